Source: an optimization exercise on an open RTL-to-GDS flow (aim: small area and a short achievable clock period). Production flows keep margins and buffers that such runs may drop. At most, simulation tests tie the RTL to the original design; equivalence was not proved. Order is by start time. A run may have started before the one above it ended, and the first run may already hold edits. Some runs may be left out. An edit can pass the tests and still lose a function that they never use. The RTL of run 2 was laid out without a check of its function. Power is estimated from default activity; no workload was simulated.

## flow/config.mk

```make
export PLATFORM = sky130hd
export DESIGN_NAME = CPU
export DESIGN_NICKNAME = CPU
export VERILOG_FILES = /design/flow/design.v
export SDC_FILE = /design/flow/constraint.sdc
export NUM_CORES = 4
export LEC_CHECK = 0
export CAP_MARGIN = 20
export CORE_MARGIN = 2
export CORE_UTILIZATION = 30
export GPL_ROUTABILITY_DRIVEN = 1
export PLACE_DENSITY = 0.42
export SLEW_MARGIN = 20
```

## flow/constraint.sdc

```tcl
create_clock -name core_clock -period 12.0 [get_ports {clk}]
set_input_delay 2.4000 -clock core_clock [delete_from_list [all_inputs] [get_ports {clk}]]
set_output_delay 2.4000 -clock core_clock [all_outputs]
set_load 0.01 [all_outputs]
```

## flow/design.v

```verilog
`timescale 1ns / 1ps
module ALU(
    input [31:0] A,
    input [31:0] B,
    input [3:0] Op,
    output [31:0] C
    );
	wire [4:0] shamt;
	wire [31:0] ShiftTemp;
	assign shamt=A[4:0];
	assign ShiftTemp=$signed(B)>>>shamt;
	assign C=(Op==4'b0000)?(A+B):
				  (Op==4'b0001)?(A-B):
				  (Op==4'b0010)?(A&B):
				  (Op==4'b0011)?(A|B):
				  (Op==4'b0100)?(A^B):
				  (Op==4'b0101)?(~(A|B)):
				  (Op==4'b1000)?(B<<shamt):
				  (Op==4'b1001)?(B>>shamt):
				  (Op==4'b1010)?(ShiftTemp):
				  (Op==4'b1100)?($signed(A)<$signed(B)):
				  (Op==4'b1101)?(A<B):
				  32'hffff_ffff;
endmodule
`timescale 1ns / 1ps
module BJPC(
    input [31:0] PCin,
    output [31:0] PCout,
	 output [31:0] PCplus8,
    input Branch,
    input jump,
    input [31:0] BOffset,
    input [31:0] JAddr
    );
	assign PCplus8=PCin+8;
	assign PCout=(jump)?JAddr:
					 (Branch)?(PCin+4+(BOffset<<2)):
					 (PCin+4);
endmodule
`timescale 1ns / 1ps
module CMP( 
			Br,
			A,
			B,
			Op);
	input [31:0] A;
	input [31:0] B;
	input [2:0] Op;
	output Br;
	assign Br = (Op==3'b000)?(A[31]):
					(Op==3'b001)?(A[31]|(A==32'b0)):
					(Op==3'b010)?(~A[31]&(A!=32'b0)):
					(Op==3'b011)?(~A[31]):
					(Op==3'b100)?(A==B):
					(Op==3'b101)?(A!=B):1'b0;
endmodule
`timescale 1ns / 1ps
module CP0( 
			IntReq,
			Dout,
			EPC,
			clk,
			rst,
			Addr,
			We,
			Din,
			PC,
			HWInt,
			EXLClr);
	input clk;
	input rst;
	input [4:0] Addr;
	input We;
	input [31:0] Din;
	input [31:0] PC;
	input [15:10] HWInt;
	input EXLClr;
	output IntReq;
	output [31:0] Dout;
	output reg [31:0] EPC;
	reg [15:10] IP;
	reg [15:10] IM;
	reg EXL,IE;
	wire [31:0] SR,Cause,PRId;
	assign IntReq=(|(HWInt&IM))&~EXL&IE;
	always @(posedge clk) begin
		if (rst) begin
			IM<=6'b111111;
			EXL<=1'b0;
			IE<=1'b1;	
		end
		else if (IntReq) begin
			EXL<=1'b1;
		end
		else if (EXLClr) begin
			EXL<=1'b0;
		end
		else if(We&&(Addr==5'd12)) begin
			IM<=Din[15:10];
			EXL<=Din[1];
			IE<=Din[0];
		end 
	end
	assign SR={16'b0,IM,8'b0,EXL,IE};
	always @(posedge clk) begin
		if (rst) begin
			IP<=6'b0;			
		end
		else if (IntReq) begin
			IP<=HWInt;
		end		
	end
	assign Cause={16'b0,IP,10'b0};
	always @(posedge clk) begin
		if (rst) begin
			EPC<=32'b0;			
		end
		else if (IntReq) begin
			EPC<=PC;
		end
		else if(We&&(Addr==5'd14)) begin
			EPC<=Din;
		end
	end
	assign PRId = 32'h14061139;
	assign Dout = (Addr==5'd12)?SR:
				  (Addr==5'd13)?Cause:
				  (Addr==5'd14)?EPC:
				  (Addr==5'd15)?PRId:
				  32'b0;
endmodule
`timescale 1ns / 1ps
module DMIN( 
			WDOut,
			DMWe,
			BE,
			WDIn,
			Addr,
			MemWrite);
	input [31:0] WDIn;
	input [1:0] Addr;
	input [1:0] MemWrite;
	output [31:0] WDOut;
	output DMWe;
	output [3:0] BE;
	wire sw,sh,sb;
	assign sw=(MemWrite==2'b11);
	assign sh=(MemWrite==2'b01);
	assign sb=(MemWrite==2'b10);
	assign BE[3]=sw|(sh&Addr[1])|(sb&Addr[1]&Addr[0]);
	assign BE[2]=sw|(sh&Addr[1])|(sb&Addr[1]&~Addr[0]);
	assign BE[1]=sw|(sh&~Addr[1])|(sb&~Addr[1]&Addr[0]);
	assign BE[0]=sw|(sh&~Addr[1])|(sb&~Addr[1]&~Addr[0]);
	assign DMWe=sw|sh|sb;
	assign WDOut=(sw)?WDIn:
				 (sh)?(Addr[1]?{WDIn[15:0],16'b0}:{16'b0,WDIn[15:0]}):
				 (sb)?((Addr==2'b00)?{24'b0,WDIn[7:0]}:
				 	   (Addr==2'b01)?{16'b0,WDIn[7:0],8'b0}:
				 	   (Addr==2'b10)?{8'b0,WDIn[7:0],16'b0}:
				 	   {Addr==2'b11}?{WDIn[7:0],24'b0}:
				 	   32'b0):
				 32'b0;
endmodule
`timescale 1ns / 1ps
module EXT(
    input [15:0] imm16,
    input [1:0] EXTOp,
    output [31:0] imm32
    );
	assign imm32=(EXTOp==2'b00)?{16'b0,imm16}:
					 (EXTOp==2'b01)?{{16{imm16[15]}},imm16}:
					 ((EXTOp==2'b10)||(EXTOp==2'b11))?{imm16,16'b0}:
					 32'hffff_ffff;
endmodule
`timescale 1ns / 1ps
module HazardUnit( 
			Forward_rs_D,
			Forward_rs_E,
			Forward_rt_D,
			Forward_rt_E,
			Forward_rt_M,
			stall_D,
			stall_E,
			RegWrite_E,
			RegWrite_M,
			RegWrite_W,
			RegWriteSrcE_E,
			RegWriteSrcM_E,
			RegWriteSrcM_M,
			RFA3_E,
			RFA3_M,
			RFA3_W,
			rs_D,
			rs_E,
			rt_D,
			rt_E,
			rt_M,
			rsUseInID_D,
			rsUseInEXE_D,
			rsUseInEXE_E,
			rtUseInID_D,
			rtUseInEXE_D,
			rtUseInEXE_E,
			MnDStart_E,
			MnDBusy_E,
			MnDWe_D,
			MnDMove_D,
			MnDStart_D);
	input RegWrite_E,RegWrite_M,RegWrite_W;
	input [1:0] RegWriteSrcE_E,RegWriteSrcM_M,RegWriteSrcM_E;
	input [4:0] RFA3_E,RFA3_M,RFA3_W;
	input [4:0] rs_D,rs_E;
	input [4:0] rt_D,rt_E,rt_M;
	input rsUseInID_D,rsUseInEXE_D,rsUseInEXE_E;
	input rtUseInID_D,rtUseInEXE_D,rtUseInEXE_E;
	input MnDStart_E,MnDBusy_E;
	input MnDWe_D,MnDMove_D,MnDStart_D;
	output reg [1:0] Forward_rs_D,Forward_rs_E;
	output reg [1:0] Forward_rt_D,Forward_rt_E;
	output reg Forward_rt_M;
	output reg stall_D,stall_E;
	always@(*)
		begin
			if(RegWrite_E&&rs_D==RFA3_E&&RFA3_E!=5'b0&&RegWriteSrcE_E==2'b11)			 
				Forward_rs_D=2'b01;										
			else if(RegWrite_M&&rs_D==RFA3_M&&RFA3_M!=5'b0&&RegWriteSrcM_M==2'b11) 		 
				Forward_rs_D=2'b10;										
			else
				Forward_rs_D=2'b00; 							 
			if(RegWrite_E&&rt_D==RFA3_E&&RFA3_E!=5'b0&&RegWriteSrcE_E==2'b11)
				Forward_rt_D=2'b01;
			else if(RegWrite_M&&rt_D==RFA3_M&&RFA3_M!=5'b0&&RegWriteSrcM_M==2'b11)
				Forward_rt_D=2'b10;
			else
				Forward_rt_D=2'b00;
			if(RegWrite_M&&rs_E==RFA3_M&&RFA3_M!=5'b0&&RegWriteSrcM_M==2'b11) 			 
				Forward_rs_E=2'b01; 											 
			else if(RegWrite_W&&rs_E==RFA3_W&&RFA3_W!=5'b0)										 
				Forward_rs_E=2'b10;											 
			else
				Forward_rs_E=2'b00; 							 
			if(RegWrite_M&&rt_E==RFA3_M&&RFA3_M!=5'b0)
				Forward_rt_E=2'b01;
			else if(RegWrite_W&&rt_E==RFA3_W&&RFA3_W!=5'b0)
				Forward_rt_E=2'b10;
			else
				Forward_rt_E=2'b00;
			if(RegWrite_W&&rt_M==RFA3_W&&RFA3_W!=5'b0) 			 
				Forward_rt_M=1; 								 
			else
				Forward_rt_M=0;
			if(RegWrite_E&&rs_D==RFA3_E&&RFA3_E!=5'b0&&RegWriteSrcE_E!=2'b11&&rsUseInID_D)
				stall_D=1;
			else if(RegWrite_M&&rs_D==RFA3_M&&RFA3_M!=5'b0&&RegWriteSrcM_M!=2'b11&&rsUseInID_D)
				stall_D=1;
			else if(RegWrite_E&&rt_D==RFA3_E&&RFA3_E!=5'b0&&RegWriteSrcE_E!=2'b11&&rtUseInID_D)
				stall_D=1;
			else if(RegWrite_M&&rt_D==RFA3_M&&RFA3_M!=5'b0&&RegWriteSrcM_M!=2'b11&&rtUseInID_D)
				stall_D=1;
			else if((MnDStart_E||MnDBusy_E)&&(MnDWe_D||MnDMove_D||MnDStart_D))		 
				stall_D=1;
			else if(RegWrite_E && RegWriteSrcM_E!=2'b11 &&
			   ((rsUseInEXE_D && RFA3_E==rs_D && rs_D!=5'b0)||
			   	(rtUseInEXE_D && RFA3_E==rt_D && rt_D!=5'b0)))
				stall_D=1;
			else
				stall_D=0;
			if(RegWrite_M&&rs_E==RFA3_M&&RFA3_M!=5'b0&&RegWriteSrcM_M!=2'b11&&rsUseInEXE_E)
				stall_E=1;
			else if(RegWrite_M&&rt_E==RFA3_M&&RFA3_M!=5'b0&&RegWriteSrcM_M!=2'b11&&rtUseInEXE_E)
				stall_E=1;
			else
				stall_E=0;
		end
endmodule
`timescale 1ns / 1ps
module LOADOUT( 
			Dout,
			A,
			Din,
			Op);
	input [1:0] A;
	input [31:0] Din;
	input [2:0] Op;
	output [31:0] Dout;
	wire lh,lb,lhu,lbu;
	wire [7:0] Byte;
	wire [15:0] Half;
	assign Byte=(A==2'b00)?Din[7:0]:
				(A==2'b01)?Din[15:8]:
				(A==2'b10)?Din[23:16]:
				(A==2'b11)?Din[31:24]:
				8'b0;
	assign Half=(A[1])?Din[31:16]:Din[15:0];
	assign lb=(Op==3'b010);
	assign lh=(Op==3'b100);
	assign lbu=(Op==3'b001);
	assign lhu=(Op==3'b011);
	assign Dout = (lbu)?{24'b0,Byte}:
				  (lhu)?{16'b0,Half}:
				  (lb)?{{24{Byte[7]}},Byte}:
				  (lh)?{{16{Half[15]}},Half}:
				  Din;
endmodule
`timescale 1ns / 1ps
module MULandDIV( 
			Busy,
			HI,
			LO,
			clk,
			rst,
			D1,
			D2,
			HiLo,
			Op,
			Start,
			We);
	input clk,rst;
	input [31:0] D1,D2;
	input HiLo;
	input [1:0] Op;
	input Start;
	input We;
	output reg Busy;
	output reg [31:0] HI,LO;
	reg [31:0] SrcA,SrcB;
	reg [5:0] count;
	reg [1:0] OpReg;
	wire [63:0] SignedMulTemp,UnsignedMulTemp;
	wire [31:0] SignedDivTempQ,SignedDivTempR;
	wire [31:0] UnsignedDivTempQ,UnsignedDivTempR;
	reg [31:0] DivR,DivQ;
	wire DivSigned = OpReg[0];
	wire [31:0] DivBMag = (DivSigned&SrcB[31])?(-SrcB):SrcB;
	wire [32:0] DivRShift = {DivR,DivQ[31]};
	wire [32:0] DivDiff = DivRShift-{1'b0,DivBMag};
	wire DivNegQ = DivSigned&(SrcA[31]^SrcB[31]);
	wire DivNegR = DivSigned&SrcA[31];
	assign UnsignedMulTemp = SrcA*SrcB;
	assign SignedMulTemp = $signed(SrcA)*$signed(SrcB);
	assign UnsignedDivTempQ = DivQ;
	assign UnsignedDivTempR = DivR;
	assign SignedDivTempQ = DivNegQ?(-DivQ):DivQ;
	assign SignedDivTempR = DivNegR?(-DivR):DivR;
	always@(posedge clk)
		begin
			if(rst)
				begin 
					HI<=32'b0;
					LO<=32'b0;
					Busy<=1'b0;
					count<=4'b0;
					SrcA<=0;
					SrcB<=0;
				end
			else if(We)
				begin
					if(HiLo)
						HI<=D1;
					else
						LO<=D1;
				end
			else if(Start==1'b1 && Busy==1'b0)
				begin
					SrcA<=D1;
					SrcB<=D2;				
					Busy<=1'b1;
					OpReg<=Op;
					DivR<=32'b0;
					DivQ<=(Op[0]&D1[31])?(-D1):D1;
				end
			else if(Busy==1'b1)
				begin
					if(OpReg[1]&&count<6'd32)
						begin
							if(!DivDiff[32])
								begin
									DivR<=DivDiff[31:0];
									DivQ<={DivQ[30:0],1'b1};
								end
							else
								begin
									DivR<=DivRShift[31:0];
									DivQ<={DivQ[30:0],1'b0};
								end
						end
					if(OpReg==2'b00)
						begin
							if(count==6'd10)
								begin
									{HI,LO}<=UnsignedMulTemp;						
									count<=4'b0;
									Busy<=1'b0;
								end
							else 
								count<=count+1;
						end
					else if(OpReg==2'b01)
						begin
							if(count==6'd10)
								begin
									{HI,LO}<=SignedMulTemp;						
									count<=4'b0;
									Busy<=1'b0;
								end
							else 
								count<=count+1;
						end						
					else if(OpReg==2'b10)
						begin
							if(count==6'd40)
								begin
									if(SrcB!=32'b0)
										begin
											HI<=UnsignedDivTempR;
											LO<=UnsignedDivTempQ;
										end									
									count<=4'b0;
									Busy<=1'b0;
								end
							else 
								count<=count+1;
						end
					else if(OpReg==2'b11)
						begin
							if(count==6'd40)
								begin
									if(SrcB!=32'b0)
										begin
											HI<=SignedDivTempR;
											LO<=SignedDivTempQ;
										end								
									count<=4'b0;
									Busy<=1'b0;
								end
							else 
								count<=count+1;
						end	
				end
		end
endmodule
`timescale 1ns / 1ps
module PC(
    input clk,
    input rst,
    input en,
    input [31:0] nextPC,
    output reg [31:0] currentPC
    );
	always@(posedge clk)
		begin
			if(rst)
				currentPC<=32'h0000_3000;
			else if(en)
				currentPC<=nextPC;
		end
endmodule
`timescale 1ns / 1ps
module PR_EXE_MEM( 
			ALUResult_M,
			RD2_M,
			RFA3_M,
			rt_M,
			RFWDE_M,
			MemWrite_M,
			LoadOp_M,
			RegWrite_M,
			RegWriteSrcE_M,
			RegWriteSrcM_M,
			HI_M,
			LO_M,
			currentPC_M,
			rd_M,
			EXLClr_M,
			CP0_We_M,
			BorJ_M,
			clk,
			PR_EXE_MEM_Clr,
			ALUResult_E,
			RD2_Forward_E,
			RFA3_E,
			rt_E,
			RFWD_E,
			MemWrite_E,
			LoadOp_E,
			RegWrite_E,
			RegWriteSrcE_E,
			RegWriteSrcM_E,
			HI_E,
			LO_E,
			currentPC_E,
			rd_E,
			EXLClr_E,
			CP0_We_E,
			BorJ_E);
	input clk;
	input PR_EXE_MEM_Clr;
	input [31:0]ALUResult_E;
	input [31:0]RD2_Forward_E;
	input [4:0]RFA3_E;
	input [4:0]rt_E;
	input [31:0]RFWD_E;
	input [1:0] MemWrite_E;
	input [2:0] LoadOp_E;
	input RegWrite_E;
	input [1:0] RegWriteSrcE_E;
	input [1:0] RegWriteSrcM_E;
	input [31:0] HI_E;
	input [31:0] LO_E;
	input [31:0] currentPC_E;
	input [4:0] rd_E;
	input EXLClr_E;
	input CP0_We_E;
	input BorJ_E;
	output reg [31:0]ALUResult_M;
	output reg [31:0]RD2_M;
	output reg [4:0]RFA3_M;
	output reg [4:0]rt_M;
	output reg [31:0]RFWDE_M;
	output reg [1:0] MemWrite_M;
	output reg [2:0] LoadOp_M;
	output reg RegWrite_M;
	output reg [1:0] RegWriteSrcE_M;
	output reg [1:0] RegWriteSrcM_M;
	output reg [31:0] HI_M;
	output reg [31:0] LO_M;
	output reg [31:0] currentPC_M;
	output reg [4:0] rd_M;
	output reg EXLClr_M;
	output reg CP0_We_M;
	output reg BorJ_M;
	always@(posedge clk)
		begin
			if(PR_EXE_MEM_Clr)
				begin
					RegWrite_M<=1'b0;
					MemWrite_M<=2'b0;
					currentPC_M<=currentPC_E;
				end
			else
				begin
					ALUResult_M<=ALUResult_E;
					RD2_M<=RD2_Forward_E;
					RFA3_M<=RFA3_E;
					rt_M<=rt_E;
					RFWDE_M<=RFWD_E;
					MemWrite_M<=MemWrite_E;
					LoadOp_M<=LoadOp_E;
					RegWrite_M<=RegWrite_E;
					RegWriteSrcE_M<=RegWriteSrcE_E;
					RegWriteSrcM_M<=RegWriteSrcM_E;
					HI_M<=HI_E;
					LO_M<=LO_E;
					currentPC_M<=currentPC_E;
					EXLClr_M<=EXLClr_E;
					CP0_We_M<=CP0_We_E;
					rd_M<=rd_E;	
					BorJ_M<=BorJ_E;				
				end
		end
endmodule
`timescale 1ns / 1ps
module PR_ID_EXE( 
			ALUSrcA_E,
			ALUSrcB_E,
			shamt_E,
			ALUOp_E,
			MemWrite_E,
			LoadOp_E,
			RegWrite_E,
			RegWriteSrcD_E,
			RegWriteSrcE_E,
			RegWriteSrcM_E,
			RD1_E,
			RD2_E,
			imm32_E,
			rs_E,
			rt_E,
			RFA3_E,
			PCplus8_E,
			rsUseInEXE_E,
			rtUseInEXE_E,
			MnDOp_E,
			MnDWe_E,
			MnDStart_E,
			MnDHiLo_E,
			currentPC_E,
			EXLClr_E,
			CP0_We_E,
			rd_E,
			BorJ_E,
			clk,
			PR_ID_EXE_En,
			PR_ID_EXE_Clr,
			RD1_Forward_D,
			RD2_Forward_D,
			imm32_D,
			rs_D,
			rt_D,
			RFA3_D,
			PCplus8_D,
			ALUSrcA_D,
			ALUSrcB_D,
			shamt_D,
			ALUOp_D,
			MemWrite_D,
			LoadOp_D,
			RegWrite_D,
			RegWriteSrcD_D,
			RegWriteSrcE_D,
			RegWriteSrcM_D,
			rsUseInEXE_D,
			rtUseInEXE_D,
			MnDOp_D,
			MnDWe_D,
			MnDStart_D,
			MnDHiLo_D,
			currentPC_D,
			rd_D,
			EXLClr_D,
			CP0_We_D,
			BorJ_D);
	input clk;
	input PR_ID_EXE_En;
	input PR_ID_EXE_Clr;
	input [31:0] RD1_Forward_D,RD2_Forward_D,imm32_D;
	input [4:0] rs_D,rt_D,RFA3_D;
	input [31:0] PCplus8_D;
	input ALUSrcA_D;
	input ALUSrcB_D;
	input [4:0] shamt_D;
	input [3:0] ALUOp_D;
	input [1:0] MemWrite_D;
	input [2:0] LoadOp_D;
	input RegWrite_D;
	input RegWriteSrcD_D;
	input [1:0] RegWriteSrcE_D;
	input [1:0] RegWriteSrcM_D;
	input rsUseInEXE_D,rtUseInEXE_D;
	input [1:0] MnDOp_D;
	input MnDWe_D;
	input MnDStart_D;
	input MnDHiLo_D;
	input [31:0] currentPC_D;
	input [4:0] rd_D;
	input EXLClr_D;
	input CP0_We_D;
	input BorJ_D;
	output reg ALUSrcA_E;
	output reg ALUSrcB_E;
	output reg [4:0] shamt_E;
	output reg [3:0] ALUOp_E;
	output reg [1:0] MemWrite_E;
	output reg [2:0] LoadOp_E;
	output reg RegWrite_E;
	output reg RegWriteSrcD_E;
	output reg [1:0] RegWriteSrcE_E;
	output reg [1:0] RegWriteSrcM_E;
	output reg [31:0] RD1_E,RD2_E,imm32_E;
	output reg [4:0] rs_E,rt_E,RFA3_E;
	output reg [31:0] PCplus8_E;
	output reg rsUseInEXE_E,rtUseInEXE_E;
	output reg [1:0] MnDOp_E;
	output reg MnDWe_E;
	output reg MnDStart_E;
	output reg MnDHiLo_E;
	output reg [31:0] currentPC_E;
	output reg EXLClr_E;
	output reg CP0_We_E;
	output reg [4:0] rd_E;
	output reg BorJ_E;
	always@(posedge clk)
		begin
			if (PR_ID_EXE_Clr)
				begin
					RegWrite_E<=1'b0;
					MemWrite_E<=2'b0;
					MnDStart_E<=1'b0;
					MnDWe_E<=1'b0;
					rs_E<=5'b0;
					rt_E<=5'b0;
					RFA3_E<=5'b0;
					currentPC_E<=currentPC_D;
				end
			else if(PR_ID_EXE_En)
				begin
					RD1_E<=RD1_Forward_D;
					RD2_E<=RD2_Forward_D;
					imm32_E<=imm32_D;
					rs_E<=rs_D;
					rt_E<=rt_D;
					RFA3_E<=RFA3_D;
					PCplus8_E<=PCplus8_D;
					ALUSrcA_E<=ALUSrcA_D;
					ALUSrcB_E<=ALUSrcB_D;
					shamt_E<=shamt_D;
					ALUOp_E<=ALUOp_D;
					MemWrite_E<=MemWrite_D;
					LoadOp_E<=LoadOp_D;
					RegWrite_E<=RegWrite_D;
					RegWriteSrcD_E<=RegWriteSrcD_D;
					RegWriteSrcE_E<=RegWriteSrcE_D;
					RegWriteSrcM_E<=RegWriteSrcM_D;
					rsUseInEXE_E<=rsUseInEXE_D;
					rtUseInEXE_E<=rtUseInEXE_D;
					MnDOp_E<=MnDOp_D;
					MnDWe_E<=MnDWe_D;
					MnDStart_E<=MnDStart_D;
					MnDHiLo_E<=MnDHiLo_D;
					currentPC_E<=currentPC_D;
					EXLClr_E<=EXLClr_D;
					CP0_We_E<=CP0_We_D;
					rd_E<=rd_D;
					BorJ_E<=BorJ_D;
				end
		end
endmodule
`timescale 1ns / 1ps
module PR_IF_ID( 
			Instr_D,
			currentPC_D,
			clk,
			rst,
			PR_IF_ID_Clr,
			PR_IF_ID_En,
			Instr_F,
			currentPC_F);
	input clk,rst;
	input PR_IF_ID_Clr;
	input PR_IF_ID_En;
	input [31:0]Instr_F;
	input [31:0]currentPC_F;
	output reg [31:0]Instr_D;
	output reg [31:0]currentPC_D;
	always@(posedge clk)
		begin
			if(PR_IF_ID_Clr||rst)
				begin
					Instr_D<=32'h0000_0000;
					currentPC_D<=32'h0000_3000;
				end
			else if(PR_IF_ID_En)
				begin
					Instr_D<=Instr_F;
					currentPC_D<=currentPC_F;
				end
		end
endmodule
`timescale 1ns / 1ps
module PR_MEM_WB( 
			LoadOut_W,
			ByteAddr_W,
			RFA3_W,
			RFWDM_W,
			RegWrite_W,
			RegWriteSrcM_W,
			LoadOp_W,
			CP0_Out_W,
			currentPC_W,
			BorJ_W,
			EXLClr_W,
			clk,
			PR_MEM_WB_Clr,
			LoadOut_M,
			ByteAddr_M,
			RFA3_M,
			RFWD_M,
			RegWrite_M,
			RegWriteSrcM_M,
			LoadOp_M,
			CP0_Out_M,
			currentPC_M,
			BorJ_M,
			EXLClr_M);
	input clk;
	input PR_MEM_WB_Clr;
	input [31:0] LoadOut_M;
	input [1:0] ByteAddr_M;
	input [4:0] RFA3_M;
	input [31:0] RFWD_M;
	input RegWrite_M;
	input [1:0] RegWriteSrcM_M;
	input [2:0] LoadOp_M;
	input [31:0] CP0_Out_M;
	input [31:0] currentPC_M;
	input BorJ_M;
	input EXLClr_M;
	output reg [31:0] LoadOut_W;
	output reg [1:0] ByteAddr_W;
	output reg [4:0] RFA3_W;
	output reg [31:0] RFWDM_W;
	output reg RegWrite_W;
	output reg [1:0] RegWriteSrcM_W;
	output reg [2:0] LoadOp_W;
	output reg [31:0] CP0_Out_W;
	output reg [31:0] currentPC_W;
	output reg BorJ_W;
	output reg EXLClr_W;
	always@(posedge clk)
		begin
			if(PR_MEM_WB_Clr)
				begin
					RegWrite_W<=0;
				end
			else
				begin
					LoadOut_W<=LoadOut_M;
					ByteAddr_W<=ByteAddr_M;
					RFA3_W<=RFA3_M;
					RFWDM_W<=RFWD_M;
					RegWrite_W<=RegWrite_M;
					RegWriteSrcM_W<=RegWriteSrcM_M;
					LoadOp_W<=LoadOp_M;
					CP0_Out_W<=CP0_Out_M;	
					currentPC_W<=currentPC_M;
					BorJ_W<=BorJ_M;
					EXLClr_W<=EXLClr_M;
				end
		end
endmodule
`timescale 1ns / 1ps
module RegFile(
    input Clk,
    input Rst,
    input [4:0] A1,
    input [4:0] A2,
    input [4:0] A3,
    input [31:0] WD,
    input We,
    output [31:0] RD1,
    output [31:0] RD2
    );
	reg [31:0] GPR[1:31];
	integer i;
	always@(posedge Clk)
		begin
			if(Rst)
				for(i=1;i<32;i=i+1)
					GPR[i]<=32'b0;
			else if(We&&A3!=5'b0)
				begin
					GPR[A3]<=WD;
				end
		end
	assign RD1=(A1==5'b0)?32'b0:
			   (We==1&&A1==A3)?WD:GPR[A1];
	assign RD2=(A2==5'b0)?32'b0:
			   (We==1&&A2==A3)?WD:GPR[A2];
endmodule
`timescale 1ns / 1ps
module Controller( 
			RegWrite,
			jump,
			JumpSrc,
			RegWriteSrcD,
			RegWriteSrcE,
			RegWriteSrcM,
			Branch,
			CMPOp,
			MemWrite,
			LoadOp,
			ALUOp,
			ALUSrcB,
			ALUSrcA,
			RegDst,
			EXTOp,
			rsUseInID,
			rsUseInEXE,
			rtUseInID,
			rtUseInEXE,
			MnDOp,
			MnDWe,
			MnDStart,
			MnDHiLo,
			MnDMove,
			EXLClr,
			CP0_We,
			op,
			funct,
			rs,
			rt);
	input [5:0] op,funct;
	input [4:0] rs,rt;
	output RegWrite,jump,JumpSrc;
	output RegWriteSrcD;
	output [1:0] RegWriteSrcE;
	output [1:0] RegWriteSrcM;
	output Branch;
	output [2:0] CMPOp;
	output [1:0] MemWrite;
	output [2:0] LoadOp;
	output [3:0] ALUOp;
	output ALUSrcB,ALUSrcA;
	output [1:0] RegDst,EXTOp;
	output rsUseInID,rsUseInEXE;
	output rtUseInID,rtUseInEXE;
	output [1:0] MnDOp;
	output MnDWe,MnDStart,MnDHiLo,MnDMove;
	output EXLClr,CP0_We;
	wire R,add,addu,sub,subu,And,Or,Xor,Nor,sll,srl,sra,sllv,srlv,srav,slt,sltu,jr,jalr;
	wire R_Shift,R_Arithmetic;
	wire addi,addiu,andi,ori,xori,lui,slti,sltiu,I_Arithmetic;
	wire lw,lh,lb,lhu,lbu,Load;
	wire sw,sh,sb,Store;
	wire beq,bne,bltz,blez,bgtz,bgez,branch,REGIMM;
	wire j,jal;
	wire mult,multu,div,divu,mfhi,mflo,mthi,mtlo;
	wire COP0,eret,mfc0,mtc0;
	assign R    =(op==6'b000000);
	assign add  =R&(funct==6'b100000);
	assign addu =R&(funct==6'b100001);
	assign sub  =R&(funct==6'b100010);
	assign subu =R&(funct==6'b100011); 
	assign And  =R&(funct==6'b100100);
	assign Or   =R&(funct==6'b100101);
	assign Xor  =R&(funct==6'b100110);
	assign Nor  =R&(funct==6'b100111);
	assign sll  =R&(funct==6'b000000);
	assign srl  =R&(funct==6'b000010);
	assign sra  =R&(funct==6'b000011);
	assign sllv =R&(funct==6'b000100);
	assign srlv =R&(funct==6'b000110);
	assign srav =R&(funct==6'b000111);
	assign slt  =R&(funct==6'b101010);	
	assign sltu =R&(funct==6'b101011);
	assign mult =R&(funct==6'b011000);
	assign multu=R&(funct==6'b011001);
	assign div  =R&(funct==6'b011010);
	assign divu =R&(funct==6'b011011);
	assign mfhi =R&(funct==6'b010000);
	assign mflo =R&(funct==6'b010010);
	assign mthi =R&(funct==6'b010001);
	assign mtlo =R&(funct==6'b010011);
	assign R_Shift=sll|srl|sra|sllv|srlv|srav;
	assign R_Arithmetic=add|addu|sub|subu|And|Or|Xor|Nor|sllv|srlv|srav|slt|sltu;
	assign jr   =R&(funct==6'b001000);
	assign jalr =R&(funct==6'b001001);
	assign addi =(op==6'b001000);
	assign addiu=(op==6'b001001);
	assign andi =(op==6'b001100);
	assign ori  =(op==6'b001101);
	assign xori =(op==6'b001110);
	assign lui  =(op==6'b001111);
	assign slti =(op==6'b001010);
	assign sltiu=(op==6'b001011);
	assign I_Arithmetic=addi|addiu|andi|ori|xori|lui|slti|sltiu;
	assign lw   =(op==6'b100011);
	assign lh   =(op==6'b100001);
	assign lb   =(op==6'b100000);
	assign lhu  =(op==6'b100101);
	assign lbu  =(op==6'b100100);
	assign sw   =(op==6'b101011);
	assign sh   =(op==6'b101001);
	assign sb   =(op==6'b101000);
	assign Load=lw|lh|lb|lhu|lbu;
	assign Store=sw|sh|sb;
	assign REGIMM=(op==6'b000001);
	assign beq  =(op==6'b000100);
	assign bne  =(op==6'b000101);
	assign bltz =REGIMM&(rt==5'b00000);
	assign blez =(op==6'b000110);
	assign bgtz =(op==6'b000111);
	assign bgez =REGIMM&(rt==5'b00001);
	assign branch=beq|bne|bltz|blez|bgtz|bgez;
	assign j    =(op==6'b000010);
	assign jal  =(op==6'b000011);
	assign COP0 =(op==6'b010000);
	assign eret =COP0&(funct==6'b011000);
	assign mfc0 =COP0&(rs==5'b00000);
	assign mtc0 =COP0&(rs==5'b00100);
	assign RegDst[1]=jal;
	assign RegDst[0]=I_Arithmetic|Load|mfc0;
	assign RegWrite=R_Arithmetic|R_Shift|I_Arithmetic|Load|jal|jalr|mfhi|mflo|mfc0;
	assign ALUSrcB=I_Arithmetic|Load|Store;
	assign ALUSrcA=sll|srl|sra;
	assign ALUOp[3]=R_Shift|slt|sltu|slti|sltiu;
	assign ALUOp[2]=Xor|Nor|xori|slt|sltu|slti|sltiu;
	assign ALUOp[1]=And|andi|Or|ori|sra|srav;
	assign ALUOp[0]=sub|subu|Or|ori|Nor|beq|srl|srlv|sltu|sltiu;
	assign EXTOp[1]=lui;
	assign EXTOp[0]=addi|addiu|slti|sltiu|Load|Store|branch;
	assign CMPOp[2]=beq|bne;
	assign CMPOp[1]=bgtz|bgez;
	assign CMPOp[0]=bne|blez|bgez;
	assign RegWriteSrcD=jal|jalr;
	assign RegWriteSrcE[1]=jal|jalr|lui|mfhi;
	assign RegWriteSrcE[0]=jal|jalr|lui|mflo;
	assign RegWriteSrcM[1]=~Load;
	assign RegWriteSrcM[0]=~Load&~mfc0;
	assign MemWrite[1]=sw|sb;
	assign MemWrite[0]=sw|sh;
	assign LoadOp[2]=lh;
	assign LoadOp[1]=lb|lhu;
	assign LoadOp[0]=lhu|lbu;
	assign Branch=branch;
	assign jump=j|jr|jal|jalr;
	assign JumpSrc=jr|jalr;
	assign rsUseInID=branch|jr|jalr;
	assign rtUseInID=beq|bne;
	assign rsUseInEXE=R_Arithmetic|I_Arithmetic|Load|Store|mult|multu|div|divu|mthi|mtlo;
	assign rtUseInEXE=R_Arithmetic|sll|srl|sra|mult|multu|div|divu|mtc0;
	assign MnDOp[1] = div|divu;
	assign MnDOp[0] = mult|div;
	assign MnDWe = mthi|mtlo;
	assign MnDStart = mult|multu|div|divu;
	assign MnDHiLo = mthi;
	assign MnDMove = mfhi|mflo;
	assign EXLClr = eret;
	assign CP0_We = mtc0;
endmodule
`timescale 1ns / 1ps
module CPU(
    input clk,
    input rst,
    input [31:0] PrRD,
    input [15:10] HWInt,
    output [31:0] PrAddr,
    output [31:0] PrWD,
    output PrWe,
    output [12:2] IAddr,
    input [31:0] IRD,
    output [11:2] DAddr,
    output [3:0] DBE,
    output [31:0] DWD,
    output DWe,
    input [31:0] DRD
    );
	wire [31:0]currentPC_F,nextPC_F,NormalnextPC_F,eretPC_F;
	wire [31:0]Instr_F;
	wire NormalPCSrc_F;
	wire [1:0] PCSrc_F;
	wire [31:0]IMaddr_F;
	wire [31:0]Instr_D;
	wire [5:0] op_D,funct_D;
	wire [4:0] rs_D,rt_D,rd_D;
	wire [4:0] shamt_D;
	wire [15:0]imm16_D;
	wire [25:0]imm26_D;
	wire [31:0]currentPC_D,PCplus8_D;
	wire [31:0]JAddr_D,JImm_D;
	wire [31:0]BorJPC_D;
	wire BorJ_D;
	wire CMPResult_D;
	wire [31:0] RD1_D,RD2_D;
	wire [4:0] RFA3_D;
	wire [31:0] RD1_Forward_D,RD2_Forward_D;
	wire [31:0]imm32_D;
	wire [31:0]currentPC_E;
	wire [31:0] RD1_E,RD2_E,imm32_E;
	wire [31:0] RD1_Forward_E,RD2_Forward_E;
	wire [4:0] rs_E,rt_E,rd_E,RFA3_E;
	wire [31:0] ALUinA_E,ALUinB_E;
	wire [4:0] shamt_E;
	wire [31:0] ALUResult_E;
	wire [31:0] PCplus8_E;
	wire [31:0] RFWD_E;
	wire MnDBusy_E;
	wire [31:0] HI_E,LO_E;
	wire BorJ_E;
	wire [31:0]currentPC_M;
	wire [31:0]ALUResult_M;
	wire [31:0]RD2_M,RD2_Forward_M;
	wire [4:0]RFA3_M;
	wire [4:0]rt_M,rd_M;
	wire [31:0] DMRD_M;
	wire [31:0] RFWD_M,RFWDE_M;
	wire DMWe_M;
	wire [31:0] DMWD_M;
	wire [3:0] BE_M;
	wire [31:0] DMlowAddr_M;
	wire [31:0] HI_M,LO_M;
	wire [31:0] LoadOut_M;
	wire [1:0] ByteAddr_M;
	wire BorJ_M;
	wire [31:0]LoadOut_W;
	wire [31:0]LoadResult_W;
	wire [31:0]DMRD_W;
	wire [1:0] ByteAddr_W;
	wire [4:0]RFA3_W;
	wire [31:0]RFWD_W,RFWDM_W;
	wire [31:0] currentPC_W;
	wire BorJ_W;
	wire [1:0]EXTOp_D;
	wire Branch_D; 
	wire jump_D;
	wire JumpSrc_D;
	wire [1:0]RegDst_D;
	wire ALUSrcA_D;
	wire ALUSrcB_D;
	wire [3:0]ALUOp_D;
	wire [1:0]MemWrite_D;
	wire [2:0]LoadOp_D;
	wire RegWrite_D;
	wire RegWriteSrcD_D;
	wire [1:0]RegWriteSrcE_D;
	wire [1:0]RegWriteSrcM_D;
	wire rsUseInID_D,rsUseInEXE_D;
	wire rtUseInID_D,rtUseInEXE_D;
	wire [2:0] CMPOp_D;
	wire [1:0] MnDOp_D;
	wire MnDWe_D,MnDStart_D,MnDHiLo_D,MnDMove_D;
	wire EXLClr_D;
	wire CP0_We_D;
	wire ALUSrcA_E;
	wire ALUSrcB_E;
	wire [3:0]ALUOp_E;
	wire [1:0]MemWrite_E;
	wire [2:0]LoadOp_E;
	wire RegWrite_E;
	wire RegWriteSrcD_E;
	wire [1:0]RegWriteSrcE_E;
	wire [1:0]RegWriteSrcM_E;
	wire rsUseInEXE_E;
	wire rtUseInEXE_E;
	wire [1:0] MnDOp_E;
	wire MnDWe_E,MnDStart_E,MnDHiLo_E;
	wire EXLClr_E;
	wire CP0_We_E;
	wire [1:0]MemWrite_M;
	wire [2:0]LoadOp_M;
	wire RegWrite_M;
	wire [1:0]RegWriteSrcE_M;
	wire [1:0]RegWriteSrcM_M;
	wire EXLClr_M;
	wire CP0_We_M;
	wire RegWrite_W;
	wire [1:0]RegWriteSrcM_W;
	wire [2:0]LoadOp_W;
	wire EXLClr_W;
	wire [1:0] Forward_rs_D,Forward_rs_E;
	wire [1:0] Forward_rt_D,Forward_rt_E;
	wire Forward_rt_M;
	wire stall_D,stall_E;
	wire PC_En;
	wire PR_IF_ID_En,PR_ID_EXE_En;
	wire PR_IF_ID_Clr,PR_ID_EXE_Clr,PR_EXE_MEM_Clr,PR_MEM_WB_Clr;
	wire IntReq;
	wire [31:0] CP0_Out_M,CP0_Out_W; 
	wire [31:0] CP0_PCin;
	wire [31:0] EPC;
	assign NormalPCSrc_F=(Branch_D&CMPResult_D)|jump_D;
	assign NormalnextPC_F=(NormalPCSrc_F)?BorJPC_D:(currentPC_F+4);
	assign eretPC_F=(CP0_We_E&&(rd_E==5'd14))?RD2_Forward_E:
					(CP0_We_M&&(rd_M==5'd14))?RD2_Forward_M:
					EPC;
	assign PCSrc_F[1]=IntReq|EXLClr_D;
	assign PCSrc_F[0]=EXLClr_D;	
	assign nextPC_F=(PCSrc_F[1]==1'b1)?
						((PCSrc_F[0]==1'b1)?eretPC_F:32'h0000_4180):
						NormalnextPC_F;
	assign IMaddr_F=currentPC_F-32'h0000_3000;
	PC PC(.clk(clk),.rst(rst),.en(PC_En),.nextPC(nextPC_F),.currentPC(currentPC_F));
	assign IAddr=IMaddr_F[12:2];
	assign Instr_F=IRD;
PR_IF_ID IF_ID( 
			.Instr_D(Instr_D[31:0]),
			.currentPC_D(currentPC_D[31:0]),
			.clk(clk),
			.rst(rst),
			.PR_IF_ID_Clr(PR_IF_ID_Clr),
			.PR_IF_ID_En(PR_IF_ID_En),
			.Instr_F(Instr_F[31:0]),
			.currentPC_F(currentPC_F[31:0]));
	assign op_D=Instr_D[31:26];
	assign funct_D=Instr_D[5:0];
	assign rs_D=Instr_D[25:21];
	assign rt_D=Instr_D[20:16];
	assign rd_D=Instr_D[15:11];
	assign shamt_D=Instr_D[10:6];
	assign imm16_D=Instr_D[15:0];
	assign imm26_D=Instr_D[25:0];
	RegFile RF(.Clk(clk),.Rst(rst),.A1(rs_D),.A2(rt_D),.A3(RFA3_W),
				  .WD(RFWD_W),.We(RegWrite_W),.RD1(RD1_D),.RD2(RD2_D));
	assign RD1_Forward_D=(Forward_rs_D==2'b01)?RFWD_E:
						 (Forward_rs_D==2'b10)?RFWD_M:
						 RD1_D;
	assign RD2_Forward_D=(Forward_rt_D==2'b01)?RFWD_E:
						 (Forward_rt_D==2'b10)?RFWD_M:
						 RD2_D;
	EXT EXT(.imm16(imm16_D),.EXTOp(EXTOp_D),.imm32(imm32_D));
	assign JImm_D={currentPC_D[31:28],imm26_D,2'b00};
	assign JAddr_D=(JumpSrc_D)?RD1_Forward_D:JImm_D;
	CMP CMP(.A(RD1_Forward_D),.B(RD2_Forward_D),.Op(CMPOp_D),.Br(CMPResult_D));
	BJPC BJPC(.PCin(currentPC_D),.PCout(BorJPC_D),.PCplus8(PCplus8_D),
				 .Branch(Branch_D),.jump(jump_D),.BOffset(imm32_D),.JAddr(JAddr_D));
	assign BorJ_D = Branch_D|jump_D;
	assign RFA3_D=(RegDst_D[1])?5'b11111:
				  (RegDst_D[0])?rt_D:rd_D;
PR_ID_EXE ID_EXE( 
			.ALUSrcA_E(ALUSrcA_E),
			.ALUSrcB_E(ALUSrcB_E),
			.shamt_E(shamt_E[4:0]),
			.ALUOp_E(ALUOp_E[3:0]),
			.MemWrite_E(MemWrite_E[1:0]),
			.LoadOp_E(LoadOp_E[2:0]),
			.RegWrite_E(RegWrite_E),
			.RegWriteSrcD_E(RegWriteSrcD_E),
			.RegWriteSrcE_E(RegWriteSrcE_E[1:0]),
			.RegWriteSrcM_E(RegWriteSrcM_E[1:0]),
			.RD1_E(RD1_E[31:0]),
			.RD2_E(RD2_E[31:0]),
			.imm32_E(imm32_E[31:0]),
			.rs_E(rs_E[4:0]),
			.rt_E(rt_E[4:0]),
			.RFA3_E(RFA3_E[4:0]),
			.PCplus8_E(PCplus8_E[31:0]),
			.rsUseInEXE_E(rsUseInEXE_E),
			.rtUseInEXE_E(rtUseInEXE_E),
			.MnDOp_E(MnDOp_E[1:0]),
			.MnDWe_E(MnDWe_E),
			.MnDStart_E(MnDStart_E),
			.MnDHiLo_E(MnDHiLo_E),
			.currentPC_E(currentPC_E[31:0]),
			.EXLClr_E(EXLClr_E),
			.CP0_We_E(CP0_We_E),
			.rd_E(rd_E[4:0]),
			.BorJ_E(BorJ_E),
			.clk(clk),
			.PR_ID_EXE_En(PR_ID_EXE_En),
			.PR_ID_EXE_Clr(PR_ID_EXE_Clr),
			.RD1_Forward_D(RD1_Forward_D[31:0]),
			.RD2_Forward_D(RD2_Forward_D[31:0]),
			.imm32_D(imm32_D[31:0]),
			.rs_D(rs_D[4:0]),
			.rt_D(rt_D[4:0]),
			.RFA3_D(RFA3_D[4:0]),
			.PCplus8_D(PCplus8_D[31:0]),
			.ALUSrcA_D(ALUSrcA_D),
			.ALUSrcB_D(ALUSrcB_D),
			.shamt_D(shamt_D[4:0]),
			.ALUOp_D(ALUOp_D[3:0]),
			.MemWrite_D(MemWrite_D[1:0]),
			.LoadOp_D(LoadOp_D[2:0]),
			.RegWrite_D(RegWrite_D),
			.RegWriteSrcD_D(RegWriteSrcD_D),
			.RegWriteSrcE_D(RegWriteSrcE_D[1:0]),
			.RegWriteSrcM_D(RegWriteSrcM_D[1:0]),
			.rsUseInEXE_D(rsUseInEXE_D),
			.rtUseInEXE_D(rtUseInEXE_D),
			.MnDOp_D(MnDOp_D[1:0]),
			.MnDWe_D(MnDWe_D),
			.MnDStart_D(MnDStart_D),
			.MnDHiLo_D(MnDHiLo_D),
			.currentPC_D(currentPC_D[31:0]),
			.rd_D(rd_D[4:0]),
			.EXLClr_D(EXLClr_D),
			.CP0_We_D(CP0_We_D),
			.BorJ_D(BorJ_D));
	assign RD1_Forward_E=(Forward_rs_E==2'b01)?RFWD_M:
						 (Forward_rs_E==2'b10)?RFWD_W:
						 RD1_E;
	assign RD2_Forward_E=(Forward_rt_E==2'b01)?RFWD_M:
						 (Forward_rt_E==2'b10)?RFWD_W:
						 RD2_E;
	assign ALUinA_E=(ALUSrcA_E)?({26'b0,shamt_E}):RD1_Forward_E;
	assign ALUinB_E=(ALUSrcB_E)?imm32_E:RD2_Forward_E;
	assign RFWD_E=(RegWriteSrcD_E)?PCplus8_E:imm32_E;
	ALU ALU(.A(ALUinA_E),.B(ALUinB_E),.Op(ALUOp_E),.C(ALUResult_E));
	MULandDIV MULandDIV( 
			.Busy(MnDBusy_E),
			.HI(HI_E),
			.LO(LO_E),
			.clk(clk),
			.rst(rst),
			.D1(RD1_Forward_E),
			.D2(RD2_Forward_E),
			.HiLo(MnDHiLo_E),
			.Op(MnDOp_E),
			.Start(MnDStart_E&(~IntReq)),
			.We(MnDWe_E&(~IntReq)));
PR_EXE_MEM EXE_MEM( 
			.ALUResult_M(ALUResult_M[31:0]),
			.RD2_M(RD2_M[31:0]),
			.RFA3_M(RFA3_M[4:0]),
			.rt_M(rt_M[4:0]),
			.RFWDE_M(RFWDE_M[31:0]),
			.MemWrite_M(MemWrite_M[1:0]),
			.LoadOp_M(LoadOp_M[2:0]),
			.RegWrite_M(RegWrite_M),
			.RegWriteSrcE_M(RegWriteSrcE_M[1:0]),
			.RegWriteSrcM_M(RegWriteSrcM_M[1:0]),
			.HI_M(HI_M[31:0]),
			.LO_M(LO_M[31:0]),
			.currentPC_M(currentPC_M[31:0]),
			.rd_M(rd_M[4:0]),
			.EXLClr_M(EXLClr_M),
			.CP0_We_M(CP0_We_M),
			.BorJ_M(BorJ_M),
			.clk(clk),
			.PR_EXE_MEM_Clr(PR_EXE_MEM_Clr),
			.ALUResult_E(ALUResult_E[31:0]),
			.RD2_Forward_E(RD2_Forward_E[31:0]),
			.RFA3_E(RFA3_E[4:0]),
			.rt_E(rt_E[4:0]),
			.RFWD_E(RFWD_E[31:0]),
			.MemWrite_E(MemWrite_E[1:0]),
			.LoadOp_E(LoadOp_E[2:0]),
			.RegWrite_E(RegWrite_E),
			.RegWriteSrcE_E(RegWriteSrcE_E[1:0]),
			.RegWriteSrcM_E(RegWriteSrcM_E[1:0]),
			.HI_E(HI_E[31:0]),
			.LO_E(LO_E[31:0]),
			.currentPC_E(currentPC_E[31:0]),
			.rd_E(rd_E[4:0]),
			.EXLClr_E(EXLClr_E),
			.CP0_We_E(CP0_We_E),
			.BorJ_E(BorJ_E));
	assign RD2_Forward_M=(Forward_rt_M)?RFWD_W:RD2_M;
	assign RFWD_M=(RegWriteSrcE_M==2'b00)?ALUResult_M:
				  (RegWriteSrcE_M==2'b01)?LO_M:
				  (RegWriteSrcE_M==2'b10)?HI_M:
				  RFWDE_M;
	assign DMlowAddr_M=ALUResult_M;
	assign ByteAddr_M=DMlowAddr_M[1:0];
	assign PrWD = RD2_Forward_M;
	assign PrAddr = DMlowAddr_M;
	assign PrWe = (MemWrite_M[1]&MemWrite_M[0])&(~IntReq);
	DMIN DMIN(.WDOut(DMWD_M),
			  .DMWe(DMWe_M),
			  .BE(BE_M),
			  .WDIn(RD2_Forward_M),
			  .Addr(DMlowAddr_M[1:0]),
			  .MemWrite(MemWrite_M));
	assign DAddr=DMlowAddr_M[11:2];
	assign DBE=BE_M;
	assign DWD=DMWD_M;
	assign DWe=DMWe_M&(~IntReq)&(DMlowAddr_M[31:8]!=24'h0000_7f);
	assign DMRD_M=DRD;
	assign LoadOut_M = (DMlowAddr_M[31:8]==24'h0000_7f)?PrRD:DMRD_M;
PR_MEM_WB MEM_WB( 
			.LoadOut_W(LoadOut_W[31:0]),
			.ByteAddr_W(ByteAddr_W[1:0]),
			.RFA3_W(RFA3_W[4:0]),
			.RFWDM_W(RFWDM_W[31:0]),
			.RegWrite_W(RegWrite_W),
			.RegWriteSrcM_W(RegWriteSrcM_W[1:0]),
			.LoadOp_W(LoadOp_W[2:0]),
			.CP0_Out_W(CP0_Out_W[31:0]),
			.currentPC_W(currentPC_W[31:0]),
			.BorJ_W(BorJ_W),
			.EXLClr_W(EXLClr_W),
			.clk(clk),
			.PR_MEM_WB_Clr(PR_MEM_WB_Clr),
			.LoadOut_M(LoadOut_M[31:0]),
			.ByteAddr_M(ByteAddr_M[1:0]),
			.RFA3_M(RFA3_M[4:0]),
			.RFWD_M(RFWD_M[31:0]),
			.RegWrite_M(RegWrite_M),
			.RegWriteSrcM_M(RegWriteSrcM_M[1:0]),
			.LoadOp_M(LoadOp_M[2:0]),
			.CP0_Out_M(CP0_Out_M[31:0]),
			.currentPC_M(currentPC_M[31:0]),
			.BorJ_M(BorJ_M),
			.EXLClr_M(EXLClr_M));
	LOADOUT LOADOUT( 
			.Dout(LoadResult_W),
			.A(ByteAddr_W),
			.Din(LoadOut_W),
			.Op(LoadOp_W));
	assign RFWD_W=(RegWriteSrcM_W[1])?
					((RegWriteSrcM_W[0])?RFWDM_W:CP0_Out_W):
					LoadResult_W;
Controller Controller( 
			.RegWrite(RegWrite_D),
			.jump(jump_D),
			.JumpSrc(JumpSrc_D),
			.RegWriteSrcD(RegWriteSrcD_D),
			.RegWriteSrcE(RegWriteSrcE_D),
			.RegWriteSrcM(RegWriteSrcM_D),
			.Branch(Branch_D),
			.CMPOp(CMPOp_D),
			.MemWrite(MemWrite_D),
			.LoadOp(LoadOp_D),
			.ALUOp(ALUOp_D),
			.ALUSrcB(ALUSrcB_D),
			.ALUSrcA(ALUSrcA_D),
			.RegDst(RegDst_D),
			.EXTOp(EXTOp_D),
			.rsUseInID(rsUseInID_D),
			.rsUseInEXE(rsUseInEXE_D),
			.rtUseInID(rtUseInID_D),
			.rtUseInEXE(rtUseInEXE_D),
			.MnDOp(MnDOp_D),
			.MnDWe(MnDWe_D),
			.MnDStart(MnDStart_D),
			.MnDHiLo(MnDHiLo_D),
			.MnDMove(MnDMove_D),
			.EXLClr(EXLClr_D),
			.CP0_We(CP0_We_D),
			.op(op_D),
			.funct(funct_D),
			.rs(rs_D),
			.rt(rt_D));
HazardUnit HazardUnit( 
			.Forward_rs_D(Forward_rs_D[1:0]),
			.Forward_rs_E(Forward_rs_E[1:0]),
			.Forward_rt_D(Forward_rt_D[1:0]),
			.Forward_rt_E(Forward_rt_E[1:0]),
			.Forward_rt_M(Forward_rt_M),
			.stall_D(stall_D),
			.stall_E(stall_E),
			.RegWrite_E(RegWrite_E),
			.RegWrite_M(RegWrite_M),
			.RegWrite_W(RegWrite_W),
			.RegWriteSrcE_E(RegWriteSrcE_E[1:0]),
			.RegWriteSrcM_M(RegWriteSrcM_M[1:0]),
			.RegWriteSrcM_E(RegWriteSrcM_E[1:0]),
			.RFA3_E(RFA3_E[4:0]),
			.RFA3_M(RFA3_M[4:0]),
			.RFA3_W(RFA3_W[4:0]),
			.rs_D(rs_D[4:0]),
			.rs_E(rs_E[4:0]),
			.rt_D(rt_D[4:0]),
			.rt_E(rt_E[4:0]),
			.rt_M(rt_M[4:0]),
			.rsUseInID_D(rsUseInID_D),
			.rsUseInEXE_D(rsUseInEXE_D),
			.rsUseInEXE_E(rsUseInEXE_E),
			.rtUseInID_D(rtUseInID_D),
			.rtUseInEXE_D(rtUseInEXE_D),
			.rtUseInEXE_E(rtUseInEXE_E),
			.MnDStart_E(MnDStart_E),
			.MnDBusy_E(MnDBusy_E),
			.MnDWe_D(MnDWe_D),
			.MnDMove_D(MnDMove_D),
			.MnDStart_D(MnDStart_D));
	assign PC_En=(~(stall_D|stall_E))|IntReq;
	assign PR_IF_ID_En=~(stall_D|stall_E);
	assign PR_ID_EXE_En=~stall_E;
	assign PR_IF_ID_Clr=rst|IntReq|EXLClr_D;
	assign PR_ID_EXE_Clr=stall_D&~stall_E|IntReq;
	assign PR_EXE_MEM_Clr=stall_E|IntReq;
	assign PR_MEM_WB_Clr=(IntReq&~EXLClr_E);
	assign CP0_PCin = (BorJ_W)?currentPC_W:
					  (EXLClr_E)?currentPC_F:
					  (EXLClr_M)?currentPC_D:
					  (EXLClr_W)?currentPC_E:
					  currentPC_M;
	CP0 CP0( 
			.IntReq(IntReq),
			.Dout(CP0_Out_M),
			.EPC(EPC[31:0]),
			.clk(clk),
			.rst(rst),
			.Addr(rd_M),
			.We(CP0_We_M&(~IntReq)),
			.Din(RD2_Forward_M),
			.PC(CP0_PCin),
			.HWInt(HWInt),
			.EXLClr(EXLClr_D));
endmodule
```

## flow/run.sh

```bash
#!/bin/bash
# synth_recipe.tcl (not shown) runs the flow's synth.tcl, then flattens the netlist and writes it again
# the make line also repeats each setting of config.mk as NAME=value (left out here)
make -C /OpenROAD-flow-scripts/flow DESIGN_CONFIG=/design/flow/config.mk WORK_HOME=/design/flow/orfs CLKGATE_MAP_FILE= SYNTH_SCRIPT=/design/flow/synth_recipe.tcl finish
```

==> results.py, run 1 <==
metrics = {
    "setup_path": {
        "timing.critical_path.fanout_max": 16,
        "worst_path_most_repeated_cell": "sky130_fd_sc_hd__fa_1",
        "reg2regPathDepth": 29,
        "critPathSlowestCell": "sky130_fd_sc_hd__a2111oi_1",
        "critPathMaxStageDelay_ns": 0.96,
        "path_buf_inv": 5,
        "timing.critical_path.from": "MULandDIV.SrcA[7]",
        "critPathCaptureType": "flip-flop",
        "timing.setup.critical_path_class": "reg2reg",
        "arrival_ns": 11.04,
        "cp_top_family": "compound AO/OA/AOI/OAI gates",
        "critical_path.reg2reg.endpoint": "MULandDIV.HI[30]",
        "r2r_start": "MULandDIV.SrcA[7]",
        "timing.critical_path.required_ns": 12.78,
        "rrSetupSlack_ns": 1.74,
        "startpoint_class_of_the_critical_path": "flip-flop",
    },
    "cts": {
        "cts_htree_levels": 4,
        "tritoncts": "done",
        "worst_skew_late_latency_ns": 1.03,
        "post-cts-setup-buffers": 0,
        "cts.hold.buffers_added": 0,
        "clock_sinks": 1952,
        "tritoncts.num_buffers": 240,
        "post_cts_resized": 0,
        "cts_max_path_buffers": 4,
        "cts-root-buf": "sky130_fd_sc_hd__clkbuf_16",
        "cts.reportedPaths.clkPinSlew_ns": 0.06,
    },
    "timing": {
        "final_hold_viol_count": 0,
        "fin_worst_skew_ns": 0.133,
        "fin_setup_tns_ns": 0,
        "finalCritPeriodShare_pct": 85.5,
        "final_period_minus_worst_setup_slack_ns": 10.26,
        "transition_time_at_the_pin_with_the_least_slew_margin_ns": 1.39,
        "finalSetupViolCount": 0,
        "max-slew-margin-rel_pct": 7.04,
        "grt_setup_unrepaired": "no",
        "max_clock_freq_mhz": 97.4,
        "report.final.slew_viol_count": 0,
    },
    "min_path": {
        "worstHoldStart": "ID_EXE.currentPC_E[28]",
        "holdPathStages": 0,
        "min_to": "EXE_MEM.currentPC_M[28]",
        "hp-class": "reg2reg",
    },
    "yosys": {
        "synth_cells": 16163,
        "ys_dominant_reg_cell": "sky130_fd_sc_hd__edfxtp_1",
        "synth-seq-area-share_pct": 33.5,
        "yosysUniqueCellTypes": 117,
        "synth_largest_type_area_fraction_pct": 29.3,
        "yosysWarningCount": 9,
        "syn_area_cell_um2": 10.2,
        "yosysTopAreaCell": "sky130_fd_sc_hd__edfxtp_1",
        "ys_async_sr_fraction_pct": 0,
        "ys_top_cells_by_area": "sky130_fd_sc_hd__edfxtp_1, sky130_fd_sc_hd__fa_1, sky130_fd_sc_hd__mux4_2, sky130_fd_sc_hd__nor2_1, sky130_fd_sc_hd__ha_1",
        "cell_area_synth_um2": 165000,
        "synth_enable_flop_cells": 1609,
        "ys_seq_elements": 1952,
    },
    "finish": {
        "drive_gt1_share_pct": 11.6,
        "syn2layout_area_growth_pct": 11.9,
        "register_containing_the_most_flip_flops_in_the_final_layout": "RF.GPR",
        "layout_commonest_cell": "sky130_fd_sc_hd__nor2_1",
        "fin_area_um2": 184000,
        "num-nets-final": 18185,
        "fin_cells": 23583,
        "most-common-layout-cells": "sky130_fd_sc_hd__nor2_1, sky130_fd_sc_hd__inv_1, sky130_fd_sc_hd__edfxtp_1",
        "max_reg_flops": 1024,
    },
    "power_and_ir_drop": {
        "intPower_mw": 13.2,
        "pwr-share-comb_pct": 23.6,
        "power.share.sequential_pct": 39.8,
        "power.ir.vdd_worst_mv": 0.144,
        "power_density_nw_per_um2": 111,
        "power.static_leakage_nw": 74.9,
        "net-switching-power_mw": 7.20,
        "power.share.clock_pct": 36.5,
        "switching_share_pct": 35.2,
    },
    "floorplanning": {
        "starting_density_of_the_core_pct": 30.1,
        "core_area_um2": 548000,
        "ioPinCount": 227,
        "placement_rows": 272,
        "die_x_um": 745,
        "floorplan.die.height_um": 745,
        "die-area_um2": 555000,
    },
    "placement": {
        "numPortBuffers": 226,
        "dp_cells": 23066,
        "finalWeightedCongestion": 1.00,
        "placed_area_um2": 177000,
        "post_dp_hpwl_um": 608000,
    },
    "routing": {
        "wire_length_per_cell_um": 34.3,
        "drcViolationCount": 0,
        "routed-via-count": 133096,
        "drtAntennaViolNets": 0,
        "post_drt_via_cell_ratio": 5.64,
        "totalWireLength_um": 808000,
        "dr.first_iter.drc_count": 17738,
        "dr.pass1.iters": 7,
    },
    "global_route": {
        "antenna_violations_before_repair": 132,
        "grt_pass1_wl_um": 1110000,
        "number_of_global_route_vias_before_repair": 129804,
        "track_usage_pct": 28.4,
        "pin_count_of_the_biggest_net_entering_global_routing": 140,
        "grt_overflow": 0,
    },
    "run_status": {
        "status": "timing/DRC/antenna clean",
    },
    "job": {
        "cap_violations": 0,
    },
}
-- cell type report --
| type | instances | area [um2] |
|---|---|---|
| multi-input combinational | 11204 | 98600 |
| clock buffer | 310 | 6520 |
| sequential | 1952 | 55300 |
| fill | 56181 | 363000 |
| clock inverter | 135 | 1170 |
| antenna | 70 | 175 |
| timing repair buffer | 782 | 6610 |
| inverter | 1869 | 7020 |
| tap | 7261 | 9080 |
-- worst reg2reg max path: cells and delay by family, from the launching register on --
kind | cells | cell delay (ns)
buf+inv | 5 | 0.57
compound gates | 13 | 4.26
fa+ha+maj | 9 | 3.90
simple gates | 2 | 0.46
flops | 1 | 0.86
-- per-layer routing --
layer | vias up | track usage (%) | part of all wire [%]
met1 | 69500 | 39.9 | 43
met4 | 48 | 11.9 | 4.9
met3 | 1201 | 7.07 | 10
li1 | 55378 | - | -
met5 | - | 0 | 0.046
met2 | 6969 | 41.4 | 42
-- how the worst max path moves through the flow --
stage                         to  slack, ns  cells past startpoint
6_report        MULandDIV.HI[30]       1.74                     29
4_1_cts         MULandDIV.HI[30]       1.82                     27
5_1_grt         MULandDIV.HI[30]       1.30                     28
3_3_place_gp    MULandDIV.HI[26]       2.03                     27
2_1_floorplan  ID_EXE.ALUOp_E[0]       1.65                      7
3_5_place_dp    MULandDIV.HI[30]       1.96                     27
-- synth_stat cells, drive strengths merged (191+ instances only) --
cell type / count
o21ai: 473
ha: 556
mux4: 467
dfxtp: 343
mux2i: 478
buf: 320
nor2: 1894
nand2: 1371
a21oi: 736
fa: 1476
edfxtp: 1609
inv: 1859
xor2: 191
clkbuf: 849
and2: 589
nor3: 206
a211oi: 233
xnor2: 270
-- cell families (layout without fill, tap and decap cells) --
family	count (synthesis)	in the layout	synth area share, %
and+or+nand+nor	4899	4899	13.5
buffers and inverters	3038	3096	7.26
AOI/OAI and AO/OA	2696	2696	10.9
adders and majority gates	2032	2032	22.1
DFF	1952	1952	33.5
muxes	1084	1084	10.2
xor gates and xnor gates	461	461	2.45
other	1	102	0.00227
-- through the flow --
stage          setup WS (ns)  util [%]  power, mW  hold WS (ns)
6_report                1.74      33.7       20.4         0.355
5_1_grt                 1.30      33.6       20.8         0.373
4_1_cts                 1.82      33.6       20.2         0.355
3_5_place_dp            1.96      32.2       12.9         0.354
3_3_place_gp            2.03      32.2       12.9         0.351
2_1_floorplan           1.65         -       10.4         0.348
-- power by group through the flow --
stage	clock, mW	combinational (mW)	sequential [mW]
finish	7.46	4.83	8.13
global placement	0	4.63	8.25
CTS	7.50	4.63	8.11
detailed placement	0	4.62	8.25
floorplan	0	2.38	8.00
global route	7.73	4.88	8.14
==> inputs of run 2 (changes only) <==
--- a/flow/design.v
+++ b/flow/design.v
@@ -6,20 +6,34 @@
     output [31:0] C
     );
-	wire [4:0] shamt;
-	wire [31:0] ShiftTemp;
-	assign shamt=A[4:0];
-	assign ShiftTemp=$signed(B)>>>shamt;
-	assign C=(Op==4'b0000)?(A+B):
-				  (Op==4'b0001)?(A-B):
-				  (Op==4'b0010)?(A&B):
-				  (Op==4'b0011)?(A|B):
-				  (Op==4'b0100)?(A^B):
-				  (Op==4'b0101)?(~(A|B)):
-				  (Op==4'b1000)?(B<<shamt):
-				  (Op==4'b1001)?(B>>shamt):
-				  (Op==4'b1010)?(ShiftTemp):
-				  (Op==4'b1100)?($signed(A)<$signed(B)):
-				  (Op==4'b1101)?(A<B):
-				  32'hffff_ffff;
+	wire sub = Op[0] | Op[2];
+	wire [31:0] Bx = B ^ {32{sub}};
+	wire [32:0] sum = {1'b0,A} + {1'b0,Bx} + {32'b0,sub};
+	wire ltu = ~sum[32];
+	wire lts = (A[31]^B[31]) ? A[31] : sum[31];
+	wire lt = Op[0] ? ltu : lts;
+	wire left = ~Op[1] & ~Op[0];
+	wire [4:0] shamt = A[4:0];
+	reg [31:0] Brev, Rrev;
+	integer i;
+	always @(*)
+		for (i=0;i<32;i=i+1)
+			Brev[i] = B[31-i];
+	wire [31:0] Sin = left ? Brev : B;
+	wire [31:0] Sr = $signed({Op[1]&B[31],Sin}) >>> shamt;
+	always @(*)
+		for (i=0;i<32;i=i+1)
+			Rrev[i] = Sr[31-i];
+	wire [31:0] Sh = left ? Rrev : Sr;
+	reg [31:0] Lg;
+	always @(*)
+		case (Op[1:0])
+			2'b00: Lg = A^B;
+			2'b01: Lg = ~(A|B);
+			2'b10: Lg = A&B;
+			default: Lg = A|B;
+		endcase
+	assign C = Op[3] ? (Op[2] ? {31'b0,lt} : Sh) :
+			   (Op[2] | Op[1]) ? Lg :
+			   sum[31:0];
 endmodule
 `timescale 1ns / 1ps
@@ -27,5 +41,4 @@
     input [31:0] PCin,
     output [31:0] PCout,
-	 output [31:0] PCplus8,
     input Branch,
     input jump,
@@ -33,8 +46,6 @@
     input [31:0] JAddr
     );
-	assign PCplus8=PCin+8;
-	assign PCout=(jump)?JAddr:
-					 (Branch)?(PCin+4+(BOffset<<2)):
-					 (PCin+4);
+	wire [29:0] BTarget = PCin[31:2] + BOffset[29:0] + 30'd1;
+	assign PCout=(jump)?JAddr:{BTarget,PCin[1:0]};
 endmodule
 `timescale 1ns / 1ps
@@ -324,33 +335,39 @@
 	output reg Busy;
 	output reg [31:0] HI,LO;
-	reg [31:0] SrcA,SrcB;
+	reg [31:0] M;
 	reg [5:0] count;
 	reg [1:0] OpReg;
-	wire [63:0] SignedMulTemp,UnsignedMulTemp;
-	wire [31:0] SignedDivTempQ,SignedDivTempR;
-	wire [31:0] UnsignedDivTempQ,UnsignedDivTempR;
-	reg [31:0] DivR,DivQ;
-	wire DivSigned = OpReg[0];
-	wire [31:0] DivBMag = (DivSigned&SrcB[31])?(-SrcB):SrcB;
-	wire [32:0] DivRShift = {DivR,DivQ[31]};
-	wire [32:0] DivDiff = DivRShift-{1'b0,DivBMag};
-	wire DivNegQ = DivSigned&(SrcA[31]^SrcB[31]);
-	wire DivNegR = DivSigned&SrcA[31];
-	assign UnsignedMulTemp = SrcA*SrcB;
-	assign SignedMulTemp = $signed(SrcA)*$signed(SrcB);
-	assign UnsignedDivTempQ = DivQ;
-	assign UnsignedDivTempR = DivR;
-	assign SignedDivTempQ = DivNegQ?(-DivQ):DivQ;
-	assign SignedDivTempR = DivNegR?(-DivR):DivR;
+	reg DivZ,NegQ,NegR;
+	wire sgn = OpReg[0];
+	wire isdiv = OpReg[1];
+	wire c0 = (count==6'd0);
+	wire dstep = ~c0 & ~count[5] | (count==6'd32);	 
+	wire fixR = (count==6'd33);
+	wire fixQ = (count==6'd34);
+	wire mlast = (count==6'd10);
+	wire [35:0] Aext = {{4{sgn&M[31]}},M};
+	wire [35:0] Hext = {{4{sgn&HI[31]}},HI};
+	wire mneg = mlast&sgn&LO[1];
+	wire [35:0] pp0 = LO[0] ? Aext : 36'b0;
+	wire [35:0] pp1 = LO[1] ? {Aext[34:0],1'b0} : 36'b0;
+	wire [35:0] pp2 = (LO[2]&~mlast) ? {Aext[33:0],2'b0} : 36'b0;
+	wire madd = sgn&M[31];			 
+	wire [31:0] NegSrc = fixR ? HI : LO;
+	wire [35:0] X = ~isdiv ? Hext : dstep ? {3'b0,HI,LO[31]} : 36'b0;
+	wire [35:0] Y = ~isdiv ? pp0 :
+					dstep ? (madd ? Aext : ~{4'b0,M}) :
+					{4'hf,~NegSrc};
+	wire [35:0] Z = ~isdiv ? (mneg ? ~pp1 : pp1) : 36'b0;
+	wire [35:0] W = ~isdiv ? pp2 : 36'b0;
+	wire cin = ~isdiv ? mneg : ~(dstep & madd);
+	wire [35:0] sum = X + Y + Z + W + {35'b0,cin};
 	always@(posedge clk)
 		begin
 			if(rst)
-				begin 
+				begin
 					HI<=32'b0;
 					LO<=32'b0;
 					Busy<=1'b0;
-					count<=4'b0;
-					SrcA<=0;
-					SrcB<=0;
+					count<=6'b0;
 				end
 			else if(We)
@@ -363,78 +380,85 @@
 			else if(Start==1'b1 && Busy==1'b0)
 				begin
-					SrcA<=D1;
-					SrcB<=D2;				
 					Busy<=1'b1;
 					OpReg<=Op;
-					DivR<=32'b0;
-					DivQ<=(Op[0]&D1[31])?(-D1):D1;
+					DivZ<=(D2==32'b0);
+					if(Op[1])
+						begin
+							M<=D2;
+							if(D2!=32'b0)
+								LO<=D1;
+						end
+					else
+						begin
+							M<=D1;
+							LO<=D2;
+							HI<=32'b0;
+						end
 				end
 			else if(Busy==1'b1)
 				begin
-					if(OpReg[1]&&count<6'd32)
+					if(!isdiv)
 						begin
-							if(!DivDiff[32])
+							if(mlast)
 								begin
-									DivR<=DivDiff[31:0];
-									DivQ<={DivQ[30:0],1'b1};
+									HI<=sum[33:2];
+									LO<={sum[1:0],LO[31:2]};
+									count<=6'b0;
+									Busy<=1'b0;
 								end
 							else
 								begin
-									DivR<=DivRShift[31:0];
-									DivQ<={DivQ[30:0],1'b0};
+									HI<=sum[34:3];
+									LO<={sum[2:0],LO[31:3]};
+									count<=count+1;
 								end
 						end
-					if(OpReg==2'b00)
+					else
 						begin
-							if(count==6'd10)
+							if(count==6'd40)
 								begin
-									{HI,LO}<=UnsignedMulTemp;						
-									count<=4'b0;
+									count<=6'b0;
 									Busy<=1'b0;
 								end
-							else 
+							else
 								count<=count+1;
-						end
-					else if(OpReg==2'b01)
-						begin
-							if(count==6'd10)
+							if(c0)
 								begin
-									{HI,LO}<=SignedMulTemp;						
-									count<=4'b0;
-									Busy<=1'b0;
+									NegQ<=sgn&(LO[31]^M[31]);
+									NegR<=sgn&LO[31];
 								end
-							else 
-								count<=count+1;
-						end						
-					else if(OpReg==2'b10)
-						begin
-							if(count==6'd40)
+							if(!DivZ)
 								begin
-									if(SrcB!=32'b0)
+									if(c0)
 										begin
-											HI<=UnsignedDivTempR;
-											LO<=UnsignedDivTempQ;
-										end									
-									count<=4'b0;
-									Busy<=1'b0;
-								end
-							else 
-								count<=count+1;
-						end
-					else if(OpReg==2'b11)
-						begin
-							if(count==6'd40)
-								begin
-									if(SrcB!=32'b0)
+											HI<=32'b0;
+											if(sgn&LO[31])
+												LO<=sum[31:0];
+										end
+									else if(dstep)
 										begin
-											HI<=SignedDivTempR;
-											LO<=SignedDivTempQ;
-										end								
-									count<=4'b0;
-									Busy<=1'b0;
+											if(!sum[35])
+												begin
+													HI<=sum[31:0];
+													LO<={LO[30:0],1'b1};
+												end
+											else
+												begin
+													HI<={HI[30:0],LO[31]};
+													LO<={LO[30:0],1'b0};
+												end
+										end
+									else if(fixR)
+										begin
+											if(NegR)
+												HI<=sum[31:0];
+										end
+									else if(fixQ)
+										begin
+											if(NegQ)
+												LO<=sum[31:0];
+										end
 								end
-							else 
-								count<=count+1;
-						end	
+						end
 				end
 		end
@@ -457,104 +481,55 @@
 endmodule
 `timescale 1ns / 1ps
-module PR_EXE_MEM( 
-			ALUResult_M,
-			RD2_M,
-			RFA3_M,
-			rt_M,
-			RFWDE_M,
-			MemWrite_M,
-			LoadOp_M,
-			RegWrite_M,
-			RegWriteSrcE_M,
-			RegWriteSrcM_M,
-			HI_M,
-			LO_M,
-			currentPC_M,
-			rd_M,
-			EXLClr_M,
-			CP0_We_M,
-			BorJ_M,
-			clk,
-			PR_EXE_MEM_Clr,
-			ALUResult_E,
-			RD2_Forward_E,
-			RFA3_E,
-			rt_E,
-			RFWD_E,
-			MemWrite_E,
-			LoadOp_E,
-			RegWrite_E,
-			RegWriteSrcE_E,
-			RegWriteSrcM_E,
-			HI_E,
-			LO_E,
-			currentPC_E,
-			rd_E,
-			EXLClr_E,
-			CP0_We_E,
-			BorJ_E);
-	input clk;
-	input PR_EXE_MEM_Clr;
-	input [31:0]ALUResult_E;
-	input [31:0]RD2_Forward_E;
-	input [4:0]RFA3_E;
-	input [4:0]rt_E;
-	input [31:0]RFWD_E;
-	input [1:0] MemWrite_E;
-	input [2:0] LoadOp_E;
-	input RegWrite_E;
-	input [1:0] RegWriteSrcE_E;
-	input [1:0] RegWriteSrcM_E;
-	input [31:0] HI_E;
-	input [31:0] LO_E;
-	input [31:0] currentPC_E;
-	input [4:0] rd_E;
-	input EXLClr_E;
-	input CP0_We_E;
-	input BorJ_E;
-	output reg [31:0]ALUResult_M;
-	output reg [31:0]RD2_M;
-	output reg [4:0]RFA3_M;
-	output reg [4:0]rt_M;
-	output reg [31:0]RFWDE_M;
-	output reg [1:0] MemWrite_M;
-	output reg [2:0] LoadOp_M;
-	output reg RegWrite_M;
-	output reg [1:0] RegWriteSrcE_M;
-	output reg [1:0] RegWriteSrcM_M;
-	output reg [31:0] HI_M;
-	output reg [31:0] LO_M;
-	output reg [31:0] currentPC_M;
-	output reg [4:0] rd_M;
-	output reg EXLClr_M;
-	output reg CP0_We_M;
-	output reg BorJ_M;
+module PR_EXE_MEM(
+	input clk,
+	input PR_EXE_MEM_Clr,
+	input [31:0] ALUResult_E,
+	input [31:0] RD2_Forward_E,
+	input [4:0] RFA3_E,
+	input [4:0] rt_E,
+	input [1:0] MemWrite_E,
+	input [2:0] LoadOp_E,
+	input RegWrite_E,
+	input [1:0] RegWriteSrcM_E,
+	input [31:0] currentPC_E,
+	input [4:0] rd_E,
+	input EXLClr_E,
+	input CP0_We_E,
+	input BorJ_E,
+	output reg [31:0] ALUResult_M,
+	output reg [31:0] RD2_M,
+	output reg [4:0] RFA3_M,
+	output reg [4:0] rt_M,
+	output reg [1:0] MemWrite_M,
+	output reg [2:0] LoadOp_M,
+	output reg RegWrite_M,
+	output reg [1:0] RegWriteSrcM_M,
+	output reg [31:0] currentPC_M,
+	output reg [4:0] rd_M,
+	output reg EXLClr_M,
+	output reg CP0_We_M,
+	output reg BorJ_M);
 	always@(posedge clk)
 		begin
+			ALUResult_M<=ALUResult_E;
+			currentPC_M<=currentPC_E;
 			if(PR_EXE_MEM_Clr)
 				begin
 					RegWrite_M<=1'b0;
 					MemWrite_M<=2'b0;
-					currentPC_M<=currentPC_E;
 				end
 			else
 				begin
-					ALUResult_M<=ALUResult_E;
 					RD2_M<=RD2_Forward_E;
 					RFA3_M<=RFA3_E;
 					rt_M<=rt_E;
-					RFWDE_M<=RFWD_E;
 					MemWrite_M<=MemWrite_E;
 					LoadOp_M<=LoadOp_E;
 					RegWrite_M<=RegWrite_E;
-					RegWriteSrcE_M<=RegWriteSrcE_E;
 					RegWriteSrcM_M<=RegWriteSrcM_E;
-					HI_M<=HI_E;
-					LO_M<=LO_E;
-					currentPC_M<=currentPC_E;
 					EXLClr_M<=EXLClr_E;
 					CP0_We_M<=CP0_We_E;
-					rd_M<=rd_E;	
-					BorJ_M<=BorJ_E;				
+					rd_M<=rd_E;
+					BorJ_M<=BorJ_E;
 				end
 		end
@@ -564,5 +539,4 @@
 			ALUSrcA_E,
 			ALUSrcB_E,
-			shamt_E,
 			ALUOp_E,
 			MemWrite_E,
@@ -574,9 +548,9 @@
 			RD1_E,
 			RD2_E,
-			imm32_E,
+			imm16_E,
+			EXTOp_E,
 			rs_E,
 			rt_E,
 			RFA3_E,
-			PCplus8_E,
 			rsUseInEXE_E,
 			rtUseInEXE_E,
@@ -588,5 +562,4 @@
 			EXLClr_E,
 			CP0_We_E,
-			rd_E,
 			BorJ_E,
 			clk,
@@ -595,12 +568,11 @@
 			RD1_Forward_D,
 			RD2_Forward_D,
-			imm32_D,
+			imm16_D,
+			EXTOp_D,
 			rs_D,
 			rt_D,
 			RFA3_D,
-			PCplus8_D,
 			ALUSrcA_D,
 			ALUSrcB_D,
-			shamt_D,
 			ALUOp_D,
 			MemWrite_D,
@@ -617,5 +589,4 @@
 			MnDHiLo_D,
 			currentPC_D,
-			rd_D,
 			EXLClr_D,
 			CP0_We_D,
@@ -624,10 +595,10 @@
 	input PR_ID_EXE_En;
 	input PR_ID_EXE_Clr;
-	input [31:0] RD1_Forward_D,RD2_Forward_D,imm32_D;
+	input [31:0] RD1_Forward_D,RD2_Forward_D;
+	input [15:0] imm16_D;
+	input [1:0] EXTOp_D;
 	input [4:0] rs_D,rt_D,RFA3_D;
-	input [31:0] PCplus8_D;
 	input ALUSrcA_D;
 	input ALUSrcB_D;
-	input [4:0] shamt_D;
 	input [3:0] ALUOp_D;
 	input [1:0] MemWrite_D;
@@ -643,5 +614,4 @@
 	input MnDHiLo_D;
 	input [31:0] currentPC_D;
-	input [4:0] rd_D;
 	input EXLClr_D;
 	input CP0_We_D;
@@ -649,5 +619,4 @@
 	output reg ALUSrcA_E;
 	output reg ALUSrcB_E;
-	output reg [4:0] shamt_E;
 	output reg [3:0] ALUOp_E;
 	output reg [1:0] MemWrite_E;
@@ -657,7 +626,8 @@
 	output reg [1:0] RegWriteSrcE_E;
 	output reg [1:0] RegWriteSrcM_E;
-	output reg [31:0] RD1_E,RD2_E,imm32_E;
+	output reg [31:0] RD1_E,RD2_E;
+	output reg [15:0] imm16_E;
+	output reg [1:0] EXTOp_E;
 	output reg [4:0] rs_E,rt_E,RFA3_E;
-	output reg [31:0] PCplus8_E;
 	output reg rsUseInEXE_E,rtUseInEXE_E;
 	output reg [1:0] MnDOp_E;
@@ -668,5 +638,4 @@
 	output reg EXLClr_E;
 	output reg CP0_We_E;
-	output reg [4:0] rd_E;
 	output reg BorJ_E;
 	always@(posedge clk)
@@ -687,12 +656,11 @@
 					RD1_E<=RD1_Forward_D;
 					RD2_E<=RD2_Forward_D;
-					imm32_E<=imm32_D;
+					imm16_E<=imm16_D;
+					EXTOp_E<=EXTOp_D;
 					rs_E<=rs_D;
 					rt_E<=rt_D;
 					RFA3_E<=RFA3_D;
-					PCplus8_E<=PCplus8_D;
 					ALUSrcA_E<=ALUSrcA_D;
 					ALUSrcB_E<=ALUSrcB_D;
-					shamt_E<=shamt_D;
 					ALUOp_E<=ALUOp_D;
 					MemWrite_E<=MemWrite_D;
@@ -711,5 +679,4 @@
 					EXLClr_E<=EXLClr_D;
 					CP0_We_E<=CP0_We_D;
-					rd_E<=rd_D;
 					BorJ_E<=BorJ_D;
 				end
@@ -748,55 +715,23 @@
 endmodule
 `timescale 1ns / 1ps
-module PR_MEM_WB( 
-			LoadOut_W,
-			ByteAddr_W,
-			RFA3_W,
-			RFWDM_W,
-			RegWrite_W,
-			RegWriteSrcM_W,
-			LoadOp_W,
-			CP0_Out_W,
-			currentPC_W,
-			BorJ_W,
-			EXLClr_W,
-			clk,
-			PR_MEM_WB_Clr,
-			LoadOut_M,
-			ByteAddr_M,
-			RFA3_M,
-			RFWD_M,
-			RegWrite_M,
-			RegWriteSrcM_M,
-			LoadOp_M,
-			CP0_Out_M,
-			currentPC_M,
-			BorJ_M,
-			EXLClr_M);
-	input clk;
-	input PR_MEM_WB_Clr;
-	input [31:0] LoadOut_M;
-	input [1:0] ByteAddr_M;
-	input [4:0] RFA3_M;
-	input [31:0] RFWD_M;
-	input RegWrite_M;
-	input [1:0] RegWriteSrcM_M;
-	input [2:0] LoadOp_M;
-	input [31:0] CP0_Out_M;
-	input [31:0] currentPC_M;
-	input BorJ_M;
-	input EXLClr_M;
-	output reg [31:0] LoadOut_W;
-	output reg [1:0] ByteAddr_W;
-	output reg [4:0] RFA3_W;
-	output reg [31:0] RFWDM_W;
-	output reg RegWrite_W;
-	output reg [1:0] RegWriteSrcM_W;
-	output reg [2:0] LoadOp_W;
-	output reg [31:0] CP0_Out_W;
-	output reg [31:0] currentPC_W;
-	output reg BorJ_W;
-	output reg EXLClr_W;
+module PR_MEM_WB(
+	input clk,
+	input PR_MEM_WB_Clr,
+	input [4:0] RFA3_M,
+	input [31:0] RFWD_M,
+	input RegWrite_M,
+	input [31:0] currentPC_M,
+	input BorJ_M,
+	input EXLClr_M,
+	output reg [4:0] RFA3_W,
+	output reg [31:0] RFWDM_W,
+	output reg RegWrite_W,
+	output reg [31:0] currentPC_W,
+	output reg BorJ_W,
+	output reg EXLClr_W);
 	always@(posedge clk)
 		begin
+			RFA3_W<=RFA3_M;
+			RFWDM_W<=RFWD_M;
 			if(PR_MEM_WB_Clr)
 				begin
@@ -805,12 +740,5 @@
 			else
 				begin
-					LoadOut_W<=LoadOut_M;
-					ByteAddr_W<=ByteAddr_M;
-					RFA3_W<=RFA3_M;
-					RFWDM_W<=RFWD_M;
 					RegWrite_W<=RegWrite_M;
-					RegWriteSrcM_W<=RegWriteSrcM_M;
-					LoadOp_W<=LoadOp_M;
-					CP0_Out_W<=CP0_Out_M;	
 					currentPC_W<=currentPC_M;
 					BorJ_W<=BorJ_M;
@@ -819,5 +747,4 @@
 		end
 endmodule
-`timescale 1ns / 1ps
 module RegFile(
     input Clk,
@@ -831,20 +758,19 @@
     output [31:0] RD2
     );
-	reg [31:0] GPR[1:31];
-	integer i;
-	always@(posedge Clk)
-		begin
-			if(Rst)
-				for(i=1;i<32;i=i+1)
-					GPR[i]<=32'b0;
-			else if(We&&A3!=5'b0)
-				begin
-					GPR[A3]<=WD;
-				end
-		end
-	assign RD1=(A1==5'b0)?32'b0:
-			   (We==1&&A1==A3)?WD:GPR[A1];
-	assign RD2=(A2==5'b0)?32'b0:
-			   (We==1&&A2==A3)?WD:GPR[A2];
+	wire [31:0] wd = WD & {32{~Rst}};
+	wire [32*32-1:0] flat;
+	assign flat[31:0] = 32'b0;
+	genvar i;
+	generate for (i=1;i<32;i=i+1) begin : g
+		reg [31:0] r;
+		always @(posedge Clk)
+			if (Rst | (We && A3==i))
+				r <= wd;
+		assign flat[i*32+31:i*32] = r;
+	end endgenerate
+	wire [31:0] g1 = flat[A1*32 +: 32];
+	wire [31:0] g2 = flat[A2*32 +: 32];
+	assign RD1=(A1==5'b0)?32'b0:(We==1&&A1==A3)?WD:g1;
+	assign RD2=(A2==5'b0)?32'b0:(We==1&&A2==A3)?WD:g2;
 endmodule
 `timescale 1ns / 1ps
@@ -1182,5 +1108,5 @@
 	assign JAddr_D=(JumpSrc_D)?RD1_Forward_D:JImm_D;
 	CMP CMP(.A(RD1_Forward_D),.B(RD2_Forward_D),.Op(CMPOp_D),.Br(CMPResult_D));
-	BJPC BJPC(.PCin(currentPC_D),.PCout(BorJPC_D),.PCplus8(PCplus8_D),
+	BJPC BJPC(.PCin(currentPC_D),.PCout(BorJPC_D),
 				 .Branch(Branch_D),.jump(jump_D),.BOffset(imm32_D),.JAddr(JAddr_D));
 	assign BorJ_D = Branch_D|jump_D;
@@ -1190,19 +1116,18 @@
 			.ALUSrcA_E(ALUSrcA_E),
 			.ALUSrcB_E(ALUSrcB_E),
-			.shamt_E(shamt_E[4:0]),
 			.ALUOp_E(ALUOp_E[3:0]),
 			.MemWrite_E(MemWrite_E[1:0]),
 			.LoadOp_E(LoadOp_E[2:0]),
 			.RegWrite_E(RegWrite_E),
-			.RegWriteSrcD_E(RegWriteSrcD_E),
 			.RegWriteSrcE_E(RegWriteSrcE_E[1:0]),
+			.RegWriteSrcD_E(RegWriteSrcD_E),
 			.RegWriteSrcM_E(RegWriteSrcM_E[1:0]),
 			.RD1_E(RD1_E[31:0]),
 			.RD2_E(RD2_E[31:0]),
-			.imm32_E(imm32_E[31:0]),
+			.imm16_E(imm16_E),
+			.EXTOp_E(EXTOp_E),
 			.rs_E(rs_E[4:0]),
 			.rt_E(rt_E[4:0]),
 			.RFA3_E(RFA3_E[4:0]),
-			.PCplus8_E(PCplus8_E[31:0]),
 			.rsUseInEXE_E(rsUseInEXE_E),
 			.rtUseInEXE_E(rtUseInEXE_E),
@@ -1214,5 +1139,4 @@
 			.EXLClr_E(EXLClr_E),
 			.CP0_We_E(CP0_We_E),
-			.rd_E(rd_E[4:0]),
 			.BorJ_E(BorJ_E),
 			.clk(clk),
@@ -1221,12 +1145,11 @@
 			.RD1_Forward_D(RD1_Forward_D[31:0]),
 			.RD2_Forward_D(RD2_Forward_D[31:0]),
-			.imm32_D(imm32_D[31:0]),
+			.imm16_D(imm16_D),
+			.EXTOp_D(EXTOp_D),
 			.rs_D(rs_D[4:0]),
 			.rt_D(rt_D[4:0]),
 			.RFA3_D(RFA3_D[4:0]),
-			.PCplus8_D(PCplus8_D[31:0]),
 			.ALUSrcA_D(ALUSrcA_D),
 			.ALUSrcB_D(ALUSrcB_D),
-			.shamt_D(shamt_D[4:0]),
 			.ALUOp_D(ALUOp_D[3:0]),
 			.MemWrite_D(MemWrite_D[1:0]),
@@ -1243,5 +1166,4 @@
 			.MnDHiLo_D(MnDHiLo_D),
 			.currentPC_D(currentPC_D[31:0]),
-			.rd_D(rd_D[4:0]),
 			.EXLClr_D(EXLClr_D),
 			.CP0_We_D(CP0_We_D),
@@ -1253,7 +1175,17 @@
 						 (Forward_rt_E==2'b10)?RFWD_W:
 						 RD2_E;
+	wire [15:0] imm16_E;
+	wire [1:0] EXTOp_E;
+	assign shamt_E=imm16_E[10:6];
+	assign rd_E=imm16_E[15:11];
+	EXT EXT_E(.imm16(imm16_E),.EXTOp(EXTOp_E),.imm32(imm32_E));
 	assign ALUinA_E=(ALUSrcA_E)?({26'b0,shamt_E}):RD1_Forward_E;
 	assign ALUinB_E=(ALUSrcB_E)?imm32_E:RD2_Forward_E;
+	assign PCplus8_E=currentPC_E+32'd8;
 	assign RFWD_E=(RegWriteSrcD_E)?PCplus8_E:imm32_E;
+	wire [31:0] Res_E=(RegWriteSrcE_E==2'b00)?ALUResult_E:
+				  (RegWriteSrcE_E==2'b01)?LO_E:
+				  (RegWriteSrcE_E==2'b10)?HI_E:
+				  RFWD_E;
 	ALU ALU(.A(ALUinA_E),.B(ALUinB_E),.Op(ALUOp_E),.C(ALUResult_E));
 	MULandDIV MULandDIV( 
@@ -1274,12 +1206,8 @@
 			.RFA3_M(RFA3_M[4:0]),
 			.rt_M(rt_M[4:0]),
-			.RFWDE_M(RFWDE_M[31:0]),
 			.MemWrite_M(MemWrite_M[1:0]),
 			.LoadOp_M(LoadOp_M[2:0]),
 			.RegWrite_M(RegWrite_M),
-			.RegWriteSrcE_M(RegWriteSrcE_M[1:0]),
 			.RegWriteSrcM_M(RegWriteSrcM_M[1:0]),
-			.HI_M(HI_M[31:0]),
-			.LO_M(LO_M[31:0]),
 			.currentPC_M(currentPC_M[31:0]),
 			.rd_M(rd_M[4:0]),
@@ -1289,16 +1217,12 @@
 			.clk(clk),
 			.PR_EXE_MEM_Clr(PR_EXE_MEM_Clr),
-			.ALUResult_E(ALUResult_E[31:0]),
+			.ALUResult_E(Res_E),
 			.RD2_Forward_E(RD2_Forward_E[31:0]),
 			.RFA3_E(RFA3_E[4:0]),
 			.rt_E(rt_E[4:0]),
-			.RFWD_E(RFWD_E[31:0]),
 			.MemWrite_E(MemWrite_E[1:0]),
 			.LoadOp_E(LoadOp_E[2:0]),
 			.RegWrite_E(RegWrite_E),
-			.RegWriteSrcE_E(RegWriteSrcE_E[1:0]),
 			.RegWriteSrcM_E(RegWriteSrcM_E[1:0]),
-			.HI_E(HI_E[31:0]),
-			.LO_E(LO_E[31:0]),
 			.currentPC_E(currentPC_E[31:0]),
 			.rd_E(rd_E[4:0]),
@@ -1307,8 +1231,8 @@
 			.BorJ_E(BorJ_E));
 	assign RD2_Forward_M=(Forward_rt_M)?RFWD_W:RD2_M;
-	assign RFWD_M=(RegWriteSrcE_M==2'b00)?ALUResult_M:
-				  (RegWriteSrcE_M==2'b01)?LO_M:
-				  (RegWriteSrcE_M==2'b10)?HI_M:
-				  RFWDE_M;
+	assign RFWD_M=ALUResult_M;
+	wire [31:0] Res_M=(RegWriteSrcM_M[1])?
+					((RegWriteSrcM_M[0])?RFWD_M:CP0_Out_M):
+					LoadResult_M;
 	assign DMlowAddr_M=ALUResult_M;
 	assign ByteAddr_M=DMlowAddr_M[1:0];
@@ -1328,13 +1252,14 @@
 	assign DMRD_M=DRD;
 	assign LoadOut_M = (DMlowAddr_M[31:8]==24'h0000_7f)?PrRD:DMRD_M;
+	wire [31:0] LoadResult_M;
+	LOADOUT LOADOUT( 
+			.Dout(LoadResult_M),
+			.A(ByteAddr_M),
+			.Din(LoadOut_M),
+			.Op(LoadOp_M));
 PR_MEM_WB MEM_WB( 
-			.LoadOut_W(LoadOut_W[31:0]),
-			.ByteAddr_W(ByteAddr_W[1:0]),
 			.RFA3_W(RFA3_W[4:0]),
 			.RFWDM_W(RFWDM_W[31:0]),
 			.RegWrite_W(RegWrite_W),
-			.RegWriteSrcM_W(RegWriteSrcM_W[1:0]),
-			.LoadOp_W(LoadOp_W[2:0]),
-			.CP0_Out_W(CP0_Out_W[31:0]),
 			.currentPC_W(currentPC_W[31:0]),
 			.BorJ_W(BorJ_W),
@@ -1342,23 +1267,11 @@
 			.clk(clk),
 			.PR_MEM_WB_Clr(PR_MEM_WB_Clr),
-			.LoadOut_M(LoadOut_M[31:0]),
-			.ByteAddr_M(ByteAddr_M[1:0]),
 			.RFA3_M(RFA3_M[4:0]),
-			.RFWD_M(RFWD_M[31:0]),
+			.RFWD_M(Res_M),
 			.RegWrite_M(RegWrite_M),
-			.RegWriteSrcM_M(RegWriteSrcM_M[1:0]),
-			.LoadOp_M(LoadOp_M[2:0]),
-			.CP0_Out_M(CP0_Out_M[31:0]),
 			.currentPC_M(currentPC_M[31:0]),
 			.BorJ_M(BorJ_M),
 			.EXLClr_M(EXLClr_M));
-	LOADOUT LOADOUT( 
-			.Dout(LoadResult_W),
-			.A(ByteAddr_W),
-			.Din(LoadOut_W),
-			.Op(LoadOp_W));
-	assign RFWD_W=(RegWriteSrcM_W[1])?
-					((RegWriteSrcM_W[0])?RFWDM_W:CP0_Out_W):
-					LoadResult_W;
+	assign RFWD_W=RFWDM_W;
 Controller Controller( 
 			.RegWrite(RegWrite_D),
==> results.py, run 2 <==
metrics = {
    "run_status": {
        "status": "timing/DRC/antenna clean",
    },
    "power_and_ir_drop": {
        "power.ir.vdd_worst_mv": 0.114,
        "power_density_nw_per_um2": 151,
        "power.static_leakage_nw": 39.0,
    },
    "timing": {
        "grt_setup_unrepaired": "no",
        "max_clock_freq_mhz": 120,
        "transition_time_at_the_pin_with_the_least_slew_margin_ns": 1.32,
        "fin_worst_skew_ns": 0.0688,
        "finalCritPeriodShare_pct": 69.4,
        "finalSetupViolCount": 0,
        "fin_setup_tns_ns": 0,
        "report.final.slew_viol_count": 0,
        "final_period_minus_worst_setup_slack_ns": 8.33,
        "max-slew-margin-rel_pct": 11.2,
        "final_hold_viol_count": 0,
    },
    "cts": {
        "tritoncts.num_buffers": 193,
        "cts_max_path_buffers": 4,
        "tritoncts": "done",
        "post-cts-setup-buffers": 0,
        "worst_skew_late_latency_ns": 0.92,
        "cts_htree_levels": 4,
        "cts.hold.buffers_added": 0,
        "post_cts_resized": 0,
        "cts-root-buf": "sky130_fd_sc_hd__clkbuf_16",
        "clock_sinks": 1592,
        "cts.reportedPaths.clkPinSlew_ns": 0.06,
    },
    "setup_path": {
        "rrSetupSlack_ns": 3.67,
        "cp_top_family": "simple AND/OR/NAND/NOR gates",
        "critPathMaxStageDelay_ns": 0.63,
        "timing.critical_path.required_ns": 12.78,
        "critPathCaptureType": "flip-flop",
        "critPathSlowestCell": "sky130_fd_sc_hd__or4b_2",
        "startpoint_class_of_the_critical_path": "flip-flop",
        "worst_path_most_repeated_cell": "sky130_fd_sc_hd__buf_4",
        "timing.setup.critical_path_class": "reg2reg",
        "reg2regPathDepth": 27,
        "timing.critical_path.fanout_max": 52,
        "path_buf_inv": 5,
        "r2r_start": "MULandDIV.count[0]",
        "arrival_ns": 9.11,
        "critical_path.reg2reg.endpoint": "MULandDIV.HI[13]",
    },
    "min_path": {
        "min_to": "MEM_WB.BorJ_W",
        "holdPathStages": 0,
        "hp-class": "reg2reg",
        "worstHoldStart": "EXE_MEM.BorJ_M",
    },
    "placement": {
        "post_dp_hpwl_um": 348000,
        "numPortBuffers": 226,
        "finalWeightedCongestion": 0.976,
        "dp_cells": 12886,
    },
    "floorplanning": {
        "ioPinCount": 227,
        "die-area_um2": 328000,
        "core_area_um2": 321000,
        "floorplan.die.height_um": 572,
        "starting_density_of_the_core_pct": 30.2,
        "placement_rows": 208,
        "die_x_um": 572,
    },
    "yosys": {
        "cell_area_synth_um2": 96900,
        "yosysUniqueCellTypes": 113,
        "synth_enable_flop_cells": 1254,
        "yosysTopAreaCell": "sky130_fd_sc_hd__edfxtp_1",
        "synth_cells": 8695,
        "syn_area_cell_um2": 11.1,
        "synth-seq-area-share_pct": 45.8,
        "synth_largest_type_area_fraction_pct": 38.8,
        "most_common_cell_in_the_netlist": "sky130_fd_sc_hd__edfxtp_1",
        "ys_async_sr_fraction_pct": 0,
        "synth.top_cells.by_count": "sky130_fd_sc_hd__edfxtp_1, sky130_fd_sc_hd__nand2_1, sky130_fd_sc_hd__nor2_1",
        "ys_seq_elements": 1592,
        "yosysWarningCount": 10,
        "ys_dominant_reg_cell": "sky130_fd_sc_hd__edfxtp_1",
        "ys_top_cells_by_area": "sky130_fd_sc_hd__edfxtp_1, sky130_fd_sc_hd__mux4_2, sky130_fd_sc_hd__dfxtp_1, sky130_fd_sc_hd__mux2i_1, sky130_fd_sc_hd__nand2_1",
    },
    "global_route": {
        "antenna_violations_before_repair": 53,
        "grt_overflow": 0,
        "grt_pass1_wl_um": 675000,
        "pin_count_of_the_biggest_net_entering_global_routing": 137,
        "track_usage_pct": 29.7,
        "number_of_global_route_vias_before_repair": 77789,
    },
    "finish": {
        "layout_commonest_cell": "sky130_fd_sc_hd__edfxtp_1",
        "drive_gt1_share_pct": 17.1,
        "fin_cells": 13255,
        "syn2layout_area_growth_pct": 15.0,
        "most-common-layout-cells": "sky130_fd_sc_hd__edfxtp_1, sky130_fd_sc_hd__nand2_1, sky130_fd_sc_hd__nor2_1",
        "num-nets-final": 9119,
        "register_containing_the_most_flip_flops_in_the_final_layout": "RF.g.r",
        "max_reg_flops": 992,
    },
    "routing": {
        "drtAntennaViolNets": 0,
        "drcViolationCount": 0,
        "dr.pass1.iters": 8,
        "totalWireLength_um": 499000,
        "routed-via-count": 81021,
        "post_drt_via_cell_ratio": 6.11,
        "wire_length_per_cell_um": 37.7,
        "dr.first_iter.drc_count": 10903,
    },
    "job": {
        "cap_violations": 0,
    },
}
==> run 2: changes by cell type in the layout (fill, tap and decap cells not counted), moves of 76 or more <==
cell	change
sky130_fd_sc_hd__inv_1	-1637
sky130_fd_sc_hd__fa_1	-1405
sky130_fd_sc_hd__nor2_1	-1268
sky130_fd_sc_hd__and2_1	-511
sky130_fd_sc_hd__nand2_1	-473
sky130_fd_sc_hd__ha_1	-389
sky130_fd_sc_hd__edfxtp_1	-355
sky130_fd_sc_hd__buf_4	-171
sky130_fd_sc_hd__a21oi_1	-143
sky130_fd_sc_hd__xnor2_1	-134
sky130_fd_sc_hd__a211oi_1	-110
sky130_fd_sc_hd__nor3_1	-84
sky130_fd_sc_hd__mux2i_1	-76
==> run 2: per-stage QoR <==
step | setup WS, ns | power, mW | cell area (um2) | hold slack (ns) | util [%]
global route | 3.17 | 17.3 | 111000 | 0.432 | 34.7
detailed placement | 3.77 | 10.7 | 105000 | 0.406 | 32.6
CTS | 3.74 | 16.8 | 111000 | 0.419 | 34.6
floorplan | 0.789 | 8.81 | 96900 | 0.343 | -
finish | 3.67 | 16.9 | 111000 | 0.418 | 34.7
global placement | 3.73 | 10.7 | 105000 | 0.404 | 32.6
==> run 2: cell families (layout without fill, tap and decap cells) <==
| logic type | count (synthesis) | after routing | share of synthesized area (%) |
|---|---|---|---|
| AOI/OAI and AO/OA | 2195 | 2195 | 15.0 |
| xor gates and xnor gates | 268 | 268 | 2.42 |
| adders and majority gates | 238 | 238 | 3.61 |
| buffers and inverters | 945 | 1181 | 4.35 |
| DFF | 1592 | 1592 | 45.8 |
| muxes | 1046 | 1046 | 17.2 |
| other | 0 | 19 | 0 |
| and+or+nand+nor | 2411 | 2411 | 11.6 |
==> run 2: worst max-delay path by stage <==
stage                             end               start  cells past startpoint
floorplan           ID_EXE.ALUOp_E[0]           HWInt[12]                      7
global placement     MULandDIV.HI[13]  MULandDIV.count[2]                     26
detailed placement   MULandDIV.HI[13]  MULandDIV.count[0]                     27
CTS                  MULandDIV.HI[13]  MULandDIV.count[2]                     26
global route         MULandDIV.HI[13]  MULandDIV.count[0]                     27
finish               MULandDIV.HI[13]  MULandDIV.count[0]                     27
==> run 2: final cells by class <==
cell class	instances	area [um2]
Fill cell	31790	210000
Antenna cell	19	47.5
Timing Repair Buffer	609	5260
Inverter	224	842
Sequential cell	1592	44500
Clock inverter	99	1140
Clock buffer	249	5300
Multi-Input combinational cell	6158	49000
Tap cell	4305	5390
==> run 2: power by group <==
group	total (mW)	switching, mW	internal, mW
Sequential	6.88	0.396	6.49
Combinational	3.82	2.57	1.26
Clock	6.16	2.57	3.59
==> run 2: metal layers <==
layer  track usage, %  wire length [um]  part of all wire, %  up-vias
li1                 -                 -                    -    33684
met5                0               328                0.066        -
met2             46.4            225000                   45     4391
met1             38.5            200000                   40    41866
met4             15.9             30800                  6.2       38
met3             6.16             43800                  8.8     1042
==> inputs of run 3 (changes only) <==
--- a/flow/design.v
+++ b/flow/design.v
@@ -164,12 +164,8 @@
 	assign BE[0]=sw|(sh&~Addr[1])|(sb&~Addr[1]&~Addr[0]);
 	assign DMWe=sw|sh|sb;
-	assign WDOut=(sw)?WDIn:
-				 (sh)?(Addr[1]?{WDIn[15:0],16'b0}:{16'b0,WDIn[15:0]}):
-				 (sb)?((Addr==2'b00)?{24'b0,WDIn[7:0]}:
-				 	   (Addr==2'b01)?{16'b0,WDIn[7:0],8'b0}:
-				 	   (Addr==2'b10)?{8'b0,WDIn[7:0],16'b0}:
-				 	   {Addr==2'b11}?{WDIn[7:0],24'b0}:
-				 	   32'b0):
-				 32'b0;
+	assign WDOut[7:0]=WDIn[7:0];
+	assign WDOut[15:8]=MemWrite[0]?WDIn[15:8]:WDIn[7:0];
+	assign WDOut[23:16]=sw?WDIn[23:16]:WDIn[7:0];
+	assign WDOut[31:24]=sw?WDIn[31:24]:MemWrite[0]?WDIn[15:8]:WDIn[7:0];
 endmodule
 `timescale 1ns / 1ps
@@ -338,12 +334,23 @@
 	reg [5:0] count;
 	reg [1:0] OpReg;
-	reg DivZ,NegQ,NegR;
+	reg DivZ,NegQ,NegR,Rs;
+	reg c0,mlast,dstep,fixC,fixR,fixQ,cend;
 	wire sgn = OpReg[0];
 	wire isdiv = OpReg[1];
-	wire c0 = (count==6'd0);
-	wire dstep = ~c0 & ~count[5] | (count==6'd32);	 
-	wire fixR = (count==6'd33);
-	wire fixQ = (count==6'd34);
-	wire mlast = (count==6'd10);
+	wire start = Start & ~Busy;
+	wire done = Busy & (isdiv ? cend : mlast);
+	wire [5:0] count_n = (rst | done) ? 6'd0 :
+						 (~We & ~start & Busy) ? count+6'd1 : count;
+	always@(posedge clk)
+		begin
+			count<=count_n;
+			c0<=(count_n==6'd0);
+			mlast<=(count_n==6'd10);
+			dstep<=(count_n>=6'd1)&&(count_n<=6'd32);
+			fixC<=(count_n==6'd33);
+			fixR<=(count_n==6'd34);
+			fixQ<=(count_n==6'd35);
+			cend<=(count_n==6'd40);
+		end
 	wire [35:0] Aext = {{4{sgn&M[31]}},M};
 	wire [35:0] Hext = {{4{sgn&HI[31]}},HI};
@@ -352,13 +359,16 @@
 	wire [35:0] pp1 = LO[1] ? {Aext[34:0],1'b0} : 36'b0;
 	wire [35:0] pp2 = (LO[2]&~mlast) ? {Aext[33:0],2'b0} : 36'b0;
-	wire madd = sgn&M[31];			 
+	wire addM = Rs ^ (sgn&M[31]);		 
+	wire divadd = dstep | fixC;
 	wire [31:0] NegSrc = fixR ? HI : LO;
-	wire [35:0] X = ~isdiv ? Hext : dstep ? {3'b0,HI,LO[31]} : 36'b0;
+	wire [35:0] X = ~isdiv ? Hext :
+					dstep ? {{3{Rs}},HI,LO[31]} :
+					fixC ? {{4{Rs}},HI} : 36'b0;
 	wire [35:0] Y = ~isdiv ? pp0 :
-					dstep ? (madd ? Aext : ~{4'b0,M}) :
+					divadd ? (addM ? Aext : ~Aext) :
 					{4'hf,~NegSrc};
 	wire [35:0] Z = ~isdiv ? (mneg ? ~pp1 : pp1) : 36'b0;
 	wire [35:0] W = ~isdiv ? pp2 : 36'b0;
-	wire cin = ~isdiv ? mneg : ~(dstep & madd);
+	wire cin = ~isdiv ? mneg : ~(divadd & addM);
 	wire [35:0] sum = X + Y + Z + W + {35'b0,cin};
 	always@(posedge clk)
@@ -369,5 +379,4 @@
 					LO<=32'b0;
 					Busy<=1'b0;
-					count<=6'b0;
 				end
 			else if(We)
@@ -378,5 +387,5 @@
 						LO<=D1;
 				end
-			else if(Start==1'b1 && Busy==1'b0)
+			else if(start)
 				begin
 					Busy<=1'b1;
@@ -398,4 +407,6 @@
 			else if(Busy==1'b1)
 				begin
+					if(done)
+						Busy<=1'b0;
 					if(!isdiv)
 						begin
@@ -404,6 +415,4 @@
 									HI<=sum[33:2];
 									LO<={sum[1:0],LO[31:2]};
-									count<=6'b0;
-									Busy<=1'b0;
 								end
 							else
@@ -411,20 +420,13 @@
 									HI<=sum[34:3];
 									LO<={sum[2:0],LO[31:3]};
-									count<=count+1;
 								end
 						end
 					else
 						begin
-							if(count==6'd40)
-								begin
-									count<=6'b0;
-									Busy<=1'b0;
-								end
-							else
-								count<=count+1;
 							if(c0)
 								begin
 									NegQ<=sgn&(LO[31]^M[31]);
 									NegR<=sgn&LO[31];
+									Rs<=1'b0;
 								end
 							if(!DivZ)
@@ -438,14 +440,12 @@
 									else if(dstep)
 										begin
-											if(!sum[35])
-												begin
-													HI<=sum[31:0];
-													LO<={LO[30:0],1'b1};
-												end
-											else
-												begin
-													HI<={HI[30:0],LO[31]};
-													LO<={LO[30:0],1'b0};
-												end
+											HI<=sum[31:0];
+											Rs<=sum[35];
+											LO<={LO[30:0],~sum[35]};
+										end
+									else if(fixC)
+										begin
+											if(Rs)
+												HI<=sum[31:0];
 										end
 									else if(fixR)
@@ -687,4 +687,6 @@
 			Instr_D,
 			currentPC_D,
+			S1_D,
+			S2_D,
 			clk,
 			rst,
@@ -700,4 +702,7 @@
 	output reg [31:0]Instr_D;
 	output reg [31:0]currentPC_D;
+	output reg [31:0]S1_D,S2_D;
+	wire [31:0] S1_F = 32'b1 << Instr_F[25:21];
+	wire [31:0] S2_F = 32'b1 << Instr_F[20:16];
 	always@(posedge clk)
 		begin
@@ -706,4 +711,6 @@
 					Instr_D<=32'h0000_0000;
 					currentPC_D<=32'h0000_3000;
+					S1_D<=32'b1;
+					S2_D<=32'b1;
 				end
 			else if(PR_IF_ID_En)
@@ -711,4 +718,6 @@
 					Instr_D<=Instr_F;
 					currentPC_D<=currentPC_F;
+					S1_D<=S1_F;
+					S2_D<=S2_F;
 				end
 		end
@@ -747,9 +756,12 @@
 		end
 endmodule
+`timescale 1ns / 1ps
 module RegFile(
     input Clk,
     input Rst,
-    input [4:0] A1,
-    input [4:0] A2,
+    input B1,
+    input B2,
+    input [31:0] S1,
+    input [31:0] S2,
     input [4:0] A3,
     input [31:0] WD,
@@ -758,19 +770,25 @@
     output [31:0] RD2
     );
-	wire [31:0] wd = WD & {32{~Rst}};
-	wire [32*32-1:0] flat;
-	assign flat[31:0] = 32'b0;
+	wire [31:0] wdata = WD & {32{~Rst}};
+	reg [31:0] o1, o2;
+	wire [31:0] r [1:31];
 	genvar i;
 	generate for (i=1;i<32;i=i+1) begin : g
-		reg [31:0] r;
+		reg [31:0] q;
 		always @(posedge Clk)
 			if (Rst | (We && A3==i))
-				r <= wd;
-		assign flat[i*32+31:i*32] = r;
+				q <= wdata;
+		assign r[i] = q;
 	end endgenerate
-	wire [31:0] g1 = flat[A1*32 +: 32];
-	wire [31:0] g2 = flat[A2*32 +: 32];
-	assign RD1=(A1==5'b0)?32'b0:(We==1&&A1==A3)?WD:g1;
-	assign RD2=(A2==5'b0)?32'b0:(We==1&&A2==A3)?WD:g2;
+	integer k;
+	always @(*) begin
+		o1 = 32'b0; o2 = 32'b0;
+		for (k=1;k<32;k=k+1) begin
+			o1 = o1 | (r[k] & {32{S1[k]}});
+			o2 = o2 | (r[k] & {32{S2[k]}});
+		end
+	end
+	assign RD1 = B1 ? WD : o1;
+	assign RD2 = B2 ? WD : o2;
 endmodule
 `timescale 1ns / 1ps
@@ -958,4 +976,5 @@
 	wire [31:0]IMaddr_F;
 	wire [31:0]Instr_D;
+	wire [31:0]S1_D,S2_D;
 	wire [5:0] op_D,funct_D;
 	wire [4:0] rs_D,rt_D,rd_D;
@@ -1082,4 +1101,6 @@
 			.Instr_D(Instr_D[31:0]),
 			.currentPC_D(currentPC_D[31:0]),
+			.S1_D(S1_D),
+			.S2_D(S2_D),
 			.clk(clk),
 			.rst(rst),
@@ -1096,11 +1117,11 @@
 	assign imm16_D=Instr_D[15:0];
 	assign imm26_D=Instr_D[25:0];
-	RegFile RF(.Clk(clk),.Rst(rst),.A1(rs_D),.A2(rt_D),.A3(RFA3_W),
+	RegFile RF(.Clk(clk),.Rst(rst),.B1(Byp_rs_D),.B2(Byp_rt_D),.S1(S1_D),.S2(S2_D),.A3(RFA3_W),
 				  .WD(RFWD_W),.We(RegWrite_W),.RD1(RD1_D),.RD2(RD2_D));
-	assign RD1_Forward_D=(Forward_rs_D==2'b01)?RFWD_E:
-						 (Forward_rs_D==2'b10)?RFWD_M:
+	assign RD1_Forward_D=(Fwd_rs_D==2'b01)?RFWD_E:
+						 (Fwd_rs_D==2'b10)?RFWD_M:
 						 RD1_D;
-	assign RD2_Forward_D=(Forward_rt_D==2'b01)?RFWD_E:
-						 (Forward_rt_D==2'b10)?RFWD_M:
+	assign RD2_Forward_D=(Fwd_rt_D==2'b01)?RFWD_E:
+						 (Fwd_rt_D==2'b10)?RFWD_M:
 						 RD2_D;
 	EXT EXT(.imm16(imm16_D),.EXTOp(EXTOp_D),.imm32(imm32_D));
@@ -1169,9 +1190,9 @@
 			.CP0_We_D(CP0_We_D),
 			.BorJ_D(BorJ_D));
-	assign RD1_Forward_E=(Forward_rs_E==2'b01)?RFWD_M:
-						 (Forward_rs_E==2'b10)?RFWD_W:
+	assign RD1_Forward_E=(Fwd_rs_E==2'b01)?RFWD_M:
+						 (Fwd_rs_E==2'b10)?RFWD_W:
 						 RD1_E;
-	assign RD2_Forward_E=(Forward_rt_E==2'b01)?RFWD_M:
-						 (Forward_rt_E==2'b10)?RFWD_W:
+	assign RD2_Forward_E=(Fwd_rt_E==2'b01)?RFWD_M:
+						 (Fwd_rt_E==2'b10)?RFWD_W:
 						 RD2_E;
 	wire [15:0] imm16_E;
@@ -1230,5 +1251,9 @@
 			.CP0_We_E(CP0_We_E),
 			.BorJ_E(BorJ_E));
-	assign RD2_Forward_M=(Forward_rt_M)?RFWD_W:RD2_M;
+	reg Forward_rt_M_r;
+	always@(posedge clk)
+		Forward_rt_M_r<=~PR_MEM_WB_Clr&RegWrite_M&(RFA3_M!=5'b0)&
+						((PR_EXE_MEM_Clr?rt_M:rt_E)==RFA3_M);
+	assign RD2_Forward_M=(Forward_rt_M_r)?RFWD_W:RD2_M;
 	assign RFWD_M=ALUResult_M;
 	wire [31:0] Res_M=(RegWriteSrcM_M[1])?
@@ -1340,4 +1365,34 @@
 	assign PC_En=(~(stall_D|stall_E))|IntReq;
 	assign PR_IF_ID_En=~(stall_D|stall_E);
+	wire [4:0] rs_D_n=PR_IF_ID_Clr?5'b0:PR_IF_ID_En?Instr_F[25:21]:rs_D;
+	wire [4:0] rt_D_n=PR_IF_ID_Clr?5'b0:PR_IF_ID_En?Instr_F[20:16]:rt_D;
+	wire RegWrite_E_n=PR_ID_EXE_Clr?1'b0:PR_ID_EXE_En?RegWrite_D:RegWrite_E;
+	wire [4:0] RFA3_E_n=PR_ID_EXE_Clr?5'b0:PR_ID_EXE_En?RFA3_D:RFA3_E;
+	wire [1:0] RWSE_E_n=(~PR_ID_EXE_Clr&PR_ID_EXE_En)?RegWriteSrcE_D:RegWriteSrcE_E;
+	wire [4:0] rs_E_n=PR_ID_EXE_Clr?5'b0:PR_ID_EXE_En?rs_D:rs_E;
+	wire [4:0] rt_E_n=PR_ID_EXE_Clr?5'b0:PR_ID_EXE_En?rt_D:rt_E;
+	wire RegWrite_M_n=PR_EXE_MEM_Clr?1'b0:RegWrite_E;
+	wire [4:0] RFA3_M_n=PR_EXE_MEM_Clr?RFA3_M:RFA3_E;
+	wire [1:0] RWSM_M_n=PR_EXE_MEM_Clr?RegWriteSrcM_M:RegWriteSrcM_E;
+	wire RegWrite_W_n=PR_MEM_WB_Clr?1'b0:RegWrite_M;
+	wire [4:0] RFA3_W_n=RFA3_M;
+	wire E_ok_n=RegWrite_E_n&&RFA3_E_n!=5'b0&&RWSE_E_n==2'b11;
+	wire M_ok_n=RegWrite_M_n&&RFA3_M_n!=5'b0;
+	wire W_ok_n=RegWrite_W_n&&RFA3_W_n!=5'b0;
+	reg [1:0] Fwd_rs_D,Fwd_rt_D,Fwd_rs_E,Fwd_rt_E;
+	reg Byp_rs_D,Byp_rt_D;
+	always@(posedge clk)
+		begin
+			Fwd_rs_D<=(E_ok_n&&rs_D_n==RFA3_E_n)?2'b01:
+					  (M_ok_n&&RWSM_M_n==2'b11&&rs_D_n==RFA3_M_n)?2'b10:2'b00;
+			Fwd_rt_D<=(E_ok_n&&rt_D_n==RFA3_E_n)?2'b01:
+					  (M_ok_n&&RWSM_M_n==2'b11&&rt_D_n==RFA3_M_n)?2'b10:2'b00;
+			Fwd_rs_E<=(M_ok_n&&RWSM_M_n==2'b11&&rs_E_n==RFA3_M_n)?2'b01:
+					  (W_ok_n&&rs_E_n==RFA3_W_n)?2'b10:2'b00;
+			Fwd_rt_E<=(M_ok_n&&rt_E_n==RFA3_M_n)?2'b01:
+					  (W_ok_n&&rt_E_n==RFA3_W_n)?2'b10:2'b00;
+			Byp_rs_D<=W_ok_n&&rs_D_n==RFA3_W_n;
+			Byp_rt_D<=W_ok_n&&rt_D_n==RFA3_W_n;
+		end
 	assign PR_ID_EXE_En=~stall_E;
 	assign PR_IF_ID_Clr=rst|IntReq|EXLClr_D;
--- a/flow/config.mk
+++ b/flow/config.mk
@@ -11,3 +11,4 @@
 export GPL_ROUTABILITY_DRIVEN = 1
 export PLACE_DENSITY = 0.42
+export SETUP_SLACK_MARGIN = 5
 export SLEW_MARGIN = 20
==> results.py, run 3 <==
metrics = {
    "yosys": {
        "synth.top_cells.by_count": "sky130_fd_sc_hd__edfxtp_1, sky130_fd_sc_hd__nor2_1, sky130_fd_sc_hd__a21oi_1",
        "ys_seq_elements": 1673,
        "syn_area_cell_um2": 10.3,
        "cell_area_synth_um2": 94200,
        "synth_largest_type_area_fraction_pct": 39.6,
        "yosysWarningCount": 11,
        "synth_cells": 9157,
        "yosysUniqueCellTypes": 91,
        "ys_async_sr_fraction_pct": 0,
        "synth_enable_flop_cells": 1243,
        "most_common_cell_in_the_netlist": "sky130_fd_sc_hd__edfxtp_1",
        "synth-seq-area-share_pct": 48.7,
        "ys_dominant_reg_cell": "sky130_fd_sc_hd__edfxtp_1",
        "ys_top_cells_by_area": "sky130_fd_sc_hd__edfxtp_1, sky130_fd_sc_hd__dfxtp_1, sky130_fd_sc_hd__mux2i_1, sky130_fd_sc_hd__a22oi_1, sky130_fd_sc_hd__a21oi_1",
        "yosysTopAreaCell": "sky130_fd_sc_hd__edfxtp_1",
    },
    "finish": {
        "max_reg_flops": 992,
        "fin_area_um2": 110000,
        "register_containing_the_most_flip_flops_in_the_final_layout": "RF.g.q",
        "num-nets-final": 9618,
        "most-common-layout-cells": "sky130_fd_sc_hd__edfxtp_1, sky130_fd_sc_hd__nor2_1, sky130_fd_sc_hd__a21oi_1",
        "layout_commonest_cell": "sky130_fd_sc_hd__edfxtp_1",
        "fin_cells": 13622,
        "drive_gt1_share_pct": 12.8,
        "syn2layout_area_growth_pct": 16.8,
    },
    "routing": {
        "dr.first_iter.drc_count": 15035,
        "drtAntennaViolNets": 0,
        "wire_length_per_cell_um": 42.3,
        "post_drt_via_cell_ratio": 6.54,
        "dr.pass1.iters": 10,
        "routed-via-count": 89061,
        "drcViolationCount": 0,
        "totalWireLength_um": 576000,
    },
    "setup_path": {
        "r2r_start": "IF_ID.S1_D[31]",
        "path_buf_inv": 2,
        "critPathSlowestCell": "sky130_fd_sc_hd__nor4_1",
        "timing.setup.critical_path_class": "reg2reg",
        "timing.critical_path.required_ns": 12.79,
        "critPathMaxStageDelay_ns": 0.87,
        "critical_path.cell_chain": "buf_4 > a22oi_1 > nand2_1 > nor4_1 > a211oi_1 > o22ai_1 > nor2_1 > or3_1 > or4_1 > or4_1 > o2111ai_1 > and3b_1 > o21ai_2 > nor2_4 > buf_4 > mux2_2 > a211oi_1",
        "timing.critical_path.fanout_max": 22,
        "rrSetupSlack_ns": 5.04,
        "arrival_ns": 7.75,
        "cp_top_family": "simple AND/OR/NAND/NOR gates",
        "critPathCaptureType": "flip-flop",
        "critical_path.reg2reg.endpoint": "PC.currentPC[12]",
        "startpoint_class_of_the_critical_path": "flip-flop",
        "reg2regPathDepth": 17,
    },
    "floorplanning": {
        "core_area_um2": 312000,
        "starting_density_of_the_core_pct": 30.2,
        "die_x_um": 564,
        "die-area_um2": 319000,
        "placement_rows": 205,
        "floorplan.die.height_um": 564,
        "ioPinCount": 227,
    },
    "power_and_ir_drop": {
        "power.ir.vdd_worst_mv": 0.103,
        "power.static_leakage_nw": 39.6,
        "power_density_nw_per_um2": 163,
    },
    "timing": {
        "fin_worst_skew_ns": 0.0978,
        "finalSetupViolCount": 0,
        "max_clock_freq_mhz": 144,
        "final_hold_viol_count": 0,
        "grt_setup_unrepaired": "yes",
        "max-slew-margin-rel_pct": 17.1,
        "final_period_minus_worst_setup_slack_ns": 6.96,
        "report.final.slew_viol_count": 0,
        "finalCritPeriodShare_pct": 58.0,
        "transition_time_at_the_pin_with_the_least_slew_margin_ns": 1.24,
        "fin_setup_tns_ns": 0,
    },
    "global_route": {
        "pin_count_of_the_biggest_net_entering_global_routing": 173,
        "grt_use_met2_pct": 52.7,
        "globalRouteMet1Util_pct": 43.8,
        "grt_overflow": 0,
        "track_usage_pct": 34.8,
        "number_of_global_route_vias_before_repair": 83040,
        "globalRoute.busiestLayer": "met2",
        "antenna_violations_before_repair": 54,
        "grt_use_met3_pct": 8.58,
        "grt_pass1_wl_um": 759000,
    },
    "cts": {
        "cts_max_path_buffers": 4,
        "worst_skew_late_latency_ns": 0.94,
        "cts-root-buf": "sky130_fd_sc_hd__clkbuf_16",
        "tritoncts.num_buffers": 200,
        "cts_htree_levels": 4,
        "tritoncts": "done",
        "cts.reportedPaths.clkPinSlew_ns": 0.06,
        "clock_sinks": 1673,
    },
    "min_path": {
        "worstHoldStart": "ID_EXE.currentPC_E[1]",
        "min_to": "EXE_MEM.currentPC_M[1]",
        "hp-class": "reg2reg",
        "holdPathStages": 0,
    },
    "placement": {
        "post_dp_hpwl_um": 385000,
        "numPortBuffers": 226,
        "placed_area_um2": 103000,
        "dp_cells": 13201,
        "finalWeightedCongestion": 0.981,
    },
    "job": {
        "cap_violations": 0,
    },
    "run_status": {
        "status": "timing/DRC/antenna clean",
    },
}
## run 3: changes by cell type after synthesis, sizes merged, moves of 99 or more
cell    before  now
nor2       630  750
a21oi      583  682
nand2      845  658
buf        294  194
clkbuf     427  556
a22oi      101  488
a22o        48  327
mux4       478   12
a221oi     133  326
## run 3: cell families after synthesis
kind of cell / after synthesis / share of synthesized area [%]
AOI/OAI and AO/OA: 2965 / 21.8
and+or+nand+nor: 2399 / 11.9
DFF: 1673 / 48.7
buffers and inverters: 946 / 3.90
muxes: 628 / 7.04
xor gates and xnor gates: 312 / 2.90
adders and majority gates: 234 / 3.66
## run 3: report_power, final
part / switching, mW / total (mW) / internal (mW)
logic: 2.62 / 3.71 / 1.08
registers: 0.571 / 7.49 / 6.92
clock network: 2.75 / 6.69 / 3.95
## run 3: per-layer routing
metal	routed length (um)	vias to the layer above
li1	-	35582
met1	218000	44501
met2	248000	6989
met3	62300	1973
met4	48400	16
met5	101	-
## run 3: final cells by class
| type | instances | area [um2] |
|---|---|---|
| repair inverters | 1 | 5.00 |
| clock buffers | 247 | 5360 |
| repair buffers | 670 | 5680 |
| multi-input cells | 6538 | 45400 |
| well taps | 4140 | 5180 |
| fillers | 31038 | 202000 |
| diodes | 34 | 85.1 |
| clock inverters | 123 | 1600 |
| flip-flops and latches | 1673 | 46000 |
| inverters | 196 | 743 |
## run 3: timing repair
action,in CTS,in global routing
buffers inserted,0,10
setup endpoints to repair,25,35
resized for setup,9,33
pin swaps,0,4
hold buffers,0,0
cloned,0,3
## run 3: stage by stage
| stage | utilization [%] | setup WS [ns] | hold WS, ns | total power, mW |
|---|---|---|---|---|
| 4_1_cts | 35.1 | 4.79 | 0.421 | 17.7 |
| 3_5_place_dp | 32.9 | 4.33 | 0.408 | 11.1 |
| 3_3_place_gp | 32.9 | 3.88 | 0.393 | 11.1 |
| 2_1_floorplan | - | 5.38 | 0.346 | 9.08 |
| 6_report | 35.3 | 5.04 | 0.416 | 17.9 |
| 5_1_grt | 35.2 | 4.91 | 0.433 | 18.2 |
## run 3: worst register-to-register path, cell delays in order (launching register included)
cell                        delay [ns]
sky130_fd_sc_hd__dfxtp_2          0.58
sky130_fd_sc_hd__buf_4            0.55
sky130_fd_sc_hd__a22oi_1          0.30
sky130_fd_sc_hd__nand2_1          0.10
sky130_fd_sc_hd__nor4_1           0.87
sky130_fd_sc_hd__a211oi_1         0.18
sky130_fd_sc_hd__o22ai_1          0.71
sky130_fd_sc_hd__nor2_1           0.10
sky130_fd_sc_hd__or3_1            0.33
sky130_fd_sc_hd__or4_1            0.40
sky130_fd_sc_hd__or4_1            0.63
sky130_fd_sc_hd__o2111ai_1        0.16
sky130_fd_sc_hd__and3b_1          0.60
sky130_fd_sc_hd__o21ai_2          0.20
sky130_fd_sc_hd__nor2_4           0.31
sky130_fd_sc_hd__buf_4            0.27
sky130_fd_sc_hd__mux2_2           0.35
sky130_fd_sc_hd__a211oi_1         0.21
## run 3: worst max-delay path by stage
stage                       start               end  slack [ns]  cells after the start
3_5_place_dp      MULandDIV.dstep  MULandDIV.HI[30]        4.33                     28
5_1_grt        MULandDIV.OpReg[1]  MULandDIV.HI[30]        4.91                     24
3_3_place_gp      MULandDIV.dstep  MULandDIV.HI[30]        3.88                     27
4_1_cts           MULandDIV.M[31]  MULandDIV.HI[30]        4.79                     28
6_report           IF_ID.S1_D[31]  PC.currentPC[12]        5.04                     17
2_1_floorplan           HWInt[12]       Fwd_rt_D[1]        5.38                      9
==> inputs of run 4 (changes only) <==
--- a/flow/design.v
+++ b/flow/design.v
@@ -8,5 +8,6 @@
 	wire sub = Op[0] | Op[2];
 	wire [31:0] Bx = B ^ {32{sub}};
-	wire [32:0] sum = {1'b0,A} + {1'b0,Bx} + {32'b0,sub};
+	wire [33:0] sumc = {1'b0,A,1'b1} + {1'b0,Bx,sub};
+	wire [32:0] sum = sumc[33:1];
 	wire ltu = ~sum[32];
 	wire lts = (A[31]^B[31]) ? A[31] : sum[31];
@@ -46,5 +47,6 @@
     input [31:0] JAddr
     );
-	wire [29:0] BTarget = PCin[31:2] + BOffset[29:0] + 30'd1;
+	wire [30:0] BTargetC = {PCin[31:2],1'b1} + {BOffset[29:0],1'b1};
+	wire [29:0] BTarget = BTargetC[30:1];
 	assign PCout=(jump)?JAddr:{BTarget,PCin[1:0]};
 endmodule
@@ -334,91 +336,77 @@
 	reg [5:0] count;
 	reg [1:0] OpReg;
-	reg DivZ,NegQ,NegR,Rs;
+	reg DivZ,NegQ,NegR,Rs,L0;
 	reg c0,mlast,dstep,fixC,fixR,fixQ,cend;
+	reg sXm,sXd,sXc,sY0,sYp,sYn,sYneg,sNegHI,sZ,sWp,sWn;
 	wire sgn = OpReg[0];
 	wire isdiv = OpReg[1];
+	wire [35:0] Aext = {{4{sgn&M[31]}},M};
+	wire [35:0] A8 = {Aext[32:0],3'b0};
+	wire [35:0] Hext = {{4{sgn&HI[31]}},HI};
+	wire [31:0] NegSrc = sNegHI ? HI : LO;
+	wire [35:0] X = ({36{sXm}} & Hext) |
+					({36{sXd}} & {HI,LO[31],3'b0}) |
+					({36{sXc}} & {Rs,HI,3'b0});
+	wire [35:0] Y = ({36{sY0}} & Aext) |
+					({36{sYp}} & A8) |
+					({36{sYn}} & ~A8) |
+					({36{sYneg}} & {1'b1,~NegSrc,3'b111});
+	wire [35:0] Z = {36{sZ}} & {Aext[34:0],1'b0};
+	wire [35:0] W = ({36{sWp}} & {Aext[33:0],2'b0}) |
+					({36{sWn}} & ~{Aext[33:0],2'b0});
+	wire cin = sWn | sYn | sYneg;
+	wire [35:0] sum = X + Y + Z + W + {35'b0,cin};
 	wire start = Start & ~Busy;
 	wire done = Busy & (isdiv ? cend : mlast);
 	wire [5:0] count_n = (rst | done) ? 6'd0 :
 						 (~We & ~start & Busy) ? count+6'd1 : count;
-	always@(posedge clk)
-		begin
-			count<=count_n;
-			c0<=(count_n==6'd0);
-			mlast<=(count_n==6'd10);
-			dstep<=(count_n>=6'd1)&&(count_n<=6'd32);
-			fixC<=(count_n==6'd33);
-			fixR<=(count_n==6'd34);
-			fixQ<=(count_n==6'd35);
-			cend<=(count_n==6'd40);
-		end
-	wire [35:0] Aext = {{4{sgn&M[31]}},M};
-	wire [35:0] Hext = {{4{sgn&HI[31]}},HI};
-	wire mneg = mlast&sgn&LO[1];
-	wire [35:0] pp0 = LO[0] ? Aext : 36'b0;
-	wire [35:0] pp1 = LO[1] ? {Aext[34:0],1'b0} : 36'b0;
-	wire [35:0] pp2 = (LO[2]&~mlast) ? {Aext[33:0],2'b0} : 36'b0;
-	wire addM = Rs ^ (sgn&M[31]);		 
-	wire divadd = dstep | fixC;
-	wire [31:0] NegSrc = fixR ? HI : LO;
-	wire [35:0] X = ~isdiv ? Hext :
-					dstep ? {{3{Rs}},HI,LO[31]} :
-					fixC ? {{4{Rs}},HI} : 36'b0;
-	wire [35:0] Y = ~isdiv ? pp0 :
-					divadd ? (addM ? Aext : ~Aext) :
-					{4'hf,~NegSrc};
-	wire [35:0] Z = ~isdiv ? (mneg ? ~pp1 : pp1) : 36'b0;
-	wire [35:0] W = ~isdiv ? pp2 : 36'b0;
-	wire cin = ~isdiv ? mneg : ~(divadd & addM);
-	wire [35:0] sum = X + Y + Z + W + {35'b0,cin};
-	always@(posedge clk)
+	reg [31:0] HI_n,LO_n,M_n;
+	reg [1:0] OpReg_n;
+	reg Busy_n,DivZ_n,NegQ_n,NegR_n,Rs_n,L0_n;
+	always@(*)
 		begin
+			HI_n=HI; LO_n=LO; M_n=M; OpReg_n=OpReg; Busy_n=Busy;
+			DivZ_n=DivZ; NegQ_n=NegQ; NegR_n=NegR; Rs_n=Rs; L0_n=L0;
 			if(rst)
 				begin
-					HI<=32'b0;
-					LO<=32'b0;
-					Busy<=1'b0;
+					HI_n=32'b0;
+					LO_n=32'b0;
+					Busy_n=1'b0;
 				end
 			else if(We)
 				begin
 					if(HiLo)
-						HI<=D1;
+						HI_n=D1;
 					else
-						LO<=D1;
+						LO_n=D1;
 				end
 			else if(start)
 				begin
-					Busy<=1'b1;
-					OpReg<=Op;
-					DivZ<=(D2==32'b0);
+					Busy_n=1'b1;
+					OpReg_n=Op;
+					DivZ_n=(D2==32'b0);
+					L0_n=1'b0;
 					if(Op[1])
 						begin
-							M<=D2;
+							M_n=D2;
 							if(D2!=32'b0)
-								LO<=D1;
+								LO_n=D1;
 						end
 					else
 						begin
-							M<=D1;
-							LO<=D2;
-							HI<=32'b0;
+							M_n=D1;
+							LO_n=D2;
+							HI_n=32'b0;
 						end
 				end
-			else if(Busy==1'b1)
+			else if(Busy)
 				begin
 					if(done)
-						Busy<=1'b0;
+						Busy_n=1'b0;
 					if(!isdiv)
 						begin
-							if(mlast)
-								begin
-									HI<=sum[33:2];
-									LO<={sum[1:0],LO[31:2]};
-								end
-							else
-								begin
-									HI<=sum[34:3];
-									LO<={sum[2:0],LO[31:3]};
-								end
+							HI_n=sum[34:3];
+							LO_n={sum[2:0],LO[31:3]};
+							L0_n=LO[2];
 						end
 					else
@@ -426,7 +414,7 @@
 							if(c0)
 								begin
-									NegQ<=sgn&(LO[31]^M[31]);
-									NegR<=sgn&LO[31];
-									Rs<=1'b0;
+									NegQ_n=sgn&(LO[31]^M[31]);
+									NegR_n=sgn&LO[31];
+									Rs_n=1'b0;
 								end
 							if(!DivZ)
@@ -434,28 +422,28 @@
 									if(c0)
 										begin
-											HI<=32'b0;
+											HI_n=32'b0;
 											if(sgn&LO[31])
-												LO<=sum[31:0];
+												LO_n=sum[34:3];
 										end
 									else if(dstep)
 										begin
-											HI<=sum[31:0];
-											Rs<=sum[35];
-											LO<={LO[30:0],~sum[35]};
+											HI_n=sum[34:3];
+											Rs_n=sum[35];
+											LO_n={LO[30:0],~sum[35]};
 										end
 									else if(fixC)
 										begin
 											if(Rs)
-												HI<=sum[31:0];
+												HI_n=sum[34:3];
 										end
 									else if(fixR)
 										begin
 											if(NegR)
-												HI<=sum[31:0];
+												HI_n=sum[34:3];
 										end
 									else if(fixQ)
 										begin
 											if(NegQ)
-												LO<=sum[31:0];
+												LO_n=sum[34:3];
 										end
 								end
@@ -463,4 +451,32 @@
 				end
 		end
+	wire isdiv_n = OpReg_n[1];
+	wire dstep_n = (count_n>=6'd1)&&(count_n<=6'd32);
+	wire fixC_n = (count_n==6'd33);
+	wire addM_n = Rs_n^(OpReg_n[0]&M_n[31]);
+	always@(posedge clk)
+		begin
+			HI<=HI_n; LO<=LO_n; M<=M_n; OpReg<=OpReg_n; Busy<=Busy_n;
+			DivZ<=DivZ_n; NegQ<=NegQ_n; NegR<=NegR_n; Rs<=Rs_n; L0<=L0_n;
+			count<=count_n;
+			c0<=(count_n==6'd0);
+			mlast<=(count_n==6'd10);
+			dstep<=dstep_n;
+			fixC<=fixC_n;
+			fixR<=(count_n==6'd34);
+			fixQ<=(count_n==6'd35);
+			cend<=(count_n==6'd40);
+			sXm<=~isdiv_n;
+			sXd<=isdiv_n&dstep_n;
+			sXc<=isdiv_n&fixC_n;
+			sY0<=~isdiv_n&L0_n;
+			sYp<=isdiv_n&(dstep_n|fixC_n)&addM_n;
+			sYn<=isdiv_n&(dstep_n|fixC_n)&~addM_n;
+			sYneg<=isdiv_n&((count_n==6'd0)|(count_n==6'd34)|(count_n==6'd35));
+			sNegHI<=(count_n==6'd34);
+			sZ<=~isdiv_n&LO_n[0];
+			sWp<=~isdiv_n&LO_n[1]&~((count_n==6'd10)&OpReg_n[0]);
+			sWn<=~isdiv_n&LO_n[1]&(count_n==6'd10)&OpReg_n[0];
+		end
 endmodule
 `timescale 1ns / 1ps
@@ -1201,5 +1217,5 @@
 	assign rd_E=imm16_E[15:11];
 	EXT EXT_E(.imm16(imm16_E),.EXTOp(EXTOp_E),.imm32(imm32_E));
-	assign ALUinA_E=(ALUSrcA_E)?({26'b0,shamt_E}):RD1_Forward_E;
+	assign ALUinA_E={RD1_Forward_E[31:5],(ALUSrcA_E)?shamt_E:RD1_Forward_E[4:0]};
 	assign ALUinB_E=(ALUSrcB_E)?imm32_E:RD2_Forward_E;
 	assign PCplus8_E=currentPC_E+32'd8;
==> flow/flow/run.sh (new file) <==
#!/bin/bash
# Own flow: the standard layout (standard.sh, standard synthesis
# unchanged) with two changes to how the layout is made:
#  - the port buffers that placement inserts are buf_2 cells (ORFS's
#    default choice here is a delay cell, clkdlybuf4s50_1);
#  - timing repair aims for a setup slack margin of 5.8 ns.
# The SDC, clock period, IO delays and loads are the standard flow's, unchanged.
set -euo pipefail
export BUFFER_PORTS_ARGS="-buffer_cell sky130_fd_sc_hd__buf_2"
bash standard.sh SETUP_SLACK_MARGIN=5.8 finish > standard_flow.log 2>&1
==> flow/standard.sh (new file) <==
#!/bin/bash
# synth_recipe.tcl (not shown) runs the flow's synth.tcl, then flattens the netlist and writes it again
# the make line also repeats each setting of config.mk as NAME=value (left out here)
make -C /OpenROAD-flow-scripts/flow DESIGN_CONFIG=/design/flow/config.mk WORK_HOME=/design/flow/orfs CLKGATE_MAP_FILE= SYNTH_SCRIPT=/design/flow/synth_recipe.tcl "${@:-finish}"
--- a/flow/config.mk
+++ b/flow/config.mk
@@ -8,7 +8,6 @@
 export CAP_MARGIN = 20
 export CORE_MARGIN = 2
-export CORE_UTILIZATION = 30
+export CORE_UTILIZATION = 50
 export GPL_ROUTABILITY_DRIVEN = 1
-export PLACE_DENSITY = 0.42
-export SETUP_SLACK_MARGIN = 5
+export PLACE_DENSITY = 0.6
 export SLEW_MARGIN = 20
removed: flow/run.sh
==> results.py, run 4 <==
metrics = {
    "timing": {
        "final_hold_viol_count": 0,
        "layout_setup_ws_ns": 5.56,
        "fin_setup_tns_ns": 0,
        "grt_setup_unrepaired": "yes",
        "report.final.slew_viol_count": 0,
        "finalCritPeriodShare_pct": 53.7,
        "finalSetupViolCount": 0,
        "transition_time_at_the_pin_with_the_least_slew_margin_ns": 1.35,
        "final_period_minus_worst_setup_slack_ns": 6.44,
        "max_clock_freq_mhz": 155,
        "fin_worst_skew_ns": 0.0864,
        "max-slew-margin-rel_pct": 10.2,
    },
    "cts": {
        "cts.reportedPaths.clkPinSlew_ns": 0.06,
        "clock_sinks": 1684,
        "cts-root-buf": "sky130_fd_sc_hd__clkbuf_16",
        "cts_htree_levels": 4,
        "cts_max_path_buffers": 3,
        "tritoncts": "done",
        "worst_skew_late_latency_ns": 0.91,
        "tritoncts.num_buffers": 179,
        "cts.hold.buffers_added": 0,
    },
    "yosys": {
        "ys_dominant_reg_cell": "sky130_fd_sc_hd__edfxtp_1",
        "yosysWarningCount": 11,
        "syn_area_cell_um2": 10.4,
        "cell_area_synth_um2": 94100,
        "synth_largest_type_area_fraction_pct": 39.6,
        "most_common_cell_in_the_netlist": "sky130_fd_sc_hd__edfxtp_1",
        "synth_cells": 9032,
        "ys_async_sr_fraction_pct": 0,
        "ys_top_cells_by_area": "sky130_fd_sc_hd__edfxtp_1, sky130_fd_sc_hd__dfxtp_1, sky130_fd_sc_hd__mux2i_1, sky130_fd_sc_hd__a22oi_1, sky130_fd_sc_hd__a21oi_1",
        "yosysTopAreaCell": "sky130_fd_sc_hd__edfxtp_1",
        "yosysUniqueCellTypes": 102,
        "synth-seq-area-share_pct": 49.0,
        "synth.top_cells.by_count": "sky130_fd_sc_hd__edfxtp_1, sky130_fd_sc_hd__nor2_1, sky130_fd_sc_hd__a21oi_1",
        "ys_seq_elements": 1684,
        "synth_enable_flop_cells": 1239,
    },
    "routing": {
        "drtAntennaViolNets": 0,
        "totalWireLength_um": 499000,
        "routed-via-count": 88793,
        "drcViolationCount": 0,
        "wire_length_per_cell_um": 42.3,
        "post_drt_via_cell_ratio": 7.52,
        "dr.first_iter.drc_count": 17561,
        "dr.pass1.iters": 27,
    },
    "power_and_ir_drop": {
        "power.share.sequential_pct": 44.3,
        "net-switching-power_mw": 5.72,
        "switching_share_pct": 33.7,
        "power.static_leakage_nw": 39.2,
        "power.share.clock_pct": 34.6,
        "pwr-share-comb_pct": 21.1,
        "power.ir.vdd_worst_mv": 0.191,
        "power_density_nw_per_um2": 161,
        "intPower_mw": 11.2,
    },
    "global_route": {
        "grt_pass1_wl_um": 671000,
        "track_usage_pct": 50.3,
        "antenna_violations_before_repair": 41,
        "grt_overflow": 0,
        "number_of_global_route_vias_before_repair": 81663,
        "pin_count_of_the_biggest_net_entering_global_routing": 106,
    },
    "placement": {
        "finalWeightedCongestion": 1.05,
        "dp_cells": 11426,
        "placed_area_um2": 99000,
        "post_dp_hpwl_um": 330000,
        "numPortBuffers": 226,
        "detailedPlace.worstSlack_ns": 5.34,
    },
    "floorplanning": {
        "placement_rows": 159,
        "starting_density_of_the_core_pct": 50.2,
        "die-area_um2": 192000,
        "core_area_um2": 187000,
        "ioPinCount": 227,
        "floorplan.die.height_um": 438,
        "die_x_um": 438,
    },
    "setup_path": {
        "arrival_ns": 7.22,
        "critPathCaptureType": "flip-flop",
        "startpoint_class_of_the_critical_path": "flip-flop",
        "rrSetupSlack_ns": 5.56,
        "reg2regPathDepth": 17,
        "worstSetupEndpoint": "PC.currentPC[31]",
        "r2r_start": "IF_ID.S1_D[1]",
        "timing.critical_path.required_ns": 12.78,
        "timing.setup.critical_path_class": "reg2reg",
        "critical_path.reg2reg.endpoint": "PC.currentPC[31]",
        "timing.critical_path.fanout_max": 58,
        "timing.critical_path.from": "IF_ID.S1_D[1]",
    },
    "finish": {
        "max_reg_flops": 992,
        "most-common-layout-cells": "sky130_fd_sc_hd__edfxtp_1, sky130_fd_sc_hd__nor2_1, sky130_fd_sc_hd__a21oi_1",
        "register_containing_the_most_flip_flops_in_the_final_layout": "RF.g.q",
        "syn2layout_area_growth_pct": 12.2,
        "layout_commonest_cell": "sky130_fd_sc_hd__edfxtp_1",
        "num-nets-final": 9470,
        "drive_gt1_share_pct": 14.6,
        "fin_cells": 11809,
        "fin_area_um2": 106000,
    },
    "run_status": {
        "status": "timing/DRC/antenna clean",
    },
    "min_path": {
        "hp-class": "reg2reg",
    },
    "job": {
        "cap_violations": 0,
    },
}
-- run 4: changes by cell type after synthesis, sizes merged, moves of 40 or more --
| cell | delta |
|---|---|
| nand2 | -54 |
| a221oi | +40 |
| xor2 | -53 |
| inv | +136 |
| a22o | -42 |
| nor2 | -60 |
| a222oi | +71 |
| o22ai | -67 |
| o21ai | -45 |
-- run 4: cell families (layout without fill, tap and decap cells) --
logic type | after synthesis | after routing | synth area share [%]
compound gates | 2851 | 2851 | 21.6
xor+xnor | 280 | 280 | 2.61
fa+ha+maj | 237 | 237 | 3.71
buf+inv | 1059 | 1315 | 4.42
flops | 1684 | 1684 | 49.0
mux | 645 | 645 | 7.22
other cells | 0 | 26 | 0
simple gates | 2276 | 2276 | 11.4
-- run 4: metrics by stage --
| step | power (mW) | utilization (%) | hold slack (ns) |
|---|---|---|---|
| after floorplan | 9.19 | - | 0.329 |
| after global placement | 10.9 | 52.8 | 0.404 |
| after detailed placement | 10.9 | 52.8 | 0.406 |
| after CTS | 16.6 | 56.1 | 0.368 |
| after global routing | 17.2 | 56.3 | 0.390 |
| final | 16.9 | 56.3 | 0.376 |
-- run 4: power groups by stage --
stage          clock network (mW)  logic, mW  registers, mW
6_report                     5.87       3.57           7.51
5_1_grt                      6.04       3.65           7.52
4_1_cts                      5.82       3.36           7.47
2_1_floorplan                   0       1.89           7.31
3_3_place_gp                    0       3.32           7.58
3_5_place_dp                    0       3.34           7.59
-- run 4: worst min-delay path by stage --
stage / end / start / slack, ns / depth (start not counted)
6_report: MEM_WB.currentPC_W[1] / EXE_MEM.currentPC_M[1] / 0.38 / 0
2_1_floorplan: MEM_WB.RFA3_W[1] / EXE_MEM.RFA3_M[1] / 0.33 / 0
4_1_cts: MEM_WB.currentPC_W[1] / EXE_MEM.currentPC_M[1] / 0.37 / 0
3_5_place_dp: MEM_WB.currentPC_W[2] / EXE_MEM.currentPC_M[2] / 0.41 / 0
3_3_place_gp: MEM_WB.currentPC_W[2] / EXE_MEM.currentPC_M[2] / 0.40 / 0
5_1_grt: MEM_WB.currentPC_W[1] / EXE_MEM.currentPC_M[1] / 0.39 / 0
-- run 4: critical path, stage by stage (launching register included) --
cell                       delay [ns]
sky130_fd_sc_hd__dfxtp_2         0.54
sky130_fd_sc_hd__buf_4           0.44
sky130_fd_sc_hd__a22o_1          0.28
sky130_fd_sc_hd__a221oi_1        0.21
sky130_fd_sc_hd__nand4_1         0.47
sky130_fd_sc_hd__o221a_2         0.46
sky130_fd_sc_hd__a311oi_2        0.72
sky130_fd_sc_hd__xnor2_1         0.19
sky130_fd_sc_hd__nand3b_1        0.09
sky130_fd_sc_hd__nor4_1          0.33
sky130_fd_sc_hd__and4_1          0.31
sky130_fd_sc_hd__nand4_1         0.34
sky130_fd_sc_hd__o32a_1          0.41
sky130_fd_sc_hd__a31oi_1         0.37
sky130_fd_sc_hd__o31a_2          0.22
sky130_fd_sc_hd__clkbuf_8        0.37
sky130_fd_sc_hd__o31ai_1         0.15
sky130_fd_sc_hd__a211o_1         0.31
-- run 4: area by class of cell --
type | count | area (um2)
antenna | 26 | 65.1
clock buffer | 213 | 4720
clock inverter | 125 | 1400
fill | 16241 | 81800
inverter | 334 | 1270
multi-input combinational | 6289 | 44400
sequential | 1684 | 46200
tap | 2495 | 3120
timing repair buffer | 642 | 4350
timing repair inverter | 1 | 5.00
-- run 4: per-layer routing --
layer	GRT usage, %	up-vias	wire length, um
li1	-	35090	-
met1	60.8	42615	169000
met2	71.6	8430	202000
met3	17.6	2632	72000
met4	43.1	26	55800
met5	0	-	168
-- run 4: repair_timing --
item | CTS | global route
pin swaps | 0 | 0
resized for setup | 19 | 34
setup endpoints to repair | 48 | 51
buffers inserted | 1 | 14
cloned | 0 | 1
==> inputs of run 5 (changes only) <==
==> flow/run.sh (new file) <==
#!/bin/bash
# synth_recipe.tcl (not shown) runs the flow's synth.tcl, then flattens the netlist and writes it again
# the make line also repeats each setting of config.mk as NAME=value (left out here)
make -C /OpenROAD-flow-scripts/flow DESIGN_CONFIG=/design/flow/config.mk WORK_HOME=/design/flow/orfs CLKGATE_MAP_FILE= SYNTH_SCRIPT=/design/flow/synth_recipe.tcl finish
--- a/flow/config.mk
+++ b/flow/config.mk
@@ -8,6 +8,7 @@
 export CAP_MARGIN = 20
 export CORE_MARGIN = 2
-export CORE_UTILIZATION = 50
+export CORE_UTILIZATION = 30
 export GPL_ROUTABILITY_DRIVEN = 1
-export PLACE_DENSITY = 0.6
+export PLACE_DENSITY = 0.42
+export SETUP_SLACK_MARGIN = 5
 export SLEW_MARGIN = 20
removed: flow/flow/run.sh
removed: flow/standard.sh
==> results.py, run 5 <==
metrics = {
    "run_status": {
        "status": "timing/DRC/antenna clean",
    },
    "setup_path": {
        "arrival_ns": 4.54,
        "critPathMaxStageDelay_ns": 0.58,
        "timing.setup.critical_path_class": "in2out",
        "worst_path_most_repeated_cell": "sky130_fd_sc_hd__clkdlybuf4s50_1",
        "critical_path.cell_chain": "clkdlybuf4s50_1 > a22oi_1 > nand3_1 > nor3b_4 > buf_4 > buf_6 > nor2_4 > clkdlybuf4s50_1",
        "critPathCaptureType": "output port",
        "timing.critical_path.required_ns": 9.60,
        "path_buf_inv": 4,
        "cp_top_family": "buffers and inverters",
        "startpoint_class_of_the_critical_path": "primary input",
        "reg2regPathDepth": 17,
        "critPathSlowestCell": "sky130_fd_sc_hd__clkdlybuf4s50_1",
        "r2r_start": "Byp_rs_D",
        "rrSetupSlack_ns": 5.08,
        "timing.critical_path.fanout_max": 27,
        "critical_path.reg2reg.endpoint": "PC.currentPC[20]",
    },
    "yosys": {
        "ys_async_sr_fraction_pct": 0,
        "synth_cells": 9032,
        "synth-seq-area-share_pct": 49.0,
        "ys_seq_elements": 1684,
        "ys_top_cells_by_area": "sky130_fd_sc_hd__edfxtp_1, sky130_fd_sc_hd__dfxtp_1, sky130_fd_sc_hd__mux2i_1, sky130_fd_sc_hd__a22oi_1, sky130_fd_sc_hd__a21oi_1",
        "cell_area_synth_um2": 94100,
        "synth.top_cells.by_count": "sky130_fd_sc_hd__edfxtp_1, sky130_fd_sc_hd__nor2_1, sky130_fd_sc_hd__a21oi_1",
        "yosysUniqueCellTypes": 102,
        "yosysTopAreaCell": "sky130_fd_sc_hd__edfxtp_1",
        "most_common_cell_in_the_netlist": "sky130_fd_sc_hd__edfxtp_1",
        "ys_dominant_reg_cell": "sky130_fd_sc_hd__edfxtp_1",
        "yosysWarningCount": 11,
        "synth_enable_flop_cells": 1239,
        "syn_area_cell_um2": 10.4,
        "synth_largest_type_area_fraction_pct": 39.6,
    },
    "cts": {
        "cts.hold.buffers_added": 0,
        "worst_skew_late_latency_ns": 0.94,
        "cts_max_path_buffers": 4,
        "clock_sinks": 1684,
        "tritoncts": "done",
        "tritoncts.num_buffers": 198,
        "cts.reportedPaths.clkPinSlew_ns": 0.06,
        "cts-root-buf": "sky130_fd_sc_hd__clkbuf_16",
        "cts_htree_levels": 4,
    },
    "floorplanning": {
        "die_x_um": 564,
        "placement_rows": 205,
        "starting_density_of_the_core_pct": 30.2,
        "core_area_um2": 312000,
        "floorplan.die.height_um": 564,
        "ioPinCount": 227,
        "die-area_um2": 318000,
    },
    "finish": {
        "syn2layout_area_growth_pct": 16.4,
        "final_util_pct": 35.1,
        "nFillCells": 31217,
        "register_containing_the_most_flip_flops_in_the_final_layout": "RF.g.q",
        "num-nets-final": 9528,
        "layout_commonest_cell": "sky130_fd_sc_hd__edfxtp_1",
        "drive_gt1_share_pct": 12.6,
        "max_reg_flops": 992,
        "most-common-layout-cells": "sky130_fd_sc_hd__edfxtp_1, sky130_fd_sc_hd__nor2_1, sky130_fd_sc_hd__a21oi_1",
    },
    "timing": {
        "finalCritPeriodShare_pct": 57.9,
        "transition_time_at_the_pin_with_the_least_slew_margin_ns": 1.33,
        "fin_setup_tns_ns": 0,
        "max-slew-margin-rel_pct": 10.1,
        "final_hold_viol_count": 0,
        "layout_setup_ws_ns": 5.06,
        "finalSetupViolCount": 0,
        "fin_worst_skew_ns": 0.104,
        "final.hold.worst_slack_ns": 0.410,
        "final_period_minus_worst_setup_slack_ns": 6.94,
        "grt_setup_unrepaired": "no",
        "max_clock_freq_mhz": 144,
        "report.final.slew_viol_count": 0,
    },
    "routing": {
        "post_drt_via_cell_ratio": 6.52,
        "dr.pass1.iters": 10,
        "routed_wire_length_on_met2_um": 246000,
        "dr.first_iter.drc_count": 15047,
        "drtAntennaViolNets": 0,
        "m1WireLength_um": 208000,
        "wire_length_per_cell_um": 41.9,
        "detail_route_met3_wl_um": 60500,
        "drcViolationCount": 0,
        "top_layer_used": "met5",
        "totalWireLength_um": 566000,
        "routed-via-count": 88148,
    },
    "min_path": {
        "hp-class": "reg2reg",
        "min_to": "MEM_WB.currentPC_W[19]",
        "holdPathStages": 0,
        "worstHoldStart": "EXE_MEM.currentPC_M[19]",
    },
    "global_route": {
        "track_usage_pct": 34.3,
        "number_of_global_route_vias_before_repair": 82381,
        "grt_overflow": 0,
        "antenna_violations_before_repair": 54,
        "grt_pass1_wl_um": 746000,
        "pin_count_of_the_biggest_net_entering_global_routing": 116,
    },
    "placement": {
        "numPortBuffers": 226,
        "detailedPlace.worstSlack_ns": 4.49,
        "post_dp_hpwl_um": 381000,
        "finalWeightedCongestion": 1.02,
    },
    "power_and_ir_drop": {
        "power.ir.vdd_worst_mv": 0.125,
        "power_density_nw_per_um2": 161,
        "power.static_leakage_nw": 39.6,
    },
    "job": {
        "cap_violations": 0,
    },
}
==> run 5: where the power goes <==
group / total [mW] / internal, mW / leakage (nW) / switching (mW)
registers: 7.53 / 6.95 / 16.3 / 0.581
logic: 3.72 / 1.11 / 20.0 / 2.61
clock network: 6.38 / 3.71 / 3.21 / 2.67
==> run 5: how the worst max path moves through the flow <==
stage / from / endpoint / slack (ns) / cells past startpoint
2_1_floorplan: HWInt[10] / Fwd_rs_D[1] / 5.14 / 9
3_3_place_gp: HWInt[15] / PrWe / 4.14 / 7
3_5_place_dp: HWInt[13] / PrWe / 4.49 / 7
4_1_cts: HWInt[15] / PrWe / 4.95 / 8
5_1_grt: HWInt[10] / PrWe / 5.01 / 8
6_report: HWInt[13] / PrWe / 5.06 / 8
==> run 5: worst reg2reg max path: stages, from the launching register on <==
cell	delay, ns
sky130_fd_sc_hd__dfxtp_2	0.31
sky130_fd_sc_hd__buf_4	0.48
sky130_fd_sc_hd__buf_4	0.73
sky130_fd_sc_hd__inv_1	0.37
sky130_fd_sc_hd__buf_4	0.37
sky130_fd_sc_hd__o32a_1	0.38
sky130_fd_sc_hd__a221oi_1	0.53
sky130_fd_sc_hd__nand4b_1	0.15
sky130_fd_sc_hd__nor4_1	0.94
sky130_fd_sc_hd__nand4_1	0.43
sky130_fd_sc_hd__nand4bb_1	0.32
sky130_fd_sc_hd__o211a_1	0.14
sky130_fd_sc_hd__inv_1	0.06
sky130_fd_sc_hd__a31oi_1	0.05
sky130_fd_sc_hd__o31a_2	0.34
sky130_fd_sc_hd__buf_4	0.31
sky130_fd_sc_hd__a2111o_1	0.62
sky130_fd_sc_hd__a311oi_2	0.27
==> run 5: area by class of cell <==
class | count | area [um2] | share of cell area [%]
tap | 4140 | 5180 | 4.73
clock inverter | 107 | 1270 | 1.16
inverter | 334 | 1270 | 1.16
sequential | 1684 | 46200 | 42.2
antenna | 27 | 67.6 | 0.0617
timing repair buffer | 681 | 5720 | 5.22
multi-input combinational | 6289 | 44400 | 40.6
timing repair inverter | 1 | 5.00 | 0.00457
clock buffer | 255 | 5320 | 4.86
==> run 5: timing repair <==
action                     CTS  global route
setup buffers                3            10
resized for setup            5             9
pin swaps                    1             0
setup endpoints to repair    5            19
cloned                       0             1
==> run 5: cells by family (layout without fill, tap and decap cells) <==
logic type | Yosys count | count (layout) | synth area share (%)
xor gates and xnor gates | 280 | 280 | 2.61
adders and majority gates | 237 | 237 | 3.71
DFF | 1684 | 1684 | 49.0
buffers and inverters | 1059 | 1378 | 4.42
AOI/OAI and AO/OA | 2851 | 2851 | 21.6
and+or+nand+nor | 2276 | 2276 | 11.4
muxes | 645 | 645 | 7.22
other | 0 | 27 | 0
==> run 5: metal layers <==
metal,global-route usage (%),up-vias
li1,-,35187
met4,25.1,26
met5,0.818,-
met1,41.6,44046
met3,8.85,1992
met2,52.6,6897
==> run 5: stage by stage <==
stage	instances	power [mW]	instance area [um2]
detailed placement	13114	11.2	103000
finish	13518	17.6	109000
floorplan	9032	9.19	94100
global route	13493	18.0	109000
CTS	13479	17.5	109000
global placement	13114	11.2	103000
==> inputs of run 6 (changes only) <==
==> flow/flow/run.sh (new file) <==
#!/bin/bash
# Own flow: the standard layout (standard.sh, standard synthesis
# unchanged) with two changes to how the layout is made:
#  - the port buffers that placement inserts are buf_2 cells (ORFS's
#    default choice here is a delay cell, clkdlybuf4s50_1);
#  - timing repair aims for a setup slack margin of 6.25 ns.
# The SDC, clock period, IO delays and loads are the standard flow's, unchanged.
set -euo pipefail
export BUFFER_PORTS_ARGS="-buffer_cell sky130_fd_sc_hd__buf_2"
bash standard.sh SETUP_SLACK_MARGIN=6.25 finish > standard_flow.log 2>&1
==> flow/standard.sh (new file) <==
#!/bin/bash
# synth_recipe.tcl (not shown) runs the flow's synth.tcl, then flattens the netlist and writes it again
# the make line also repeats each setting of config.mk as NAME=value (left out here)
make -C /OpenROAD-flow-scripts/flow DESIGN_CONFIG=/design/flow/config.mk WORK_HOME=/design/flow/orfs CLKGATE_MAP_FILE= SYNTH_SCRIPT=/design/flow/synth_recipe.tcl "${@:-finish}"
--- a/flow/config.mk
+++ b/flow/config.mk
@@ -8,7 +8,6 @@
 export CAP_MARGIN = 20
 export CORE_MARGIN = 2
-export CORE_UTILIZATION = 30
+export CORE_UTILIZATION = 45
 export GPL_ROUTABILITY_DRIVEN = 1
-export PLACE_DENSITY = 0.42
-export SETUP_SLACK_MARGIN = 5
+export PLACE_DENSITY = 0.55
 export SLEW_MARGIN = 20
removed: flow/run.sh
==> results.py, run 6 <==
metrics = {
    "run_status": {
        "status": "timing/DRC/antenna clean",
    },
    "finish": {
        "drive_gt1_share_pct": 16.2,
        "max_reg_flops": 992,
        "num-nets-final": 9557,
        "layout_commonest_cell": "sky130_fd_sc_hd__edfxtp_1",
        "most-common-layout-cells": "sky130_fd_sc_hd__edfxtp_1, sky130_fd_sc_hd__nor2_1, sky130_fd_sc_hd__a21oi_1",
        "syn2layout_area_growth_pct": 14.5,
        "register_containing_the_most_flip_flops_in_the_final_layout": "RF.g.q",
    },
    "timing": {
        "finalSetupViolCount": 0,
        "final_hold_viol_count": 0,
        "fin_worst_skew_ns": 0.0489,
        "final_period_minus_worst_setup_slack_ns": 5.96,
        "report.final.slew_viol_count": 0,
        "transition_time_at_the_pin_with_the_least_slew_margin_ns": 1.35,
        "max-slew-margin-rel_pct": 9.16,
        "finalCritPeriodShare_pct": 49.7,
        "fin_setup_tns_ns": 0,
        "grt_setup_unrepaired": "yes",
        "max_clock_freq_mhz": 168,
        "layout_setup_ws_ns": 6.04,
    },
    "placement": {
        "finalWeightedCongestion": 1.06,
        "detailedPlace.worstSlack_ns": 5.20,
        "numPortBuffers": 226,
        "post_dp_hpwl_um": 341000,
    },
    "global_route": {
        "grt_use_met3_pct": 16.1,
        "number_of_global_route_vias_before_repair": 82814,
        "grt_pass1_wl_um": 695000,
        "globalRouteMet1Util_pct": 55.8,
        "antenna_violations_before_repair": 55,
        "grt_use_met2_pct": 69.2,
        "globalRoute.busiestLayer": "met2",
        "pin_count_of_the_biggest_net_entering_global_routing": 74,
        "track_usage_pct": 47.3,
        "grt_overflow": 0,
    },
    "floorplanning": {
        "floorplan.die.height_um": 461,
        "die_x_um": 461,
        "core_area_um2": 207000,
        "die-area_um2": 213000,
        "ioPinCount": 227,
        "placement_rows": 167,
        "starting_density_of_the_core_pct": 45.3,
    },
    "routing": {
        "post_drt_via_cell_ratio": 7.37,
        "dr.first_iter.drc_count": 16682,
        "routed-via-count": 89886,
        "totalWireLength_um": 519000,
        "drtAntennaViolNets": 0,
        "dr.pass1.iters": 12,
        "wire_length_per_cell_um": 42.6,
        "drcViolationCount": 0,
    },
    "power_and_ir_drop": {
        "intPower_mw": 11.5,
        "power.share.sequential_pct": 43.3,
        "power_density_nw_per_um2": 161,
        "power.ir.vdd_worst_mv": 0.186,
        "power.share.clock_pct": 35.2,
        "power.static_leakage_nw": 40.0,
        "switching_share_pct": 33.6,
        "pwr-share-comb_pct": 21.5,
        "net-switching-power_mw": 5.81,
    },
    "yosys": {
        "ys_top_cells_by_area": "sky130_fd_sc_hd__edfxtp_1, sky130_fd_sc_hd__dfxtp_1, sky130_fd_sc_hd__mux2i_1, sky130_fd_sc_hd__a22oi_1, sky130_fd_sc_hd__a21oi_1",
        "yosysWarningCount": 11,
        "yosysUniqueCellTypes": 102,
        "ys_async_sr_fraction_pct": 0,
        "most_common_cell_in_the_netlist": "sky130_fd_sc_hd__edfxtp_1",
        "synth_largest_type_area_fraction_pct": 39.6,
        "ys_dominant_reg_cell": "sky130_fd_sc_hd__edfxtp_1",
        "yosysTopAreaCell": "sky130_fd_sc_hd__edfxtp_1",
        "synth-seq-area-share_pct": 49.0,
        "synth.top_cells.by_count": "sky130_fd_sc_hd__edfxtp_1, sky130_fd_sc_hd__nor2_1, sky130_fd_sc_hd__a21oi_1",
        "ys_seq_elements": 1684,
        "synth_cells": 9032,
        "synth_enable_flop_cells": 1239,
        "cell_area_synth_um2": 94100,
        "syn_area_cell_um2": 10.4,
    },
    "cts": {
        "cts_max_path_buffers": 3,
        "cts-root-buf": "sky130_fd_sc_hd__clkbuf_16",
        "clock_sinks": 1684,
        "tritoncts": "done",
        "cts.reportedPaths.clkPinSlew_ns": 0.07,
        "tritoncts.num_buffers": 184,
        "cts_htree_levels": 4,
        "worst_skew_late_latency_ns": 0.89,
    },
    "setup_path": {
        "startpoint_class_of_the_critical_path": "flip-flop",
        "timing.setup.critical_path_class": "reg2reg",
        "critPathCaptureType": "flip-flop",
        "arrival_ns": 6.74,
        "timing.critical_path.fanout_max": 29,
        "timing.critical_path.required_ns": 12.77,
    },
    "job": {
        "cap_violations": 0,
    },
    "min_path": {
        "hp-class": "reg2reg",
    },
}
## run 6: cells by family after synthesis
kind of cell	Yosys count	synth area share, %
buffers and inverters	1059	4.42
multiplexers	645	7.22
XOR/XNOR	280	2.61
flip-flops	1684	49.0
AND/OR/NAND/NOR	2276	11.4
AO/OA/AOI/OAI	2851	21.6
adder cells (fa/ha/maj)	237	3.71
## run 6: per-layer routing
layer | vias up | part of all wire (%)
met1 | 43327 | 33
met4 | 44 | 11
met2 | 8585 | 42
met3 | 2708 | 14
li1 | 35222 | -
met5 | - | 0.075
## run 6: metrics by stage
stage                     cell area [um2]  total power, mW  hold slack [ns]  util (%)  instances
after floorplan                     94100             9.19            0.329         -       9032
after global placement              99600             11.0            0.406      48.0      11751
after global routing               108000             17.6            0.435      51.9      12169
after CTS                          107000             17.0            0.420      51.5      12135
after detailed placement            99700             11.0            0.407      48.0      11753
final                              108000             17.3            0.420      51.9      12192
## run 6: final timing paths
check	depth (start not counted)	slack (ns)	to	start
hold / removal	0	0.42	EXE_MEM.LoadOp_M[2]	ID_EXE.LoadOp_E[2]
hold reg to reg	0	0.42	EXE_MEM.LoadOp_M[2]	ID_EXE.LoadOp_E[2]
setup / recovery	18	6.04	PC.currentPC[20]	IF_ID.S1_D[8]
setup reg to reg	18	6.04	PC.currentPC[20]	IF_ID.S1_D[8]
## run 6: cell type report
| type | count | area [um2] |
|---|---|---|
| fillers | 18748 | 99800 |
| diodes | 31 | 77.6 |
| repair buffers | 723 | 5410 |
| multi-input cells | 6290 | 44900 |
| clock buffers | 220 | 4860 |
| inverters | 334 | 1270 |
| repair inverters | 1 | 5.00 |
| flip-flops and latches | 1684 | 46200 |
| well taps | 2788 | 3490 |
| clock inverters | 121 | 1420 |
## run 6: critical path, cell delays in order, from the launching register on
cell,delay [ns]
sky130_fd_sc_hd__dfxtp_2,0.31
sky130_fd_sc_hd__buf_4,0.48
sky130_fd_sc_hd__buf_4,0.56
sky130_fd_sc_hd__a22o_1,0.23
sky130_fd_sc_hd__a221oi_1,0.05
sky130_fd_sc_hd__nand4_1,0.11
sky130_fd_sc_hd__nor3_1,0.08
sky130_fd_sc_hd__a21oi_1,0.64
sky130_fd_sc_hd__a211oi_1,0.25
sky130_fd_sc_hd__a31oi_4,0.45
sky130_fd_sc_hd__xor2_1,0.21
sky130_fd_sc_hd__nand3_1,0.09
sky130_fd_sc_hd__or4_4,0.57
sky130_fd_sc_hd__o21ai_1,0.19
sky130_fd_sc_hd__a31oi_2,0.16
sky130_fd_sc_hd__o31a_4,0.39
sky130_fd_sc_hd__bufbuf_16,0.32
sky130_fd_sc_hd__a2111o_1,0.42
sky130_fd_sc_hd__a311oi_2,0.24
## run 6: what timing repair did
| action | CTS | global route |
|---|---|---|
| hold buffers | 0 | 0 |
| cloned | 7 | 1 |
| resized for setup | 118 | 100 |
| setup buffers | 34 | 22 |
| pin swaps | 14 | 26 |
| endpoints found under the setup margin | 72 | 71 |
| hold endpoints to repair | 0 | 0 |
## run 6: power by group through the flow
stage	combinational, mW	sequential [mW]	clock, mW
global route	3.80	7.52	6.26
detailed placement	3.41	7.58	0
CTS	3.48	7.46	6.04
finish	3.72	7.50	6.08
floorplan	1.89	7.31	0
global placement	3.40	7.57	0
==> inputs of run 7 (changes only) <==
--- a/flow/config.mk
+++ b/flow/config.mk
@@ -9,4 +9,6 @@
 export CORE_MARGIN = 2
 export CORE_UTILIZATION = 45
+export CTS_CLUSTER_DIAMETER = 70
+export CTS_CLUSTER_SIZE = 20
 export GPL_ROUTABILITY_DRIVEN = 1
 export PLACE_DENSITY = 0.55
==> results.py, run 7 <==
metrics = {
    "yosys": {
        "yosysWarningCount": 11,
        "ys_dominant_reg_cell": "sky130_fd_sc_hd__edfxtp_1",
        "syn_area_cell_um2": 10.4,
        "synth_enable_flop_cells": 1239,
        "cell_area_synth_um2": 94100,
        "synth-seq-area-share_pct": 49.0,
        "ys_top_cells_by_area": "sky130_fd_sc_hd__edfxtp_1, sky130_fd_sc_hd__dfxtp_1, sky130_fd_sc_hd__mux2i_1, sky130_fd_sc_hd__a22oi_1, sky130_fd_sc_hd__a21oi_1",
        "synth_largest_type_area_fraction_pct": 39.6,
        "most_common_cell_in_the_netlist": "sky130_fd_sc_hd__edfxtp_1",
        "yosysUniqueCellTypes": 102,
        "ys_async_sr_fraction_pct": 0,
        "ys_seq_elements": 1684,
        "synth_cells": 9032,
        "synth.top_cells.by_count": "sky130_fd_sc_hd__edfxtp_1, sky130_fd_sc_hd__nor2_1, sky130_fd_sc_hd__a21oi_1",
        "yosysTopAreaCell": "sky130_fd_sc_hd__edfxtp_1",
    },
    "power_and_ir_drop": {
        "intPower_mw": 10.4,
        "power.static_leakage_nw": 39.3,
        "power.share.clock_pct": 30.4,
        "power.ir.vdd_worst_mv": 0.195,
        "power.share.sequential_pct": 46.5,
        "power_density_nw_per_um2": 152,
        "net-switching-power_mw": 5.69,
        "pwr-share-comb_pct": 23.1,
        "switching_share_pct": 35.3,
    },
    "global_route": {
        "grt_overflow": 0,
        "number_of_global_route_vias_before_repair": 82263,
        "track_usage_pct": 47.2,
        "grt_pass1_wl_um": 692000,
        "antenna_violations_before_repair": 51,
        "pin_count_of_the_biggest_net_entering_global_routing": 74,
    },
    "routing": {
        "wire_length_per_cell_um": 42.8,
        "post_drt_via_cell_ratio": 7.40,
        "routed-via-count": 89552,
        "drcViolationCount": 0,
        "dr.first_iter.drc_count": 17530,
        "totalWireLength_um": 517000,
        "dr.pass1.iters": 8,
        "drtAntennaViolNets": 0,
    },
    "timing": {
        "report.final.slew_viol_count": 0,
        "layout_setup_ws_ns": 6.03,
        "finalCritPeriodShare_pct": 49.7,
        "max-slew-margin-rel_pct": 12.2,
        "fin_worst_skew_ns": 0.0763,
        "grt_setup_unrepaired": "yes",
        "final_hold_viol_count": 0,
        "max_clock_freq_mhz": 168,
        "transition_time_at_the_pin_with_the_least_slew_margin_ns": 1.30,
        "fin_setup_tns_ns": 0,
        "finalSetupViolCount": 0,
        "final.hold.worst_slack_ns": 0.421,
        "final_period_minus_worst_setup_slack_ns": 5.97,
    },
    "placement": {
        "numPortBuffers": 226,
        "finalWeightedCongestion": 1.06,
        "detailedPlace.worstSlack_ns": 5.20,
        "post_dp_hpwl_um": 341000,
    },
    "finish": {
        "most-common-layout-cells": "sky130_fd_sc_hd__edfxtp_1, sky130_fd_sc_hd__nor2_1, sky130_fd_sc_hd__a21oi_1",
        "nFillCells": 18857,
        "num-nets-final": 9515,
        "register_containing_the_most_flip_flops_in_the_final_layout": "RF.g.q",
        "max_reg_flops": 992,
        "syn2layout_area_growth_pct": 12.9,
        "drive_gt1_share_pct": 15.9,
        "layout_commonest_cell": "sky130_fd_sc_hd__edfxtp_1",
    },
    "cts": {
        "cts_max_path_buffers": 3,
        "cts.hold.buffers_added": 0,
        "tritoncts.num_buffers": 136,
        "worst_skew_late_latency_ns": 0.90,
        "cts_htree_levels": 4,
        "cts.reportedPaths.clkPinSlew_ns": 0.08,
        "cts-root-buf": "sky130_fd_sc_hd__clkbuf_16",
        "tritoncts": "done",
        "clock_sinks": 1684,
    },
    "setup_path": {
        "reg2regPathDepth": 16,
        "critical_path.reg2reg.endpoint": "PC.currentPC[17]",
        "critPathCaptureType": "output port",
        "r2r_start": "IF_ID.S2_D[20]",
        "arrival_ns": 3.57,
        "timing.critical_path.required_ns": 9.60,
        "cp_top_family": "buffers and inverters",
        "path_buf_inv": 4,
        "rrSetupSlack_ns": 6.10,
        "timing.critical_path.fanout_max": 4,
        "startpoint_class_of_the_critical_path": "primary input",
        "critPathMaxStageDelay_ns": 0.19,
        "worst_path_most_repeated_cell": "sky130_fd_sc_hd__buf_6",
        "timing.critical_path.from": "HWInt[15]",
        "critical_path.cell_chain": "buf_6 > a22oi_2 > nand3_2 > nor3b_4 > buf_12 > buf_8 > nor2_4 > buf_6",
        "critPathSlowestCell": "sky130_fd_sc_hd__a22oi_2",
        "timing.setup.critical_path_class": "in2out",
    },
    "floorplanning": {
        "ioPinCount": 227,
        "placement_rows": 167,
        "floorplan.die.height_um": 461,
        "die-area_um2": 213000,
        "starting_density_of_the_core_pct": 45.3,
        "core_area_um2": 207000,
        "die_x_um": 461,
    },
    "min_path": {
        "worstHoldStart": "EXE_MEM.currentPC_M[14]",
        "hp-class": "reg2reg",
        "holdPathStages": 0,
        "min_to": "MEM_WB.currentPC_W[14]",
    },
    "job": {
        "cap_violations": 0,
    },
    "run_status": {
        "status": "timing/DRC/antenna clean",
    },
}
## run 7: cell families (layout without fill, tap and decap cells)
family / count (synthesis) / after routing / share of synthesized area (%)
adder cells (fa/ha/maj): 237 / 237 / 3.71
AND/OR/NAND/NOR: 2276 / 2277 / 11.4
multiplexers: 645 / 645 / 7.22
other: 0 / 33 / 0
buffers and inverters: 1059 / 1305 / 4.42
AO/OA/AOI/OAI: 2851 / 2851 / 21.6
XOR/XNOR: 280 / 280 / 2.61
flip-flops: 1684 / 1684 / 49.0
## run 7: layout make-up
cell class	count	area, um2	area share [%]
Tap cell	2788	3490	3.28
Clock inverter	80	955	0.899
Timing Repair Buffer	729	5540	5.22
Timing Repair inverter	1	5.00	0.00471
Multi-Input combinational cell	6290	45000	42.3
Clock buffer	161	3640	3.42
Sequential cell	1684	46200	43.6
Antenna cell	33	82.6	0.0778
Inverter	334	1270	1.20
## run 7: how the worst max path moves through the flow
stage	endpoint	depth (start not counted)
floorplan	PrWe	6
global placement	PC.currentPC[31]	17
detailed placement	PC.currentPC[31]	17
CTS	DWe	8
global route	DWe	8
finish	PrWe	8
## run 7: repair_timing
action                                  CTS  global route
pin swaps                                12            26
endpoints found under the setup margin   74            66
cloned                                    7             1
setup buffers                            31            30
gates resized for setup                 122           126
## run 7: metrics by stage
| stage | total power [mW] | utilization, % | std cells | instance area [um2] |
|---|---|---|---|---|
| global placement | 11.0 | 48.0 | 11751 | 99600 |
| detailed placement | 11.0 | 48.0 | 11753 | 99700 |
| global route | 16.4 | 51.1 | 12075 | 106000 |
| CTS | 15.8 | 50.7 | 12032 | 105000 |
| finish | 16.1 | 51.2 | 12100 | 106000 |
| floorplan | 9.19 | - | 9032 | 94100 |
## run 7: power by group through the flow
stage	combinational, mW	sequential (mW)	clock (mW)
after global placement	3.40	7.57	0
after global routing	3.80	7.51	5.06
after CTS	3.48	7.45	4.86
after detailed placement	3.41	7.58	0
after floorplan	1.89	7.31	0
final	3.72	7.49	4.90
## run 7: metal layers
layer  vias up  global-route usage, %  wire length (um)  share of wire [%]
li1      35137                      -                 -                  -
met1     43366                   56.1            174000                 34
met2      8396                   68.8            215000                 42
met3      2619                   15.8             71900                 14
met4        34                   39.8             55500                 11
met5         -                 0.0230               300              0.058

==> what the ideal ports hide <==
Ports are ideal in the flow. The routed layouts listed here were re-timed in OpenROAD.
Step 1, drivers: a clkbuf_16 drives clk and a buf_2 each remaining input, both assumed.
Step 2 times the ports against the registers' clock, not the clock port: input delays grow and output delays shrink by t, the midpoint of the rising clock arrivals with the driver on.
Slacks: ideal / step 1 / step 2; pairs: ideal / step 1.
run	shift t [ns]	slack for setup (ns)	worst register clock-pin slew, ns	cell pins on the clock port's net
run 1	1.103	1.738 / 1.738 / 1.738	0.08 / 0.08	1
run 2	0.981	3.672 / 3.672 / 3.672	0.07 / 0.07	1
run 3	0.994	5.040 / 5.040 / 4.864	0.07 / 0.07	1
run 4	0.962	5.558 / 5.558 / 5.558	0.07 / 0.07	1
run 5	0.984	5.058 / 5.032 / 5.032	0.07 / 0.07	1
run 6	0.959	6.036 / 6.008 / 5.606	0.07 / 0.07	1
run 7	0.948	6.034 / 5.998 / 5.615	0.09 / 0.09	1
After both steps every run listed still meets setup and hold. The setup slack of run 6, which loses most, moves by -0.028 ns with the drivers and by -0.430 ns with both steps.
